From an optimization exercise on the open Yosys and OpenROAD flow, aimed at small area and a short achievable clock period; shortcuts taken in it are not production practice. In this exercise RTL edits were held to simulation tests only and were not proved equivalent to the original. Order is by start time. A run may have started before the one above it ended, and the first run may already hold edits. Not every run is shown, and edits may drop behaviour that the tests do not exercise. Power is estimated from default activity; no workload was simulated.

==> flow/design.v <==
module ALU (
  input [3:0] ALUCtrl,  
  input sub,            
  input [31:0] in1,
  input [31:0] in2,
  output reg [31:0] ALUout,
  output [31:0] ADDERout,
  output reg branch
);
  function [31:0] flip32;
    input [31:0] x;
    integer k;
    for (k = 0; k < 32; k = k + 1) flip32[k] = x[31-k];
  endfunction
  wire [2:0] f = ALUCtrl[2:0];
  wire esp_fun = ALUCtrl[3];
  wire [4:0] shamt = in2[4:0];
  wire [31:0] shift_in = f[2] ? in1 : flip32(in1);
  wire [31:0] shift_out = $signed({esp_fun & in1[31], shift_in}) >>> shamt;
  wire [32:0] sum = {1'b0, in1} + {1'b0, in2 ^ {32{sub}}} + {32'b0, sub};
  assign ADDERout = sum[31:0];
  wire LTU = ~sum[32];
  wire LT  = (in1[31] ^ in2[31]) ? in1[31] : LTU;
  wire EQ  = (in1 == in2);
  always @(*)
    case (f)
      3'd0: ALUout = sum[31:0];
      3'd1: ALUout = flip32(shift_out);
      3'd2: ALUout = {31'b0, LT};
      3'd3: ALUout = {31'b0, LTU};
      3'd4: ALUout = in1 ^ in2;
      3'd5: ALUout = shift_out;
      3'd6: ALUout = in1 | in2;
      default: ALUout = in1 & in2;
    endcase
  always @(*)
    case (f)
      3'd0: branch = EQ;
      3'd1: branch = ~EQ;
      3'd4: branch = LT;
      3'd5: branch = ~LT;
      3'd6: branch = LTU;
      3'd7: branch = ~LTU;
      default: branch = 1'b0;
    endcase
endmodule
module registros (
  input clk,
  input rst,
  input wr_ena,
  input [4:0] readReg1,
  input [4:0] readReg2,
  output [31:0] reg1,
  output [31:0] reg2,
  input [4:0] wr_reg,
  input [31:0] wr_data
);
  wire [31:0] R [1:31];
  wire [30:0] sel1, sel2;
  wire [31:0] wd_r = rst ? 32'b0 : wr_data;
  genvar g, b;
  generate for (g = 1; g < 32; g = g + 1) begin : rf
    reg [31:0] q;
    always @(posedge clk)
      if (rst || (wr_ena && wr_reg == g)) q <= wd_r;
    assign R[g] = q;
    assign sel1[g-1] = (readReg1 == g);
    assign sel2[g-1] = (readReg2 == g);
  end endgenerate
  wire [31:0] m1, m2;
  generate for (b = 0; b < 32; b = b + 1) begin : rd
    wire [30:0] col;
    for (g = 1; g < 32; g = g + 1) begin : c
      assign col[g-1] = R[g][b];
    end
    rf_rdbit p1 (.d(col), .s(sel1), .o(m1[b]));
    rf_rdbit p2 (.d(col), .s(sel2), .o(m2[b]));
  end endgenerate
  wire byp1 = wr_ena && (wr_reg == readReg1);
  wire byp2 = wr_ena && (wr_reg == readReg2);
  assign reg1 = byp1 ? wr_data : m1;
  assign reg2 = byp2 ? wr_data : m2;
endmodule
module rf_rdbit (
  input [30:0] d,
  input [30:0] s,
  output o
);
  assign o = |(d & s);
endmodule
module StoretoMEM ( 
  input [1:0] addr_LSB,  
  input [31:0] data,  
  input memWrite,  
  input [1:0] data_width,  
  output [31:0] wr_datatoMem,
  output [3:0] mask_data
); 
  wire [3:0] mask;
  assign mask_data = {4{memWrite}} & mask; 
  wire [1:0] LSB = data_width[1]? 2'b0 : addr_LSB;  
  assign  wr_datatoMem[ 7: 0] = data[7:0];
  assign  wr_datatoMem[15: 8] = LSB[0] ? data[7:0]  : data[15: 8];
  assign  wr_datatoMem[23:16] = LSB[1] ? data[7:0]  : data[23:16];
  assign  wr_datatoMem[31:24] = LSB[0] ? data[7:0]  :
                                LSB[1] ? data[15:8] : data[31:24];
  assign mask = (data_width[1])? 4'b1111   
              : (data_width[0])?
                  (addr_LSB[1]? 4'b1100 : 4'b0011)
              :   (addr_LSB[1]? (addr_LSB[0] ? 4'b1000 : 4'b0100) 
                              : (addr_LSB[0] ? 4'b0010 : 4'b0001));
endmodule
module LoadfromMEM( 
  input [1:0] addr_LSB,  
  input [31:0] data_mem,  
  input [1:0] data_width,  
  input sin_signo,  
  output [31:0] data_readed  
); 
  wire  [7:0] data_byte;
  wire [15:0] data_half;
  assign data_half = addr_LSB[1] ? data_mem[31:16] : data_mem[15:0];
  assign data_byte = addr_LSB[0] ? data_half[15:8] : data_half[7:0]; 
  wire signo_byte,signo_half;
  assign signo_byte = (sin_signo) ? 0 :  data_byte[7];
  assign signo_half = (sin_signo) ? 0 : data_half[15];
  assign data_readed = (data_width[1])? data_mem
                     : (data_width[0])? {{16{signo_half}},data_half}
                     : {{24{signo_byte}},data_byte};
endmodule
`default_nettype none
module CoreLeon (
  input rst,
  input clk,
  output error,
  output end_prog,
  input  InstrWait,
  output InstrValid,
  output InstrStall,
  output [31:0] InstrAddr,
  input  [31:0] InstrData,
  input  [31:0] mem_in,
  output [31:0] mem_out,
  output [31:0] mem_address,
  output [ 3:0] mem_mask,
  output        mem_read,
  output        mem_write,
  output        memStall,
  input         memWait,
  input [15:0]  dbg_address,
  input [31:0]  dbg_indata,
  output [31:0] dbg_outdata,
  input dbg_rd,
  input dbg_wr,
  input dbg_isvalid,
  output dbg_ready,
  input  dbg_haltreq,
  input  dbg_resumereq,
  output dbg_halted
);
  localparam [31:0] INIT_ADDRESS = 32'h0000_0000;
  localparam I_NOP = 32'h0000_0013;
  reg [63:0] cycle, instret;
  wire [31:0] dcsr;
  wire Stall_F, Stall_D, Stall_E, Stall_M, Stall_W;
  wire Flush_D, Flush_E, Flush_M;
  reg [31:0] pc;
  reg [31:0] FD_pc;
  reg FD_nop;
  assign InstrAddr  = pc;
  assign InstrValid = ~(D_Jump | DE_Jump);
  assign InstrStall = Stall_D;
  wire [31:0] F_pcMas4 = pc + 32'd4;
  always @(posedge clk) begin
    if (rst) begin
      pc     <= INIT_ADDRESS;
      FD_nop <= 1'b1;
    end else begin
      if (!Stall_F)
        pc <= E_JumpOrBranch ? E_JumpAddr : F_pcMas4;
      if (!Stall_D) begin
        FD_pc  <= pc;
        FD_nop <= Flush_D;
      end
    end
  end
  wire [31:0] FD_instr = FD_nop ? I_NOP : InstrData;
  wire [6:0] D_opcode = FD_instr[6:0];
  wire [4:0] D_rd     = FD_instr[11:7];
  wire [2:0] D_funct3 = FD_instr[14:12];
  wire [4:0] D_rs1    = FD_instr[19:15];
  wire [4:0] D_rs2    = FD_instr[24:20];
  wire [6:0] D_funct7 = FD_instr[31:25];
  wire D_funct3ZERO = (D_funct3 == 3'b0);
  wire D_isLOAD   = (D_opcode[6:2] == 5'b00_000);
  wire D_isALUimm = (D_opcode[6:2] == 5'b00_100);
  wire D_isSTORE  = (D_opcode[6:2] == 5'b01_000);
  wire D_isALUreg = (D_opcode[6:2] == 5'b01_100);
  wire D_isAUIPC  = {D_opcode[5],D_opcode[2]} == 2'b0_1;
  wire D_isLUI    = {D_opcode[5:4],D_opcode[2]} == 3'b11_1;
  wire D_isBRANCH = {D_opcode[6],D_opcode[4],D_opcode[2]} == 3'b1_0_0;
  wire D_isJALR   = {D_opcode[6], D_opcode[3:2]} == 3'b1_01;
  wire D_isJAL    =  D_opcode[3];
  wire D_isEBREAK = D_opcode[6] & D_opcode[4] & D_funct3ZERO & FD_instr[20];
  wire D_isCSR    = D_opcode[6] & D_opcode[4] & ~D_funct3ZERO;
  wire D_ALUFun  = D_opcode[4] | D_opcode[6];
  wire D_Jump    = D_opcode[2] & D_opcode[6];
  wire D_isUpper = D_opcode[2] & D_opcode[4];
  wire [31:0] D_Iimm = {{21{FD_instr[31]}}, FD_instr[30:20]};
  wire [31:0] D_Simm = {{21{FD_instr[31]}}, FD_instr[30:25], FD_instr[11:7]};
  wire [31:0] D_Bimm = {{20{FD_instr[31]}}, FD_instr[7], FD_instr[30:25], FD_instr[11:8], 1'b0};
  wire [31:0] D_Jimm = {{12{FD_instr[31]}}, FD_instr[19:12], FD_instr[20], FD_instr[30:21], 1'b0};
  wire [31:0] D_Uimm = {FD_instr[31:12], 12'b0};
  reg [31:0] D_imm;
  always @(*) begin
    if      (D_isUpper)  D_imm = D_Uimm;
    else if (D_isBRANCH) D_imm = D_Bimm;
    else if (D_isSTORE)  D_imm = D_Simm;
    else if (D_isJAL)    D_imm = D_Jimm;
    else                 D_imm = D_Iimm;
  end
  wire D_rdNoZero = |D_rd;
  reg D_RegWrite, D_ALUSrc2, D_funQual, D_error, D_rs1Read, D_rs2Read;
  always @(*) begin
    D_error = (D_opcode[1:0] != 2'b11) | (
               (D_opcode[6]  & ~D_opcode[5]) |
               (D_opcode[3]  & ~D_opcode[2]) |
               ((D_opcode[4] ~^ D_opcode[6]) & D_opcode[2]) |
               (D_opcode[4]  &  D_opcode[3]));
    D_rs1Read  = 1'b1;
    D_rs2Read  = 1'b0;
    D_RegWrite = D_rdNoZero;
    D_ALUSrc2  = 1'b0;
    D_funQual  = 1'b0;
    if (D_isLOAD) begin
      D_ALUSrc2 = 1'b1;
    end else if (D_isALUimm) begin
      D_ALUSrc2 = 1'b1;
      D_funQual = (D_funct3[1:0] == 2'b01) ? D_funct7[5] : 1'b0;
    end else if (D_isAUIPC) begin
      D_rs1Read = 1'b0;
    end else if (D_isSTORE) begin
      D_ALUSrc2  = 1'b1;
      D_RegWrite = 1'b0;
      D_rs2Read  = 1'b1;
    end else if (D_isALUreg) begin
      D_funQual = D_funct7[5];
      D_rs2Read = 1'b1;
    end else if (D_isLUI) begin
      D_rs1Read = 1'b0;
    end else if (D_isBRANCH) begin
      D_RegWrite = 1'b0;
      D_rs2Read  = 1'b1;
    end else if (D_isJALR) begin
      D_ALUSrc2 = 1'b1;
    end else if (D_isJAL) begin
      D_rs1Read = 1'b0;
      D_ALUSrc2 = 1'b1;
    end else if (D_isEBREAK) begin
      D_RegWrite = 1'b0;
      D_rs2Read  = 1'b1;
    end else if (D_isCSR) begin
      D_rs2Read = 1'b1;
    end
  end
  wire [2:0] D_fun = D_ALUFun ? D_funct3 : 3'b0;
  wire D_sub = D_isBRANCH |
               (~D_isJALR & ((D_fun == 3'd2) | (D_fun == 3'd3) | ((D_fun == 3'd0) & D_funQual)));
  wire [4:0] D_selrs1 = dbg_sel_REG ? dbg_address[4:0] : D_rs1;
  wire [31:0] D_rs1Data, D_rs2Data, Wb_rdData;
  wire [4:0] Wb_rd;
  wire Wb_RegWrite;
  registros reg32(
    .clk(clk), .rst(rst),
    .wr_ena(Wb_RegWrite),
    .readReg1(D_selrs1), .readReg2(D_rs2),
    .reg1(D_rs1Data), .reg2(D_rs2Data),
    .wr_reg(Wb_rd), .wr_data(Wb_rdData));
  wire D_rs1_eq_DE_rd = (D_rs1 == DE_rd);
  wire D_rs2_eq_DE_rd = (D_rs2 == DE_rd);
  wire D_E_M_fwd_rs1 = DE_RegWrite && D_rs1_eq_DE_rd;
  wire D_E_M_fwd_rs2 = DE_RegWrite && D_rs2_eq_DE_rd;
  wire D_E_W_fwd_rs1 = EM_RegWrite && (D_rs1 == EM_rd);
  wire D_E_W_fwd_rs2 = EM_RegWrite && (D_rs2 == EM_rd);
  wire [31:0] D_target = FD_pc + D_imm;
  reg [31:0] DE_rs1Data, DE_rs2Data, DE_imm, DE_target;
  reg [4:0] DE_rd;
  reg [2:0] DE_funct3, DE_fun;
  reg DE_nop, DE_MemWrite, DE_RegWrite, DE_MemRead,
      DE_ALUSrc2, DE_isJALR, DE_Jump, DE_isBRANCH, DE_isEBREAK,
      DE_isCSR, DE_error, DE_LUI, DE_AUIPC, DE_funQual, DE_sub,
      DE_M_fwd_rs1, DE_M_fwd_rs2, DE_W_fwd_rs1, DE_W_fwd_rs2;
  wire DE_kill = Flush_E | FD_nop;
  always @(posedge clk) begin
    if (rst) begin
      DE_nop      <= 1'b1;
      DE_MemWrite <= 1'b0;
      DE_MemRead  <= 1'b0;
      DE_RegWrite <= 1'b0;
      DE_isJALR   <= 1'b0;
      DE_Jump     <= 1'b0;
      DE_isBRANCH <= 1'b0;
      DE_isCSR    <= 1'b0;
      DE_isEBREAK <= 1'b0;
      DE_error    <= 1'b0;
      DE_AUIPC    <= 1'b0;
      DE_LUI      <= 1'b0;
    end else if (!Stall_E) begin
      DE_rs1Data <= D_rs1Data;
      DE_rs2Data <= D_rs2Data;
      DE_imm     <= D_imm;
      DE_target  <= D_target;
      DE_rd      <= D_rd;
      DE_funct3  <= D_funct3;
      DE_fun     <= D_fun;
      DE_funQual <= D_funQual;
      DE_sub     <= D_sub;
      DE_ALUSrc2 <= D_ALUSrc2;
      DE_M_fwd_rs1 <= D_E_M_fwd_rs1;
      DE_M_fwd_rs2 <= D_E_M_fwd_rs2;
      DE_W_fwd_rs1 <= D_E_W_fwd_rs1;
      DE_W_fwd_rs2 <= D_E_W_fwd_rs2;
      DE_nop      <= DE_kill;
      DE_MemWrite <= ~DE_kill & D_isSTORE;
      DE_MemRead  <= ~DE_kill & D_isLOAD;
      DE_RegWrite <= ~DE_kill & D_RegWrite;
      DE_isJALR   <= ~DE_kill & D_isJALR;
      DE_Jump     <= ~DE_kill & D_Jump;
      DE_isBRANCH <= ~DE_kill & D_isBRANCH;
      DE_isCSR    <= ~DE_kill & D_isCSR;
      DE_isEBREAK <= ~DE_kill & D_isEBREAK;
      DE_error    <= ~DE_kill & D_error;
      DE_AUIPC    <= ~DE_kill & D_isAUIPC;
      DE_LUI      <= ~DE_kill & D_isLUI;
    end
  end
  wire [31:0] E_rs1Data = DE_M_fwd_rs1 ? EM_resultado :
                          DE_W_fwd_rs1 ? Wb_rdData    : DE_rs1Data;
  wire [31:0] E_rs2Data = DE_M_fwd_rs2 ? EM_resultado :
                          DE_W_fwd_rs2 ? Wb_rdData    : DE_rs2Data;
  wire [31:0] E_ALUin2 = DE_ALUSrc2 ? DE_imm : E_rs2Data;
  wire [31:0] E_ADDERout, E_ALUout;
  wire E_TakeBranch;
  ALU alu(
    .ALUCtrl({DE_funQual, DE_fun}),
    .sub(DE_sub),
    .in1(E_rs1Data),
    .in2(E_ALUin2),
    .ALUout(E_ALUout),
    .ADDERout(E_ADDERout),
    .branch(E_TakeBranch));
  wire [31:0] E_JumpAddr = DE_isJALR ? E_ADDERout : DE_target;
  wire E_JumpOrBranch = DE_Jump | (DE_isBRANCH & E_TakeBranch);
  assign end_prog = DE_isEBREAK;
  assign error = DE_error;
  reg [31:0] EM_resultado, EM_rs2Data;
  reg [11:0] EM_csr;
  reg [4:0]  EM_rd;
  reg [2:0]  EM_funct3;
  reg EM_nop, EM_MemRead, EM_MemWrite, EM_RegWrite, EM_isCSR;
  wire EM_kill = Flush_M | DE_nop;
  always @(posedge clk) begin
    if (rst) begin
      EM_nop      <= 1'b1;
      EM_MemRead  <= 1'b0;
      EM_MemWrite <= 1'b0;
      EM_isCSR    <= 1'b0;
      EM_RegWrite <= 1'b0;
    end else if (!Stall_M) begin
      EM_resultado <= DE_Jump  ? FD_pc     :
                      DE_AUIPC ? DE_target :
                      DE_LUI   ? DE_imm    :
                                 E_ALUout;
      EM_rs2Data  <= E_rs2Data;
      EM_csr      <= DE_imm[11:0];
      EM_rd       <= DE_rd;
      EM_funct3   <= DE_funct3;
      EM_nop      <= EM_kill;
      EM_MemRead  <= ~EM_kill & DE_MemRead;
      EM_MemWrite <= ~EM_kill & DE_MemWrite;
      EM_isCSR    <= ~EM_kill & DE_isCSR;
      EM_RegWrite <= ~EM_kill & DE_RegWrite;
    end
  end
  wire [11:0] M_csr = dbg_sel_PIPCSR ? dbg_address[11:0] : EM_csr;
  wire M_Ucsr   = (M_csr[11:8] == 4'hC);
  wire M_Dbgcsr = (M_csr[11:5] == 7'b0111101);
  wire M_lo01   = (M_csr[3:1] == 3'b000);
  wire M_lo2    = (M_csr[3:0] == 4'd2);
  wire M_selcycle    = M_Ucsr & ~M_csr[7] & M_lo01;
  wire M_selcycleh   = M_Ucsr &  M_csr[7] & M_lo01;
  wire M_selinstret  = M_Ucsr & ~M_csr[7] & M_lo2;
  wire M_selinstreth = M_Ucsr &  M_csr[7] & M_lo2;
  wire M_seldcsr     = M_Dbgcsr & M_csr[4] & (M_csr[3:0] == 4'd0);
  wire [31:0] M_CSRData = (M_selcycle    ? cycle[31:0]    : 32'b0) |
                          (M_selinstret  ? instret[31:0]  : 32'b0) |
                          (M_selcycleh   ? cycle[63:32]   : 32'b0) |
                          (M_selinstreth ? instret[63:32] : 32'b0) |
                          (M_seldcsr     ? dcsr           : 32'b0);
  wire [31:0] M_address = EM_resultado;
  StoretoMEM store (
    .addr_LSB(M_address[1:0]),
    .memWrite(EM_MemWrite),
    .data_width(EM_funct3[1:0]),
    .data(EM_rs2Data),
    .wr_datatoMem(mem_out),
    .mask_data(mem_mask));
  assign mem_address = {M_address[31:2], 2'b00};
  assign mem_read    = EM_MemRead;
  assign mem_write   = EM_MemWrite;
  assign memStall    = Stall_W;
  reg [31:0] MW_resultado;
  reg [ 4:0] MW_rd;
  reg [ 2:0] MW_funct3;
  reg [ 1:0] MW_address_LSB;
  reg MW_nop, MW_MemRead, MW_RegWrite;
  always @(posedge clk) begin
    if (rst) begin
      MW_nop      <= 1'b1;
      MW_MemRead  <= 1'b0;
      MW_RegWrite <= 1'b0;
    end else if (!Stall_W) begin
      MW_address_LSB <= M_address[1:0];
      MW_resultado   <= EM_isCSR ? M_CSRData : EM_resultado;
      MW_funct3      <= EM_funct3;
      MW_rd          <= EM_rd;
      MW_nop         <= EM_nop;
      MW_MemRead     <= ~EM_nop & EM_MemRead;
      MW_RegWrite    <= ~EM_nop & EM_RegWrite;
    end
  end
  wire [31:0] Wb_MemoryData;
  LoadfromMEM load (
    .addr_LSB(MW_address_LSB),
    .data_width(MW_funct3[1:0]),
    .sin_signo(MW_funct3[2]),
    .data_mem(mem_in),
    .data_readed(Wb_MemoryData));
  assign Wb_RegWrite = MW_RegWrite;
  assign Wb_rd = MW_rd;
  assign Wb_rdData = MW_MemRead ? Wb_MemoryData : MW_resultado;
  wire rs1Hazard  = D_rs1Read & D_rs1_eq_DE_rd;
  wire rs2Hazard  = D_rs2Read & D_rs2_eq_DE_rd;
  wire loadHazard = (DE_MemRead | DE_isCSR) & (rs1Hazard | rs2Hazard);
  wire Stall_CPU = InstrWait | memWait | dbg_mode;
  wire err_ebreak = (DE_isEBREAK & ~dbg_byOneStep) | DE_error;
  assign Flush_D = E_JumpOrBranch;
  assign Flush_E = E_JumpOrBranch | loadHazard;
  assign Flush_M = err_ebreak;
  assign Stall_F = Stall_CPU | err_ebreak | loadHazard;
  assign Stall_D = Stall_F;
  assign Stall_E = Stall_CPU | err_ebreak;
  assign Stall_M = Stall_CPU;
  assign Stall_W = Stall_CPU;
  always @(posedge clk) begin
    if (rst) begin
      cycle   <= 64'b0;
      instret <= 64'b0;
    end else begin
      if (~dbg_mode)
        cycle <= cycle + 64'd1;
      if (~(MW_nop | Stall_CPU))
        instret <= instret + 64'd1;
    end
  end
  assign dcsr = {4'b1111, 12'b0, dbg_ebreakm, 3'b0, 1'b0, 2'b11, dbg_cause, 3'b0, dbg_step, 2'b11};
  reg dbg_mode, dbg_resumeack;
  reg dbg_step, dbg_ebreakm;
  reg [2:0] dbg_cause;
  reg dbg_isvalid_q;
  wire dbg_byEbreak     = D_isEBREAK & dbg_ebreakm;
  wire dbg_byOneStep    = dbg_resumeack & dbg_step;
  wire dbg_Actdbgmode   = (dbg_haltreq | dbg_byEbreak | dbg_byOneStep) & ~(InstrWait | memWait);
  wire dbg_deActdbgmode = dbg_resumereq & dbg_mode;
  always @(posedge clk) begin
    if (rst) begin
      dbg_mode <= 1'b0;
      dbg_resumeack <= 1'b0;
    end else begin
      dbg_resumeack <= dbg_deActdbgmode;
      if (dbg_deActdbgmode)    dbg_mode <= 1'b0;
      else if (dbg_Actdbgmode) dbg_mode <= 1'b1;
    end
  end
  always @(posedge clk)
    dbg_isvalid_q <= dbg_isvalid & dbg_mode;
  wire dbg_hi0 = (dbg_address[15:13] == 3'b000);
  wire dbg_sel_CSR = dbg_isvalid_q & dbg_hi0 & ~dbg_address[12];
  wire dbg_sel_REG = dbg_isvalid_q & dbg_hi0 &  dbg_address[12];
  wire dbg_sel_PIP = dbg_isvalid_q & (dbg_address[15:12] == 4'hC);
  wire dbg_sel_PIPCSR = dbg_sel_CSR | dbg_sel_PIP;
  wire wr_dcsr = dbg_wr & dbg_isvalid_q & ~dbg_sel_PIP & M_seldcsr;
  assign dbg_outdata = dbg_hi0 ? (dbg_address[12] ? D_rs1Data : M_CSRData) : 32'h0;
  assign dbg_ready   = dbg_isvalid_q;
  assign dbg_halted  = dbg_mode;
  always @(posedge clk) begin
    if (rst) begin
      dbg_step <= 1'b0; dbg_ebreakm <= 1'b1; dbg_cause <= 3'd0;
    end else begin
      if (wr_dcsr) begin
        dbg_step    <= dbg_indata[2];
        dbg_ebreakm <= dbg_indata[15];
      end
      if (dbg_haltreq)        dbg_cause <= 3'd3;
      else if (dbg_byEbreak)  dbg_cause <= 3'd1;
      else if (dbg_byOneStep) dbg_cause <= 3'd4;
    end
  end
endmodule
`default_nettype wire
==> flow/run.sh <==
#!/bin/bash
# synth_recipe.tcl (not shown) runs the flow's synth.tcl, then flattens the netlist and writes it again
# the make line also repeats each setting of config.mk as NAME=value (left out here)
make -C /OpenROAD-flow-scripts/flow DESIGN_CONFIG=/design/flow/config.mk WORK_HOME=/design/flow/orfs CLKGATE_MAP_FILE= SYNTH_SCRIPT=/design/flow/synth_recipe.tcl finish
==> flow/config.mk <==
export PLATFORM = sky130hd
export DESIGN_NAME = CoreLeon
export DESIGN_NICKNAME = CoreLeon
export VERILOG_FILES = /design/flow/design.v
export SDC_FILE = /design/flow/constraint.sdc
export NUM_CORES = 4
export LEC_CHECK = 0
export CAP_MARGIN = 20
export CORE_MARGIN = 2
export CORE_UTILIZATION = 40
export SETUP_SLACK_MARGIN = 0.5
export SLEW_MARGIN = 20
export SYNTH_HIERARCHICAL = 1
==> flow/constraint.sdc <==
create_clock -name core_clock -period 13.0 [get_ports {clk}]
set_input_delay 2.6000 -clock core_clock [delete_from_list [all_inputs] [get_ports {clk}]]
set_output_delay 2.6000 -clock core_clock [all_outputs]
set_load 0.01 [all_outputs]
==> results.yml, run 1 <==
status:
  status: "finished clean"
die:
  core_sq_um: 190000
  std_cell_rows: 160
  io_pins: 262
  start_util_pct: 40.2
  die_h_um: 440
  die-area_sq_um: 194000
  die_x_um: 440
clock_tree:
  clock_path_buffers: 3
  clk_latency_ns: 0.85
  ctsHtreeMaxLevel: 4
  cts_setup_buffers: 0
  cts_tree: "yes"
  clock_sinks: 1485
  cts_buffers: 158
  clk_pin_slew_ns: 0.06
  cts_hold_buf: 0
  ctsResizeCount: 0
  root_buffer: "clkbuf_16"
route:
  firstDrtPassIters: 9
  wl_per_cell_um: 32.7
  wirelength_mm: 306
  antenna_left: 0
  dr.first_iter.drc_count: 10200
  drcViolationCount: 0
  vias: 61400
  via_per_inst: 6.56
setup_path:
  crit_start: "dbg_address[14]"
  required_ns: 10.40
  rr_startpoint: "MW_address_LSB[1]"
  startpoint_type: "input port"
  crit_path_end_kind: "primary output"
  worst-setup-path-type: "input port to primary output"
  cp_max_fo: 19
  cp.arrival_ns: 8.97
final_layout:
  top_regs: "reg32.rf.q x992, cycle x64, instret x64"
  n_fill_cell: 17000
  largest_reg_flops: 992
  drive_gt1_share_pct: 12.6
  nNetsFinal: 6953
  stdcell_count: 9358
  area_delta_synth_final_pct: 15.1
  regMostFlops: "reg32.rf.q"
synth:
  synth_top_cell_by_area: "edfxtp_1"
  netlist_instances: 6395
  post-synth-top-count-cell: "edfxtp_1"
  async_flop_share_pct: 0
  synth_area_sq_um: 76100
  synth_top_family_by_area: "compound AO/OA/AOI/OAI gates"
  yosys_warnings: 9
  synthTopCellsByCount: "edfxtp_1, a22oi_1, nand2_1"
  synthDistinctLibCells: 111
  ys_ff_latch: 1485
  yosys.area_share.simple_pct: 11.7
  synth_compound_area_share_pct: 18.8
  synth.area.top_cells: "edfxtp_1, a22oi_1, dfxtp_1"
  synth_edf_count: 1296
  ys.flop_type: "edfxtp_1"
  synth_mux_area_share_pct: 5.79
  avgSynthCellArea_sq_um: 11.9
  synth_xor_area_share_pct: 2.51
  yosys.area_share.adder_pct: 2.21
  yosysTopAreaCellShare_pct: 51.1
  ys_seq_area_share_pct: 56.1
power:
  clockPowerShare_pct: 41.1
  seq_power_share_pct: 49.6
  p_sw_w: 0.00289
  ir_drop_v: 0.000149
  p_sw_share_pct: 25.9
  powerDensity_nw_per_um2: 127
  leakage_nw: 30.9
  internal_power_w: 0.00827
  p_comb_share_pct: 9.3
sta:
  finalSetupTns_ns: 0
  hold_viol: 0
  grt_setup_unrepaired: "false"
  finalCritPeriodShare_pct: 89.0
  setup_violations: 0
  skew_ns: 0.0661
  period_needed_ns: 11.57
  worst_slew_pin_slew_ns: 1.29
  slew_headroom_pct: 13.7
  fin_ws_ns: 1.43
  fmax_mhz: 86.4
  slew_violations: 0
global_routing:
  grt_pass1_vias: 56200
  grt_max_degree: 92
  grt_pass1_wl_mm: 424
  grt_overflow: 0
  grt_usage_pct: 30.5
  grt_antenna_before_repair: 29
placement:
  dpl.hpwl_mm: 208
  numPlacedInstances: 9048
  io_buffer_count: 228
  finalWeightedCongestion: 1.03
  post-place-ws_ns: 1.55
worst_hold_path:
  hp-start: "EM_funct3[2]"
  hp-class: "flip-flop to flip-flop"
run:
  maxCapViolations: 0
==> modules after synthesis, one instance, submodules excluded <==
| module | flops+latches | cell area, sq um | copies in the design | cells inside |
|---|---|---|---|---|
| ALU | 0 | 7210 | 1 | 985 |
| CoreLeon | 493 | 25800 | 1 | 2648 |
| LoadfromMEM | 0 | 852 | 1 | 141 |
| StoretoMEM | 0 | 504 | 1 | 69 |
| registros | 992 | 31900 | 1 | 1272 |
| rf_rdbit | 0 | 154 | 64 | 20 |
==> path summary, 6_finish.rpt <==
kind                          end  slack, ns  cells past startpoint
setup / recovery  dbg_outdata[23]       1.43                     16
setup reg to reg           pc[10]       4.16                     23
hold / removal       MW_funct3[2]       0.42                      0
hold reg to reg      MW_funct3[2]       0.42                      0
==> worst max-delay path, stage by stage <==
cell and delay (ns):
clkdlybuf4s50_1 0.48, nor3_1 0.22, buf_4 0.21, and3_1 0.65
nand2_1 0.14, o21ai_1 0.45, nand2_1 0.45, nor3_4 0.94
buf_4 0.48, a22oi_1 0.15, nand3_1 0.13, or4_1 0.26
mux2_4 0.20, nor2_1 0.04, a211oi_1 0.82, clkdlybuf4s50_1 0.69
==> metal layers <==
| layer | GRT usage [%] | wire length (um) | vias to the layer above |
|---|---|---|---|
| met1 | 41.0 | 118000 | 30600 |
| met4 | 16.7 | 18900 | 22 |
| met5 | 0 | 142 | - |
| met3 | 7.39 | 36800 | 660 |
| met2 | 45.4 | 133000 | 4116 |
| li1 | - | - | 26100 |
==> power groups by stage <==
stage | clock network [W] | logic [W] | registers (W)
3_3_place_gp | 0 | 0.000993 | 0.00562
3_5_place_dp | 0 | 0.00100 | 0.00563
5_1_grt | 0.00480 | 0.00108 | 0.00555
6_report | 0.00459 | 0.00104 | 0.00553
2_1_floorplan | 0 | 0.000548 | 0.00560
4_1_cts | 0.00462 | 0.00101 | 0.00553
==> final cells by class <==
cell class	instances	area, sq um	area share, %
inverter	158	596	0.679
sequential	1485	42700	48.7
timing repair buffer	452	4010	4.58
multi-input combinational	4444	31900	36.4
tap	2511	3140	3.58
clock inverter	99	1080	1.24
clock buffer	192	4140	4.73
antenna	17	42.5	0.0485
==> stage by stage <==
| stage | hold slack, ns | power (W) | util (%) | area [sq um] |
|---|---|---|---|---|
| floorplan | 0.400 | 0.00614 | - | 76200 |
| global placement | 0.406 | 0.00661 | 43.4 | 82300 |
| detailed placement | 0.409 | 0.00663 | 43.4 | 82300 |
| CTS | 0.424 | 0.0112 | 46.2 | 87500 |
| global route | 0.431 | 0.0114 | 46.2 | 87600 |
| finish | 0.423 | 0.0112 | 46.2 | 87700 |
==> cells by family after synthesis <==
kind of cell,after synthesis
XOR/XNOR,217
flip-flops,1485
adder cells (fa/ha/maj),133
multiplexers,351
AND/OR/NAND/NOR,1782
other,1
AO/OA/AOI/OAI,1959
buffers and inverters,467
==> layout by cell type (no fill, tap or decap), drive strengths merged, types with 77 or more instances in the layout <==
cell,instances
inv,158
a22oi,784
a22o,88
xor2,138
mux2,162
xnor2,79
nor2,451
a221oi,88
buf,225
nand3,204
ha,131
mux2i,146
dfxtp,189
nand4,173
clkinv,77
nand2,468
clkbuf,192
clkdlybuf4s50,227
edfxtp,1296
a21oi,228
o21ai,331
==> inputs of run 2 (changes only) <==
--- a/flow/design.v
+++ b/flow/design.v
@@ -283,6 +283,8 @@
   wire D_E_W_fwd_rs1 = EM_RegWrite && (D_rs1 == EM_rd);
   wire D_E_W_fwd_rs2 = EM_RegWrite && (D_rs2 == EM_rd);
-  wire [31:0] D_target = FD_pc + D_imm;
-  reg [31:0] DE_rs1Data, DE_rs2Data, DE_imm, DE_target;
+  wire [31:0] D_target = (D_isLUI ? 32'b0 : FD_pc) + D_imm;
+  wire [11:0] D_imm12 = D_imm[11:0];
+  reg [31:0] DE_rs1Data, DE_rs2Data, DE_target;
+  reg [11:0] DE_imm;
   reg [4:0] DE_rd;
   reg [2:0] DE_funct3, DE_fun;
@@ -309,5 +311,5 @@
       DE_rs1Data <= D_rs1Data;
       DE_rs2Data <= D_rs2Data;
-      DE_imm     <= D_imm;
+      DE_imm     <= D_imm12;
       DE_target  <= D_target;
       DE_rd      <= D_rd;
@@ -339,5 +341,5 @@
   wire [31:0] E_rs2Data = DE_M_fwd_rs2 ? EM_resultado :
                           DE_W_fwd_rs2 ? Wb_rdData    : DE_rs2Data;
-  wire [31:0] E_ALUin2 = DE_ALUSrc2 ? DE_imm : E_rs2Data;
+  wire [31:0] E_ALUin2 = DE_ALUSrc2 ? {{20{DE_imm[11]}}, DE_imm} : E_rs2Data;
   wire [31:0] E_ADDERout, E_ALUout;
   wire E_TakeBranch;
@@ -355,5 +357,5 @@
   assign error = DE_error;
   reg [31:0] EM_resultado, EM_rs2Data;
-  reg [11:0] EM_csr;
+  reg [4:0] EM_csrsel;
   reg [4:0]  EM_rd;
   reg [2:0]  EM_funct3;
@@ -369,9 +371,8 @@
     end else if (!Stall_M) begin
       EM_resultado <= DE_Jump  ? FD_pc     :
-                      DE_AUIPC ? DE_target :
-                      DE_LUI   ? DE_imm    :
+                      (DE_AUIPC | DE_LUI) ? DE_target :
                                  E_ALUout;
       EM_rs2Data  <= E_rs2Data;
-      EM_csr      <= DE_imm[11:0];
+      EM_csrsel   <= csr_dec(DE_imm);
       EM_rd       <= DE_rd;
       EM_funct3   <= DE_funct3;
@@ -383,14 +384,21 @@
     end
   end
-  wire [11:0] M_csr = dbg_sel_PIPCSR ? dbg_address[11:0] : EM_csr;
-  wire M_Ucsr   = (M_csr[11:8] == 4'hC);
-  wire M_Dbgcsr = (M_csr[11:5] == 7'b0111101);
-  wire M_lo01   = (M_csr[3:1] == 3'b000);
-  wire M_lo2    = (M_csr[3:0] == 4'd2);
-  wire M_selcycle    = M_Ucsr & ~M_csr[7] & M_lo01;
-  wire M_selcycleh   = M_Ucsr &  M_csr[7] & M_lo01;
-  wire M_selinstret  = M_Ucsr & ~M_csr[7] & M_lo2;
-  wire M_selinstreth = M_Ucsr &  M_csr[7] & M_lo2;
-  wire M_seldcsr     = M_Dbgcsr & M_csr[4] & (M_csr[3:0] == 4'd0);
+  function [4:0] csr_dec;
+    input [11:0] a;
+    reg u, lo01, lo2;
+    begin
+      u    = (a[11:8] == 4'hC);
+      lo01 = (a[3:1] == 3'b000);
+      lo2  = (a[3:0] == 4'd2);
+      csr_dec = {(a[11:5] == 7'b0111101) & a[4] & (a[3:0] == 4'd0),
+                 u & a[7] & lo2, u & a[7] & lo01, u & ~a[7] & lo2, u & ~a[7] & lo01};
+    end
+  endfunction
+  wire [4:0] M_sel = dbg_sel_PIPCSR ? csr_dec(dbg_address[11:0]) : EM_csrsel;
+  wire M_selcycle    = M_sel[0];
+  wire M_selinstret  = M_sel[1];
+  wire M_selcycleh   = M_sel[2];
+  wire M_selinstreth = M_sel[3];
+  wire M_seldcsr     = M_sel[4];
   wire [31:0] M_CSRData = (M_selcycle    ? cycle[31:0]    : 32'b0) |
                           (M_selinstret  ? instret[31:0]  : 32'b0) |
--- a/flow/config.mk
+++ b/flow/config.mk
@@ -9,5 +9,5 @@
 export CORE_MARGIN = 2
 export CORE_UTILIZATION = 40
-export SETUP_SLACK_MARGIN = 0.5
+export SETUP_SLACK_MARGIN = 5
 export SLEW_MARGIN = 20
 export SYNTH_HIERARCHICAL = 1
==> run 2 against run 1 <==
  * Clock power is 3% lower
  * Wire length grew 7.3%
  * Fmax up 23%
  * Combinational power is 21% higher
  * Power about the same
==> results.yml, run 2 <==
clock_tree:
  clock_path_buffers: 3
  cts_buffers: 159
  cts_tree: "yes"
  clock_sinks: 1458
  clk_pin_slew_ns: 0.06
  ctsHtreeMaxLevel: 4
  root_buffer: "clkbuf_16"
  clk_latency_ns: 0.83
global_routing:
  grt_overflow: 0
  grt_pass1_vias: 57300
  grt_pass1_wl_mm: 445
  grt_usage_pct: 32.8
  grt_antenna_before_repair: 43
  grt_max_degree: 81
sta:
  hold_viol: 0
  fmax_mhz: 107
  slew_violations: 0
  grt_setup_unrepaired: "true"
  period_needed_ns: 9.38
  slew_headroom_pct: 18.7
  holdWs_ns: 0.419
  worst_slew_pin_slew_ns: 1.20
  skew_ns: 0.0365
  setup_violations: 0
  finalCritPeriodShare_pct: 72.2
  finalSetupTns_ns: 0
status:
  status: "finished clean"
die:
  std_cell_rows: 158
  io_pins: 262
  die-area_sq_um: 191000
  die_x_um: 437
  core_sq_um: 186000
  start_util_pct: 40.4
  die_h_um: 437
final_layout:
  layout.cells.most_common_list: "edfxtp_1, a22oi_1, nand2_1"
  multiInputGateArea_sq_um: 33400
  drive_gt1_share_pct: 18.6
  regMostFlops: "reg32.rf.q"
  seqCellArea_sq_um: 41900
  design_area_sq_um: 90200
  n_fill_cell: 16400
  top_regs: "reg32.rf.q x992, cycle x64, instret x64"
  largest_reg_flops: 992
  final_common_cell: "edfxtp_1"
  area_delta_synth_final_pct: 20.3
  nNetsFinal: 7089
synth:
  yosys_warnings: 9
  ys_seq_area_share_pct: 55.9
  avgSynthCellArea_sq_um: 11.8
  async_flop_share_pct: 0
  synthDistinctLibCells: 103
  synth.area.top_cells: "edfxtp_1, a22oi_1, dfxtp_1"
  synthTopCellsByCount: "edfxtp_1, a22oi_1, nand2_1"
  netlist_instances: 6370
  ys.flop_type: "edfxtp_1"
  post-synth-top-count-cell: "edfxtp_1"
  synth_top_cell_by_area: "edfxtp_1"
  yosysTopAreaCellShare_pct: 50.8
  synth_area_sq_um: 75000
  synth_edf_count: 1269
  ys_ff_latch: 1458
setup_path:
  cpMostUsedCell: "buf_12"
  reg2reg_setup_slack_ns: 6.19
  path_delay_family: "simple AND/OR/NAND/NOR gates"
  path_cells: "buf_8 -> or3_4 -> buf_12 -> nor2_4 -> buf_12 -> buf_16 -> mux2_4 -> nand3b_1 -> nor2_4 -> clkbuf_16 -> buf_12 -> buf_12 -> buf_4 -> a22oi_2 -> nand4_1 -> or4_4 -> mux2_4 -> nor2_2 -> a211oi_2 -> buf_2"
  worst-setup-path-type: "input port to primary output"
  r2r-end: "EM_resultado[22]"
  required_ns: 10.40
  max_stage_delay_ns: 0.64
  cp.arrival_ns: 6.78
  r2r.worst_path.cells: 19
  crit_path_top_delay_cell: "or4_4"
  rr_startpoint: "MW_address_LSB[1]"
  crit_path_end_kind: "primary output"
  startpoint_type: "input port"
  path_buf_inv: 9
  cp_max_fo: 5
power:
  ir_drop_v: 0.000121
  leakage_nw: 32.0
  power_w: 0.0112
  powerDensity_nw_per_um2: 124
run:
  maxCapViolations: 0
worst_hold_path:
  hp-start: "DE_funct3[0]"
  whs_endpoint: "EM_funct3[0]"
  hold_depth: 0
  hp-class: "flip-flop to flip-flop"
placement:
  finalWeightedCongestion: 1.02
  dpl.hpwl_mm: 217
  io_buffer_count: 228
  place_area_sq_um: 81200
route:
  vias: 62700
  firstDrtPassIters: 10
  antenna_left: 0
  wl_per_cell_um: 34.7
  via_per_inst: 6.62
  wirelength_mm: 328
  drcViolationCount: 0
  dr.first_iter.drc_count: 10200
==> run 2: changes by cell type in the layout (fill, tap and decap cells not counted), moves of 27 or more <==
cell,delta
buf_4,+67
nor2_1,-57
a22oi_2,+55
clkdlybuf4s50_1,-50
mux2_2,-47
buf_6,+43
buf_12,+39
a22oi_1,-38
or4_4,+35
a21oi_1,-30
mux2i_1,-30
or4_1,-30
edfxtp_1,-27
==> run 2: timing repair <==
| item | CTS | global route |
|---|---|---|
| hold buffers | 0 | 0 |
| gates resized for setup | 494 | 158 |
| cloned | 18 | 8 |
| pin swaps | 108 | 123 |
| buffers inserted | 95 | 51 |
| endpoints found under the setup margin | 101 | 88 |
==> run 2: final cells by class <==
type | instances | share of cell area, %
Clock inverter | 86 | 0.795
Clock buffer | 209 | 4.80
Inverter | 167 | 0.703
Tap cell | 2480 | 3.44
Timing Repair Buffer | 606 | 6.65
Multi-Input combinational cell | 4443 | 37.1
Antenna cell | 22 | 0.0611
Sequential cell | 1458 | 46.5
==> run 2: cells by family after synthesis <==
kind of cell	Yosys count	share of synthesized area, %
buffers and inverters	480	3.01
other	1	0.00500
muxes	302	5.16
AOI/OAI and AO/OA	2018	19.5
DFF	1458	55.9
xor gates and xnor gates	217	2.54
adders and majority gates	133	2.24
and+or+nand+nor	1761	11.7
==> run 2: per-layer routing <==
layer / share of wire (%) / global-route usage, % / vias to the layer above
met1: 37 / 42.7 / 31100
met4: 7.3 / 20.2 / 28
met3: 13 / 9.58 / 846
met2: 43 / 48.0 / 4398
li1: - / - / 26300
met5: 0.094 / 0.479 / -
==> run 2: how the worst max path moves through the flow <==
| stage | start | endpoint | slack, ns | cells past startpoint |
|---|---|---|---|---|
| floorplan | memWait | FD_pc[0] | 4.77 | 5 |
| detailed placement | dbg_address[14] | dbg_outdata[9] | 1.98 | 15 |
| finish | dbg_address[14] | dbg_outdata[31] | 3.62 | 20 |
| CTS | dbg_address[13] | dbg_outdata[9] | 3.69 | 17 |
| global route | dbg_address[14] | dbg_outdata[20] | 3.68 | 19 |
| global placement | dbg_address[14] | dbg_outdata[9] | 2.02 | 15 |
==> run 2: where the power goes <==
group | switching [W] | total [W] | internal (W) | leakage [nW]
registers | 0.000123 | 0.00544 | 0.00532 | 14.2
clock network | 0.00196 | 0.00445 | 0.00249 | 2.47
logic | 0.000873 | 0.00126 | 0.000392 | 15.3
total | 0.00295 | 0.0112 | 0.00820 | 32.0
==> run 2: worst register-to-register path, delay by kind of cell, from the launching register on <==
| family | cells | cell delay, ns |
|---|---|---|
| AND/OR/NAND/NOR | 4 | 0.97 |
| XOR/XNOR | 2 | 0.77 |
| AO/OA/AOI/OAI | 9 | 3.03 |
| flip-flops | 1 | 0.70 |
| adder cells (fa/ha/maj) | 1 | 0.38 |
| multiplexers | 3 | 0.69 |
==> run 2: per-module statistics from Yosys (local to each module, per instance) <==
module	cell area, sq um	times used
ALU	7210	1
CoreLeon	24600	1
LoadfromMEM	852	1
StoretoMEM	504	1
registros	31900	1
rf_rdbit	154	64
==> run 2: per-stage QoR <==
stage                     utilization (%)  setup WS [ns]  std cells
after floorplan                         -           4.77       6371
after global placement               43.7           2.02       8981
after detailed placement             43.7           1.98       8982
after CTS                            47.8           3.69       9390
after global routing                 48.5           3.68       9454
final                                48.5           3.62       9471
==> inputs of run 3 (changes only) <==
--- a/flow/design.v
+++ b/flow/design.v
@@ -50,4 +50,6 @@
   input wr_ena,
   input [4:0] readReg1,
+  input [4:0] dbgReg,
+  input useDbg,
   input [4:0] readReg2,
   output [31:0] reg1,
@@ -57,32 +59,31 @@
 );
   wire [31:0] R [1:31];
-  wire [30:0] sel1, sel2;
+  wire [31:0] sel1, sel2;
   wire [31:0] wd_r = rst ? 32'b0 : wr_data;
+  assign sel1[0] = wr_ena & (useDbg ? (wr_reg == dbgReg) : (wr_reg == readReg1));
+  assign sel2[0] = wr_ena & (wr_reg == readReg2);
   genvar g, b;
   generate for (g = 1; g < 32; g = g + 1) begin : rf
     reg [31:0] q;
+    wire wr = wr_ena && wr_reg == g;
     always @(posedge clk)
-      if (rst || (wr_ena && wr_reg == g)) q <= wd_r;
+      if (rst || wr) q <= wd_r;
     assign R[g] = q;
-    assign sel1[g-1] = (readReg1 == g);
-    assign sel2[g-1] = (readReg2 == g);
+    assign sel1[g] = (useDbg ? (dbgReg == g) : (readReg1 == g)) & ~wr;
+    assign sel2[g] = (readReg2 == g) & ~wr;
   end endgenerate
-  wire [31:0] m1, m2;
   generate for (b = 0; b < 32; b = b + 1) begin : rd
-    wire [30:0] col;
+    wire [31:0] col;
+    assign col[0] = wr_data[b];
     for (g = 1; g < 32; g = g + 1) begin : c
-      assign col[g-1] = R[g][b];
+      assign col[g] = R[g][b];
     end
-    rf_rdbit p1 (.d(col), .s(sel1), .o(m1[b]));
-    rf_rdbit p2 (.d(col), .s(sel2), .o(m2[b]));
+    rf_rdbit p1 (.d(col), .s(sel1), .o(reg1[b]));
+    rf_rdbit p2 (.d(col), .s(sel2), .o(reg2[b]));
   end endgenerate
-  wire byp1 = wr_ena && (wr_reg == readReg1);
-  wire byp2 = wr_ena && (wr_reg == readReg2);
-  assign reg1 = byp1 ? wr_data : m1;
-  assign reg2 = byp2 ? wr_data : m2;
 endmodule
 module rf_rdbit (
-  input [30:0] d,
-  input [30:0] s,
+  input [31:0] d,
+  input [31:0] s,
   output o
 );
@@ -267,5 +268,4 @@
   wire D_sub = D_isBRANCH |
                (~D_isJALR & ((D_fun == 3'd2) | (D_fun == 3'd3) | ((D_fun == 3'd0) & D_funQual)));
-  wire [4:0] D_selrs1 = dbg_sel_REG ? dbg_address[4:0] : D_rs1;
   wire [31:0] D_rs1Data, D_rs2Data, Wb_rdData;
   wire [4:0] Wb_rd;
@@ -274,5 +274,6 @@
     .clk(clk), .rst(rst),
     .wr_ena(Wb_RegWrite),
-    .readReg1(D_selrs1), .readReg2(D_rs2),
+    .readReg1(D_rs1), .dbgReg(dbg_address[4:0]), .useDbg(dbg_sel_REG),
+    .readReg2(D_rs2),
     .reg1(D_rs1Data), .reg2(D_rs2Data),
     .wr_reg(Wb_rd), .wr_data(Wb_rdData));
@@ -499,5 +500,6 @@
   wire dbg_sel_PIPCSR = dbg_sel_CSR | dbg_sel_PIP;
   wire wr_dcsr = dbg_wr & dbg_isvalid_q & ~dbg_sel_PIP & M_seldcsr;
-  assign dbg_outdata = dbg_hi0 ? (dbg_address[12] ? D_rs1Data : M_CSRData) : 32'h0;
+  assign dbg_outdata = ({32{dbg_hi0 & dbg_address[12]}} & D_rs1Data) |
+                       ({32{dbg_hi0 & ~dbg_address[12]}} & M_CSRData);
   assign dbg_ready   = dbg_isvalid_q;
   assign dbg_halted  = dbg_mode;
==> run 3 against run 2 <==
  * Worst hold slack hardly changed
  * Register-to-register slack worse by 0.32 ns
  * Die area is 0.72% lower
  * Combinational power is 15% lower
  * Critical endpoint is now dbg_outdata[22]
  * Largest power group unchanged
==> results.yml, run 3 <==
status:
  status: "finished clean"
power:
  clockPowerShare_pct: 41.5
  seq_power_share_pct: 48.9
  p_sw_share_pct: 25.7
  powerDensity_nw_per_um2: 124
  ir_drop_v: 0.000137
  p_sw_w: 0.00286
  leakage_nw: 31.1
  p_comb_share_pct: 9.6
  internal_power_w: 0.00828
clock_tree:
  clock_path_buffers: 3
  ctsHtreeMaxLevel: 4
  cts_tree: "yes"
  root_buffer: "clkbuf_16"
  clock_sinks: 1458
  clk_pin_slew_ns: 0.06
  clk_latency_ns: 0.85
  cts_buffers: 160
  cts_hold_buf: 0
synth:
  avgSynthCellArea_sq_um: 11.7
  synthTopCellsByCount: "edfxtp_1, a22oi_1, nand2_1"
  synth_area_sq_um: 74400
  synth_compound_area_share_pct: 19.3
  synth_mux_area_share_pct: 4.22
  synth.area.top_cells: "edfxtp_1, a22oi_1, dfxtp_1"
  netlist_instances: 6353
  yosys_warnings: 9
  synth_xor_area_share_pct: 2.54
  yosysTopAreaCellShare_pct: 51.2
  synth_top_cell_by_area: "edfxtp_1"
  ys_ff_latch: 1458
  synthDistinctLibCells: 118
  synth_top_family_by_area: "compound AO/OA/AOI/OAI gates"
  yosys.area_share.simple_pct: 12.5
  post-synth-top-count-cell: "edfxtp_1"
  yosys.area_share.adder_pct: 2.26
  async_flop_share_pct: 0
  ys_seq_area_share_pct: 56.3
  synth_edf_count: 1269
  ys.flop_type: "edfxtp_1"
placement:
  finalWeightedCongestion: 1.09
  place_area_sq_um: 80400
  dpl.hpwl_mm: 205
  io_buffer_count: 228
  post-place-ws_ns: 1.98
  numPlacedInstances: 8949
global_routing:
  grt_pass1_vias: 56800
  grt_overflow: 0
  grt_antenna_before_repair: 23
  grt_max_degree: 128
  grt_usage_pct: 31.3
  grt_pass1_wl_mm: 427
die:
  die_x_um: 435
  core_sq_um: 185000
  die_h_um: 435
  start_util_pct: 40.2
  die-area_sq_um: 190000
  io_pins: 262
  std_cell_rows: 158
setup_path:
  cpMostUsedCell: "buf_12"
  cp.arrival_ns: 6.17
  max_stage_delay_ns: 0.66
  path_cells: "buf_8 -> nor4b_4 -> clkbuf_16 -> and2_4 -> nand2b_4 -> and2_4 -> buf_12 -> buf_12 -> nor4_4 -> clkbuf_16 -> buf_12 -> buf_8 -> a22oi_2 -> nand4_1 -> or4_4 -> a22o_4 -> buf_6"
  crit_path_end_kind: "primary output"
  worst-setup-path-type: "input port to primary output"
  cp_max_fo: 6
  crit_path_top_delay_cell: "or4_4"
  startpoint_type: "input port"
  required_ns: 10.40
sta:
  setup_violations: 0
  hold_viol: 0
  fin_ws_ns: 4.23
  slew_violations: 0
  finalSetupTns_ns: 0
  skew_ns: 0.0558
  slew_headroom_pct: 21.3
  worst_slew_pin_slew_ns: 1.18
  finalCritPeriodShare_pct: 67.5
  period_needed_ns: 8.77
  holdWs_ns: 0.419
  grt_setup_unrepaired: "true"
  fmax_mhz: 114
final_layout:
  area_delta_synth_final_pct: 20.2
  largest_reg_flops: 992
  regMostFlops: "reg32.rf.q"
  design_area_sq_um: 89500
  stdcell_count: 9390
  layout.cells.most_common_list: "edfxtp_1, a22oi_1, nand2_1"
  nNetsFinal: 7023
  drive_gt1_share_pct: 17.0
  top_regs: "reg32.rf.q x992, cycle x64, instret x64"
  final_common_cell: "edfxtp_1"
route:
  dr.first_iter.drc_count: 9175
  antenna_left: 0
  via_per_inst: 6.59
  wirelength_mm: 309
  wl_per_cell_um: 32.9
  firstDrtPassIters: 12
  vias: 61900
  drcViolationCount: 0
run:
  maxCapViolations: 0
worst_hold_path:
  hp-class: "flip-flop to flip-flop"
run 3: cell families (layout without fill, tap and decap cells):
kind of cell / after synthesis / after routing
xor gates and xnor gates: 216 / 216
DFF: 1458 / 1458
adders and majority gates: 133 / 133
muxes: 247 / 247
AOI/OAI and AO/OA: 2017 / 2018
and+or+nand+nor: 1814 / 1816
buffers and inverters: 467 / 1007
other: 1 / 15
run 3: worst paths after layout:
kind	cells after the start	endpoint	slack, ns	startpoint
worst max-delay path	17	dbg_outdata[22]	4.23	dbg_address[14]
worst min-delay path	0	EM_funct3[0]	0.42	DE_funct3[0]
worst max register to register	21	EM_resultado[23]	5.87	MW_address_LSB[1]
worst min register to register	0	EM_funct3[0]	0.42	DE_funct3[0]
run 3: power groups by stage:
stage,Combinational [W],Sequential [W],Clock [W]
after floorplan,0.000529,0.00549,0
after global routing,0.00110,0.00546,0.00485
after CTS,0.00101,0.00544,0.00465
after detailed placement,0.000946,0.00553,0
final,0.00107,0.00544,0.00462
after global placement,0.000940,0.00552,0
run 3: repair_timing:
item,in CTS,in global routing
pin swaps,133,87
cloned,24,3
gates resized for setup,552,134
setup buffers,69,41
setup endpoints to repair,104,94
run 3: modules after synthesis, one instance, submodules excluded:
module       times used  cells inside  cell area (sq um)  flip-flops and latches
LoadfromMEM           1           141                852                       0
rf_rdbit             64            21                158                       0
StoretoMEM            1            69                504                       0
CoreLeon              1          2560              24500                     466
registros             1          1254              31300                     992
ALU                   1           985               7210                       0
run 3: layout make-up:
| type | count | area, sq um |
|---|---|---|
| Antenna cell | 13 | 32.5 |
| Clock buffer | 198 | 4240 |
| Clock inverter | 92 | 1050 |
| Fill cell | 16400 | 95800 |
| Inverter | 173 | 676 |
| Multi-Input combinational cell | 4432 | 32700 |
| Sequential cell | 1458 | 41900 |
| Tap cell | 2480 | 3100 |
| Timing Repair Buffer | 544 | 5790 |
run 3: critical path, delay by kind of cell:
| family | cells | cell delay (ns) |
|---|---|---|
| AO/OA/AOI/OAI | 2 | 0.46 |
| buffers and inverters | 8 | 1.10 |
| AND/OR/NAND/NOR | 7 | 1.96 |
run 3: through the flow:
stage / utilization [%] / total power [W]
after floorplan: - / 0.00602
after global placement: 43.4 / 0.00646
after detailed placement: 43.4 / 0.00647
after CTS: 47.8 / 0.0111
after global routing: 48.3 / 0.0114
final: 48.3 / 0.0111
run 3: routing by layer:
layer	share of wire, %	wire length, um	up-vias	track usage, %
met4	7.5	23300	4	19.7
met1	37	114000	30800	39.7
met2	46	142000	4021	49.3
met3	9.6	29700	838	6.05
met5	0.0071	22	-	0
li1	-	-	26200	-
==> inputs of run 4 (changes only) <==
--- a/flow/design.v
+++ b/flow/design.v
@@ -59,8 +59,8 @@
 );
   wire [31:0] R [1:31];
-  wire [31:0] sel1, sel2;
+  wire [31:0] sel1;
+  wire [31:1] sel2;
   wire [31:0] wd_r = rst ? 32'b0 : wr_data;
   assign sel1[0] = wr_ena & (useDbg ? (wr_reg == dbgReg) : (wr_reg == readReg1));
-  assign sel2[0] = wr_ena & (wr_reg == readReg2);
   genvar g, b;
   generate for (g = 1; g < 32; g = g + 1) begin : rf
@@ -71,5 +71,5 @@
     assign R[g] = q;
     assign sel1[g] = (useDbg ? (dbgReg == g) : (readReg1 == g)) & ~wr;
-    assign sel2[g] = (readReg2 == g) & ~wr;
+    assign sel2[g] = (readReg2 == g);
   end endgenerate
   generate for (b = 0; b < 32; b = b + 1) begin : rd
@@ -80,5 +80,5 @@
     end
     rf_rdbit p1 (.d(col), .s(sel1), .o(reg1[b]));
-    rf_rdbit p2 (.d(col), .s(sel2), .o(reg2[b]));
+    rf_rdbit2 p2 (.d(col[31:1]), .s(sel2), .o(reg2[b]));
   end endgenerate
 endmodule
@@ -90,4 +90,11 @@
   assign o = |(d & s);
 endmodule
+module rf_rdbit2 (
+  input [31:1] d,
+  input [31:1] s,
+  output o
+);
+  assign o = |(d & s);
+endmodule
 module StoretoMEM ( 
   input [1:0] addr_LSB,  
@@ -268,5 +275,5 @@
   wire D_sub = D_isBRANCH |
                (~D_isJALR & ((D_fun == 3'd2) | (D_fun == 3'd3) | ((D_fun == 3'd0) & D_funQual)));
-  wire [31:0] D_rs1Data, D_rs2Data, Wb_rdData;
+  wire [31:0] D_rs1Data, E_rfrs2, Wb_rdData;
   wire [4:0] Wb_rd;
   wire Wb_RegWrite;
@@ -275,6 +282,6 @@
     .wr_ena(Wb_RegWrite),
     .readReg1(D_rs1), .dbgReg(dbg_address[4:0]), .useDbg(dbg_sel_REG),
-    .readReg2(D_rs2),
-    .reg1(D_rs1Data), .reg2(D_rs2Data),
+    .readReg2(DE_rs2),
+    .reg1(D_rs1Data), .reg2(E_rfrs2),
     .wr_reg(Wb_rd), .wr_data(Wb_rdData));
   wire D_rs1_eq_DE_rd = (D_rs1 == DE_rd);
@@ -286,5 +293,6 @@
   wire [31:0] D_target = (D_isLUI ? 32'b0 : FD_pc) + D_imm;
   wire [11:0] D_imm12 = D_imm[11:0];
-  reg [31:0] DE_rs1Data, DE_rs2Data, DE_target;
+  reg [31:0] DE_rs1Data, DE_target;
+  reg [4:0] DE_rs2;
   reg [11:0] DE_imm;
   reg [4:0] DE_rd;
@@ -311,5 +319,5 @@
     end else if (!Stall_E) begin
       DE_rs1Data <= D_rs1Data;
-      DE_rs2Data <= D_rs2Data;
+      DE_rs2     <= D_rs2;
       DE_imm     <= D_imm12;
       DE_target  <= D_target;
@@ -341,5 +349,5 @@
                           DE_W_fwd_rs1 ? Wb_rdData    : DE_rs1Data;
   wire [31:0] E_rs2Data = DE_M_fwd_rs2 ? EM_resultado :
-                          DE_W_fwd_rs2 ? Wb_rdData    : DE_rs2Data;
+                          DE_W_fwd_rs2 ? Wb_rdData    : E_rfrs2;
   wire [31:0] E_ALUin2 = DE_ALUSrc2 ? {{20{DE_imm[11]}}, DE_imm} : E_rs2Data;
   wire [31:0] E_ADDERout, E_ALUout;
--- a/flow/config.mk
+++ b/flow/config.mk
@@ -8,5 +8,7 @@
 export CAP_MARGIN = 20
 export CORE_MARGIN = 2
-export CORE_UTILIZATION = 40
+export CORE_UTILIZATION = 55
+export CTS_BUF_LIST = sky130_fd_sc_hd__clkbuf_8
+export CTS_CLUSTER_SIZE = 30
 export SETUP_SLACK_MARGIN = 5
 export SLEW_MARGIN = 20
==> run 4 against run 3 <==
  * Synthesized cell count decreased by 1.3%
  * Critical path depth is 1 lower
  * Largest cell class unchanged
  * Register-to-register slack worse by 1.0 ns
  * Global-route usage up 19 points
  * Area after synthesis fell by 1.6%
  * Sequential power shrank 1%
  * Wire length grew 16%
  * Critical endpoint is now dbg_outdata[20]
  * Power is 6.9% lower
==> results.yml, run 4 <==
worst_hold_path:
  hp-class: "flip-flop to flip-flop"
setup_path:
  crit_path_end_kind: "primary output"
  required_ns: 10.40
  cp.arrival_ns: 6.53
  startpoint_type: "input port"
  reg2reg_setup_slack_ns: 4.85
  cp_max_fo: 16
  worst-setup-path-type: "input port to primary output"
synth:
  ys_seq_area_share_pct: 56.1
  synthTopCellsByCount: "edfxtp_1, a22oi_1, nand2_1"
  synth.area.top_cells: "edfxtp_1, a22oi_1, dfxtp_1"
  ys_ff_latch: 1431
  yosys_warnings: 9
  synth_top_cell_by_area: "edfxtp_1"
  synth_edf_count: 1242
  netlist_instances: 6270
  async_flop_share_pct: 0
  synthDistinctLibCells: 111
  yosysTopAreaCellShare_pct: 50.9
  avgSynthCellArea_sq_um: 11.7
  ys.flop_type: "edfxtp_1"
  post-synth-top-count-cell: "edfxtp_1"
  synth_area_sq_um: 73300
sta:
  slew_headroom_pct: 12.8
  hold_viol: 0
  grt_setup_unrepaired: "true"
  period_needed_ns: 9.13
  skew_ns: 0.123
  fmax_mhz: 110
  setup_violations: 0
  finalCritPeriodShare_pct: 70.2
  worst_slew_pin_slew_ns: 1.30
  finalSetupTns_ns: 0
  slew_violations: 0
placement:
  io_buffer_count: 228
  dpl.hpwl_mm: 215
  finalWeightedCongestion: 1.08
final_layout:
  multiInputGateArea_sq_um: 32300
  drive_gt1_share_pct: 18.6
  nNetsFinal: 7125
  area_delta_synth_final_pct: 19.6
  largest_reg_flops: 992
  top_regs: "reg32.rf.q x992, cycle x64, instret x64"
  layout.cells.most_common_list: "edfxtp_1, a22oi_1, nand2_1"
  final_common_cell: "edfxtp_1"
  n_fill_cell: 9928
  regMostFlops: "reg32.rf.q"
  seqCellArea_sq_um: 41100
die:
  io_pins: 262
  die_x_um: 369
  start_util_pct: 55.6
  std_cell_rows: 133
  core_sq_um: 132000
  die-area_sq_um: 136000
  die_h_um: 369
global_routing:
  grt_pass1_wl_mm: 473
  grtUsageMet1_pct: 58.4
  met2_usage_pct: 70.1
  grt_max_degree: 75
  grt_antenna_before_repair: 44
  use_met3_pct: 24.1
  grt_pass1_vias: 61000
  grt_overflow: 0
  grt_usage_pct: 50.2
  busiest_layer: "met2"
route:
  dr.first_iter.drc_count: 13400
  vias: 67000
  wirelength_mm: 357
  antenna_left: 0
  firstDrtPassIters: 11
  drcViolationCount: 0
  wl_per_cell_um: 40.3
  via_per_inst: 7.57
run:
  maxCapViolations: 0
clock_tree:
  clock_sinks: 1431
  cts_tree: "yes"
  cts_hold_buf: 0
  ctsHtreeMaxLevel: 4
  cts_buffers: 225
  clk_pin_slew_ns: 0.06
  clock_path_buffers: 3
  clk_latency_ns: 1.04
  root_buffer: "clkbuf_8"
power:
  power_w: 0.0104
  ir_drop_v: 0.000117
  powerDensity_nw_per_um2: 118
  leakage_nw: 31.7
status:
  status: "finished clean"
run 4: changes by cell type after synthesis, sizes merged, moves of 43 or more:
cell,delta
a22oi,-152
nand4,-65
nand3,+56
a222oi,+43
run 4: cell families (layout without fill, tap and decap cells):
logic type,Yosys count,after routing,share of synthesized area (%)
AOI/OAI and AO/OA,1983,1984,19.6
and+or+nand+nor,1814,1816,12.5
DFF,1431,1431,56.1
buffers and inverters,453,1235,2.79
muxes,248,250,4.29
xor gates and xnor gates,207,207,2.47
adders and majority gates,133,133,2.29
other,1,43,0.00512
run 4: stage by stage:
stage          cell area, sq um  cells  setup WS (ns)  hold WS, ns  util, %
2_1_floorplan             73500   6271           4.78        0.400        -
3_3_place_gp              78800   8204           2.60        0.403     59.8
3_5_place_dp              78900   8206           2.47        0.407     59.8
4_1_cts                   86200   8741           4.28        0.421     65.4
5_1_grt                   87600   8824           4.07        0.445     66.4
6_report                  87600   8854           3.87        0.428     66.5
run 4: power breakdown:
group	switching (W)	internal, W	leakage (nW)	total [W]
Combinational	0.000832	0.000349	15.3	0.00118
Sequential	0.000149	0.00522	14.0	0.00537
Clock	0.00196	0.00186	2.52	0.00382
Total	0.00294	0.00743	31.7	0.0104
run 4: worst max-delay path: stages:
cell and delay, ns:
clkdlybuf4s50_1 0.55, inv_2 0.12, nor2_4 0.26, buf_4 0.17
nand2_1 0.08, o21ai_2 0.24, nand2_4 0.10, buf_4 0.17
buf_4 0.14, nor3_4 0.60, clkbuf_16 0.39, a22oi_1 0.14
nand4_1 0.13, or4_4 0.37, a22o_1 0.25, buf_2 0.15
run 4: layout make-up:
cell class / count / area share (%)
Clock inverter: 173 / 1.24
Clock buffer: 241 / 3.78
Sequential cell: 1431 / 46.9
Inverter: 164 / 0.707
Timing Repair Buffer: 657 / 7.94
Antenna cell: 41 / 0.117
Tap cell: 1755 / 2.51
Multi-Input combinational cell: 4392 / 36.8
run 4: Yosys stat by module, one instance, submodules excluded:
module / cell area, sq um / cells inside
StoretoMEM: 504 / 69
registros: 31100 / 1242
rf_rdbit: 158 / 21
rf_rdbit2: 154 / 20
ALU: 7210 / 985
LoadfromMEM: 852 / 141
CoreLeon: 23600 / 2521
run 4: per-layer routing:
layer	vias to the layer above	share of wire [%]	wire, um
li1	26300	-	-
met1	31900	32	115000
met2	6733	41	145000
met3	2027	16	58900
met4	43	11	37800
met5	-	0.14	490
run 4: what timing repair did:
action / CTS / global route
setup buffers: 96 / 60
pin swaps: 125 / 127
resized for setup: 495 / 138
cloned: 25 / 11
setup endpoints to repair: 97 / 76
hold endpoints to repair: 0 / 0
run 4: path summary, 6_finish.rpt:
kind | from | end | cells past startpoint
setup reg to reg | DE_rs2[2] | pc[11] | 26
setup / recovery | InstrData[17] | dbg_outdata[20] | 16
hold / removal | DE_funct3[0] | EM_funct3[0] | 0
hold reg to reg | DE_funct3[0] | EM_funct3[0] | 0
==> inputs of run 5 (changes only) <==
--- a/flow/design.v
+++ b/flow/design.v
@@ -70,5 +70,5 @@
       if (rst || wr) q <= wd_r;
     assign R[g] = q;
-    assign sel1[g] = (useDbg ? (dbgReg == g) : (readReg1 == g)) & ~wr;
+    rf_sel s1 (.a(dbgReg == g), .b(readReg1 == g), .useA(useDbg), .off(wr), .s(sel1[g]));
     assign sel2[g] = (readReg2 == g);
   end endgenerate
@@ -97,4 +97,13 @@
   assign o = |(d & s);
 endmodule
+module rf_sel (
+  input a,
+  input b,
+  input useA,
+  input off,
+  output s
+);
+  assign s = ~off & (useA ? a : b);
+endmodule
 module StoretoMEM ( 
   input [1:0] addr_LSB,  
--- a/flow/config.mk
+++ b/flow/config.mk
@@ -8,7 +8,5 @@
 export CAP_MARGIN = 20
 export CORE_MARGIN = 2
-export CORE_UTILIZATION = 55
-export CTS_BUF_LIST = sky130_fd_sc_hd__clkbuf_8
-export CTS_CLUSTER_SIZE = 30
+export CORE_UTILIZATION = 40
 export SETUP_SLACK_MARGIN = 5
 export SLEW_MARGIN = 20
==> run 5 against run 4 <==
  * Die area up 38%
  * Still clean on timing, DRC and antenna
  * First-iteration DRC count decreased by 7.8%
  * Largest power group unchanged
  * Non-clock buffer count fell by 66
  * Register-to-register slack lost 0.19 ns
  * Count of clock-buffer cells in the layout shrank 43
  * Worst hold slack worse by 0.0047 ns
  * Combinational power decreased by 4%
  * Core utilization shrank 18 points
  * Worst setup slack improved by 0.53 ns
  * Sequential power hardly changed
  * Via count shrank 2.5%
==> results.yml, run 5 <==
sta:
  skew_ns: 0.0606
  fin_ws_ns: 4.40
  slew_violations: 0
  fmax_mhz: 116
  finalSetupTns_ns: 0
  slew_headroom_pct: 14.9
  worst_slew_pin_slew_ns: 1.26
  setup_violations: 0
  finalCritPeriodShare_pct: 66.1
  period_needed_ns: 8.60
  hold_viol: 0
  grt_setup_unrepaired: "true"
global_routing:
  grt_max_degree: 99
  grt_pass1_vias: 60700
  grt_usage_pct: 36.6
  grt_overflow: 0
  grt_pass1_wl_mm: 477
  grt_antenna_before_repair: 18
clock_tree:
  root_buffer: "clkbuf_16"
  cts_buffers: 155
  clock_path_buffers: 3
  clk_latency_ns: 0.86
  clk_pin_slew_ns: 0.06
  clock_sinks: 1431
  ctsHtreeMaxLevel: 4
  cts_tree: "yes"
setup_path:
  rr_startpoint: "DE_rs2[0]"
  max_stage_delay_ns: 0.60
  reg2reg_setup_slack_ns: 4.66
  worst-setup-path-type: "input port to primary output"
  required_ns: 10.40
  crit_path_top_delay_cell: "or4_4"
  cp_max_fo: 8
  startpoint_type: "input port"
  r2r.worst_path.cells: 24
  r2r-end: "pc[18]"
  crit_path_end_kind: "primary output"
  path_cells: "buf_12 -> nor4b_4 -> buf_4 -> and2_4 -> buf_12 -> buf_16 -> buf_12 -> buf_12 -> mux2i_4 -> nor2_4 -> clkbuf_16 -> buf_12 -> a22oi_2 -> nand4_1 -> or4_4 -> a22o_4 -> buf_2"
  cpMostUsedCell: "buf_12"
  cp.arrival_ns: 6.00
synth:
  ys.flop_type: "edfxtp_1"
  synthDistinctLibCells: 114
  ys_seq_area_share_pct: 55.6
  yosysTopAreaCellShare_pct: 50.5
  netlist_instances: 6372
  ys_ff_latch: 1431
  synth_area_sq_um: 73900
  avgSynthCellArea_sq_um: 11.6
  async_flop_share_pct: 0
  synth_edf_count: 1242
  synthTopCellsByCount: "edfxtp_1, a22oi_1, nand2_1"
  synth_top_cell_by_area: "edfxtp_1"
  yosys_warnings: 9
  synth.area.top_cells: "edfxtp_1, a22oi_1, dfxtp_1"
  post-synth-top-count-cell: "edfxtp_1"
worst_hold_path:
  hp-class: "flip-flop to flip-flop"
  hp-start: "EM_funct3[2]"
  hold_depth: 0
  whs_endpoint: "MW_funct3[2]"
route:
  firstDrtPassIters: 9
  dr.first_iter.drc_count: 12400
  wirelength_mm: 356
  via_per_inst: 6.93
  antenna_left: 0
  wl_per_cell_um: 37.7
  drcViolationCount: 0
  vias: 65300
final_layout:
  regMostFlops: "reg32.rf.q"
  area_delta_synth_final_pct: 19.5
  layout.cells.most_common_list: "edfxtp_1, a22oi_1, nand2_1"
  n_fill_cell: 16300
  largest_reg_flops: 992
  nNetsFinal: 7089
  stdcell_count: 9432
  final_common_cell: "edfxtp_1"
  top_regs: "reg32.rf.q x992, cycle x64, instret x64"
  final_core_utilization_pct: 48.2
  drive_gt1_share_pct: 16.7
die:
  core_sq_um: 183000
  die_h_um: 434
  std_cell_rows: 157
  start_util_pct: 40.3
  io_pins: 262
  die_x_um: 434
  die-area_sq_um: 188000
power:
  power_w: 0.0109
  ir_drop_v: 0.000165
  leakage_nw: 31.0
  powerDensity_nw_per_um2: 124
placement:
  numPlacedInstances: 9038
  dpl.hpwl_mm: 222
  io_buffer_count: 228
  finalWeightedCongestion: 1.02
  post-place-ws_ns: 1.95
status:
  status: "finished clean"
run:
  maxCapViolations: 0
run 5: cell count changes after synthesis, moves of 15 or more:
cell and delta:
nor2_1 +44, a22oi_1 +30, mux2i_1 +30, nand2_1 -24
xor2_1 -23, xnor2_1 +22, a221o_1 -16, and2_1 +15
run 5: layer usage:
layer / GRT usage, % / part of all wire [%] / wire length (um) / vias up
li1: - / - / - / 26300
met1: 43.2 / 34 / 121000 / 31800
met2: 53.4 / 42 / 151000 / 5719
met3: 13.8 / 14 / 50200 / 1499
met4: 28.4 / 9.5 / 33700 / 24
met5: 1.25 / 0.099 / 353 / -
run 5: layout make-up:
type / count / area (sq um) / area share [%]
diodes: 10 / 25.0 / 0.0283
clock buffers: 198 / 4150 / 4.70
clock inverters: 82 / 827 / 0.937
inverters: 164 / 636 / 0.720
multi-input cells: 4490 / 32700 / 37.0
flip-flops and latches: 1431 / 41100 / 46.5
well taps: 2464 / 3080 / 3.49
repair buffers: 591 / 5800 / 6.57
repair inverters: 2 / 10.0 / 0.0113
run 5: power breakdown:
group          internal [W]  switching (W)
clock               0.00246        0.00197
sequential          0.00522       0.000147
combinational      0.000330       0.000805
run 5: Yosys stat by module, one instance, submodules excluded:
module       area (sq um)  cells inside  flops+latches  copies in the design
rf_rdbit2             154            20              0                    32
StoretoMEM            504            69              0                     1
rf_rdbit              158            21              0                    32
CoreLeon            23700          2524            439                     1
rf_sel               13.8             2              0                    31
registros           31300          1279            992                     1
ALU                  7210           985              0                     1
LoadfromMEM           852           141              0                     1
run 5: timing repair:
action                     4_1_cts  5_1_grt
hold buffers                     0        0
pin swaps                      102       65
gates cloned                    13        6
setup endpoints to repair      103       90
setup buffers                   65       19
resized for setup              494      105
run 5: cells by family after synthesis:
family          after synthesis  share of synthesized area [%]
mux                         274                           4.60
compound gates             1979                           19.3
xor+xnor                    206                           2.44
other cells                   1                        0.00507
buf+inv                     455                           2.77
simple gates               1893                           13.0
flops                      1431                           55.6
fa+ha+maj                   133                           2.27
run 5: worst max-delay path, delay by kind of cell:
kind	cells	cell delay [ns]
AOI/OAI and AO/OA	2	0.47
and+or+nand+nor	5	1.32
muxes	1	0.27
buffers and inverters	9	1.30
run 5: stage by stage:
stage	hold WS, ns	area, sq um
5_1_grt	0.425	88300
3_3_place_gp	0.402	80300
6_report	0.423	88300
3_5_place_dp	0.406	80300
4_1_cts	0.420	87700
2_1_floorplan	0.400	74000
run 5: how the worst max path moves through the flow:
stage	startpoint	endpoint	cells after the start
6_report	dbg_address[14]	dbg_outdata[11]	17
5_1_grt	mem_in[30]	dbg_outdata[6]	12
4_1_cts	dbg_address[14]	dbg_outdata[20]	17
3_3_place_gp	mem_in[28]	DE_RegWrite	24
3_5_place_dp	mem_in[28]	DE_RegWrite	24
2_1_floorplan	dbg_address[15]	dbg_outdata[10]	12
==> inputs of run 6 (changes only) <==
==> flow/flow/run.sh (new file) <==
#!/bin/bash
set -euo pipefail
bash standard.sh SETUP_SLACK_MARGIN=6.5 "BUFFER_PORTS_ARGS=-buffer_cell sky130_fd_sc_hd__buf_2" finish > standard_flow.log 2>&1
==> flow/standard.sh (new file) <==
#!/bin/bash
# synth_recipe.tcl (not shown) runs the flow's synth.tcl, then flattens the netlist and writes it again
# the make line also repeats each setting of config.mk as NAME=value (left out here)
make -C /OpenROAD-flow-scripts/flow DESIGN_CONFIG=/design/flow/config.mk WORK_HOME=/design/flow/orfs CLKGATE_MAP_FILE= SYNTH_SCRIPT=/design/flow/synth_recipe.tcl "${@:-finish}"
--- a/flow/config.mk
+++ b/flow/config.mk
@@ -8,5 +8,7 @@
 export CAP_MARGIN = 20
 export CORE_MARGIN = 2
-export CORE_UTILIZATION = 40
+export CORE_UTILIZATION = 55
+export CTS_BUF_LIST = sky130_fd_sc_hd__clkbuf_8
+export CTS_CLUSTER_SIZE = 30
 export SETUP_SLACK_MARGIN = 5
 export SLEW_MARGIN = 20
removed: flow/run.sh
==> run 6 against run 5 <==
  * Final area grew 1.7%
  * Core utilization grew 19 points
  * Critical endpoint is now dbg_outdata[16]
  * Largest power group unchanged
  * Worst hold slack better by 0.0025 ns
==> results.yml, run 6 <==
synth:
  synth_area_sq_um: 73900
  yosysTopAreaCellShare_pct: 50.5
  netlist_instances: 6372
  yosys.area_share.adder_pct: 2.27
  ys.flop_type: "edfxtp_1"
  yosys_warnings: 9
  synth_top_family_by_area: "compound AO/OA/AOI/OAI gates"
  yosys.area_share.simple_pct: 13.0
  synth_edf_count: 1242
  async_flop_share_pct: 0
  post-synth-top-count-cell: "edfxtp_1"
  avgSynthCellArea_sq_um: 11.6
  synth_mux_area_share_pct: 4.60
  synthTopCellsByCount: "edfxtp_1, a22oi_1, nand2_1"
  synth_xor_area_share_pct: 2.44
  synthDistinctLibCells: 114
  synth_compound_area_share_pct: 19.3
  ys_seq_area_share_pct: 55.6
  ys_ff_latch: 1431
  synth.area.top_cells: "edfxtp_1, a22oi_1, dfxtp_1"
  synth_top_cell_by_area: "edfxtp_1"
sta:
  hold_viol: 0
  fmax_mhz: 117
  finalCritPeriodShare_pct: 65.7
  worst_slew_pin_slew_ns: 1.30
  slew_violations: 0
  grt_setup_unrepaired: "true"
  slew_headroom_pct: 13.5
  finalSetupTns_ns: 0
  skew_ns: 0.0987
  period_needed_ns: 8.54
  setup_violations: 0
clock_tree:
  cts_buffers: 228
  clk_pin_slew_ns: 0.06
  clk_latency_ns: 1.01
  ctsHtreeMaxLevel: 4
  root_buffer: "clkbuf_8"
  clock_path_buffers: 3
  clock_sinks: 1431
  cts_tree: "yes"
final_layout:
  area_delta_synth_final_pct: 21.5
  largest_reg_flops: 992
  final_core_utilization_pct: 67.3
  drive_gt1_share_pct: 25.2
  layout.cells.most_common_list: "edfxtp_1, a22oi_1, nand2_1"
  top_regs: "reg32.rf.q x992, cycle x64, instret x64"
  nNetsFinal: 7319
  regMostFlops: "reg32.rf.q"
  final_common_cell: "edfxtp_1"
die:
  io_pins: 262
  die_h_um: 371
  core_sq_um: 133000
  die-area_sq_um: 137000
  die_x_um: 371
  std_cell_rows: 134
  start_util_pct: 55.4
power:
  powerDensity_nw_per_um2: 117
  leakage_nw: 32.6
  ir_drop_v: 0.000143
placement:
  dpl.hpwl_mm: 218
  io_buffer_count: 228
  finalWeightedCongestion: 1.04
setup_path:
  cp.arrival_ns: 5.94
  required_ns: 10.40
  crit_path_end_kind: "primary output"
  r2r.worst_path.cells: 31
  cp_max_fo: 32
  rr_startpoint: "DE_rs2[4]"
  reg2reg_setup_slack_ns: 5.60
  startpoint_type: "input port"
  r2r-end: "pc[21]"
  worst-setup-path-type: "input port to primary output"
route:
  wl_per_cell_um: 40.6
  drcViolationCount: 0
  firstDrtPassIters: 13
  dr.first_iter.drc_count: 14000
  wirelength_mm: 368
  vias: 69100
  antenna_left: 0
  via_per_inst: 7.64
worst_hold_path:
  whs_endpoint: "MW_funct3[2]"
  hold_depth: 0
  hp-start: "EM_funct3[2]"
  hp-class: "flip-flop to flip-flop"
global_routing:
  grt_usage_pct: 51.3
  grt_pass1_vias: 62800
  grt_antenna_before_repair: 21
  grt_overflow: 0
  grt_max_degree: 83
  grt_pass1_wl_mm: 484
run:
  maxCapViolations: 0
status:
  status: "finished clean"
-- run 6: where the power goes --
| part | total, W | internal, W | switching [W] |
|---|---|---|---|
| sequential | 0.00537 | 0.00522 | 0.000154 |
| clock | 0.00388 | 0.00191 | 0.00197 |
| combinational | 0.00125 | 0.000393 | 0.000858 |
| total | 0.0105 | 0.00752 | 0.00298 |
-- run 6: worst max-delay path by stage --
stage                                from         endpoint  slack [ns]  depth (start not counted)
after detailed placement  dbg_address[14]  dbg_outdata[18]        3.26                         13
after floorplan           dbg_address[14]   dbg_outdata[4]        4.77                         12
final                     dbg_address[14]  dbg_outdata[16]        4.46                         13
after CTS                 dbg_address[13]  dbg_outdata[16]        4.64                         14
after global routing      dbg_address[14]  dbg_outdata[17]        4.51                         14
after global placement    dbg_address[14]  dbg_outdata[18]        3.29                         13
-- run 6: final cells by class --
cell class	instances	area, sq um
diodes	22	55.1
well taps	1768	2210
repair buffers	742	6830
clock buffers	235	3230
inverters	164	631
flip-flops and latches	1431	41100
fillers	10100	43700
multi-input cells	4497	34500
clock inverters	188	1260
repair inverters	1	5.00
-- run 6: metal layers --
layer | part of all wire (%) | vias to the layer above | track usage (%)
li1 | - | 26800 | -
met1 | 32 | 33100 | 60.4
met2 | 40 | 7095 | 70.9
met3 | 17 | 2042 | 24.3
met4 | 11 | 16 | 41.6
met5 | 0.12 | - | 2.06
-- run 6: per-stage QoR --
stage / cells / total power (W) / cell area, sq um / worst slack [ns] / hold WS (ns)
2_1_floorplan: 6373 / 0.00593 / 74400 / 4.77 / 0.400
4_1_cts: 8933 / 0.0103 / 87000 / 4.64 / 0.427
3_3_place_gp: 8310 / 0.00641 / 78300 / 3.29 / 0.403
6_report: 9048 / 0.0105 / 89800 / 4.46 / 0.426
3_5_place_dp: 8310 / 0.00642 / 78300 / 3.26 / 0.415
5_1_grt: 9032 / 0.0107 / 89800 / 4.51 / 0.430
-- run 6: critical path, cell delays in order --
cell and delay [ns]:
buf_8 0.10, nor4b_4 0.36, buf_12 0.16, and2_4 0.19
buf_12 0.17, mux2i_2 0.29, nor2_4 0.05, buf_6 0.21
a22oi_2 0.26, nand4_1 0.15, or4_4 0.73, a22o_4 0.36
buf_6 0.12
-- run 6: timing repair --
item	CTS	global route
setup buffers	170	84
setup endpoints to repair	110	113
gates cloned	30	9
resized for setup	494	403
hold buffers	0	0
pin swaps	136	184
-- run 6: cells by family after synthesis --
group | count (synthesis)
compound gates | 1979
xor+xnor | 206
fa+ha+maj | 133
buf+inv | 455
flops | 1431
mux | 274
other cells | 1
simple gates | 1893
-- run 6: Yosys stat by module (local to each module, per instance), excerpt --
module       area, sq um  cells inside  flip-flops and latches  times used
StoretoMEM           504            69                       0           1
LoadfromMEM          852           141                       0           1
registros          31300          1279                     992           1
ALU                 7210           985                       0           1
rf_sel              13.8             2                       0          31
rf_rdbit2            154            20                       0          32
==> inputs of run 7 (changes only) <==
--- a/flow/design.v
+++ b/flow/design.v
@@ -51,5 +51,6 @@
   input [4:0] readReg1,
   input [4:0] dbgReg,
-  input useDbg,
+  input dbgValid,
+  input [3:0] dbgHi,
   input [4:0] readReg2,
   output [31:0] reg1,
@@ -62,4 +63,5 @@
   wire [31:1] sel2;
   wire [31:0] wd_r = rst ? 32'b0 : wr_data;
+  wire useDbg = dbgValid & (dbgHi == 4'h1);
   assign sel1[0] = wr_ena & (useDbg ? (wr_reg == dbgReg) : (wr_reg == readReg1));
   genvar g, b;
@@ -70,5 +72,5 @@
       if (rst || wr) q <= wd_r;
     assign R[g] = q;
-    rf_sel s1 (.a(dbgReg == g), .b(readReg1 == g), .useA(useDbg), .off(wr), .s(sel1[g]));
+    rf_sel s1 (.a(dbgReg == g), .b(readReg1 == g), .aValid(dbgValid), .aHi(dbgHi), .off(wr), .s(sel1[g]));
     assign sel2[g] = (readReg2 == g);
   end endgenerate
@@ -100,8 +102,10 @@
   input a,
   input b,
-  input useA,
+  input aValid,
+  input [3:0] aHi,
   input off,
   output s
 );
+  wire useA = aValid & (aHi == 4'h1);
   assign s = ~off & (useA ? a : b);
 endmodule
@@ -290,5 +294,5 @@
     .clk(clk), .rst(rst),
     .wr_ena(Wb_RegWrite),
-    .readReg1(D_rs1), .dbgReg(dbg_address[4:0]), .useDbg(dbg_sel_REG),
+    .readReg1(D_rs1), .dbgReg(dbg_address[4:0]), .dbgValid(dbg_isvalid_q), .dbgHi(dbg_address[15:12]),
     .readReg2(DE_rs2),
     .reg1(D_rs1Data), .reg2(E_rfrs2),
==> flow/run.sh (new file) <==
#!/bin/bash
# synth_recipe.tcl (not shown) runs the flow's synth.tcl, then flattens the netlist and writes it again
# the make line also repeats each setting of config.mk as NAME=value (left out here)
make -C /OpenROAD-flow-scripts/flow DESIGN_CONFIG=/design/flow/config.mk WORK_HOME=/design/flow/orfs CLKGATE_MAP_FILE= SYNTH_SCRIPT=/design/flow/synth_recipe.tcl finish
--- a/flow/config.mk
+++ b/flow/config.mk
@@ -8,7 +8,5 @@
 export CAP_MARGIN = 20
 export CORE_MARGIN = 2
-export CORE_UTILIZATION = 55
-export CTS_BUF_LIST = sky130_fd_sc_hd__clkbuf_8
-export CTS_CLUSTER_SIZE = 30
+export CORE_UTILIZATION = 40
 export SETUP_SLACK_MARGIN = 5
 export SLEW_MARGIN = 20
removed: flow/flow/run.sh
removed: flow/standard.sh
==> run 7 against run 6 <==
  * Final area increased by 2.0%
  * Fmax increased by 4.4%
  * Count of clock-buffer cells in the layout decreased by 30
  * Synthesized cell count increased by 1.5%
  * Critical path type unchanged
  * Worst hold slack got worse by 0.0034 ns
  * Still clean
  * Highest routed layer unchanged
  * Final cell count increased by 6.5%
  * Critical endpoint is now dbg_outdata[3]
==> results.yml, run 7 <==
status:
  status: "finished clean"
synth:
  synthTopCellsByCount: "edfxtp_1, a22oi_1, nand2_1"
  synth_area_sq_um: 75000
  ys_ff_latch: 1431
  post-synth-top-count-cell: "edfxtp_1"
  yosys_warnings: 9
  ys_seq_area_share_pct: 54.8
  yosysTopAreaCellShare_pct: 49.7
  synth.area.top_cells: "edfxtp_1, a22oi_1, dfxtp_1"
  netlist_instances: 6469
  synthDistinctLibCells: 107
  synth_edf_count: 1242
  synth_top_cell_by_area: "edfxtp_1"
  ys.flop_type: "edfxtp_1"
  avgSynthCellArea_sq_um: 11.6
  async_flop_share_pct: 0
setup_path:
  crit_path_top_delay_cell: "or4_4"
  rr_startpoint: "DE_rs2[3]"
  crit_path_end_kind: "primary output"
  cpMostUsedCell: "buf_12"
  max_stage_delay_ns: 0.69
  r2r-end: "EM_resultado[30]"
  startpoint_type: "input port"
  required_ns: 10.40
  path_cells: "buf_12 -> nor2b_4 -> buf_12 -> buf_16 -> buf_6 -> nand2b_4 -> nor3_2 -> nand2b_1 -> mux2i_4 -> buf_12 -> a22oi_1 -> nand4_1 -> or4_4 -> a22o_4 -> buf_2"
  cp.arrival_ns: 5.59
  reg2reg_setup_slack_ns: 4.90
  cp_max_fo: 8
  r2r.worst_path.cells: 21
  worst-setup-path-type: "input port to primary output"
power:
  ir_drop_v: 0.000108
  powerDensity_nw_per_um2: 122
  leakage_nw: 32.3
  power_w: 0.0112
die:
  die-area_sq_um: 191000
  core_sq_um: 186000
  std_cell_rows: 158
  start_util_pct: 40.3
  io_pins: 262
  die_h_um: 437
  die_x_um: 437
sta:
  worst_slew_pin_slew_ns: 1.31
  finalSetupTns_ns: 0
  slew_headroom_pct: 11.7
  holdWs_ns: 0.422
  grt_setup_unrepaired: "true"
  skew_ns: 0.0824
  slew_violations: 0
  period_needed_ns: 8.19
  setup_violations: 0
  fmax_mhz: 122
  finalCritPeriodShare_pct: 63.0
  hold_viol: 0
clock_tree:
  clock_sinks: 1431
  root_buffer: "clkbuf_16"
  cts_tree: "yes"
  cts_hold_buf: 0
  ctsHtreeMaxLevel: 4
  clock_path_buffers: 3
  clk_pin_slew_ns: 0.06
  clk_latency_ns: 0.88
  cts_buffers: 158
final_layout:
  layout.cells.most_common_list: "edfxtp_1, a22oi_1, nand2_1"
  final_core_utilization_pct: 49.3
  regMostFlops: "reg32.rf.q"
  largest_reg_flops: 992
  area_delta_synth_final_pct: 22.1
  drive_gt1_share_pct: 19.2
  top_regs: "reg32.rf.q x992, cycle x64, instret x64"
  nNetsFinal: 7267
  final_common_cell: "edfxtp_1"
worst_hold_path:
  whs_endpoint: "EM_funct3[2]"
  hp-start: "DE_funct3[2]"
  hold_depth: 0
  hp-class: "flip-flop to flip-flop"
route:
  wirelength_mm: 370
  wl_per_cell_um: 38.4
  antenna_left: 0
  drcViolationCount: 0
  vias: 67300
  via_per_inst: 6.98
  dr.first_iter.drc_count: 12400
  firstDrtPassIters: 12
placement:
  io_buffer_count: 228
  finalWeightedCongestion: 1.06
  dpl.hpwl_mm: 225
global_routing:
  grt_pass1_vias: 62800
  grt_antenna_before_repair: 24
  grt_usage_pct: 37.0
  grt_overflow: 0
  grt_pass1_wl_mm: 495
  grt_max_degree: 84
run:
  maxCapViolations: 0
run 7: cell types whose count changed after synthesis, sizes merged, moves of 14 or more:
cell    change
nand2b     +59
nor2       -30
a22oi      -28
nor4       +24
nand2      +21
clkbuf     +20
a21oi      +18
xor2       +18
nand3      +16
a221o      +15
xnor2      -14
run 7: how the worst max path moves through the flow:
stage	endpoint	depth (start not counted)	start	slack, ns
final	dbg_outdata[3]	15	InstrData[15]	4.81
after global routing	dbg_outdata[3]	11	mem_in[27]	4.80
after CTS	dbg_outdata[6]	12	mem_in[30]	4.73
after detailed placement	dbg_outdata[6]	12	InstrData[18]	2.16
after global placement	dbg_outdata[6]	12	InstrData[18]	2.20
after floorplan	FD_pc[0]	6	InstrWait	5.00
run 7: logic make-up (layout without fill, tap and decap cells):
logic type | count (synthesis) | count (layout) | synth area share, %
xor gates and xnor gates | 210 | 210 | 2.47
buffers and inverters | 470 | 1135 | 2.82
and+or+nand+nor | 1961 | 1961 | 14.0
DFF | 1431 | 1431 | 54.8
other | 1 | 19 | 0.00500
muxes | 280 | 283 | 4.63
AOI/OAI and AO/OA | 1983 | 1983 | 19.0
adders and majority gates | 133 | 133 | 2.24
run 7: per-module statistics from Yosys (local to each module, per instance):
module / flops+latches / times used / cells inside
rf_rdbit2: 0 / 32 / 20
registros: 992 / 1 / 1287
StoretoMEM: 0 / 1 / 69
ALU: 0 / 1 / 985
rf_sel: 0 / 31 / 5
LoadfromMEM: 0 / 1 / 141
rf_rdbit: 0 / 32 / 21
CoreLeon: 439 / 1 / 2520
run 7: worst max-delay path, delay by kind of cell:
family	cells	cell delay, ns
buffers and inverters	6	0.94
multiplexers	1	0.20
AO/OA/AOI/OAI	2	0.52
AND/OR/NAND/NOR	6	1.29
run 7: stage by stage:
stage / cell area [sq um] / setup WS, ns / cells
3_5_place_dp: 81300 / 2.16 / 9102
5_1_grt: 91500 / 4.80 / 9621
4_1_cts: 90100 / 4.73 / 9561
3_3_place_gp: 81200 / 2.20 / 9100
2_1_floorplan: 75000 / 5.00 / 6470
6_report: 91600 / 4.81 / 9635
run 7: power breakdown:
part           switching (W)  internal (W)  leakage, nW  total [W]
sequential          0.000146       0.00522         14.0    0.00536
combinational       0.000885      0.000384         15.9    0.00127
clock                0.00202       0.00250         2.47    0.00452
total                0.00305       0.00810         32.3     0.0112
run 7: routing by layer:
| metal | vias up | share of wire [%] | global-route usage [%] | wire [um] |
|---|---|---|---|---|
| met5 | - | 0.10 | 0.781 | 376 |
| met4 | 20 | 9.3 | 27.7 | 34400 |
| met3 | 1524 | 15 | 14.4 | 54400 |
| met2 | 5931 | 42 | 54.1 | 155000 |
| met1 | 32900 | 34 | 43.9 | 126000 |
| li1 | 26800 | - | - | - |
run 7: what timing repair did:
item / in CTS / in global routing
pin swaps: 106 / 130
hold endpoints to repair: 0 / 0
cloned: 22 / 9
endpoints found under the setup margin: 103 / 91
gates resized for setup: 617 / 217
buffers inserted: 152 / 47
run 7: final cells by class:
type / instances / area (sq um)
diodes: 17 / 42.5
clock buffers: 205 / 4180
clock inverters: 80 / 953
fillers: 16400 / 94300
inverters: 170 / 656
multi-input cells: 4572 / 34100
flip-flops and latches: 1431 / 41100
well taps: 2480 / 3100
repair buffers: 680 / 7460
==> inputs of run 8 (changes only) <==
--- a/flow/design.v
+++ b/flow/design.v
@@ -51,6 +51,5 @@
   input [4:0] readReg1,
   input [4:0] dbgReg,
-  input dbgValid,
-  input [3:0] dbgHi,
+  input useDbg,
   input [4:0] readReg2,
   output [31:0] reg1,
@@ -63,5 +62,4 @@
   wire [31:1] sel2;
   wire [31:0] wd_r = rst ? 32'b0 : wr_data;
-  wire useDbg = dbgValid & (dbgHi == 4'h1);
   assign sel1[0] = wr_ena & (useDbg ? (wr_reg == dbgReg) : (wr_reg == readReg1));
   genvar g, b;
@@ -72,5 +70,5 @@
       if (rst || wr) q <= wd_r;
     assign R[g] = q;
-    rf_sel s1 (.a(dbgReg == g), .b(readReg1 == g), .aValid(dbgValid), .aHi(dbgHi), .off(wr), .s(sel1[g]));
+    rf_sel s1 (.a(dbgReg == g), .b(readReg1 == g), .useA(useDbg), .off(wr), .s(sel1[g]));
     assign sel2[g] = (readReg2 == g);
   end endgenerate
@@ -102,10 +100,8 @@
   input a,
   input b,
-  input aValid,
-  input [3:0] aHi,
+  input useA,
   input off,
   output s
 );
-  wire useA = aValid & (aHi == 4'h1);
   assign s = ~off & (useA ? a : b);
 endmodule
@@ -294,5 +290,5 @@
     .clk(clk), .rst(rst),
     .wr_ena(Wb_RegWrite),
-    .readReg1(D_rs1), .dbgReg(dbg_address[4:0]), .dbgValid(dbg_isvalid_q), .dbgHi(dbg_address[15:12]),
+    .readReg1(D_rs1), .dbgReg(dbg_address[4:0]), .useDbg(dbg_sel_REG),
     .readReg2(DE_rs2),
     .reg1(D_rs1Data), .reg2(E_rfrs2),
--- a/flow/config.mk
+++ b/flow/config.mk
@@ -9,4 +9,7 @@
 export CORE_MARGIN = 2
 export CORE_UTILIZATION = 40
+export CTS_BUF_LIST = sky130_fd_sc_hd__clkbuf_16
+export CTS_CLUSTER_DIAMETER = 80
+export CTS_CLUSTER_SIZE = 20
 export SETUP_SLACK_MARGIN = 5
 export SLEW_MARGIN = 20
==> run 8 against run 7 <==
  * Clock skew up 0.015 ns
  * Wire length decreased by 4.7%
  * Count of clock-buffer cells in the layout down 112
  * Non-clock buffer count fell by 66
  * Worst setup slack worse by 0.46 ns
  * Fmax is 5.4% lower
  * Via count fell by 3.2%
  * Clock power is about 30% lower
  * Area after synthesis shrank 1.4%
  * Critical path type unchanged
  * Critical endpoint is now dbg_outdata[16]
==> results.yml, run 8 <==
final_layout:
  top_regs: "reg32.rf.q x992, cycle x64, instret x64"
  layout.cells.most_common_list: "edfxtp_1, a22oi_1, nand2_1"
  regMostFlops: "reg32.rf.q"
  nNetsFinal: 7050
  drive_gt1_share_pct: 16.0
  largest_reg_flops: 992
  area_delta_synth_final_pct: 17.0
  n_fill_cell: 16400
  final_common_cell: "edfxtp_1"
route:
  drcViolationCount: 0
  wl_per_cell_um: 37.8
  dr.first_iter.drc_count: 11900
  via_per_inst: 6.98
  wirelength_mm: 353
  antenna_left: 0
  firstDrtPassIters: 10
  vias: 65100
sta:
  grt_setup_unrepaired: "true"
  hold_viol: 0
  slew_violations: 0
  finalSetupTns_ns: 0
  setup_violations: 0
  finalCritPeriodShare_pct: 66.5
  skew_ns: 0.0976
  period_needed_ns: 8.65
  worst_slew_pin_slew_ns: 1.18
  slew_headroom_pct: 20.4
  fmax_mhz: 116
synth:
  synth_top_cell_by_area: "edfxtp_1"
  yosys_warnings: 9
  synth_area_sq_um: 73900
  netlist_instances: 6372
  synthTopCellsByCount: "edfxtp_1, a22oi_1, nand2_1"
  post-synth-top-count-cell: "edfxtp_1"
  synthDistinctLibCells: 114
  avgSynthCellArea_sq_um: 11.6
  synth_edf_count: 1242
  ys_seq_area_share_pct: 55.6
  ys_ff_latch: 1431
  synth.area.top_cells: "edfxtp_1, a22oi_1, dfxtp_1"
  yosysTopAreaCellShare_pct: 50.5
  async_flop_share_pct: 0
  ys.flop_type: "edfxtp_1"
clock_tree:
  clk_latency_ns: 0.82
  clk_pin_slew_ns: 0.10
  cts_tree: "yes"
  clock_sinks: 1431
  cts_buffers: 93
  root_buffer: "clkbuf_16"
  clock_path_buffers: 3
  ctsHtreeMaxLevel: 3
power:
  powerDensity_nw_per_um2: 112
  ir_drop_v: 0.000107
  power_w: 0.00964
  leakage_nw: 30.1
run:
  maxCapViolations: 0
die:
  io_pins: 262
  start_util_pct: 40.3
  die_h_um: 434
  die_x_um: 434
  core_sq_um: 183000
  die-area_sq_um: 188000
  std_cell_rows: 157
global_routing:
  met2_usage_pct: 53.5
  grt_usage_pct: 36.3
  use_met3_pct: 12.9
  grtUsageMet1_pct: 42.9
  grt_pass1_vias: 60100
  grt_max_degree: 99
  grt_overflow: 0
  grt_pass1_wl_mm: 474
  grt_antenna_before_repair: 25
  busiest_layer: "met2"
setup_path:
  path_cells: "buf_12 -> nor4b_4 -> buf_4 -> buf_4 -> and2_4 -> buf_4 -> mux2i_4 -> nor2_4 -> buf_8 -> a22oi_1 -> nand4_1 -> or4_4 -> a22o_4 -> buf_6"
  cp_max_fo: 32
  startpoint_type: "input port"
  cp.arrival_ns: 6.05
  crit_path_top_delay_cell: "or4_4"
  path_buf_inv: 6
  cpMostUsedCell: "buf_4"
  max_stage_delay_ns: 0.74
  crit_path_end_kind: "primary output"
  worst-setup-path-type: "input port to primary output"
  required_ns: 10.40
  path_delay_family: "simple AND/OR/NAND/NOR gates"
placement:
  finalWeightedCongestion: 1.02
  io_buffer_count: 228
  dpl.hpwl_mm: 222
status:
  status: "finished clean"
worst_hold_path:
  hp-class: "flip-flop to flip-flop"
==> run 8: cell count changes after synthesis, moves of 18 or more <==
cell,previous run,this run
a21oi_1,217,199
clkbuf_1,177,157
nand3_1,159,141
a22oi_1,886,915
xor2_1,133,115
nor2_1,416,448
nor4_4,32,3
nand2b_1,98,39
nand2_1,501,479
==> run 8: worst reg2reg max path, cell delays in order (launching register included) <==
cell	delay, ns
edfxtp_1	0.48
nand2_1	0.47
nor3_2	1.03
buf_4	0.55
a22oi_1	0.19
nand4_1	0.10
or4_1	0.44
o21ai_0	0.28
o21ai_1	0.93
o21a_1	0.30
xor2_1	0.19
ha_1	0.37
a21o_1	0.16
a21oi_1	0.08
o21ai_0	0.22
a211oi_1	0.12
o21bai_1	0.21
nor2_1	0.09
xnor2_1	0.71
a221o_1	0.36
mux2i_1	0.11
o21ai_1	0.66
==> run 8: through the flow <==
| step | worst slack [ns] | cell area [sq um] | util [%] | instances | hold slack (ns) |
|---|---|---|---|---|---|
| floorplan | 4.77 | 74000 | - | 6373 | 0.400 |
| global placement | 1.98 | 80300 | 43.8 | 9038 | 0.402 |
| detailed placement | 1.95 | 80300 | 43.8 | 9038 | 0.406 |
| CTS | 4.49 | 85500 | 46.7 | 9266 | 0.408 |
| global route | 4.36 | 86400 | 47.1 | 9312 | 0.426 |
| finish | 4.35 | 86400 | 47.2 | 9326 | 0.416 |
==> run 8: final timing paths <==
check / from / to / slack [ns] / cells past startpoint
setup reg to reg: DE_rs2[3] / EM_resultado[30] / 4.68 / 21
hold / removal: DE_funct3[2] / EM_funct3[2] / 0.42 / 0
hold reg to reg: DE_funct3[2] / EM_funct3[2] / 0.42 / 0
setup / recovery: dbg_address[15] / dbg_outdata[16] / 4.35 / 14
==> run 8: routing by layer <==
layer,up-vias,wire (um)
li1,26200,-
met1,31700,120000
met2,5697,150000
met3,1543,48400
met4,26,33900
met5,-,376
==> run 8: kinds of logic (layout without fill, tap and decap cells) <==
family / count (synthesis) / in the layout / synth area share (%)
flip-flops: 1431 / 1431 / 55.6
XOR/XNOR: 206 / 206 / 2.44
buffers and inverters: 455 / 921 / 2.77
multiplexers: 274 / 275 / 4.60
other: 1 / 22 / 0.00507
adder cells (fa/ha/maj): 133 / 133 / 2.27
AND/OR/NAND/NOR: 1893 / 1894 / 13.0
AO/OA/AOI/OAI: 1979 / 1980 / 19.3
==> run 8: power breakdown <==
part | switching [W] | leakage, nW | internal (W) | total (W)
logic | 0.000807 | 14.7 | 0.000335 | 0.00114
clock network | 0.00173 | 1.43 | 0.00142 | 0.00315
registers | 0.000145 | 14.0 | 0.00521 | 0.00535
==> run 8: cell type report <==
cell class / count / area, sq um / share of cell area [%]
Sequential cell: 1431 / 41100 / 47.5
Multi-Input combinational cell: 4490 / 32800 / 38.0
Timing Repair Buffer: 614 / 5880 / 6.80
Tap cell: 2464 / 3080 / 3.57
Clock buffer: 93 / 2330 / 2.69
Inverter: 164 / 628 / 0.727
Clock inverter: 48 / 572 / 0.661
Antenna cell: 20 / 50.0 / 0.0579
Timing Repair inverter: 2 / 10.0 / 0.0116
==> run 8: timing repair <==
action / 4_1_cts / 5_1_grt
pin swaps: 114 / 95
setup buffers: 74 / 37
hold buffers: 0 / 0
gates resized for setup: 500 / 149
hold endpoints to repair: 0 / 0
gates cloned: 13 / 3
endpoints found under the setup margin: 107 / 92
==> run 8: per-module statistics from Yosys (local to each module, per instance) <==
module / copies in the design / cell area [sq um]
ALU: 1 / 7210
registros: 1 / 31300
rf_rdbit: 32 / 158
CoreLeon: 1 / 23700
rf_rdbit2: 32 / 154
rf_sel: 31 / 13.8
StoretoMEM: 1 / 504
LoadfromMEM: 1 / 852
==> inputs of run 9 (changes only) <==
--- a/flow/design.v
+++ b/flow/design.v
@@ -51,5 +51,6 @@
   input [4:0] readReg1,
   input [4:0] dbgReg,
-  input useDbg,
+  input dbgValid,
+  input [3:0] dbgHi,
   input [4:0] readReg2,
   output [31:0] reg1,
@@ -62,4 +63,5 @@
   wire [31:1] sel2;
   wire [31:0] wd_r = rst ? 32'b0 : wr_data;
+  wire useDbg = dbgValid & (dbgHi == 4'h1);
   assign sel1[0] = wr_ena & (useDbg ? (wr_reg == dbgReg) : (wr_reg == readReg1));
   genvar g, b;
@@ -70,5 +72,5 @@
       if (rst || wr) q <= wd_r;
     assign R[g] = q;
-    rf_sel s1 (.a(dbgReg == g), .b(readReg1 == g), .useA(useDbg), .off(wr), .s(sel1[g]));
+    rf_sel s1 (.a(dbgReg == g), .b(readReg1 == g), .aValid(dbgValid), .aHi(dbgHi), .off(wr), .s(sel1[g]));
     assign sel2[g] = (readReg2 == g);
   end endgenerate
@@ -100,8 +102,10 @@
   input a,
   input b,
-  input useA,
+  input aValid,
+  input [3:0] aHi,
   input off,
   output s
 );
+  wire useA = aValid & (aHi == 4'h1);
   assign s = ~off & (useA ? a : b);
 endmodule
@@ -290,5 +294,5 @@
     .clk(clk), .rst(rst),
     .wr_ena(Wb_RegWrite),
-    .readReg1(D_rs1), .dbgReg(dbg_address[4:0]), .useDbg(dbg_sel_REG),
+    .readReg1(D_rs1), .dbgReg(dbg_address[4:0]), .dbgValid(dbg_isvalid_q), .dbgHi(dbg_address[15:12]),
     .readReg2(DE_rs2),
     .reg1(D_rs1Data), .reg2(E_rfrs2),
==> flow/flow/run.sh (new file) <==
#!/bin/bash
set -euo pipefail
bash standard.sh SETUP_SLACK_MARGIN=6.2 "BUFFER_PORTS_ARGS=-buffer_cell sky130_fd_sc_hd__buf_2" finish > standard_flow.log 2>&1
==> flow/standard.sh (new file) <==
#!/bin/bash
# synth_recipe.tcl (not shown) runs the flow's synth.tcl, then flattens the netlist and writes it again
# the make line also repeats each setting of config.mk as NAME=value (left out here)
make -C /OpenROAD-flow-scripts/flow DESIGN_CONFIG=/design/flow/config.mk WORK_HOME=/design/flow/orfs CLKGATE_MAP_FILE= SYNTH_SCRIPT=/design/flow/synth_recipe.tcl "${@:-finish}"
--- a/flow/config.mk
+++ b/flow/config.mk
@@ -9,7 +9,4 @@
 export CORE_MARGIN = 2
 export CORE_UTILIZATION = 40
-export CTS_BUF_LIST = sky130_fd_sc_hd__clkbuf_16
-export CTS_CLUSTER_DIAMETER = 80
-export CTS_CLUSTER_SIZE = 20
 export SETUP_SLACK_MARGIN = 5
 export SLEW_MARGIN = 20
removed: flow/run.sh
==> run 9 against run 8 <==
  * Fmax grew 4.6%
  * Area after synthesis increased by 1.4%
  * Core utilization increased by 1.9 points
  * Wire length is 6.3% higher
  * Via count rose by 3.4%
  * Still clean
  * Non-clock buffer count increased by 57
  * Die area is 1.4% higher
  * Sequential cell count unchanged
  * Global-route usage rose by 1.2 points
  * Worst setup slack improved by 0.38 ns
==> results.yml, run 9 <==
setup_path:
  cp_max_fo: 7
  max_stage_delay_ns: 0.58
  required_ns: 10.40
  reg2reg_setup_slack_ns: 5.69
  startpoint_type: "input port"
  path_cells: "buf_8 -> mux4_2 -> nand2_4 -> nand4_1 -> mux2i_4 -> inv_1 -> a22oi_1 -> nand4_1 -> or4_4 -> a22o_1 -> buf_2"
  cp.arrival_ns: 5.67
  crit_start: "mem_in[31]"
  worst-setup-path-type: "input port to primary output"
  r2r.worst_path.cells: 25
  cpMostUsedCell: "nand4_1"
  crit_path_top_delay_cell: "or4_4"
  r2r-end: "pc[17]"
  crit_path_end_kind: "primary output"
  rr_startpoint: "DE_rs2[1]"
power:
  ir_drop_v: 0.000123
  power_w: 0.0112
  leakage_nw: 32.4
  powerDensity_nw_per_um2: 123
synth:
  ys_ff_latch: 1431
  synth.area.top_cells: "edfxtp_1, a22oi_1, dfxtp_1"
  avgSynthCellArea_sq_um: 11.6
  netlist_instances: 6469
  synth_edf_count: 1242
  synth_area_sq_um: 75000
  yosys_warnings: 9
  synth_top_cell_by_area: "edfxtp_1"
  synthDistinctLibCells: 107
  yosysTopAreaCellShare_pct: 49.7
  async_flop_share_pct: 0
  synthTopCellsByCount: "edfxtp_1, a22oi_1, nand2_1"
  ys_seq_area_share_pct: 54.8
  ys.flop_type: "edfxtp_1"
  post-synth-top-count-cell: "edfxtp_1"
global_routing:
  grt_overflow: 0
  grt_pass1_vias: 62400
  grt_max_degree: 195
  grt_usage_pct: 37.5
  grt_pass1_wl_mm: 498
  grt_antenna_before_repair: 25
final_layout:
  largest_reg_flops: 992
  layout.cells.most_common_list: "edfxtp_1, a22oi_1, nand2_1"
  design_area_sq_um: 91100
  area_delta_synth_final_pct: 21.5
  regMostFlops: "reg32.rf.q"
  final_core_utilization_pct: 49.0
  final_common_cell: "edfxtp_1"
  top_regs: "reg32.rf.q x992, cycle x64, instret x64"
  drive_gt1_share_pct: 22.5
  nNetsFinal: 7259
  n_fill_cell: 16400
worst_hold_path:
  hp-class: "flip-flop to flip-flop"
  hp-start: "EM_funct3[2]"
  hold_depth: 0
  whs_endpoint: "MW_funct3[2]"
sta:
  worst_slew_pin_slew_ns: 1.25
  setup_violations: 0
  slew_headroom_pct: 15.8
  hold_viol: 0
  skew_ns: 0.0759
  grt_setup_unrepaired: "true"
  finalCritPeriodShare_pct: 63.6
  slew_violations: 0
  period_needed_ns: 8.27
  finalSetupTns_ns: 0
  fmax_mhz: 121
clock_tree:
  cts_hold_buf: 0
  cts_tree: "yes"
  clk_pin_slew_ns: 0.06
  clk_latency_ns: 0.86
  clock_sinks: 1431
  clock_path_buffers: 3
  cts_buffers: 155
  ctsHtreeMaxLevel: 4
  root_buffer: "clkbuf_16"
die:
  start_util_pct: 40.3
  die_x_um: 437
  std_cell_rows: 158
  core_sq_um: 186000
  io_pins: 262
  die-area_sq_um: 191000
  die_h_um: 437
placement:
  io_buffer_count: 228
  dpl.hpwl_mm: 225
  place_area_sq_um: 80400
  finalWeightedCongestion: 1.02
run:
  maxCapViolations: 0
route:
  antenna_left: 0
  drcViolationCount: 0
  wirelength_mm: 375
  vias: 67300
  wl_per_cell_um: 39.0
  dr.first_iter.drc_count: 12100
  firstDrtPassIters: 9
  via_per_inst: 6.99
status:
  status: "finished clean"
-- run 9: worst max path at each step --
stage | end | slack (ns) | depth (start not counted)
3_5_place_dp | pc[21] | 3.50 | 24
4_1_cts | dbg_outdata[11] | 4.79 | 12
5_1_grt | dbg_outdata[12] | 4.75 | 13
2_1_floorplan | FD_pc[0] | 5.00 | 6
3_3_place_gp | DE_Jump | 3.52 | 23
6_report | dbg_outdata[10] | 4.73 | 11
-- run 9: report_power, final --
group	switching, W	internal (W)	leakage (nW)	total (W)
sequential	0.000144	0.00522	14.0	0.00536
combinational	0.000914	0.000405	15.9	0.00132
clock	0.00199	0.00255	2.48	0.00453
-- run 9: cell families (layout without fill, tap and decap cells) --
kind of cell	after synthesis	count (layout)	share of synthesized area, %
xor gates and xnor gates	210	210	2.47
AOI/OAI and AO/OA	1983	1986	19.0
adders and majority gates	133	133	2.24
other	1	14	0.00500
muxes	280	284	4.63
buffers and inverters	470	1127	2.82
DFF	1431	1431	54.8
and+or+nand+nor	1961	1961	14.0
-- run 9: stage by stage --
stage	std cells	setup slack (ns)	hold slack [ns]
finish	9626	4.73	0.430
detailed placement	9109	3.50	0.412
global route	9616	4.75	0.455
global placement	9109	3.52	0.412
CTS	9539	4.79	0.427
floorplan	6470	5.00	0.400
-- run 9: layout make-up --
cell class	count	area, sq um	area share (%)
clock buffer	197	4200	4.61
inverter	170	672	0.738
multi-input combinational	4576	34600	38.0
antenna	12	30.0	0.0330
clock inverter	89	951	1.04
timing repair buffer	671	6430	7.06
sequential	1431	41100	45.1
tap	2480	3100	3.41
-- run 9: modules after synthesis (local to each module, per instance), excerpt --
module      flip-flops and latches  copies in the design  area [sq um]  cells
rf_rdbit2                        0                    32           154     20
rf_sel                           0                    31          47.5      5
StoretoMEM                       0                     1           504     69
registros                      992                     1         31300   1287
CoreLeon                       439                     1         23700   2520
rf_rdbit                         0                    32           158     21
ALU                              0                     1          7210    985
-- run 9: worst max-delay path, delay by kind of cell --
family	cells	cell delay (ns)
and+or+nand+nor	4	1.06
muxes	2	0.78
AOI/OAI and AO/OA	2	0.67
buffers and inverters	3	0.54
-- run 9: timing repair --
| item | in CTS | in global routing |
|---|---|---|
| resized for setup | 440 | 286 |
| pin swaps | 85 | 120 |
| gates cloned | 34 | 9 |
| setup endpoints to repair | 110 | 109 |
| buffers inserted | 110 | 66 |
-- run 9: routing by layer --
| metal | part of all wire [%] | global-route usage (%) |
|---|---|---|
| met3 | 15 | 15.5 |
| met2 | 42 | 55.3 |
| met1 | 33 | 43.1 |
| met5 | 0.047 | 0 |
| met4 | 9.7 | 28.7 |
==> inputs of run 10 (changes only) <==
==> flow/run.sh (new file) <==
#!/bin/bash
# synth_recipe.tcl (not shown) runs the flow's synth.tcl, then flattens the netlist and writes it again
# the make line also repeats each setting of config.mk as NAME=value (left out here)
make -C /OpenROAD-flow-scripts/flow DESIGN_CONFIG=/design/flow/config.mk WORK_HOME=/design/flow/orfs CLKGATE_MAP_FILE= SYNTH_SCRIPT=/design/flow/synth_recipe.tcl finish
--- a/flow/config.mk
+++ b/flow/config.mk
@@ -9,4 +9,7 @@
 export CORE_MARGIN = 2
 export CORE_UTILIZATION = 40
+export CTS_BUF_LIST = sky130_fd_sc_hd__clkbuf_16
+export CTS_CLUSTER_DIAMETER = 80
+export CTS_CLUSTER_SIZE = 20
 export SETUP_SLACK_MARGIN = 5
 export SLEW_MARGIN = 20
removed: flow/flow/run.sh
removed: flow/standard.sh
==> run 10 against run 9 <==
  * Highest routed layer unchanged
  * Largest power group unchanged
  * Critical path type unchanged
  * Die area unchanged
  * Area after synthesis unchanged
  * Worst setup slack worse by 0.028 ns
  * Count of clock-buffer cells in the layout decreased by 104
==> results.yml, run 10 <==
sta:
  slew_headroom_pct: 17.5
  setup_violations: 0
  period_needed_ns: 8.30
  fmax_mhz: 120
  skew_ns: 0.0482
  grt_setup_unrepaired: "true"
  finalSetupTns_ns: 0
  worst_slew_pin_slew_ns: 1.22
  hold_viol: 0
  finalCritPeriodShare_pct: 63.9
  slew_violations: 0
clock_tree:
  clk_pin_slew_ns: 0.08
  cts_tree: "yes"
  clock_sinks: 1431
  root_buffer: "clkbuf_16"
  cts_buffers: 91
  clk_latency_ns: 0.80
  ctsHtreeMaxLevel: 3
  clock_path_buffers: 3
setup_path:
  path_cells: "buf_12 -> nor2b_4 -> buf_12 -> buf_12 -> buf_6 -> nand3b_1 -> buf_4 -> buf_6 -> nor2_2 -> nand2b_1 -> mux2i_4 -> buf_6 -> clkbuf_16 -> buf_6 -> a22oi_2 -> nand4_1 -> or4_4 -> a22o_4 -> buf_6"
  path_delay_family: "buffers and inverters"
  path_buf_inv: 10
  startpoint_type: "input port"
  required_ns: 10.40
  max_stage_delay_ns: 0.67
  reg2reg_setup_slack_ns: 4.94
  r2r.worst_path.cells: 21
  worst-setup-path-type: "input port to primary output"
  cp_max_fo: 5
  cp.arrival_ns: 5.70
  cpMostUsedCell: "buf_6"
  crit_start: "InstrData[16]"
  crit_path_top_delay_cell: "or4_4"
  rr_startpoint: "DE_rs2[1]"
  r2r-end: "EM_resultado[30]"
  crit_path_end_kind: "primary output"
synth:
  ys_ff_latch: 1431
  avgSynthCellArea_sq_um: 11.6
  synthTopCellsByCount: "edfxtp_1, a22oi_1, nand2_1"
  netlist_instances: 6469
  ys_seq_area_share_pct: 54.8
  synth_edf_count: 1242
  yosys_warnings: 9
  post-synth-top-count-cell: "edfxtp_1"
  synth_top_cell_by_area: "edfxtp_1"
  yosysTopAreaCellShare_pct: 49.7
  synth.area.top_cells: "edfxtp_1, a22oi_1, dfxtp_1"
  synth_area_sq_um: 75000
  async_flop_share_pct: 0
  ys.flop_type: "edfxtp_1"
  synthDistinctLibCells: 107
placement:
  dpl.hpwl_mm: 225
  finalWeightedCongestion: 1.06
  io_buffer_count: 228
route:
  drcViolationCount: 0
  dr.first_iter.drc_count: 11900
  via_per_inst: 6.99
  vias: 66200
  wirelength_mm: 364
  firstDrtPassIters: 13
  wl_per_cell_um: 38.4
  antenna_left: 0
global_routing:
  grt_pass1_vias: 61600
  grt_max_degree: 84
  grt_antenna_before_repair: 24
  grt_overflow: 0
  grt_pass1_wl_mm: 489
  grt_usage_pct: 36.5
die:
  die-area_sq_um: 191000
  start_util_pct: 40.3
  io_pins: 262
  core_sq_um: 186000
  die_h_um: 437
  std_cell_rows: 158
  die_x_um: 437
final_layout:
  drive_gt1_share_pct: 17.5
  nNetsFinal: 7194
  layout.cells.most_common_list: "edfxtp_1, a22oi_1, nand2_1"
  area_delta_synth_final_pct: 18.2
  regMostFlops: "reg32.rf.q"
  top_regs: "reg32.rf.q x992, cycle x64, instret x64"
  final_core_utilization_pct: 47.7
  final_common_cell: "edfxtp_1"
  largest_reg_flops: 992
worst_hold_path:
  whs_endpoint: "MW_funct3[2]"
  hold_depth: 0
  hp-class: "flip-flop to flip-flop"
  hp-start: "EM_funct3[2]"
power:
  leakage_nw: 31.0
  powerDensity_nw_per_um2: 109
  ir_drop_v: 0.000111
run:
  maxCapViolations: 0
status:
  status: "finished clean"
-- run 10: cell counts after synthesis --
Identical to the previous run, type by type.
-- run 10: cell type report --
class	count	area (sq um)
clock inverters	46	472
fillers	16700	97200
inverters	170	658
multi-input cells	4572	33800
diodes	12	30.0
flip-flops and latches	1431	41100
repair buffers	674	7140
clock buffers	93	2330
well taps	2480	3100
-- run 10: layer usage --
metal  vias to the layer above  routed length, um  track usage [%]
met3                      1381              52300             14.1
met4                        14              32400             25.7
li1                      26600                  -                -
met1                     32700             126000             43.7
met5                         -                102           0.0756
met2                      5587             153000             53.7
-- run 10: where the power goes --
| part | internal, W | leakage (nW) | total (W) | switching (W) |
|---|---|---|---|---|
| Sequential | 0.00521 | 14.0 | 0.00535 | 0.000143 |
| Clock | 0.00137 | 1.41 | 0.00306 | 0.00169 |
| Combinational | 0.000366 | 15.7 | 0.00124 | 0.000873 |
-- run 10: modules after synthesis, one instance, submodules excluded, excerpt --
module       area (sq um)  flops+latches
CoreLeon            23700            439
rf_rdbit2             154              0
LoadfromMEM           852              0
rf_rdbit              158              0
rf_sel               47.5              0
registros           31300            992
-- run 10: per-stage QoR --
| step | power (W) | worst slack (ns) | instance area, sq um | instances | hold slack (ns) |
|---|---|---|---|---|---|
| floorplan | 0.00595 | 5.00 | 75000 | 6470 | 0.400 |
| global placement | 0.00652 | 2.20 | 81200 | 9100 | 0.406 |
| detailed placement | 0.00653 | 2.16 | 81300 | 9102 | 0.411 |
| CTS | 0.00956 | 4.78 | 87500 | 9405 | 0.430 |
| global route | 0.00983 | 4.67 | 88600 | 9467 | 0.433 |
| finish | 0.00965 | 4.70 | 88600 | 9478 | 0.430 |
-- run 10: cell families after synthesis --
logic type,count (synthesis),share of synthesized area (%)
compound gates,1983,19.0
xor+xnor,210,2.47
fa+ha+maj,133,2.24
buf+inv,470,2.82
flops,1431,54.8
mux,280,4.63
other cells,1,0.00500
simple gates,1961,14.0
-- run 10: timing repair --
action                     CTS  global route
resized for setup          611           138
hold endpoints to repair     0             0
hold buffers                 0             0
pin swaps                  117            84
cloned                      19             5
buffers inserted           145            54
setup endpoints to repair  103            91
-- run 10: worst max path at each step --
| stage | depth (start not counted) | end |
|---|---|---|
| 2_1_floorplan | 6 | FD_pc[0] |
| 3_3_place_gp | 12 | dbg_outdata[6] |
| 3_5_place_dp | 12 | dbg_outdata[6] |
| 4_1_cts | 12 | dbg_outdata[6] |
| 5_1_grt | 19 | dbg_outdata[13] |
| 6_report | 19 | dbg_outdata[13] |
-- run 10: worst reg2reg max path, delay by kind of cell (launching register included) --
kind            cells  cell delay (ns)
simple gates        7             2.23
mux                 2             0.48
buf+inv             2             0.75
compound gates      7             2.79
flops               1             0.68
xor+xnor            2             0.43
fa+ha+maj           1             0.34
==> inputs of run 11 (changes only) <==
==> flow/flow/run.sh (new file) <==
#!/bin/bash
set -euo pipefail
bash standard.sh "BUFFER_PORTS_ARGS=-buffer_cell sky130_fd_sc_hd__buf_2" finish > standard_flow.log 2>&1
==> flow/standard.sh (new file) <==
#!/bin/bash
# synth_recipe.tcl (not shown) runs the flow's synth.tcl, then flattens the netlist and writes it again
# the make line also repeats each setting of config.mk as NAME=value (left out here)
make -C /OpenROAD-flow-scripts/flow DESIGN_CONFIG=/design/flow/config.mk WORK_HOME=/design/flow/orfs CLKGATE_MAP_FILE= SYNTH_SCRIPT=/design/flow/synth_recipe.tcl "${@:-finish}"
removed: flow/run.sh
==> run 11 against run 10 <==
  * Via count down 2.4%
  * Still clean on timing, DRC and antenna
  * Clock power up 4%
  * First-iteration DRC count down 7.4%
  * Wire length down 2.5%
  * Final cell count down 1.0%
  * Sequential cell count unchanged
  * Sequential share of layout area up 1.4 points
  * Register-to-register slack better by 0.05 ns
  * Fmax down 1.7%
  * Core utilization down 1.4 points
  * Area after synthesis unchanged
  * Worst setup slack worse by 0.14 ns
==> results.yml, run 11 <==
status:
  status: "finished clean"
sta:
  fin_ws_ns: 4.55
  slew_headroom_pct: 13.9
  slew_violations: 0
  fmax_mhz: 118
  hold_viol: 0
  finalSetupTns_ns: 0
  skew_ns: 0.0541
  period_needed_ns: 8.45
  worst_slew_pin_slew_ns: 1.28
  grt_setup_unrepaired: "true"
  finalCritPeriodShare_pct: 65.0
  setup_violations: 0
setup_path:
  crit_path_end_kind: "primary output"
  worst-setup-path-type: "input port to primary output"
  reg2reg_setup_slack_ns: 4.99
  startpoint_type: "input port"
  cp.arrival_ns: 5.85
  cp_max_fo: 5
  required_ns: 10.40
clock_tree:
  cts_tree: "yes"
  clk_latency_ns: 0.80
  root_buffer: "clkbuf_16"
  ctsHtreeMaxLevel: 3
  clock_sinks: 1431
  clock_path_buffers: 3
  clk_pin_slew_ns: 0.08
  cts_hold_buf: 0
  cts_buffers: 94
global_routing:
  grt_antenna_before_repair: 39
  met2_usage_pct: 53.3
  grt_overflow: 0
  grt_pass1_vias: 60800
  grt_pass1_wl_mm: 478
  use_met3_pct: 14.3
  grtUsageMet1_pct: 42.1
  grt_max_degree: 116
  busiest_layer: "met2"
  grt_usage_pct: 35.8
synth:
  ys_seq_area_share_pct: 54.8
  netlist_instances: 6469
  ys_ff_latch: 1431
  synth_area_sq_um: 75000
  synthDistinctLibCells: 107
  async_flop_share_pct: 0
  ys.flop_type: "edfxtp_1"
  yosys_warnings: 9
  synth_edf_count: 1242
  post-synth-top-count-cell: "edfxtp_1"
  avgSynthCellArea_sq_um: 11.6
  yosysTopAreaCellShare_pct: 49.7
  synth_top_cell_by_area: "edfxtp_1"
  synthTopCellsByCount: "edfxtp_1, a22oi_1, nand2_1"
  synth.area.top_cells: "edfxtp_1, a22oi_1, dfxtp_1"
placement:
  io_buffer_count: 228
  dpl.hpwl_mm: 224
  finalWeightedCongestion: 1.03
  post-place-ws_ns: 3.18
die:
  std_cell_rows: 158
  core_sq_um: 186000
  die_x_um: 437
  start_util_pct: 40.3
  die_h_um: 437
  io_pins: 262
  die-area_sq_um: 191000
final_layout:
  final_common_cell: "edfxtp_1"
  seqCellArea_sq_um: 41100
  top_regs: "reg32.rf.q x992, cycle x64, instret x64"
  layout.cells.most_common_list: "edfxtp_1, a22oi_1, nand2_1"
  n_fill_cell: 17000
  area_delta_synth_final_pct: 14.8
  regMostFlops: "reg32.rf.q"
  largest_reg_flops: 992
  drive_gt1_share_pct: 18.1
  nNetsFinal: 7087
  multiInputGateArea_sq_um: 33500
worst_hold_path:
  hp-class: "flip-flop to flip-flop"
power:
  p_sw_w: 0.00272
  powerDensity_nw_per_um2: 113
  internal_power_w: 0.00700
  p_comb_share_pct: 12.3
  power_w: 0.00972
  ir_drop_v: 0.000106
  clockPowerShare_pct: 32.7
  p_sw_share_pct: 28.0
  seq_power_share_pct: 55.0
  leakage_nw: 30.3
run:
  maxCapViolations: 0
route:
  dr.first_iter.drc_count: 11000
  wirelength_mm: 355
  antenna_left: 0
  via_per_inst: 6.89
  wl_per_cell_um: 37.8
  vias: 64700
  firstDrtPassIters: 10
  drcViolationCount: 0
run 11: cell counts after synthesis:
Identical to the previous run, type by type.
run 11: layer usage:
metal | wire (um) | up-vias | part of all wire (%)
met2 | 152000 | 5109 | 43
met3 | 50000 | 1335 | 14
met4 | 30200 | 34 | 8.5
met1 | 122000 | 31800 | 34
met5 | 418 | - | 0.12
li1 | - | 26400 | -
run 11: logic make-up after synthesis:
family | count (synthesis) | synth area share, %
compound gates | 1983 | 19.0
xor+xnor | 210 | 2.47
fa+ha+maj | 133 | 2.24
buf+inv | 470 | 2.82
flops | 1431 | 54.8
mux | 280 | 4.63
other cells | 1 | 0.00500
simple gates | 1961 | 14.0
run 11: metrics by stage:
stage	cell area (sq um)	hold WS (ns)	cells	util, %
finish	86100	0.428	9382	46.3
global route	86100	0.437	9366	46.3
CTS	85300	0.426	9339	45.9
detailed placement	80200	0.406	9111	43.2
global placement	80200	0.409	9111	43.2
floorplan	75000	0.400	6470	-
run 11: what timing repair did:
action                     in CTS  in global routing
buffers inserted               77                 17
cloned                          9                  3
setup endpoints to repair      94                 84
gates resized for setup       296                136
pin swaps                      69                 72
run 11: worst paths after layout:
check | to | cells past startpoint | start
worst min-delay path | MW_funct3[2] | 0 | EM_funct3[2]
worst min register to register | MW_funct3[2] | 0 | EM_funct3[2]
worst max register to register | EM_resultado[27] | 21 | DE_rs2[4]
worst max-delay path | dbg_outdata[11] | 11 | mem_in[23]
run 11: power groups by stage:
stage | clock (W) | combinational [W] | sequential (W)
5_1_grt | 0.00332 | 0.00122 | 0.00536
2_1_floorplan | 0 | 0.000571 | 0.00538
3_3_place_gp | 0 | 0.00107 | 0.00543
4_1_cts | 0.00318 | 0.00112 | 0.00533
3_5_place_dp | 0 | 0.00107 | 0.00544
6_report | 0.00317 | 0.00120 | 0.00535
run 11: worst max-delay path: stages:
cell and delay [ns]:
buf_12 0.11, mux4_2 0.48, nand2_4 0.14, nand4_1 0.22, mux2i_4 0.36, clkinvlp_4 0.39, a22oi_2 0.26, nand4_1 0.12
or4_4 0.67, a22o_4 0.34, buf_6 0.13
run 11: per-module statistics from Yosys, one instance, submodules excluded:
module	flip-flops and latches	area, sq um	cells inside
ALU	0	7210	985
CoreLeon	439	23700	2520
LoadfromMEM	0	852	141
StoretoMEM	0	504	69
registros	992	31300	1287
rf_rdbit	0	158	21
rf_rdbit2	0	154	20
rf_sel	0	47.5	5
run 11: area by class of cell:
type	instances	share of cell area, %
timing repair buffer	567	5.55
clock inverter	45	0.607
inverter	170	0.776
sequential	1431	47.7
antenna	23	0.0668
clock buffer	97	2.82
multi-input combinational	4569	38.9
tap	2480	3.60
==> inputs of run 12 (changes only) <==
==> flow/run.sh (new file) <==
#!/bin/bash
# synth_recipe.tcl (not shown) runs the flow's synth.tcl, then flattens the netlist and writes it again
# the make line also repeats each setting of config.mk as NAME=value (left out here)
make -C /OpenROAD-flow-scripts/flow DESIGN_CONFIG=/design/flow/config.mk WORK_HOME=/design/flow/orfs CLKGATE_MAP_FILE= SYNTH_SCRIPT=/design/flow/synth_recipe.tcl finish
--- a/flow/config.mk
+++ b/flow/config.mk
@@ -10,6 +10,6 @@
 export CORE_UTILIZATION = 40
 export CTS_BUF_LIST = sky130_fd_sc_hd__clkbuf_16
-export CTS_CLUSTER_DIAMETER = 80
-export CTS_CLUSTER_SIZE = 20
+export CTS_CLUSTER_DIAMETER = 95
+export CTS_CLUSTER_SIZE = 24
 export SETUP_SLACK_MARGIN = 5
 export SLEW_MARGIN = 20
removed: flow/flow/run.sh
removed: flow/standard.sh
==> run 12 against run 11 <==
  * Still clean
  * Clock skew decreased by 0.0073 ns
  * Core utilization increased by 1.1 points
  * First-iteration DRC count increased by 9.9%
  * Worst setup slack improved by 0.29 ns
  * Die area unchanged
  * Worst hold slack got worse by 0.0053 ns
  * Final cell count increased by 0.47%
  * Combinational power increased by 4%
  * Sequential power about the same
  * Critical path type is now flip-flop to flip-flop
  * Largest cell class unchanged
  * Largest power group unchanged
==> results.yml, run 12 <==
status:
  status: "finished clean"
setup_path:
  startpoint_type: "flip-flop"
  required_ns: 13.40
  cp_max_fo: 19
  worst-setup-path-type: "flip-flop to flip-flop"
  cp.arrival_ns: 8.56
  crit_path_end_kind: "flip-flop"
die:
  core_sq_um: 186000
  io_pins: 262
  die_h_um: 437
  die_x_um: 437
  die-area_sq_um: 191000
  start_util_pct: 40.3
  std_cell_rows: 158
global_routing:
  grt_antenna_before_repair: 32
  grt_pass1_wl_mm: 489
  grt_overflow: 0
  grt_max_degree: 84
  grt_usage_pct: 36.5
  grt_pass1_vias: 61500
sta:
  finalSetupTns_ns: 0
  worst_slew_pin_slew_ns: 1.28
  finalCritPeriodShare_pct: 62.8
  slew_violations: 0
  fmax_mhz: 123
  skew_ns: 0.0469
  grt_setup_unrepaired: "true"
  period_needed_ns: 8.16
  hold_viol: 0
  slew_headroom_pct: 13.6
  setup_violations: 0
  fin_ws_ns: 4.84
final_layout:
  drive_gt1_share_pct: 17.2
  top_regs: "reg32.rf.q x992, cycle x64, instret x64"
  layout.cells.most_common_list: "edfxtp_1, a22oi_1, nand2_1"
  final_core_utilization_pct: 47.4
  final_common_cell: "edfxtp_1"
  regMostFlops: "reg32.rf.q"
  nNetsFinal: 7150
  largest_reg_flops: 992
  area_delta_synth_final_pct: 17.5
route:
  drcViolationCount: 0
  wl_met3_mm: 53.2
  m1WireLength_mm: 124
  firstDrtPassIters: 10
  dr.max_layer_used: "met5"
  via_per_inst: 7.01
  dr.first_iter.drc_count: 12100
  antenna_left: 0
  vias: 66100
  wirelength_mm: 364
  wl_per_cell_um: 38.6
  wl_met2_mm: 153
placement:
  post-place-ws_ns: 2.16
  io_buffer_count: 228
  finalWeightedCongestion: 1.06
  dpl.hpwl_mm: 225
synth:
  ys.flop_type: "edfxtp_1"
  synthDistinctLibCells: 107
  async_flop_share_pct: 0
  netlist_instances: 6469
  synth_area_sq_um: 75000
  ys_seq_area_share_pct: 54.8
  avgSynthCellArea_sq_um: 11.6
  synth_top_cell_by_area: "edfxtp_1"
  post-synth-top-count-cell: "edfxtp_1"
  yosys_warnings: 9
  yosysTopAreaCellShare_pct: 49.7
  synth.area.top_cells: "edfxtp_1, a22oi_1, dfxtp_1"
  ys_ff_latch: 1431
  synthTopCellsByCount: "edfxtp_1, a22oi_1, nand2_1"
  synth_edf_count: 1242
clock_tree:
  cts_hold_buf: 0
  ctsHtreeMaxLevel: 3
  clk_pin_slew_ns: 0.11
  cts_buffers: 76
  clk_latency_ns: 0.79
  clock_path_buffers: 3
  clock_sinks: 1431
  cts_tree: "yes"
  root_buffer: "clkbuf_16"
worst_hold_path:
  hp-class: "flip-flop to flip-flop"
run:
  maxCapViolations: 0
power:
  leakage_nw: 30.7
  ir_drop_v: 0.0000925
  power_w: 0.00937
  powerDensity_nw_per_um2: 106
## run 12: changes by cell type in the layout (fill, tap and decap cells not counted), moves of 13 or more
| cell | delta |
|---|---|
| buf_2 | -186 |
| clkdlybuf4s50_1 | +154 |
| a22oi_1 | -37 |
| a22oi_2 | +37 |
| buf_12 | +30 |
| clkbuf_16 | -18 |
| buf_4 | +15 |
| buf_6 | +15 |
| dlygate4sd2_1 | +13 |
## run 12: stage by stage
stage	hold slack [ns]	std cells	cell area [sq um]
global placement	0.406	9100	81200
CTS	0.424	9374	87100
floorplan	0.400	6470	75000
global route	0.439	9420	88100
finish	0.422	9426	88100
detailed placement	0.411	9102	81300
## run 12: final cells by class
class,count,area (sq um)
Fill cell,16700,97700
Tap cell,2480,3100
Clock buffer,76,1900
Antenna cell,14,35.0
Timing Repair Buffer,645,7020
Sequential cell,1431,41100
Clock inverter,38,410
Inverter,170,669
Multi-Input combinational cell,4572,33900
## run 12: path summary, 6_finish.rpt
check,start,endpoint,slack [ns],cells past startpoint
worst max-delay path,DE_rs2[4],EM_resultado[30],4.84,21
worst min-delay path,DE_funct3[2],EM_funct3[2],0.42,0
worst max register to register,DE_rs2[4],EM_resultado[30],4.84,21
worst min register to register,DE_funct3[2],EM_funct3[2],0.42,0
## run 12: critical path, stage by stage (launching register included)
cell and delay, ns:
edfxtp_1 0.62, or3_1 0.58, nor2_4 0.77, buf_4 0.55, a22oi_1 0.17, nand4_1 0.14, or4_1 0.44, o21ai_0 0.20
o21ai_1 0.52, mux2_2 0.36, xor2_1 0.09, ha_1 0.34, inv_1 0.08, nor2_1 0.21, and3_1 0.41, o2111ai_4 0.25
a31oi_1 0.29, nor2_1 0.08, xnor2_1 0.40, a221o_1 0.30, mux2i_1 0.10, o21ai_0 0.85
## run 12: per-layer routing
metal	global-route usage (%)	vias up
li1	-	26500
met4	26.3	26
met3	13.4	1364
met1	43.8	32600
met2	53.7	5645
met5	0.731	-
## run 12: report_power, final
group          switching [W]  leakage [nW]  internal [W]  total (W)
registers           0.000142          14.0       0.00521    0.00535
clock network        0.00164          1.17       0.00113    0.00277
logic               0.000876          15.6      0.000374    0.00125
total                0.00266          30.7       0.00671    0.00937
## run 12: kinds of logic (layout without fill, tap and decap cells)
family | after synthesis | in the layout | share of synthesized area, %
compound gates | 1983 | 1983 | 19.0
simple gates | 1961 | 1961 | 14.0
flops | 1431 | 1431 | 54.8
buf+inv | 470 | 929 | 2.82
mux | 280 | 283 | 4.63
xor+xnor | 210 | 210 | 2.47
fa+ha+maj | 133 | 133 | 2.24
other cells | 1 | 16 | 0.00500
## run 12: what timing repair did
item                                   in CTS  in global routing
setup endpoints to repair                 103                 90
resized for setup                         653                163
endpoints found under the hold margin       0                  0
buffers inserted                          138                 32
cloned                                     20                  5
pin swaps                                 110                101
## run 12: per-module statistics from Yosys (local to each module, per instance)
module | flops+latches | area (sq um) | copies in the design
registros | 992 | 31300 | 1
StoretoMEM | 0 | 504 | 1
LoadfromMEM | 0 | 852 | 1
rf_sel | 0 | 47.5 | 31
ALU | 0 | 7210 | 1
CoreLeon | 439 | 23700 | 1
rf_rdbit | 0 | 158 | 32
rf_rdbit2 | 0 | 154 | 32
==> inputs of run 13 (changes only) <==
==> flow/flow/run.sh (new file) <==
#!/bin/bash
set -euo pipefail
bash standard.sh "BUFFER_PORTS_ARGS=-buffer_cell sky130_fd_sc_hd__buf_2" finish > standard_flow.log 2>&1
==> flow/standard.sh (new file) <==
#!/bin/bash
# synth_recipe.tcl (not shown) runs the flow's synth.tcl, then flattens the netlist and writes it again
# the make line also repeats each setting of config.mk as NAME=value (left out here)
make -C /OpenROAD-flow-scripts/flow DESIGN_CONFIG=/design/flow/config.mk WORK_HOME=/design/flow/orfs CLKGATE_MAP_FILE= SYNTH_SCRIPT=/design/flow/synth_recipe.tcl "${@:-finish}"
removed: flow/run.sh
==> run 13 against run 12 <==
  * Combinational power shrank 3%
  * Global-route usage decreased by 0.43 points
  * Wire length down 1.4%
  * Clock power increased by 5%
  * Area after synthesis unchanged
  * Worst hold slack better by 0.0086 ns
==> results.yml, run 13 <==
sta:
  slew_headroom_pct: 11.6
  setup_violations: 0
  finalCritPeriodShare_pct: 63.7
  worst_slew_pin_slew_ns: 1.31
  grt_setup_unrepaired: "true"
  skew_ns: 0.0778
  fin_ws_ns: 4.72
  holdWs_ns: 0.431
  finalSetupTns_ns: 0
  fmax_mhz: 121
  hold_viol: 0
  period_needed_ns: 8.28
  slew_violations: 0
route:
  antenna_left: 0
  drcViolationCount: 0
  vias: 65000
  dr.first_iter.drc_count: 11500
  wirelength_mm: 359
  wl_per_cell_um: 38.2
  via_per_inst: 6.92
  firstDrtPassIters: 12
synth:
  ys_ff_latch: 1431
  netlist_instances: 6469
  avgSynthCellArea_sq_um: 11.6
  synth_edf_count: 1242
  yosys_warnings: 9
  async_flop_share_pct: 0
  ys_seq_area_share_pct: 54.8
  post-synth-top-count-cell: "edfxtp_1"
  synth_area_sq_um: 75000
  synth_top_cell_by_area: "edfxtp_1"
  yosysTopAreaCellShare_pct: 49.7
  synth.area.top_cells: "edfxtp_1, a22oi_1, dfxtp_1"
  ys.flop_type: "edfxtp_1"
  synthDistinctLibCells: 107
  synthTopCellsByCount: "edfxtp_1, a22oi_1, nand2_1"
global_routing:
  grt_usage_pct: 36.0
  grt_max_degree: 116
  grt_pass1_wl_mm: 481
  grt_antenna_before_repair: 31
  grt_pass1_vias: 60600
  grt_overflow: 0
clock_tree:
  ctsHtreeMaxLevel: 3
  clock_sinks: 1431
  cts_buffers: 79
  clk_pin_slew_ns: 0.09
  root_buffer: "clkbuf_16"
  clock_path_buffers: 3
  cts_tree: "yes"
  cts_hold_buf: 0
  clk_latency_ns: 0.79
worst_hold_path:
  hold_depth: 0
  whs_endpoint: "MW_funct3[2]"
  hp-start: "EM_funct3[2]"
  hp-class: "flip-flop to flip-flop"
setup_path:
  reg2reg_setup_slack_ns: 4.88
  crit_start: "mem_in[23]"
  cp.arrival_ns: 5.68
  crit_path_end_kind: "primary output"
  r2r-end: "EM_resultado[8]"
  max_stage_delay_ns: 0.68
  crit_path_top_delay_cell: "or4_4"
  worst-setup-path-type: "input port to primary output"
  path_cells: "buf_12 -> mux4_2 -> nand2_4 -> nand4_1 -> mux2i_4 -> clkinvlp_4 -> buf_6 -> a22oi_2 -> nand4_1 -> or4_4 -> a22o_4 -> buf_6"
  required_ns: 10.40
  startpoint_type: "input port"
  r2r.worst_path.cells: 24
  rr_startpoint: "DE_rs2[4]"
  cp_max_fo: 6
status:
  status: "finished clean"
placement:
  finalWeightedCongestion: 1.03
  numPlacedInstances: 9111
  io_buffer_count: 228
  dpl.hpwl_mm: 224
  post-place-ws_ns: 3.18
final_layout:
  top_regs: "reg32.rf.q x992, cycle x64, instret x64"
  largest_reg_flops: 992
  nNetsFinal: 7110
  regMostFlops: "reg32.rf.q"
  layout.cells.most_common_list: "edfxtp_1, a22oi_1, nand2_1"
  drive_gt1_share_pct: 18.7
  final_common_cell: "edfxtp_1"
  stdcell_count: 9392
  area_delta_synth_final_pct: 15.2
power:
  ir_drop_v: 0.000103
  clockPowerShare_pct: 30.7
  seq_power_share_pct: 56.5
  p_comb_share_pct: 12.8
  powerDensity_nw_per_um2: 110
  p_sw_share_pct: 28.4
  leakage_nw: 30.4
  internal_power_w: 0.00678
  p_sw_w: 0.00269
die:
  die_x_um: 437
  std_cell_rows: 158
  die_h_um: 437
  io_pins: 262
  die-area_sq_um: 191000
  core_sq_um: 186000
  start_util_pct: 40.3
run:
  maxCapViolations: 0
run 13: cell counts after synthesis:
No cell type changed its count.
run 13: logic make-up (layout without fill, tap and decap cells):
group,Yosys count,after routing,share of synthesized area (%)
AO/OA/AOI/OAI,1983,1983,19.0
XOR/XNOR,210,210,2.47
adder cells (fa/ha/maj),133,133,2.24
buffers and inverters,470,892,2.82
flip-flops,1431,1431,54.8
multiplexers,280,282,4.63
other,1,20,0.00500
AND/OR/NAND/NOR,1961,1961,14.0
run 13: area by class of cell:
cell class / instances / area (sq um)
inverters: 170 / 674
well taps: 2480 / 3100
clock buffers: 81 / 2030
fillers: 16900 / 99500
clock inverters: 38 / 505
diodes: 18 / 45.0
multi-input cells: 4571 / 33600
flip-flops and latches: 1431 / 41100
repair buffers: 603 / 5260
run 13: how the worst max path moves through the flow:
stage / end / slack (ns) / cells past startpoint
2_1_floorplan: FD_pc[0] / 5.00 / 6
3_3_place_gp: dbg_outdata[17] / 3.26 / 12
3_5_place_dp: pc[21] / 3.18 / 23
4_1_cts: dbg_outdata[24] / 4.75 / 13
5_1_grt: dbg_outdata[11] / 4.72 / 12
6_report: dbg_outdata[12] / 4.72 / 12
run 13: critical path, delay by kind of cell:
kind,cells,cell delay [ns]
simple gates,4,1.14
mux,2,0.86
buf+inv,4,0.57
compound gates,2,0.50
run 13: per-stage QoR:
step / utilization (%) / total power [W] / instance area [sq um]
after detailed placement: 43.2 / 0.00651 / 80200
final: 46.5 / 0.00948 / 86400
after CTS: 45.8 / 0.00938 / 85100
after global placement: 43.2 / 0.00650 / 80200
after floorplan: - / 0.00595 / 75000
after global routing: 46.5 / 0.00965 / 86300
run 13: what timing repair did:
action,in CTS,in global routing
pin swaps,81,83
resized for setup,321,180
cloned,16,5
endpoints found under the setup margin,94,84
buffers inserted,74,49
run 13: per-module statistics from Yosys, one instance, submodules excluded:
module,cell area (sq um),cells,flops+latches,copies in the design
ALU,7210,985,0,1
CoreLeon,23700,2520,439,1
LoadfromMEM,852,141,0,1
StoretoMEM,504,69,0,1
registros,31300,1287,992,1
rf_rdbit,158,21,0,32
rf_rdbit2,154,20,0,32
rf_sel,47.5,5,0,31
run 13: power groups by stage:
stage	logic [W]	registers (W)	clock network (W)
floorplan	0.000571	0.00538	0
global placement	0.00107	0.00543	0
detailed placement	0.00107	0.00544	0
CTS	0.00113	0.00533	0.00291
global route	0.00124	0.00536	0.00306
finish	0.00121	0.00535	0.00291
run 13: routing by layer:
layer / vias to the layer above / part of all wire, % / global-route usage [%]
li1: 26400 / - / -
met1: 31800 / 34 / 42.4
met2: 5433 / 43 / 53.6
met3: 1335 / 15 / 14.1
met4: 30 / 8.7 / 25.9
met5: - / 0.052 / 0

-- port drivers added, routing unchanged --
No port has a modelled driver above. Below, the same layouts with a new extraction and two added sets of constraints.
Step 1: set_driving_cell puts a clkbuf_16 on clk and a buf_2 on each other input, an assumption about the parent block.
Step 2 adds t to the input delays and takes it off the output delays; t is the mean of the earliest and latest rising clock arrival at the registers after step 1. Input paths then give back, and output paths get back, about the clock's delay inside the block.
Three values: ideal, step 1, step 2; two values: the first two.
run | t, ns | slack for setup (ns) | worst setup path at the end | latest minus earliest clock arrival (ns) | worst data-port slew with drivers (ns)
run 1 | 0.910 | 1.427 / 1.404 / 1.404 | input to output | 0.073 / 0.073 | 0.12
run 2 | 0.893 | 3.615 / 3.574 / 3.574 | input to output | 0.043 / 0.042 | 0.12
run 3 | 0.907 | 4.226 / 4.188 / 3.910 | input to register | 0.057 / 0.057 | 0.36
run 4 | 1.056 | 3.870 / 3.812 / 3.812 | input to output | 0.126 / 0.127 | 0.06
run 5 | 0.920 | 4.404 / 4.339 / 3.941 | input to register | 0.061 / 0.061 | 0.09
run 6 | 1.042 | 4.457 / 4.414 / 4.414 | input to output | 0.105 / 0.105 | 0.16
run 7 | 0.922 | 4.813 / 4.750 / 4.095 | input to register | 0.088 / 0.089 | 0.19
run 8 | 0.859 | 4.349 / 4.291 / 4.060 | input to register | 0.099 / 0.099 | 0.09
run 9 | 0.904 | 4.726 / 4.650 / 4.650 | input to output | 0.077 / 0.076 | 0.10
run 10 | 0.857 | 4.698 / 4.651 / 4.257 | input to register | 0.062 / 0.063 | 0.19
run 11 | 0.863 | 4.555 / 4.446 / 4.239 | input to register | 0.056 / 0.056 | 0.19
run 12 | 0.837 | 4.842 / 4.770 / 4.236 | input to register | 0.063 / 0.062 | 0.18
run 13 | 0.840 | 4.719 / 4.604 / 4.133 | input to register | 0.078 / 0.077 | 0.18
After both steps setup and hold are still met in every run listed. For run 7, which loses most, drivers alone change the setup slack by -0.063 ns; drivers and shift together by -0.718 ns.
